This design comes from an exercise in tuning for small area on the open sky130 flow, not from production work. Function was checked by simulation only, so behaviour that the tests miss may differ from the original. Runs are listed by start time; runs that overlapped did not see each other's results, and the first one shown may already differ from the original design. The series may have gaps, and a smaller design here may also do less where the tests do not look. Power is estimated from default activity; no workload was simulated.

--- run.sh ---
#!/bin/bash
# synth_recipe.tcl (not shown) runs the flow's synth.tcl, then flattens the netlist and writes it again
# the make line also repeats each setting of config.mk as NAME=value (left out here)
make -C /OpenROAD-flow-scripts/flow DESIGN_CONFIG=/design/flow/config.mk WORK_HOME=/design/flow/orfs CLKGATE_MAP_FILE= SYNTH_SCRIPT=/design/flow/synth_recipe.tcl finish
--- config.mk ---
export PLATFORM = sky130hd
export DESIGN_NAME = spi_intface
export DESIGN_NICKNAME = spi_intface
export VERILOG_FILES = /design/flow/design.v
export SDC_FILE = /design/flow/constraint.sdc
export NUM_CORES = 4
export LEC_CHECK = 0
export CAP_MARGIN = 20
export CORE_MARGIN = 2
export CORE_UTILIZATION = 40
export SLEW_MARGIN = 20
--- constraint.sdc ---
create_clock -name core_clock -period 12.0 [get_ports {S_SYSCLK}]
set_input_delay 2.4000 -clock core_clock [delete_from_list [all_inputs] [get_ports {S_SYSCLK}]]
set_output_delay 2.4000 -clock core_clock [all_outputs]
set_load 0.01 [all_outputs]
--- design.v ---
module spi_clk_gen #
(parameter integer C_DIVIDER_WIDTH = 8)
(
    input  sysclk,           
    input  rst_n,            
    input  enable,           
    input  go,               
    input  CPOL,             
    input  last_clk,         
    input  [C_DIVIDER_WIDTH-1:0] divider_i,  
    output reg clk_out,      
    output reg pos_edge,     
    output reg neg_edge      
);
wire cnt_zero;
wire cnt_one;
reg [C_DIVIDER_WIDTH-1:0] cnt;
assign cnt_zero = (cnt == {C_DIVIDER_WIDTH{1'b0}});
assign cnt_one  = (cnt == {{C_DIVIDER_WIDTH-1{1'b0}}, 1'b1});
always @(posedge sysclk )
begin
    if(rst_n == 1'b0)
        cnt <= {C_DIVIDER_WIDTH{1'b1}};
    else
    begin
        if(!enable || cnt_zero)
            cnt <= divider_i;
        else
            cnt <= cnt - {{C_DIVIDER_WIDTH-1{1'b0}}, 1'b1};
    end
end
always @(posedge sysclk )
begin
    if(rst_n == 1'b0)
        clk_out <= CPOL;
    else
        if (enable) begin
            clk_out <= (enable && cnt_zero && (!last_clk || clk_out)) ? ~clk_out : clk_out;
        end
        else begin
            clk_out <= CPOL;
        end
end
always @(posedge sysclk  )
begin
    if(rst_n == 1'b0)
    begin
        pos_edge  <= 1'b0;
        neg_edge  <= 1'b0;
    end
    else
    begin
        pos_edge  <= (enable && !clk_out && cnt_one) || (!(|divider_i) && clk_out) || (!(|divider_i) && go && !enable);
        neg_edge  <= (enable && clk_out && cnt_one) || (!(|divider_i) && !clk_out && enable);
    end
end
endmodule
module spi_intface # (parameter NCS = 4)
(
    input  wire S_SYSCLK,   
    input  wire S_RESETN,   
    input  wire [7:0] S_AWADDR,
    input  wire [31: 0] S_WDATA,
    input  wire [3 : 0] S_WSTRB,
    input  wire S_REG_WEN,
    input  wire [7 : 0]  S_ARADDR,
    output wire [31 : 0] S_RDATA,
    input  wire S_REG_RDEN,
    output wire S_INTERRUPT,
    output wire S_SPI_SCK,
    input  wire S_SPI_MISO,
    input  wire S_SPI_MOSI_I,
    output wire S_SPI_MOSI_O,
    output wire S_SPI_MOSI_OE,
    output wire [NCS-1:0] S_SPI_SEL
);
 localparam REG_WIDTH           = 32;
localparam NBITS_PER_WORD      = 32;
localparam NBITS_PER_BYTE      = 8;
localparam NBYTES_PER_WORD   = (NBITS_PER_WORD / NBITS_PER_BYTE);
localparam NBITS_CHAR_LEN_MAX  = 16;
localparam C_ADDR_WIDTH = 8;
localparam C_DATA_WIDTH = 32;
localparam ADDR_SPMODE       = 8'h00;
localparam ADDR_SPIE         = 8'h04;
localparam ADDR_SPIM         = 8'h08;
localparam ADDR_SPCOM        = 8'h0c;
localparam ADDR_SPITF        = 8'h10;
localparam ADDR_SPIRF        = 8'h14;
localparam ADDR_REV0         = 8'h18;
localparam ADDR_REV1         = 8'h1c;
localparam ADDR_CSMODE0      = 8'h20;
localparam ADDR_CSMODE1      = 8'h24;
localparam ADDR_CSMODE2      = 8'h28;
localparam ADDR_CSMODE3      = 8'h2c;
localparam SPMODE_EN         = 31;
localparam SPMODE_LOOP       = 30;
localparam SPMODE_TXTHR_HI   = 13;
localparam SPMODE_TXTHR_LO   = 8;
localparam SPMODE_RXTHR_HI   = 4;
localparam SPMODE_RXTHR_LO   = 0;
localparam SPIE_RXCNT_HI     = 29;
localparam SPIE_RXCNT_LO     = 24;
localparam SPIE_TXCNT_HI     = 21;
localparam SPIE_TXCNT_LO     = 16;
localparam SPIE_TXE          = 15;
localparam SPIE_DON          = 14;
localparam SPIE_RXT          = 13;
localparam SPIE_RXF          = 12;
localparam SPIE_TXT          = 11;
localparam SPIE_RNE          = 9;
localparam SPIE_TNF          = 8;
localparam SPIM_TXE          = SPIE_TXE;
localparam SPIM_DON          = SPIE_DON;
localparam SPIM_RXT          = SPIE_RXT;
localparam SPIM_RXF          = SPIE_RXF;
localparam SPIM_TXT          = SPIE_TXT;
localparam SPIM_RNE          = SPIE_RNE;
localparam SPIM_TNF          = SPIE_TNF;
localparam SPCOM_CS_HI       = 31;
localparam SPCOM_CS_LO       = 30;
localparam SPCOM_TO          = 27;  
localparam SPCOM_RSKIP_HI    = 23;  
localparam SPCOM_RSKIP_LO    = 16;
localparam SPCOM_TRANLEN_HI  = 15;
localparam SPCOM_TRANLEN_LO  = 0;
localparam CSMODE_CPOL      = 31;  
localparam CSMODE_CPHA      = 30;  
localparam CSMODE_REV       = 29;
localparam CSMODE_DIV16     = 28;
localparam CSMODE_PM_HI     = 27;
localparam CSMODE_PM_LO     = 24;
localparam CSMODE_3WIRE     = 23;
localparam CSMODE_POL       = 20;  
localparam CSMODE_LEN_HI    = 19;
localparam CSMODE_LEN_LO    = 16;
localparam CSMODE_CSBEF_HI  = 15;
localparam CSMODE_CSBEF_LO  = 12;
localparam CSMODE_CSAFT_HI  = 11;
localparam CSMODE_CSAFT_LO  = 8;
localparam CSMODE_CSCG_HI   = 7;
localparam CSMODE_CSCG_LO   = 3;
localparam NBITS_TXTHR      = SPMODE_TXTHR_HI - SPMODE_TXTHR_LO + 1;
localparam NBITS_RXTHR      = SPMODE_RXTHR_HI - SPMODE_RXTHR_LO + 1;
localparam NBITS_RXCNT      = SPIE_RXCNT_HI - SPIE_RXCNT_LO + 1;
localparam NBITS_TXCNT      = SPIE_TXCNT_HI - SPIE_TXCNT_LO + 1;
localparam NBITS_CS         = SPCOM_CS_HI - SPCOM_CS_LO + 1;
localparam NBITS_RSKIP      = SPCOM_RSKIP_HI - SPCOM_RSKIP_LO + 1;
localparam NBITS_TRANLEN    = SPCOM_TRANLEN_HI - SPCOM_TRANLEN_LO + 1;
localparam NBITS_PM         = CSMODE_PM_HI - CSMODE_PM_LO + 1;
localparam NBITS_CHARLEN    = CSMODE_LEN_HI - CSMODE_LEN_LO + 1;
localparam NBITS_CSBEF      = CSMODE_CSBEF_HI - CSMODE_CSBEF_LO + 1;
localparam NBITS_CSAFT      = CSMODE_CSAFT_HI - CSMODE_CSAFT_LO + 1;
localparam NBITS_CSCG       = CSMODE_CSCG_HI - CSMODE_CSCG_LO + 1;
localparam SPMODE_DEF       = (16 << SPMODE_TXTHR_LO)|(15 << SPMODE_RXTHR_LO);
localparam SPIE_DEF         = 32 << SPIE_TXCNT_LO|(1<<SPIE_TNF)|(1<<SPIE_TXE);
localparam SPIM_DEF         = 32'h0000_0000;
localparam SPCOM_DEF        = 32'h0000_0000;
localparam SPITF_DEF        = 32'h0000_0000;
localparam SPIRF_DEF        = 32'h0000_0000;
localparam CSMODE_DEF       = 1 << CSMODE_POL;
localparam NBYTES_TXFIFO     = 1 << (NBITS_TXCNT - 1);
localparam NBYTES_RXFIFO     = 1 << (NBITS_RXCNT - 1);
localparam NWORD_TXFIFO      = NBYTES_TXFIFO / NBYTES_PER_WORD;
localparam NWORD_RXFIFO      = NBYTES_TXFIFO / NBYTES_PER_WORD;
function integer clogb2 (input integer bit_depth);
begin
    for(clogb2=0; bit_depth > 0; clogb2=clogb2+1)
        bit_depth = bit_depth >> 1;
end
endfunction
localparam NBITS_WORD_TXFIFO = clogb2 (NWORD_TXFIFO-1);
localparam NBITS_WORD_RXFIFO = clogb2 (NWORD_RXFIFO-1);
reg [31: 0] SPMODE;
reg [31: 0] SPIE;
reg [31: 0] SPIM;
reg [31: 0] SPCOM;
wire [31: 0] SPITF;
reg [31: 0] SPIRF;
reg [31: 0] CSXMODE[0:NCS-1];
reg [31: 0] SPI_TXFIFO[0:NWORD_TXFIFO-1];
reg [31: 0] SPI_RXFIFO[0:NWORD_RXFIFO-1];
reg csmodex_updated;
reg [31: 0]  csmodex;
wire [31: 0] CSMODE;
wire [NBITS_PM-1:0]         CSMODE_PM;
wire [NBITS_CHARLEN-1:0]    CSMODE_LEN;
wire [NBITS_CSBEF-1:0]      CSMODE_CSBEF;
wire [NBITS_CSAFT-1:0]      CSMODE_CSAFT;
wire [NBITS_CSCG-1:0]       CSMODE_CSCG;
wire [NBITS_CS-1: 0]        SPCOM_CS;
wire [NBITS_TRANLEN-1:0]    SPCOM_RSKIP;
wire [NBITS_TRANLEN-1:0]    TXTHR;
wire [NBITS_TRANLEN-1:0]    RXTHR;
wire [NBITS_RXCNT-1:0]      SPIE_RXCNT;
wire [NBITS_TXCNT-1:0]      SPIE_TXCNT;
wire [NBITS_TRANLEN-1:0]    SPCOM_TRANLEN;
reg [NBITS_CSBEF-1:0]       cnt_csbef;
reg [NBITS_CSAFT-1:0]       cnt_csaft;
reg [NBITS_CSCG   :0]       cnt_cscg;
reg [NCS-1:0] spi_sel;
reg [31:0] reg_data_out;
reg frame_in_process;
reg frame_next_start;
reg frame_go;
reg frame_done;
reg [2:0] frame_state;  
reg  chr_go;
reg  chr_done;
reg  spirf_wr_updated;
localparam FRAME_SM_IDLE      = 0;
localparam FRAME_SM_BEF_WAIT  = 1;
localparam FRAME_SM_DATA_WAIT = 2;
localparam FRAME_SM_IN_TRANS  = 3;
localparam FRAME_SM_AFT_WAIT  = 4;
localparam FRAME_SM_CG_WAIT   = 5;
reg [3:0] char_bit_cnt;
localparam MAX_BITNO_OF_CHAR = 4'hf;
reg [15:0] data_rx;
reg [15:0] data_tx;
reg  spi_brg_go;
wire brg_clk;
wire brg_pos_edge;
wire brg_neg_edge;
localparam NBITS_BRG_DIVIDER = NBITS_PM + 4 + 2;
wire [NBITS_BRG_DIVIDER-1:0] csmode_pm;
wire [NBITS_BRG_DIVIDER-1:0] brg_divider;
wire [NBITS_TRANLEN-1:0] nbytes_to_spitf;
reg  [NBITS_TRANLEN-1:0] char_trx_idx;
reg  [NBITS_TRANLEN-1:0] char_rx_idx;  
reg  [NBITS_TRANLEN-1:0] num_spitf_upd;
wire [NBITS_TRANLEN-1:0] num_spitf_trx;
wire TXE;  
wire TNF;  
wire TXT;  
reg [1:0] cs_idx;
reg [NBITS_WORD_TXFIFO-1:0]  spitf_idx;
wire [NBITS_WORD_RXFIFO-1:0] spirf_wr_idx;  
reg [NBITS_TRANLEN-1:0] spirf_char_idx;  
reg [NBITS_WORD_RXFIFO-1:0] spirf_rd_idx;
wire [NBITS_WORD_TXFIFO-1:0] spitf_trx_idx;
wire [NBITS_WORD_TXFIFO-1:0] spitf_trx_char_off;
wire [NBITS_TRANLEN-1:0] num_bytes_to_mosi;
wire [NBITS_TRANLEN-1:0] nbytes_need_tx;
wire [NBITS_TRANLEN-1:0] TXCNT;
assign SPITF = SPI_TXFIFO[spitf_trx_idx];
assign spitf_trx_idx = CSMODE_LEN > 7 ?  char_trx_idx[NBITS_WORD_TXFIFO:1] : char_trx_idx[NBITS_WORD_TXFIFO+1:2];
assign spitf_trx_char_off = CSMODE_LEN > 7 ? {{(NBITS_WORD_TXFIFO-1){1'b0}}, char_trx_idx[0]}:{{(NBITS_WORD_TXFIFO-2){1'b0}}, char_trx_idx[1:0]};
assign num_bytes_to_mosi = CSMODE_LEN > 7 ? {char_trx_idx[NBITS_TRANLEN-2:0], 1'b0} : char_trx_idx;
wire [NBITS_TRANLEN-1:0] nbytes_word_aligned_trx;
wire [NBITS_TRANLEN-1:0] nword_need_tx_in_fifo;
assign nbytes_word_aligned_trx = (num_bytes_to_mosi + 3) & {{(NBITS_TRANLEN-2){1'b1}}, 2'b00};
assign num_spitf_trx = CSMODE_LEN > 7 ?  {1'b0, char_trx_idx[15:1]} : {2'b00, char_trx_idx[15:2]};
assign nbytes_to_spitf = {num_spitf_upd[NBITS_TRANLEN-3:0], 2'b00};
assign nbytes_need_tx = nbytes_to_spitf - num_bytes_to_mosi;
assign nword_need_tx_in_fifo = {2'b00, nbytes_need_tx[NBITS_TRANLEN-2:2]};
assign TXE = (num_spitf_trx == num_spitf_upd) ? 1'b1: 1'b0;
assign TXCNT = num_spitf_upd > 0 ? NBYTES_TXFIFO - nbytes_need_tx : NBYTES_TXFIFO;
assign TNF = TXCNT > (NBYTES_PER_WORD - 1) ? 1'b1 : 1'b0;
assign TXT = TXCNT < TXTHR ? 1'b1 : 1'b0;
wire   [NBITS_TRANLEN-1:0] nbytes_rx_from_miso;
wire   [NBITS_TRANLEN-1:0] nbytes_valid_in_rxfifo;
wire   RNE;    
wire   RXT;    
wire   RXF;    
wire   [NBITS_TRANLEN-1:0] RXCNT;  
reg    [NBITS_TRANLEN-1:0] nbytes_read_from_spirf;
assign nbytes_rx_from_miso = CSMODE_LEN > 7 ? {char_rx_idx[NBITS_TRANLEN-1:1], 1'b0} : char_rx_idx;
assign nbytes_valid_in_rxfifo = nbytes_rx_from_miso - nbytes_read_from_spirf;
assign spirf_wr_idx = CSMODE_LEN > 7 ? spirf_char_idx[NBITS_WORD_TXFIFO:1] : spirf_char_idx[NBITS_WORD_TXFIFO+1:2];
assign RNE   = nbytes_valid_in_rxfifo > 0 ? 1'b1 : 1'b0;
assign RXF   = nbytes_valid_in_rxfifo < NBYTES_RXFIFO ? 1'b0 : 1'b1;
assign RXT   = nbytes_valid_in_rxfifo > RXTHR ? 1'b1 : 1'b0;
assign RXCNT = nbytes_valid_in_rxfifo < NBYTES_RXFIFO ? nbytes_valid_in_rxfifo : NBYTES_RXFIFO;
reg spcom_updated;
reg spitf_updated;
reg spirf_updated;
integer idx;
integer byte_index;
wire i_spi_mosi;
wire o_spi_mosi;
reg  t_spi_mosi;
wire i_spi_miso;
wire din;
assign o_spi_mosi = (FRAME_SM_IN_TRANS == frame_state) ? data_tx[char_bit_cnt] : 1'b0;
assign S_SPI_SCK  = (FRAME_SM_IN_TRANS == frame_state) ? brg_clk : CSMODE[CSMODE_CPOL];
assign S_SPI_SEL  = spi_sel;
assign i_spi_miso = CSMODE[CSMODE_3WIRE] ? i_spi_mosi : S_SPI_MISO;
assign din = SPMODE[SPMODE_LOOP] ? o_spi_mosi : i_spi_miso;
assign S_SPI_MOSI_O  = o_spi_mosi;
assign S_SPI_MOSI_OE = ~t_spi_mosi;
assign i_spi_mosi    = t_spi_mosi ? S_SPI_MOSI_I : o_spi_mosi;
assign S_INTERRUPT = | (SPIM & SPIE);
assign SPCOM_CS     = SPCOM[SPCOM_CS_HI: SPCOM_CS_LO];
assign SPCOM_RSKIP  = {{(NBITS_TRANLEN-NBITS_RSKIP){1'b0}}, SPCOM[SPCOM_RSKIP_HI:SPCOM_RSKIP_LO]};
assign SPCOM_TRANLEN= SPCOM[SPCOM_TRANLEN_HI:SPCOM_TRANLEN_LO];
assign TXTHR = {{(NBITS_TRANLEN-NBITS_TXTHR){1'b0}},SPMODE[SPMODE_TXTHR_HI:SPMODE_TXTHR_LO]};
assign RXTHR = {{(NBITS_TRANLEN-NBITS_RXTHR){1'b0}},SPMODE[SPMODE_RXTHR_HI:SPMODE_RXTHR_LO]};
assign SPIE_RXCNT   = SPIE[SPIE_RXCNT_HI:SPIE_RXCNT_LO];
assign SPIE_TXCNT   = SPIE[SPIE_TXCNT_HI:SPIE_TXCNT_LO];
assign CSMODE       = CSXMODE[SPCOM_CS];
assign CSMODE_LEN   = CSMODE[CSMODE_LEN_HI  : CSMODE_LEN_LO];
assign CSMODE_PM    = CSMODE[CSMODE_PM_HI   : CSMODE_PM_LO];
assign CSMODE_CSBEF = CSMODE[CSMODE_CSBEF_HI: CSMODE_CSBEF_LO];
assign CSMODE_CSAFT = CSMODE[CSMODE_CSAFT_HI: CSMODE_CSAFT_LO];
assign CSMODE_CSCG  = CSMODE[CSMODE_CSCG_HI : CSMODE_CSCG_LO];
assign csmode_pm   = {{(NBITS_BRG_DIVIDER-NBITS_PM){1'b0}}, CSMODE_PM} + 1;
assign brg_divider = CSMODE[CSMODE_DIV16] ? (csmode_pm << 4)-1 : csmode_pm-1;
wire   char_go_wire;
assign char_go_wire = chr_go;
wire   brg_out_first_edge;
assign brg_out_first_edge = CSMODE[CSMODE_CPOL] ? brg_neg_edge : brg_pos_edge;
wire   brg_out_second_edge;
assign brg_out_second_edge = CSMODE[CSMODE_CPOL] ? brg_pos_edge : brg_neg_edge;
always @(posedge S_SYSCLK  )
begin
    if (1'b0 == S_RESETN) begin
        data_rx <= 0;
        spi_sel <= {NCS{1'b1}};
        cnt_csbef <= 0;
        cnt_csaft <= 0;
        cnt_cscg  <= 0;
        t_spi_mosi <= 0;
        spi_brg_go <= 0;
        chr_go       <= 0;
        chr_done     <= 0;
        char_bit_cnt <= 0;
        char_trx_idx <= 0;
        frame_go   <= 0;
        frame_done <= 0;
        frame_in_process <= 0;
        frame_next_start <= 0;
        frame_state <= FRAME_SM_IDLE;
        for (idx = 0; idx < NCS; idx = idx + 1) begin
            CSXMODE[idx] <= CSMODE_DEF;
        end
    end
    else begin
        if (csmodex_updated) begin
            CSXMODE[cs_idx] <= csmodex;
            spi_sel[cs_idx] <= csmodex[CSMODE_POL] ? 1'b1 : 1'b0;
        end
        if (frame_go) begin
            frame_go <= 0;
            t_spi_mosi <= 1'b0;
            char_trx_idx <= 0;
            spi_sel[SPCOM_CS] <= CSMODE[CSMODE_POL] ? 1'b0 : 1'b1;
            spi_brg_go <= 1;
        end
        if (1'b1 == frame_done) begin
            frame_done <= 0;
            char_trx_idx <= 0;
        end
        if (chr_done) begin
            chr_done <= 0;
            if (1'b0 == SPCOM[SPCOM_TO]) begin
                if (CSMODE[CSMODE_3WIRE]) begin
                    if ((SPCOM_RSKIP > 0) && (char_trx_idx == SPCOM_RSKIP)) begin
                        t_spi_mosi <= 1'b1;  
                    end
                end
            end
            if (frame_in_process) begin
                case(frame_state)
                    FRAME_SM_IN_TRANS:
                    begin
                        if (TXE) begin
                            frame_state <= FRAME_SM_DATA_WAIT;
                        end
                    end
                    default:;
                endcase
            end
        end
        if (chr_go) begin
            chr_go <= 0;
            data_rx <= 0;
        end
        if (char_go_wire || spcom_updated) begin
            if (CSMODE[CSMODE_CPHA]) begin
                if (CSMODE[CSMODE_REV]) begin
                    char_bit_cnt <= CSMODE_LEN + 1;
                end
                else begin
                    char_bit_cnt <= MAX_BITNO_OF_CHAR;
                end
            end
            else begin
                if (CSMODE[CSMODE_REV]) begin
                    char_bit_cnt <= CSMODE_LEN;
                end
                else begin
                    char_bit_cnt <= 0;
                end
            end
        end
        if (spcom_updated) begin
            char_trx_idx <= 0;
            if (FRAME_SM_IDLE == frame_state) begin
                frame_go <= 1;
                spi_brg_go <= 0;
                frame_in_process <= 1;
                frame_state <= FRAME_SM_BEF_WAIT;
                cnt_cscg <= CSMODE_CSCG;
            end
            else begin
                frame_next_start <= 1;
            end
            cnt_csbef <= CSMODE_CSBEF;
            cnt_csaft <= CSMODE_CSAFT;
        end
        if (1'b1 == brg_out_second_edge) begin
            if (FRAME_SM_IN_TRANS == frame_state) begin
                if (1'b1 == CSMODE[CSMODE_CPHA]) begin
                    data_rx[char_bit_cnt] <= din;
                end  
                else begin  
                    if (CSMODE[CSMODE_REV]) begin
                        char_bit_cnt <= char_bit_cnt - 1;
                    end
                    else begin
                        char_bit_cnt <= char_bit_cnt + 1;
                    end
                end
                if (CSMODE[CSMODE_REV]) begin
                    if (0 == char_bit_cnt) begin
                        chr_done <= 1;
                        char_trx_idx <= char_trx_idx + 1;
                        if (char_trx_idx == SPCOM_TRANLEN) begin
                            char_trx_idx <= 0;
                            frame_state <= FRAME_SM_AFT_WAIT;
                        end
                        else begin
                            chr_go <= 1;
                        end
                    end
                end
                else begin
                    if (CSMODE_LEN == char_bit_cnt) begin
                        chr_done <= 1;
                        char_trx_idx <= char_trx_idx + 1;
                        if (char_trx_idx == SPCOM_TRANLEN) begin
                            char_trx_idx <= 0;
                            frame_state <= FRAME_SM_AFT_WAIT;
                        end
                        else begin
                            chr_go <= 1;
                        end
                    end
                end
            end  
            case (frame_state)
                FRAME_SM_IDLE: ;
                FRAME_SM_BEF_WAIT:
                begin
                    if (cnt_csbef > 0) begin
                        cnt_csbef <= cnt_csbef - 1;
                    end
                    else begin
                        if (TXE) begin
                            frame_state <= FRAME_SM_DATA_WAIT;
                        end
                        else begin
                            chr_go <= 1;
                            frame_state <= FRAME_SM_IN_TRANS;
                        end
                    end
                end
                FRAME_SM_DATA_WAIT:
                begin
                    if (!TXE) begin
                        frame_state <= FRAME_SM_IN_TRANS;
                        chr_go <= 1;
                    end
                end
                FRAME_SM_IN_TRANS:;
                FRAME_SM_AFT_WAIT:
                begin
                    if (cnt_csaft > 0) begin
                        cnt_csaft <= cnt_csaft - 1;
                    end
                    else begin
                        frame_done <= 1;
                        frame_in_process <= 0;
                        frame_state <= FRAME_SM_CG_WAIT;
                        spi_sel[SPCOM_CS] <= CSMODE[CSMODE_POL] ? 1'b1 : 1'b0;
                    end
                end
                FRAME_SM_CG_WAIT:
                begin
                    if (cnt_cscg > 0) begin
                        cnt_cscg <= cnt_cscg - 1;
                    end
                    else begin
                        spi_brg_go <= 0;
                        if (frame_next_start) begin
                            frame_state <= FRAME_SM_BEF_WAIT;
                            frame_next_start <= 0;
                            frame_go <= 1;
                            frame_in_process <= 1;
                            cnt_cscg <= CSMODE_CSCG;
                        end
                        else begin
                            frame_state <= FRAME_SM_IDLE;
                        end
                    end
                end
                default:;
            endcase
        end  
        if (brg_out_first_edge) begin
            if (FRAME_SM_IN_TRANS == frame_state) begin
                if (1'b1 == CSMODE[CSMODE_CPHA])
                begin
                    if (CSMODE[CSMODE_REV]) begin
                        char_bit_cnt <= char_bit_cnt - 1;
                    end
                    else begin
                        char_bit_cnt <= char_bit_cnt + 1;
                    end
                end  
                else begin
                    data_rx[char_bit_cnt] <= din;
                end
            end
        end
    end
end
always @(posedge S_SYSCLK  )
begin
    if (1'b0 == S_RESETN || (1'b0 == SPMODE[SPMODE_EN])) begin
        for (byte_index = 0; byte_index < NWORD_TXFIFO; byte_index = byte_index + 1)
        begin
            SPI_RXFIFO[byte_index] <= 0;
        end
        SPIRF <= SPIRF_DEF;
        char_rx_idx <= 0;
        spirf_char_idx <= 0;
        spirf_wr_updated <= 0;
        spirf_rd_idx <= 0;
        nbytes_read_from_spirf <= 0;
    end
    else begin
        if (spcom_updated) begin
            char_rx_idx <= 0;
            spirf_rd_idx <= 0;
            spirf_char_idx <= 0;
            nbytes_read_from_spirf <= 0;
        end
        if (spirf_updated) begin
            if (1'b0 == SPCOM[SPCOM_TO]) begin
                if (RNE) begin
                    if (nbytes_valid_in_rxfifo < NBYTES_PER_WORD) begin
                        spirf_rd_idx <= 0;
                        spirf_char_idx <= 0;  
                        nbytes_read_from_spirf <= nbytes_read_from_spirf + nbytes_valid_in_rxfifo;
                    end
                    else begin
                        spirf_rd_idx <= spirf_rd_idx + 1;
                        nbytes_read_from_spirf <= nbytes_read_from_spirf + NBYTES_PER_WORD;
                    end
                end
            end
        end
        if (chr_done) begin  
            if (1'b0 == SPCOM[SPCOM_TO]) begin
                SPI_RXFIFO[spirf_wr_idx] <= SPIRF;
                if (char_rx_idx > 0) begin
                    spirf_char_idx <= spirf_char_idx + 1;
                end
                else begin
                    spirf_char_idx <= 0;
                end
            end
        end  
        if (1'b1 == brg_out_second_edge && (1'b0 == SPCOM[SPCOM_TO])) begin
            if (FRAME_SM_IN_TRANS == frame_state) begin
                if (CSMODE[CSMODE_CPHA]) begin
                    if (CSMODE[CSMODE_REV]) begin
                        if (0 == char_bit_cnt) begin
                            if (~(|SPCOM_RSKIP)) begin
                                char_rx_idx <= char_rx_idx + 1;
                            end
                            else begin
                                if (char_trx_idx > (SPCOM_RSKIP - 1)) begin
                                    char_rx_idx <= char_trx_idx + 1 - SPCOM_RSKIP;
                                end
                                else if (char_rx_idx > 0) begin
                                    char_rx_idx <= char_rx_idx + 1;
                                end
                            end
                            if (CSMODE_LEN > 7) begin
                                if (spirf_char_idx[0]) begin
                                    SPIRF[31:16] <= {data_rx[15:1], din};
                                end
                                else begin
                                    SPIRF <= {{16{1'b0}}, data_rx[15:1], din};
                                end
                            end
                            else begin
                                case(spirf_char_idx[1:0])
                                    0 : SPIRF        <= {{24{1'b0}}, data_rx[7:1], din};
                                    1 : SPIRF[15:8]  <= {data_rx[7:1], din};
                                    2 : SPIRF[23:16] <= {data_rx[7:1], din};
                                    3 : SPIRF[31:24] <= {data_rx[7:1], din};
                                endcase
                            end
                        end
                    end  
                    else begin  
                        if (CSMODE_LEN == char_bit_cnt) begin
                            if (~(|SPCOM_RSKIP)) begin
                                char_rx_idx <= char_rx_idx + 1;
                            end
                            else begin
                                if (char_trx_idx > (SPCOM_RSKIP - 1)) begin
                                    char_rx_idx <= char_trx_idx + 1 - SPCOM_RSKIP;
                                end
                                else if (char_rx_idx > 0) begin
                                    char_rx_idx <= char_rx_idx + 1;
                                end
                            end
                            if (CSMODE_LEN > 7) begin
                                if (spirf_char_idx[0]) begin
                                    case (CSMODE_LEN)
                                         8: SPIRF[31:16] <= {{7{1'b0}}, din, data_rx[7:0]};
                                         9: SPIRF[31:16] <= {{6{1'b0}}, din, data_rx[8:0]};
                                        10: SPIRF[31:16] <= {{5{1'b0}}, din, data_rx[9:0]};
                                        11: SPIRF[31:16] <= {{4{1'b0}}, din, data_rx[10:0]};
                                        12: SPIRF[31:16] <= {{3{1'b0}}, din, data_rx[11:0]};
                                        13: SPIRF[31:16] <= {{2{1'b0}}, din, data_rx[12:0]};
                                        14: SPIRF[31:16] <= {{1{1'b0}}, din, data_rx[13:0]};
                                        15: SPIRF[31:16] <= {           din, data_rx[14:0]};
                                    endcase
                                end
                                else begin
                                    case (CSMODE_LEN)
                                         8: SPIRF <= {{23{1'b0}}, din, data_rx[7:0]};
                                         9: SPIRF <= {{22{1'b0}}, din, data_rx[8:0]};
                                        10: SPIRF <= {{21{1'b0}}, din, data_rx[9:0]};
                                        11: SPIRF <= {{20{1'b0}}, din, data_rx[10:0]};
                                        12: SPIRF <= {{19{1'b0}}, din, data_rx[11:0]};
                                        13: SPIRF <= {{18{1'b0}}, din, data_rx[11:0]};
                                        14: SPIRF <= {{17{1'b0}}, din, data_rx[13:0]};
                                        15: SPIRF <= {{16{1'b0}}, din, data_rx[14:0]};
                                    endcase
                                end
                            end
                            else begin
                                if (0 == spirf_char_idx[1:0]) begin
                                    case (CSMODE_LEN)
                                        0: SPIRF <= {{31{1'b0}}, din               };
                                        1: SPIRF <= {{30{1'b0}}, din, data_rx[0]};
                                        2: SPIRF <= {{29{1'b0}}, din, data_rx[1:0]};
                                        3: SPIRF <= {{28{1'b0}}, din, data_rx[2:0]};
                                        4: SPIRF <= {{27{1'b0}}, din, data_rx[3:0]};
                                        5: SPIRF <= {{26{1'b0}}, din, data_rx[4:0]};
                                        6: SPIRF <= {{25{1'b0}}, din, data_rx[5:0]};
                                        7: SPIRF <= {{24{1'b0}}, din, data_rx[6:0]};
                                    endcase
                                end
                                if (1 == spirf_char_idx[1:0]) begin
                                    case (CSMODE_LEN)
                                        0: SPIRF[15:8] <= {{7{1'b0}}, din               };
                                        1: SPIRF[15:8] <= {{6{1'b0}}, din, data_rx[  0]};
                                        2: SPIRF[15:8] <= {{5{1'b0}}, din, data_rx[1:0]};
                                        3: SPIRF[15:8] <= {{4{1'b0}}, din, data_rx[2:0]};
                                        4: SPIRF[15:8] <= {{3{1'b0}}, din, data_rx[3:0]};
                                        5: SPIRF[15:8] <= {{2{1'b0}}, din, data_rx[4:0]};
                                        6: SPIRF[15:8] <= {{1{1'b0}}, din, data_rx[5:0]};
                                        7: SPIRF[15:8] <= {           din, data_rx[6:0]};
                                    endcase
                                end
                                if (2 == spirf_char_idx[1:0]) begin
                                    case (CSMODE_LEN)
                                        0: SPIRF[23:16] <= {{7{1'b0}}, din               };
                                        1: SPIRF[23:16] <= {{6{1'b0}}, din, data_rx[  0]};
                                        2: SPIRF[23:16] <= {{5{1'b0}}, din, data_rx[1:0]};
                                        3: SPIRF[23:16] <= {{4{1'b0}}, din, data_rx[2:0]};
                                        4: SPIRF[23:16] <= {{3{1'b0}}, din, data_rx[3:0]};
                                        5: SPIRF[23:16] <= {{2{1'b0}}, din, data_rx[4:0]};
                                        6: SPIRF[23:16] <= {{1{1'b0}}, din, data_rx[5:0]};
                                        7: SPIRF[23:16] <= {           din, data_rx[6:0]};
                                    endcase
                                end
                                if (3 == spirf_char_idx[1:0]) begin
                                    case (CSMODE_LEN)
                                        0: SPIRF[31:24] <= {{7{1'b0}}, din               };
                                        1: SPIRF[31:24] <= {{6{1'b0}}, din, data_rx[  0]};
                                        2: SPIRF[31:24] <= {{5{1'b0}}, din, data_rx[1:0]};
                                        3: SPIRF[31:24] <= {{4{1'b0}}, din, data_rx[2:0]};
                                        4: SPIRF[31:24] <= {{3{1'b0}}, din, data_rx[3:0]};
                                        5: SPIRF[31:24] <= {{2{1'b0}}, din, data_rx[4:0]};
                                        6: SPIRF[31:24] <= {{1{1'b0}}, din, data_rx[5:0]};
                                        7: SPIRF[31:24] <= {           din, data_rx[6:0]};
                                    endcase
                                end
                            end
                        end
                    end  
                end  
                else begin
                    if ((CSMODE[CSMODE_REV] && ~(|char_bit_cnt)) || (!CSMODE[CSMODE_REV] && (CSMODE_LEN == char_bit_cnt))) begin
                        if (~(|SPCOM_RSKIP)) begin
                            char_rx_idx <= char_rx_idx + 1;
                        end
                        else begin
                            if (char_trx_idx > (SPCOM_RSKIP - 1)) begin
                                char_rx_idx <= char_trx_idx + 1 - SPCOM_RSKIP;
                            end
                            else if (char_rx_idx > 0) begin
                                char_rx_idx <= char_rx_idx + 1;
                            end
                        end
                        if (CSMODE_LEN > 7) begin
                            if (spirf_char_idx[0]) begin
                                SPIRF[31:16] <= data_rx;
                            end
                            else begin
                                SPIRF <= {{16{1'b0}}, data_rx};
                            end
                        end
                        else begin
                            case(spirf_char_idx[1:0])
                                0 : SPIRF        <= {{24{1'b0}}, data_rx};
                                1 : SPIRF[15:8]  <= data_rx[7:0];
                                2 : SPIRF[23:16] <= data_rx[7:0];
                                3 : SPIRF[31:24] <= data_rx[7:0];
                            endcase
                        end
                    end
                end  
            end  
        end  
    end  
end
always @(posedge S_SYSCLK  )
begin
    if (1'b0 == S_RESETN)
    begin
        data_tx <= 16'h0000;
    end
    else begin
        if (CSMODE_LEN > 7) begin
            if (spitf_trx_char_off[0]) begin
                data_tx <= SPITF[31:16];
            end
            else begin
                data_tx <= SPITF[15:0];
            end
        end
        else begin
            case (spitf_trx_char_off[1:0])
                0: data_tx <= {8'h00, SPITF[7:0]};
                1: data_tx <= {8'h00, SPITF[15:8]};
                2: data_tx <= {8'h00, SPITF[23:16]};
                3: data_tx <= {8'h00, SPITF[31:24]};
                default :;
            endcase
        end
    end
end
always @(posedge S_SYSCLK  )
begin
    if (S_RESETN == 1'b0 )
    begin
        SPMODE  <= SPMODE_DEF;
        SPIE    <= SPIE_DEF;
        SPIM    <= SPIM_DEF;
        SPCOM   <= SPCOM_DEF;
        cs_idx <= 0;
        csmodex <= CSMODE_DEF;
        csmodex_updated <= 0;
        spcom_updated <= 0;
        spitf_updated <= 0;
        spirf_updated <= 0;
        spitf_idx <= 0;
        num_spitf_upd <= 0;
        for (byte_index = 0; byte_index < NWORD_TXFIFO; byte_index = byte_index + 1)
        begin
            SPI_TXFIFO[byte_index] <= 0;
        end
    end
    else begin
        if (1'b0 == SPMODE[SPMODE_EN]) begin
            spitf_idx <= 0;
            num_spitf_upd <= 0;
            spirf_updated <= 0;
        end
        SPIE[SPIE_TXE] <= TXE;
        SPIE[SPIE_TNF] <= TNF;
        SPIE[SPIE_TXT] <= TXT;
        SPIE[SPIE_RNE] <= RNE;
        SPIE[SPIE_RXF] <= RXF;
        SPIE[SPIE_RXT] <= RXT;
        SPIE[SPIE_RXCNT_HI:SPIE_RXCNT_LO] <= RXCNT[NBITS_RXCNT-1: 0];
        SPIE[SPIE_TXCNT_HI:SPIE_TXCNT_LO] <= TXCNT[NBITS_TXCNT-1: 0];
        if (frame_done) begin
            SPIE[SPIE_DON] <= 1'b1;
            spitf_idx <= 0;
            num_spitf_upd <= 0;
        end
        if (frame_go) begin
            spirf_updated <= 0;
        end
        if (1'b1 == spcom_updated) begin
            spcom_updated <= 0;
        end
        if (1'b1 == spitf_updated) begin
            spitf_updated <= 0;
        end
        if (1'b1 == spirf_updated) begin
            spirf_updated <= 0;
        end
        if (csmodex_updated) begin
            csmodex_updated <= 0;
        end
        if (S_REG_RDEN)
        begin
            case (S_ARADDR)
                ADDR_SPIRF  :
                begin
                    spirf_updated <= 1;
                end
                default: ;
            endcase
        end
        if (S_REG_WEN) begin
            if (S_WSTRB == {4{1'b1}}) begin  
                case (S_AWADDR[7:2])
                    ADDR_SPMODE : SPMODE <= S_WDATA;
                    ADDR_SPIE[7:2]:
                    begin
                        for (idx = 0; idx < NBITS_PER_WORD; idx = idx + 1) begin
                            if (S_WDATA[idx]) begin
                                SPIE[idx] <= 1'b0;
                            end
                        end
                    end
                    ADDR_SPIM[7:2]: SPIM <= S_WDATA;
                    ADDR_SPCOM[7:2]:
                    begin
                        if ((FRAME_SM_IDLE == frame_state) || (FRAME_SM_CG_WAIT == frame_state)) begin
                            SPCOM <= S_WDATA;
                            if (1'b1 == SPMODE[SPMODE_EN]) begin
                                spcom_updated <= 1;  
                            end
                        end
                    end
                    ADDR_SPITF[7:2]:
                    begin
                        if (SPMODE[SPMODE_EN]) begin
                            if (TNF)
                            begin
                                spitf_updated <= 1;
                                SPI_TXFIFO[spitf_idx] <= S_WDATA;
                                spitf_idx <= spitf_idx + 1;
                                num_spitf_upd <= num_spitf_upd  + 1;
                            end
                        end
                    end
                    ADDR_SPIRF[7:2]: ;  
                    ADDR_CSMODE0[7:2], ADDR_CSMODE1[7:2], ADDR_CSMODE2[7:2], ADDR_CSMODE3[7:2]:
                    begin
                        cs_idx <= S_AWADDR[7:2] - ADDR_CSMODE0[7:2];
                        csmodex <= S_WDATA;
                        csmodex_updated <= 1;
                    end
                    default : begin
                    end
                endcase
            end
        end
    end
end
spi_clk_gen # (.C_DIVIDER_WIDTH(NBITS_BRG_DIVIDER)) spi_brg (
    .sysclk(S_SYSCLK),            
    .rst_n(S_RESETN),             
    .enable(spi_brg_go & SPMODE[SPMODE_EN]),   
    .go(spi_brg_go),                  
    .CPOL(CSMODE[CSMODE_CPOL]),            
    .last_clk(1'b0),      
    .divider_i(brg_divider),      
    .clk_out(brg_clk),            
    .pos_edge(brg_pos_edge),      
    .neg_edge(brg_neg_edge)       
);
assign S_RDATA = reg_data_out;
always @(*)
begin
    case (S_ARADDR)
        ADDR_SPMODE : reg_data_out <= SPMODE;
        ADDR_SPIE   : reg_data_out <= SPIE;      
        ADDR_SPCOM  : reg_data_out <= SPCOM;
        ADDR_SPIM   : reg_data_out <= SPIM;
        ADDR_CSMODE0: reg_data_out <= CSXMODE[0];
        ADDR_CSMODE1: reg_data_out <= NCS < 2? {32{1'b0}} : CSXMODE[1];
        ADDR_CSMODE2: reg_data_out <= NCS < 3? {32{1'b0}} : CSXMODE[2];
        ADDR_CSMODE3: reg_data_out <= NCS < 4? {32{1'b0}} : CSXMODE[3];
        ADDR_SPITF  : reg_data_out <= (|spitf_idx) ? SPI_TXFIFO[spitf_idx-1] : 0;
        ADDR_SPIRF  : reg_data_out <= RNE ? SPI_RXFIFO[spirf_rd_idx] : 0;
        default     : reg_data_out <= 0;
    endcase
end
endmodule
localparam REG_WIDTH           = 32;
localparam NBITS_PER_WORD      = 32;
localparam NBITS_PER_BYTE      = 8;
localparam NBYTES_PER_WORD   = (NBITS_PER_WORD / NBITS_PER_BYTE);
localparam NBITS_CHAR_LEN_MAX  = 16;
localparam C_ADDR_WIDTH = 8;
localparam C_DATA_WIDTH = 32;
localparam ADDR_SPMODE       = 8'h00;
localparam ADDR_SPIE         = 8'h04;
localparam ADDR_SPIM         = 8'h08;
localparam ADDR_SPCOM        = 8'h0c;
localparam ADDR_SPITF        = 8'h10;
localparam ADDR_SPIRF        = 8'h14;
localparam ADDR_REV0         = 8'h18;
localparam ADDR_REV1         = 8'h1c;
localparam ADDR_CSMODE0      = 8'h20;
localparam ADDR_CSMODE1      = 8'h24;
localparam ADDR_CSMODE2      = 8'h28;
localparam ADDR_CSMODE3      = 8'h2c;
localparam SPMODE_EN         = 31;
localparam SPMODE_LOOP       = 30;
localparam SPMODE_TXTHR_HI   = 13;
localparam SPMODE_TXTHR_LO   = 8;
localparam SPMODE_RXTHR_HI   = 4;
localparam SPMODE_RXTHR_LO   = 0;
localparam SPIE_RXCNT_HI     = 29;
localparam SPIE_RXCNT_LO     = 24;
localparam SPIE_TXCNT_HI     = 21;
localparam SPIE_TXCNT_LO     = 16;
localparam SPIE_TXE          = 15;
localparam SPIE_DON          = 14;
localparam SPIE_RXT          = 13;
localparam SPIE_RXF          = 12;
localparam SPIE_TXT          = 11;
localparam SPIE_RNE          = 9;
localparam SPIE_TNF          = 8;
localparam SPIM_TXE          = SPIE_TXE;
localparam SPIM_DON          = SPIE_DON;
localparam SPIM_RXT          = SPIE_RXT;
localparam SPIM_RXF          = SPIE_RXF;
localparam SPIM_TXT          = SPIE_TXT;
localparam SPIM_RNE          = SPIE_RNE;
localparam SPIM_TNF          = SPIE_TNF;
localparam SPCOM_CS_HI       = 31;
localparam SPCOM_CS_LO       = 30;
localparam SPCOM_TO          = 27;  
localparam SPCOM_RSKIP_HI    = 23;  
localparam SPCOM_RSKIP_LO    = 16;
localparam SPCOM_TRANLEN_HI  = 15;
localparam SPCOM_TRANLEN_LO  = 0;
localparam CSMODE_CPOL      = 31;  
localparam CSMODE_CPHA      = 30;  
localparam CSMODE_REV       = 29;
localparam CSMODE_DIV16     = 28;
localparam CSMODE_PM_HI     = 27;
localparam CSMODE_PM_LO     = 24;
localparam CSMODE_3WIRE     = 23;
localparam CSMODE_POL       = 20;  
localparam CSMODE_LEN_HI    = 19;
localparam CSMODE_LEN_LO    = 16;
localparam CSMODE_CSBEF_HI  = 15;
localparam CSMODE_CSBEF_LO  = 12;
localparam CSMODE_CSAFT_HI  = 11;
localparam CSMODE_CSAFT_LO  = 8;
localparam CSMODE_CSCG_HI   = 7;
localparam CSMODE_CSCG_LO   = 3;
localparam NBITS_TXTHR      = SPMODE_TXTHR_HI - SPMODE_TXTHR_LO + 1;
localparam NBITS_RXTHR      = SPMODE_RXTHR_HI - SPMODE_RXTHR_LO + 1;
localparam NBITS_RXCNT      = SPIE_RXCNT_HI - SPIE_RXCNT_LO + 1;
localparam NBITS_TXCNT      = SPIE_TXCNT_HI - SPIE_TXCNT_LO + 1;
localparam NBITS_CS         = SPCOM_CS_HI - SPCOM_CS_LO + 1;
localparam NBITS_RSKIP      = SPCOM_RSKIP_HI - SPCOM_RSKIP_LO + 1;
localparam NBITS_TRANLEN    = SPCOM_TRANLEN_HI - SPCOM_TRANLEN_LO + 1;
localparam NBITS_PM         = CSMODE_PM_HI - CSMODE_PM_LO + 1;
localparam NBITS_CHARLEN    = CSMODE_LEN_HI - CSMODE_LEN_LO + 1;
localparam NBITS_CSBEF      = CSMODE_CSBEF_HI - CSMODE_CSBEF_LO + 1;
localparam NBITS_CSAFT      = CSMODE_CSAFT_HI - CSMODE_CSAFT_LO + 1;
localparam NBITS_CSCG       = CSMODE_CSCG_HI - CSMODE_CSCG_LO + 1;
localparam SPMODE_DEF       = (16 << SPMODE_TXTHR_LO)|(15 << SPMODE_RXTHR_LO);
localparam SPIE_DEF         = 32 << SPIE_TXCNT_LO|(1<<SPIE_TNF)|(1<<SPIE_TXE);
localparam SPIM_DEF         = 32'h0000_0000;
localparam SPCOM_DEF        = 32'h0000_0000;
localparam SPITF_DEF        = 32'h0000_0000;
localparam SPIRF_DEF        = 32'h0000_0000;
localparam CSMODE_DEF       = 1 << CSMODE_POL;
localparam NBYTES_TXFIFO     = 1 << (NBITS_TXCNT - 1);
localparam NBYTES_RXFIFO     = 1 << (NBITS_RXCNT - 1);
localparam NWORD_TXFIFO      = NBYTES_TXFIFO / NBYTES_PER_WORD;
localparam NWORD_RXFIFO      = NBYTES_TXFIFO / NBYTES_PER_WORD;
function integer clogb2 (input integer bit_depth);
begin
    for(clogb2=0; bit_depth > 0; clogb2=clogb2+1)
        bit_depth = bit_depth >> 1;
end
endfunction
==> run_results.csv, run 1 <==
group,metric,value,unit
run_status,status,"timing/DRC/antenna clean",
setup_path,cp_data_arrival_time,7.04,ns
yosys,synth-seq-cells,979,
setup_path,cp_top_family,"compound AO/OA/AOI/OAI gates",
timing,finalMaxSlewViolations,0,
timing,finalHoldViolCount,0,
routing,wl_per_cell,26.4,µm
routing,first_iter_violations,5694,
routing,drcViolationCount,0,
yosys,synth.distinct_cells,84,
routing,wl,189000,µm
global_route,grt_overflow,0,
floorplan,rows,134,
floorplan,die_width,371,µm
floorplan,start_util,40.4,%
routing,vias_per_cell,6.03,
setup_path,start_kind,"flop",
floorplan,io_pins,98,
timing,setup_viol,0,
setup_path,cpMostUsedCell,"buf_4",
cts,clk_pin_slew,0.06,ns
placed_design,dp_hpwl,123000,µm
timing,fin_skew,0.0861,ns
timing,worst_slew_pin_slew,1.19,ns
floorplan,dieArea,0.138,mm²
setup_path,slowest_stage,"clkdlybuf4s50_1",
floorplan,core_area,0.134,mm²
cts,ctsHtreeMaxLevel,3,
cts,hold_buffers,0,
power,ir_worst_vdd,0.110,mV
timing,max_freq,0.106,GHz
yosys,synth-warning-count,2,
layout,antenna-diode-count,0,
cts,cts_resized,0,
timing,period_minus_slack,9.44,ns
timing,grt_setup_unrepaired,"false",
yosys,synth-seq-area-share,48.2,%
yosys,synthArstFlopShare,0,%
yosys,ys.flop_type,"edfxtp_1",
yosys,netlist_instances,5364,
layout,area_delta_synth_final,11.5,%
run,drv_cap,0,
cts,cts_tree,"done",
power,p_per_area,122,mW/mm²
setup_path,max_stage_delay,0.67,ns
setup_path,crit_buf_inv,5,
layout,final_cells,7145,
cts,clk_latency,0.77,ns
global_route,grt_pass1_wl,274000,µm
placed_design,gp_congestion,0.936,
placed_design,io_buffers,95,
power,total_leakage_power,21.9,nW
layout,drive_gt1_share,9.84,%
global_route,gr-usage-all-layers,26.9,%
layout,nets,5472,
setup_path,cp.required,9.60,ns
routing,vias,43100,
yosys,synth.avg_cell_area,10.1,µm²
timing,setup_tns,0,ns
floorplan,die_h,371,µm
global_route,grt_max_degree,81,
cts,cts_root_buf,"clkbuf_16",
setup_path,cp_max_fo,22,
cts,cts_buffer_depth,3,
cts,numCtsBuffers,109,
cts,cts.sinks,979,
setup_path,endpoint_kind,"primary output",
routing,antenna_left,0,
yosys,syn_area,0.0540,mm²
setup_path,setup.worst_path.class,"flop to primary output",
yosys,synth_edf_count,641,
placed_design,place_inst,6937,
min_path,holdCritPathClass,"flop to flop",
routing,drt-pass1-iter-count,8,
global_route,grt_antenna_before_repair,14,
timing,maxSlewHeadroom,20.1,%
setup_path,crit_chain,"buf_4 -> mux2_2 -> nand2_1 -> ha_1 -> inv_1 -> fa_1 -> a211oi_1 -> o21ai_0 -> and2_1 -> o311ai_0 -> a221oi_1 -> and4bb_2 -> nand2_1 -> buf_4 -> o21ai_2 -> buf_4 -> o2111ai_1 -> clkdlybuf4s50_1",
timing,post-route-period-util,78.7,%
global_route,grt_pass1_vias,40500,
yosys,syn-num-nets,5555,
cts,postCtsSetupBuffers,0,
## cell usage in the layout, fill, tap and decap left out, types with 104 or more instances in the layout
| master | instances |
|---|---|
| o21ai_0 | 177 |
| nand3_1 | 160 |
| and2_1 | 629 |
| nand2_1 | 818 |
| edfxtp_1 | 641 |
| mux4_2 | 160 |
| inv_1 | 110 |
| nor2_1 | 233 |
| ha_1 | 128 |
| dfxtp_1 | 333 |
| mux2i_1 | 104 |
| clkbuf_16 | 112 |
| a21oi_1 | 365 |
## synthesized netlist by cell type (all sizes together) (13+ instances only)
| cell type | n | share of area (%) |
|---|---|---|
| or2 | 15 | 0.17 |
| and2 | 633 | 7.3 |
| nor2 | 247 | 1.7 |
| ha | 129 | 3.0 |
| mux4 | 160 | 6.7 |
| edfxtp | 641 | 36 |
| a211oi | 41 | 0.57 |
| nor3b | 25 | 0.35 |
| clkbuf | 337 | 2.3 |
| a221oi | 46 | 0.75 |
| or3 | 27 | 0.31 |
| nor3 | 92 | 0.85 |
| nor4 | 28 | 0.32 |
| nor2b | 38 | 0.44 |
| a32oi | 18 | 0.29 |
| a222oi | 13 | 0.24 |
| and3 | 93 | 1.1 |
| nand4 | 27 | 0.31 |
| a22oi | 88 | 1.2 |
| xnor2 | 69 | 1.1 |
| a31oi | 41 | 0.48 |
| nand2b | 53 | 0.61 |
| mux2i | 108 | 2.0 |
| o22ai | 16 | 0.19 |
| a21oi | 365 | 3.4 |
| a311oi | 46 | 0.79 |
| inv | 115 | 0.80 |
| o21a | 19 | 0.26 |
| o21ai | 188 | 1.7 |
| xor2 | 55 | 0.89 |
| nand3 | 161 | 1.5 |
| o221ai | 15 | 0.24 |
| a21o | 30 | 0.42 |
| o211ai | 25 | 0.35 |
| nand2 | 820 | 5.7 |
| dfxtp | 338 | 13 |
| buf | 49 | 0.64 |
## routing by layer
| metal | track usage, % | part of all wire (%) | vias up |
|---|---|---|---|
| met5 | 0 | 0.082 | - |
| met4 | 8.96 | 3.5 | 26 |
| met3 | 6.30 | 12 | 346 |
| met2 | 39.3 | 43 | 2278 |
| met1 | 39.1 | 42 | 21200 |
| li1 | - | - | 19300 |
## state kept, by name, indices dropped and copies added, names as in the netlist, 19 cells and up, named ones only
register    cells
SPIM           32
SPIE           19
csmodex        32
CSXMODE       128
SPI_RXFIFO    256
SPMODE         32
SPIRF          32
SPI_TXFIFO    256
SPCOM          32
## cells by family (layout without fill, tap and decap cells)
logic type	Yosys count	in the layout	share of synthesized area, %
flops	979	979	48.2
fa+ha+maj	133	133	3.14
xor+xnor	124	124	2.01
compound gates	1050	1050	12.5
simple gates	2304	2304	21.5
mux	273	273	8.79
buf+inv	501	514	3.78
## path summary, 6_finish.rpt
path	startpoint	to	slack, ns	cells past startpoint
worst min-delay path	SPIM[5]	SPIM[5]	0.45	2
worst max register to register	flop	SPI_TXFIFO[3][13]	3.49	19
worst min register to register	SPIM[5]	SPIM[5]	0.45	2
worst max-delay path	flop	S_RDATA[13]	2.56	18
## worst register-to-register path, stage by stage, from the launching register on
cell and delay (ns):
dfxtp_1 0.43, buf_4 0.52, mux4_2 0.53, mux2i_4 0.22, buf_4 0.50, clkinv_2 0.92
ha_1 0.79, ha_1 0.24, or2_2 0.31, and2_1 0.14, a311o_1 0.35, nand2_1 0.13
a31oi_1 0.10, nor4b_1 0.16, buf_4 0.17, a311oi_2 0.70, nor4b_4 0.32, buf_4 0.47
nand2b_2 0.67, buf_4 0.43
## power by group
| group | internal [mW] | total [mW] | switching, mW | leakage (nW) |
|---|---|---|---|---|
| Sequential | 3.63 | 3.66 | 0.0336 | 9.72 |
| Clock | 1.90 | 3.37 | 1.47 | 1.76 |
| Combinational | 0.103 | 0.319 | 0.216 | 10.4 |
## area by class of cell
type	count	area [µm²]
fill	12400	73400
clock inverter	54	508
multi-input combinational	3884	26200
clock buffer	153	3110
sequential	979	26000
timing repair buffer	192	1680
inverter	115	438
tap	1768	2210
## metrics by stage
step / worst slack, ns / total power [mW] / cell area (µm²) / util [%] / hold slack, ns
after floorplan: 4.70 / 3.89 / 54000 / - / 0.431
after global placement: 3.20 / 4.04 / 56500 / 42.3 / 0.437
after detailed placement: 3.18 / 4.04 / 56500 / 42.3 / 0.445
after CTS: 2.51 / 7.38 / 60100 / 45.0 / 0.451
after global routing: 2.04 / 7.54 / 60200 / 45.0 / 0.469
final: 2.56 / 7.35 / 60200 / 45.0 / 0.453
==> run 2, diff against run 1 <==
--- a/config.mk
+++ b/config.mk
@@ -6,6 +6,7 @@
 export NUM_CORES = 4
 export LEC_CHECK = 0
+export ABC_AREA = 1
 export CAP_MARGIN = 20
 export CORE_MARGIN = 2
-export CORE_UTILIZATION = 40
+export CORE_UTILIZATION = 60
 export SLEW_MARGIN = 20
==> run_results.csv, run 2 <==
group,metric,value,unit
routing,first_iter_violations,7332,
floorplan,io_pins,98,
floorplan,dieArea,0.0923,mm²
layout,area_delta_synth_final,9.61,%
timing,max_freq,0.110,GHz
setup_path,cp_data_arrival_time,6.72,ns
cts,numCtsBuffers,104,
timing,maxSlewHeadroom,23.0,%
timing,finalHoldViolCount,0,
cts,cts.sinks,979,
timing,layout_setup_ws,2.88,ns
yosys,synth.distinct_cells,67,
layout,drive_gt1_share,5.69,%
setup_path,crit_chain,"clkdlybuf4s50_1 -> nor2_1 -> inv_1 -> nor3_1 -> nand2_1 -> inv_1 -> a221oi_1 -> nand2_1 -> a31oi_1 -> o31ai_1 -> clkdlybuf4s50_1",
global_route,grt_pass1_wl,289000,µm
setup_path,setup.worst_path.class,"input port to primary output",
cts,clk_pin_slew,0.06,ns
cts,ctsHtreeMaxLevel,3,
layout,top_regs,"SPI_RXFIFO: 256 flops, SPI_TXFIFO: 256 flops, CSXMODE: 128 flops",
timing,grt_setup_unrepaired,"false",
layout,layout_common_cells,"nor2_1, nand2_1, o21ai_0, edfxtp_1, a21oi_1",
placed_design,io_buffers,95,
cts,postCtsSetupBuffers,0,
yosys,synth-warning-count,2,
setup_path,start_kind,"input port",
timing,hold_ws,0.467,ns
layout,final_cells,7777,
yosys,synth-seq-area-share,48.2,%
yosys,synth_area_leaders,"edfxtp_1, dfxtp_1, nor2_1",
cts,cts_tree,"done",
timing,setup_tns,0,ns
cts,cts_resized,0,
run,drv_cap,0,
timing,period_minus_slack,9.12,ns
yosys,netlist_instances,6641,
yosys,synthArstFlopShare,0,%
floorplan,core_area,0.0888,mm²
global_route,grt_antenna_before_repair,9,
timing,post-route-period-util,76.0,%
yosys,syn_area,0.0539,mm²
layout,layout_commonest_cell,"nor2_1",
run_status,status,"timing/DRC/antenna clean",
power,total_leakage_power,23.0,nW
timing,worst_slew_pin_slew,1.15,ns
placed_design,gp_congestion,0.985,
global_route,grt_pass1_vias,46500,
routing,drcViolationCount,0,
yosys,ys.flop_type,"edfxtp_1",
yosys,yosysTopAreaCell,"edfxtp_1",
global_route,grt_max_degree,100,
placed_design,place_inst,7572,
layout,nets,6710,
power,total_power,7.33,mW
cts,clk_latency,0.70,ns
setup_path,max_stage_delay,1.01,ns
yosys,synth_edf_count,641,
timing,finalMaxSlewViolations,0,
power,p_per_area,124,mW/mm²
floorplan,die_h,304,µm
cts,hold_buffers,0,
floorplan,rows,109,
timing,fin_skew,0.0179,ns
setup_path,endpoint_kind,"primary output",
placed_design,dp_hpwl,126000,µm
yosys,syn-num-nets,6832,
routing,antenna_left,0,
routing,wl,197000,µm
layout,fin_util,66.6,%
routing,vias_per_cell,6.52,
cts,cts_buffer_depth,3,
floorplan,start_util,60.7,%
yosys,yosysMostFrequentCell,"nor2_1",
floorplan,die_width,304,µm
global_route,gr-usage-all-layers,41.4,%
cts,cts_root_buf,"clkbuf_16",
routing,drt-pass1-iter-count,9,
routing,vias,50700,
min_path,holdCritPathClass,"flop to flop",
yosys,netlist_top_cells_count,"nor2_1, nand2_1, o21ai_0, edfxtp_1, a21oi_1",
placed_design,dpl_worst_slack,3.05,ns
yosys,yosysTopAreaCellShare,35.7,%
yosys,synth-seq-cells,979,
global_route,grt_overflow,0,
setup_path,slowest_stage,"inv_1",
placed_design,place_area,0.0554,mm²
timing,setup_viol,0,
yosys,synth.avg_cell_area,8.12,µm²
layout,stdcell_area,0.0591,mm²
setup_path,cp.required,9.60,ns
setup_path,cp_max_fo,21,
routing,wl_per_cell,25.3,µm
power,ir_worst_vdd,0.117,mV
==> run 2: changes by cell type in the layout (fill, tap and decap cells not counted), moves of 44 or more <==
| cell | change |
|---|---|
| a22oi_1 | -85 |
| nor2_1 | +990 |
| and3_1 | -89 |
| inv_1 | +417 |
| o211ai_1 | +60 |
| nand3_1 | +145 |
| mux2i_1 | -104 |
| and2_1 | -629 |
| a311oi_1 | -44 |
| nand4_1 | +70 |
| mux4_2 | -160 |
| o221ai_1 | +48 |
| a21oi_1 | +168 |
| o21ai_0 | +584 |
==> run 2: worst paths after layout <==
| kind | start | to | slack, ns | depth (start not counted) |
|---|---|---|---|---|
| worst min register to register | SPIRF[26] | SPIRF[26] | 0.47 | 2 |
| worst max register to register | flop | SPI_TXFIFO[7][17] | 4.59 | 24 |
| worst max-delay path | S_ARADDR[7] | S_RDATA[13] | 2.88 | 11 |
| worst min-delay path | SPIRF[26] | SPIRF[26] | 0.47 | 2 |
==> run 2: layout make-up <==
cell class	instances	area, µm²
multi-input cells	4666	24100
well taps	1165	1460
fillers	7504	29700
inverters	583	2200
clock inverters	55	589
repair buffers	185	1730
clock buffers	143	2960
diodes	1	2.50
flip-flops and latches	979	26000
==> run 2: cells by family (layout without fill, tap and decap cells) <==
logic type	count (synthesis)	after routing	share of synthesized area, %
and+or+nand+nor	2653	2653	20.4
xor gates and xnor gates	126	126	2.05
AOI/OAI and AO/OA	1754	1754	18.8
other	0	1	0
buffers and inverters	996	966	7.31
adders and majority gates	133	133	3.14
DFF	979	979	48.2
==> run 2: where the power goes <==
part           internal [mW]  switching [mW]  leakage, nW  total, mW
Sequential              3.62          0.0267         9.85       3.64
Combinational         0.0827           0.233         11.4      0.316
Clock                   1.95            1.42         1.74       3.37
==> run 2: metal layers <==
metal | vias up | part of all wire, % | GRT usage [%]
met5 | - | 0.018 | 0
met4 | 6 | 5.7 | 21.2
met3 | 627 | 14 | 10.8
met2 | 3563 | 42 | 61.1
met1 | 23800 | 38 | 56.3
li1 | 22700 | - | -
==> run 2: critical path: cells and delay by family <==
| kind | cells | cell delay, ns |
|---|---|---|
| AND/OR/NAND/NOR | 4 | 1.83 |
| buffers and inverters | 4 | 2.05 |
| AO/OA/AOI/OAI | 3 | 0.42 |
==> run 3, diff against run 2 <==
==> design.v (replaced) <==
module spi_clk_gen #
(parameter integer C_DIVIDER_WIDTH = 8)
(
    input  sysclk,
    input  rst_n,
    input  enable,
    input  go,
    input  CPOL,
    input  [C_DIVIDER_WIDTH-1:0] divider_i,
    output reg clk_out,
    output reg pos_edge,
    output reg neg_edge
);
reg [C_DIVIDER_WIDTH-1:0] cnt;
wire cnt_zero = (cnt == {C_DIVIDER_WIDTH{1'b0}});
wire cnt_one  = (cnt == {{C_DIVIDER_WIDTH-1{1'b0}}, 1'b1});
wire div_zero = ~(|divider_i);
always @(posedge sysclk)
begin
    if (rst_n == 1'b0)
        cnt <= {C_DIVIDER_WIDTH{1'b1}};
    else if (!enable || cnt_zero)
        cnt <= divider_i;
    else
        cnt <= cnt - 1'b1;
end
always @(posedge sysclk)
begin
    if (rst_n == 1'b0)
        clk_out <= CPOL;
    else if (enable)
        clk_out <= clk_out ^ cnt_zero;
    else
        clk_out <= CPOL;
end
always @(posedge sysclk)
begin
    if (rst_n == 1'b0) begin
        pos_edge <= 1'b0;
        neg_edge <= 1'b0;
    end
    else begin
        pos_edge <= (enable && !clk_out && cnt_one) || (div_zero && clk_out) || (div_zero && go && !enable);
        neg_edge <= (enable && clk_out && cnt_one) || (div_zero && !clk_out && enable);
    end
end
endmodule
module spi_intface # (parameter NCS = 4)
(
    input  wire S_SYSCLK,   
    input  wire S_RESETN,   
    input  wire [7:0] S_AWADDR,
    input  wire [31: 0] S_WDATA,
    input  wire [3 : 0] S_WSTRB,
    input  wire S_REG_WEN,
    input  wire [7 : 0]  S_ARADDR,
    output wire [31 : 0] S_RDATA,
    input  wire S_REG_RDEN,
    output wire S_INTERRUPT,
    output wire S_SPI_SCK,
    input  wire S_SPI_MISO,
    input  wire S_SPI_MOSI_I,
    output wire S_SPI_MOSI_O,
    output wire S_SPI_MOSI_OE,
    output wire [NCS-1:0] S_SPI_SEL
);
 localparam REG_WIDTH           = 32;
localparam NBITS_PER_WORD      = 32;
localparam NBITS_PER_BYTE      = 8;
localparam NBYTES_PER_WORD   = (NBITS_PER_WORD / NBITS_PER_BYTE);
localparam NBITS_CHAR_LEN_MAX  = 16;
localparam C_ADDR_WIDTH = 8;
localparam C_DATA_WIDTH = 32;
localparam ADDR_SPMODE       = 8'h00;
localparam ADDR_SPIE         = 8'h04;
localparam ADDR_SPIM         = 8'h08;
localparam ADDR_SPCOM        = 8'h0c;
localparam ADDR_SPITF        = 8'h10;
localparam ADDR_SPIRF        = 8'h14;
localparam ADDR_REV0         = 8'h18;
localparam ADDR_REV1         = 8'h1c;
localparam ADDR_CSMODE0      = 8'h20;
localparam ADDR_CSMODE1      = 8'h24;
localparam ADDR_CSMODE2      = 8'h28;
localparam ADDR_CSMODE3      = 8'h2c;
localparam SPMODE_EN         = 31;
localparam SPMODE_LOOP       = 30;
localparam SPMODE_TXTHR_HI   = 13;
localparam SPMODE_TXTHR_LO   = 8;
localparam SPMODE_RXTHR_HI   = 4;
localparam SPMODE_RXTHR_LO   = 0;
localparam SPIE_RXCNT_HI     = 29;
localparam SPIE_RXCNT_LO     = 24;
localparam SPIE_TXCNT_HI     = 21;
localparam SPIE_TXCNT_LO     = 16;
localparam SPIE_TXE          = 15;
localparam SPIE_DON          = 14;
localparam SPIE_RXT          = 13;
localparam SPIE_RXF          = 12;
localparam SPIE_TXT          = 11;
localparam SPIE_RNE          = 9;
localparam SPIE_TNF          = 8;
localparam SPIM_TXE          = SPIE_TXE;
localparam SPIM_DON          = SPIE_DON;
localparam SPIM_RXT          = SPIE_RXT;
localparam SPIM_RXF          = SPIE_RXF;
localparam SPIM_TXT          = SPIE_TXT;
localparam SPIM_RNE          = SPIE_RNE;
localparam SPIM_TNF          = SPIE_TNF;
localparam SPCOM_CS_HI       = 31;
localparam SPCOM_CS_LO       = 30;
localparam SPCOM_TO          = 27;  
localparam SPCOM_RSKIP_HI    = 23;  
localparam SPCOM_RSKIP_LO    = 16;
localparam SPCOM_TRANLEN_HI  = 15;
localparam SPCOM_TRANLEN_LO  = 0;
localparam CSMODE_CPOL      = 31;  
localparam CSMODE_CPHA      = 30;  
localparam CSMODE_REV       = 29;
localparam CSMODE_DIV16     = 28;
localparam CSMODE_PM_HI     = 27;
localparam CSMODE_PM_LO     = 24;
localparam CSMODE_3WIRE     = 23;
localparam CSMODE_POL       = 20;  
localparam CSMODE_LEN_HI    = 19;
localparam CSMODE_LEN_LO    = 16;
localparam CSMODE_CSBEF_HI  = 15;
localparam CSMODE_CSBEF_LO  = 12;
localparam CSMODE_CSAFT_HI  = 11;
localparam CSMODE_CSAFT_LO  = 8;
localparam CSMODE_CSCG_HI   = 7;
localparam CSMODE_CSCG_LO   = 3;
localparam NBITS_TXTHR      = SPMODE_TXTHR_HI - SPMODE_TXTHR_LO + 1;
localparam NBITS_RXTHR      = SPMODE_RXTHR_HI - SPMODE_RXTHR_LO + 1;
localparam NBITS_RXCNT      = SPIE_RXCNT_HI - SPIE_RXCNT_LO + 1;
localparam NBITS_TXCNT      = SPIE_TXCNT_HI - SPIE_TXCNT_LO + 1;
localparam NBITS_CS         = SPCOM_CS_HI - SPCOM_CS_LO + 1;
localparam NBITS_RSKIP      = SPCOM_RSKIP_HI - SPCOM_RSKIP_LO + 1;
localparam NBITS_TRANLEN    = SPCOM_TRANLEN_HI - SPCOM_TRANLEN_LO + 1;
localparam NBITS_PM         = CSMODE_PM_HI - CSMODE_PM_LO + 1;
localparam NBITS_CHARLEN    = CSMODE_LEN_HI - CSMODE_LEN_LO + 1;
localparam NBITS_CSBEF      = CSMODE_CSBEF_HI - CSMODE_CSBEF_LO + 1;
localparam NBITS_CSAFT      = CSMODE_CSAFT_HI - CSMODE_CSAFT_LO + 1;
localparam NBITS_CSCG       = CSMODE_CSCG_HI - CSMODE_CSCG_LO + 1;
localparam SPMODE_DEF       = (16 << SPMODE_TXTHR_LO)|(15 << SPMODE_RXTHR_LO);
localparam SPIE_DEF         = 32 << SPIE_TXCNT_LO|(1<<SPIE_TNF)|(1<<SPIE_TXE);
localparam SPIM_DEF         = 32'h0000_0000;
localparam SPCOM_DEF        = 32'h0000_0000;
localparam SPITF_DEF        = 32'h0000_0000;
localparam SPIRF_DEF        = 32'h0000_0000;
localparam CSMODE_DEF       = 1 << CSMODE_POL;
localparam NBYTES_TXFIFO     = 1 << (NBITS_TXCNT - 1);
localparam NBYTES_RXFIFO     = 1 << (NBITS_RXCNT - 1);
localparam NWORD_TXFIFO      = NBYTES_TXFIFO / NBYTES_PER_WORD;
localparam NWORD_RXFIFO      = NBYTES_TXFIFO / NBYTES_PER_WORD;
localparam FRAME_SM_IDLE      = 3'd0;
localparam FRAME_SM_BEF_WAIT  = 3'd1;
localparam FRAME_SM_DATA_WAIT = 3'd2;
localparam FRAME_SM_IN_TRANS  = 3'd3;
localparam FRAME_SM_AFT_WAIT  = 3'd4;
localparam FRAME_SM_CG_WAIT   = 3'd5;
wire rstn = S_RESETN;
reg [31:0] SPMODE;
reg [31:0] SPIM;
reg [31:0] SPCOM;
reg [31:0] SPIRF;
reg [31:0] CSXMODE [0:3];
reg [31:0] SPI_TXFIFO [0:7];
reg [31:0] SPI_RXFIFO [0:7];
reg        ie_txe, ie_don, ie_rxt, ie_rxf, ie_txt, ie_rne, ie_tnf;
reg [5:0]  ie_rxcnt, ie_txcnt;
wire [31:0] SPIE = {2'b00, ie_rxcnt, 2'b00, ie_txcnt, ie_txe, ie_don, ie_rxt,
                    ie_rxf, ie_txt, 1'b0, ie_rne, ie_tnf, 8'h00};
reg        csmodex_updated;
reg [31:0] csmodex;
reg [1:0]  cs_idx;
reg        spcom_updated;
reg        spirf_updated;
reg [2:0]  spitf_idx;
reg [15:0] num_spitf_upd;
reg [3:0]  spi_sel;
reg [3:0]  cnt_csbef;
reg [3:0]  cnt_csaft;
reg [4:0]  cnt_cscg;
reg        t_spi_mosi;
reg        spi_brg_go;
reg        chr_go;
reg        chr_done;
reg [3:0]  char_bit_cnt;
reg [15:0] char_trx_idx;
reg        frame_go;
reg        frame_done;
reg        frame_next_start;
reg [2:0]  frame_state;
reg [15:0] data_rx;
reg        mosi_r;
reg [15:0] char_rx_idx;
reg [4:0]  spirf_char_idx;
reg [2:0]  spirf_rd_idx;
reg [15:0] nbytes_read_from_spirf;
wire        EN     = SPMODE[SPMODE_EN];
wire        LOOP   = SPMODE[SPMODE_LOOP];
wire [5:0]  TXTHR  = SPMODE[SPMODE_TXTHR_HI:SPMODE_TXTHR_LO];
wire [4:0]  RXTHR  = SPMODE[SPMODE_RXTHR_HI:SPMODE_RXTHR_LO];
wire [1:0]  SPCOM_CS = SPCOM[SPCOM_CS_HI:SPCOM_CS_LO];
wire        TO     = SPCOM[SPCOM_TO];
wire [7:0]  RSKIP  = SPCOM[SPCOM_RSKIP_HI:SPCOM_RSKIP_LO];
wire [15:0] TRANLEN = SPCOM[SPCOM_TRANLEN_HI:SPCOM_TRANLEN_LO];
wire [31:0] CSMODE = CSXMODE[SPCOM_CS];
wire        CPOL   = CSMODE[CSMODE_CPOL];
wire        CPHA   = CSMODE[CSMODE_CPHA];
wire        REV    = CSMODE[CSMODE_REV];
wire        DIV16  = CSMODE[CSMODE_DIV16];
wire [3:0]  PM     = CSMODE[CSMODE_PM_HI:CSMODE_PM_LO];
wire        W3     = CSMODE[CSMODE_3WIRE];
wire        POL    = CSMODE[CSMODE_POL];
wire [3:0]  LEN    = CSMODE[CSMODE_LEN_HI:CSMODE_LEN_LO];
wire [3:0]  CSBEF  = CSMODE[CSMODE_CSBEF_HI:CSMODE_CSBEF_LO];
wire [3:0]  CSAFT  = CSMODE[CSMODE_CSAFT_HI:CSMODE_CSAFT_LO];
wire [4:0]  CSCG   = CSMODE[CSMODE_CSCG_HI:CSMODE_CSCG_LO];
wire        WIDE   = LEN[3];           
wire st_idle  = (frame_state == FRAME_SM_IDLE);
wire st_trans = (frame_state == FRAME_SM_IN_TRANS);
wire st_cg    = (frame_state == FRAME_SM_CG_WAIT);
wire [15:0] num_spitf_trx = WIDE ? {1'b0, char_trx_idx[15:1]} : {2'b00, char_trx_idx[15:2]};
wire        TXE = (num_spitf_trx == num_spitf_upd);
wire [15:0] num_bytes_to_mosi = WIDE ? {char_trx_idx[14:0], 1'b0} : char_trx_idx;
wire [15:0] nbytes_need_tx = {num_spitf_upd[13:0], 2'b00} - num_bytes_to_mosi;
wire [15:0] TXCNT = (|num_spitf_upd) ? 16'd32 - nbytes_need_tx : 16'd32;
wire        TNF = (TXCNT > 16'd3);
wire        TXT = (TXCNT < {10'd0, TXTHR});
wire [15:0] nbytes_rx_from_miso = WIDE ? {char_rx_idx[15:1], 1'b0} : char_rx_idx;
wire [15:0] nvalid = nbytes_rx_from_miso - nbytes_read_from_spirf;
wire        RNE = |nvalid;
wire        RXF = |nvalid[15:5];
wire        RXT = RXF | (nvalid[4:0] > RXTHR);
wire [5:0]  RXCNT = RXF ? 6'd32 : {1'b0, nvalid[4:0]};
wire brg_clk, brg_pos_edge, brg_neg_edge;
wire o_spi_mosi = st_trans & mosi_r;
wire i_spi_mosi = t_spi_mosi ? S_SPI_MOSI_I : o_spi_mosi;
wire i_spi_miso = W3 ? i_spi_mosi : S_SPI_MISO;
wire din = LOOP ? o_spi_mosi : i_spi_miso;
assign S_SPI_SCK     = st_trans ? brg_clk : CPOL;
assign S_SPI_SEL     = spi_sel;
assign S_SPI_MOSI_O  = o_spi_mosi;
assign S_SPI_MOSI_OE = ~t_spi_mosi;
assign S_INTERRUPT   = |(SPIM & SPIE);
wire first_edge  = CPOL ? brg_neg_edge : brg_pos_edge;
wire second_edge = CPOL ? brg_pos_edge : brg_neg_edge;
wire char_end = REV ? (char_bit_cnt == 4'd0) : (char_bit_cnt == LEN);
wire [3:0] cbc_step = REV ? char_bit_cnt - 4'd1 : char_bit_cnt + 4'd1;
wire [3:0] cbc_init = CPHA ? (REV ? LEN + 4'd1 : 4'hf) : (REV ? LEN : 4'h0);
wire wr_ok   = S_REG_WEN & (&S_WSTRB);
wire [5:0] wa = S_AWADDR[7:2];
wire wr_spmode = wr_ok & (wa == 6'd0);
wire wr_spie   = wr_ok & (wa == 6'd1);
wire wr_spim   = wr_ok & (wa == 6'd2);
wire wr_spcom  = wr_ok & (wa == 6'd3) & (st_idle | st_cg);
wire wr_spitf  = wr_ok & (wa == 6'd4) & EN & TNF;
wire wr_csm    = wr_ok & (wa[5:2] == 4'd2);
wire [31:0] wd0 = S_WDATA & {32{rstn}};
wire [31:0] wd1 = S_WDATA | {32{~rstn}};
always @(posedge S_SYSCLK) begin
    if (~rstn | wr_spmode)
        SPMODE <= {wd0[31:13], wd1[12], wd0[11:4], wd1[3:0]};
    if (~rstn | wr_spim)
        SPIM <= wd0;
    if (~rstn | wr_spcom)
        SPCOM <= wd0;
    if (~rstn | wr_csm)
        csmodex <= {wd0[31:21], wd1[20], wd0[19:0]};
end
integer i, j, k, m;
always @(posedge S_SYSCLK) begin
    for (i = 0; i < 8; i = i + 1)
        if (~rstn | (wr_spitf & (spitf_idx == i)))
            SPI_TXFIFO[i] <= wd0;
end
always @(posedge S_SYSCLK) begin
    if (!rstn) begin
        cs_idx <= 0;
        csmodex_updated <= 0;
        spcom_updated <= 0;
        spirf_updated <= 0;
        spitf_idx <= 0;
        num_spitf_upd <= 0;
    end
    else begin
        csmodex_updated <= wr_csm;
        if (wr_csm)
            cs_idx <= wa[1:0];
        spcom_updated <= wr_spcom & EN;
        spirf_updated <= S_REG_RDEN & (S_ARADDR == ADDR_SPIRF);
        if (!EN || frame_done) begin
            spitf_idx <= 0;
            num_spitf_upd <= 0;
        end
        if (wr_spitf) begin
            spitf_idx <= spitf_idx + 1'b1;
            num_spitf_upd <= num_spitf_upd + 1'b1;
        end
    end
end
always @(posedge S_SYSCLK) begin
    if (!rstn) begin
        ie_txe <= 1'b1; ie_tnf <= 1'b1; ie_txt <= 1'b0; ie_rne <= 1'b0;
        ie_rxf <= 1'b0; ie_rxt <= 1'b0; ie_don <= 1'b0;
        ie_rxcnt <= 6'd0; ie_txcnt <= 6'd32;
    end
    else begin
        ie_txe   <= TXE & ~(wr_spie & S_WDATA[SPIE_TXE]);
        ie_tnf   <= TNF & ~(wr_spie & S_WDATA[SPIE_TNF]);
        ie_txt   <= TXT & ~(wr_spie & S_WDATA[SPIE_TXT]);
        ie_rne   <= RNE & ~(wr_spie & S_WDATA[SPIE_RNE]);
        ie_rxf   <= RXF & ~(wr_spie & S_WDATA[SPIE_RXF]);
        ie_rxt   <= RXT & ~(wr_spie & S_WDATA[SPIE_RXT]);
        ie_don   <= (ie_don | frame_done) & ~(wr_spie & S_WDATA[SPIE_DON]);
        ie_rxcnt <= RXCNT & ~({6{wr_spie}} & S_WDATA[SPIE_RXCNT_HI:SPIE_RXCNT_LO]);
        ie_txcnt <= TXCNT[5:0] & ~({6{wr_spie}} & S_WDATA[SPIE_TXCNT_HI:SPIE_TXCNT_LO]);
    end
end
wire [31:0] cm0 = csmodex & {32{rstn}};
wire [31:0] cm1 = csmodex | {32{~rstn}};
always @(posedge S_SYSCLK) begin
    for (j = 0; j < 4; j = j + 1)
        if (~rstn | (csmodex_updated & (cs_idx == j)))
            CSXMODE[j] <= {cm0[31:21], cm1[20], cm0[19:0]};
end
reg [3:0] cbc_nx;
always @(*) begin
    cbc_nx = char_bit_cnt;
    if (chr_go || spcom_updated)
        cbc_nx = cbc_init;
    if (second_edge && st_trans && !CPHA)
        cbc_nx = cbc_step;
    if (first_edge && st_trans && CPHA)
        cbc_nx = cbc_step;
    if (!rstn)
        cbc_nx = 4'd0;
end
always @(posedge S_SYSCLK)
    char_bit_cnt <= cbc_nx;
always @(posedge S_SYSCLK)
begin
    if (!rstn) begin
        data_rx <= 0;
        spi_sel <= 4'hf;
        cnt_csbef <= 0;
        cnt_csaft <= 0;
        cnt_cscg  <= 0;
        t_spi_mosi <= 0;
        spi_brg_go <= 0;
        chr_go       <= 0;
        chr_done     <= 0;
        char_trx_idx <= 0;
        frame_go   <= 0;
        frame_done <= 0;
        frame_next_start <= 0;
        frame_state <= FRAME_SM_IDLE;
    end
    else begin
        if (csmodex_updated)
            spi_sel[cs_idx] <= csmodex[CSMODE_POL];
        if (frame_go) begin
            frame_go <= 0;
            t_spi_mosi <= 1'b0;
            char_trx_idx <= 0;
            spi_sel[SPCOM_CS] <= ~POL;
            spi_brg_go <= 1;
        end
        if (frame_done) begin
            frame_done <= 0;
            char_trx_idx <= 0;
        end
        if (chr_done) begin
            chr_done <= 0;
            if (!TO && W3 && (|RSKIP) && (char_trx_idx == {8'd0, RSKIP}))
                t_spi_mosi <= 1'b1;
            if (st_trans && TXE)
                frame_state <= FRAME_SM_DATA_WAIT;
        end
        if (chr_go) begin
            chr_go <= 0;
            data_rx <= 0;
        end
        if (spcom_updated) begin
            char_trx_idx <= 0;
            if (st_idle) begin
                frame_go <= 1;
                spi_brg_go <= 0;
                frame_state <= FRAME_SM_BEF_WAIT;
                cnt_cscg <= CSCG;
            end
            else begin
                frame_next_start <= 1;
            end
            cnt_csbef <= CSBEF;
            cnt_csaft <= CSAFT;
        end
        if (second_edge) begin
            if (st_trans) begin
                if (CPHA)
                    data_rx[char_bit_cnt] <= din;
                if (char_end) begin
                    chr_done <= 1;
                    if (char_trx_idx == TRANLEN) begin
                        char_trx_idx <= 0;
                        frame_state <= FRAME_SM_AFT_WAIT;
                    end
                    else begin
                        char_trx_idx <= char_trx_idx + 1'b1;
                        chr_go <= 1;
                    end
                end
            end
            case (frame_state)
                FRAME_SM_BEF_WAIT:
                    if (|cnt_csbef)
                        cnt_csbef <= cnt_csbef - 1'b1;
                    else if (TXE)
                        frame_state <= FRAME_SM_DATA_WAIT;
                    else begin
                        chr_go <= 1;
                        frame_state <= FRAME_SM_IN_TRANS;
                    end
                FRAME_SM_DATA_WAIT:
                    if (!TXE) begin
                        frame_state <= FRAME_SM_IN_TRANS;
                        chr_go <= 1;
                    end
                FRAME_SM_AFT_WAIT:
                    if (|cnt_csaft)
                        cnt_csaft <= cnt_csaft - 1'b1;
                    else begin
                        frame_done <= 1;
                        frame_state <= FRAME_SM_CG_WAIT;
                        spi_sel[SPCOM_CS] <= POL;
                    end
                FRAME_SM_CG_WAIT:
                    if (|cnt_cscg)
                        cnt_cscg <= cnt_cscg - 1'b1;
                    else begin
                        spi_brg_go <= 0;
                        if (frame_next_start) begin
                            frame_state <= FRAME_SM_BEF_WAIT;
                            frame_next_start <= 0;
                            frame_go <= 1;
                            cnt_cscg <= CSCG;
                        end
                        else
                            frame_state <= FRAME_SM_IDLE;
                    end
                default: ;
            endcase
        end
        if (first_edge && st_trans && !CPHA)
            data_rx[char_bit_cnt] <= din;
    end
end
wire [255:0] txbits = {SPI_TXFIFO[7], SPI_TXFIFO[6], SPI_TXFIFO[5], SPI_TXFIFO[4],
                       SPI_TXFIFO[3], SPI_TXFIFO[2], SPI_TXFIFO[1], SPI_TXFIFO[0]};
wire [7:0] tx_addr = WIDE ? {char_trx_idx[3:0], cbc_nx[3:0]} : {char_trx_idx[4:0], cbc_nx[2:0]};
always @(posedge S_SYSCLK)
    mosi_r <= rstn & ~(~WIDE & cbc_nx[3]) & txbits[tx_addr];
wire rx_ev = second_edge & ~TO & st_trans & char_end;
wire [3:0] llen = (LEN == 4'd13 && !spirf_char_idx[0]) ? 4'd12 : LEN;
reg  [15:0] rx_char;
always @(*) begin
    if (CPHA) begin
        if (REV)
            rx_char = {data_rx[15:1], din};
        else begin
            for (k = 0; k < 16; k = k + 1)
                rx_char[k] = (k < llen) ? data_rx[k] : ((k == llen) ? din : 1'b0);
        end
    end
    else
        rx_char = data_rx;
    if (!WIDE && CPHA)
        rx_char[15:8] = 8'h00;
end
wire [31:0] rf0 = SPIRF & {32{rstn & EN}};
always @(posedge S_SYSCLK) begin
    for (m = 0; m < 8; m = m + 1)
        if (~(rstn & EN) | (chr_done & ~TO & ((WIDE ? spirf_char_idx[3:1] : spirf_char_idx[4:2]) == m)))
            SPI_RXFIFO[m] <= rf0;
end
always @(posedge S_SYSCLK)
begin
    if (!rstn || !EN) begin
        SPIRF <= 0;
        char_rx_idx <= 0;
        spirf_char_idx <= 0;
        spirf_rd_idx <= 0;
        nbytes_read_from_spirf <= 0;
    end
    else begin
        if (spcom_updated) begin
            char_rx_idx <= 0;
            spirf_rd_idx <= 0;
            spirf_char_idx <= 0;
            nbytes_read_from_spirf <= 0;
        end
        if (spirf_updated && !TO && RNE) begin
            if (nvalid < 16'd4) begin
                spirf_rd_idx <= 0;
                spirf_char_idx <= 0;
                nbytes_read_from_spirf <= nbytes_rx_from_miso;
            end
            else begin
                spirf_rd_idx <= spirf_rd_idx + 1'b1;
                nbytes_read_from_spirf <= nbytes_read_from_spirf + 16'd4;
            end
        end
        if (chr_done && !TO) begin
            if (|char_rx_idx)
                spirf_char_idx <= spirf_char_idx + 1'b1;
            else
                spirf_char_idx <= 0;
        end
        if (rx_ev) begin
            if (~(|RSKIP))
                char_rx_idx <= char_rx_idx + 1'b1;
            else if (char_trx_idx >= {8'd0, RSKIP})
                char_rx_idx <= char_trx_idx + 1'b1 - {8'd0, RSKIP};
            else if (|char_rx_idx)
                char_rx_idx <= char_rx_idx + 1'b1;
            if (WIDE) begin
                if (spirf_char_idx[0])
                    SPIRF[31:16] <= rx_char;
                else
                    SPIRF <= {16'h0000, rx_char};
            end
            else begin
                case (spirf_char_idx[1:0])
                    2'd0: SPIRF        <= {16'h0000, rx_char};
                    2'd1: SPIRF[15:8]  <= rx_char[7:0];
                    2'd2: SPIRF[23:16] <= rx_char[7:0];
                    2'd3: SPIRF[31:24] <= rx_char[7:0];
                endcase
            end
        end
    end
end
spi_clk_gen #(.C_DIVIDER_WIDTH(8)) spi_brg (
    .sysclk(S_SYSCLK),
    .rst_n(rstn),
    .enable(spi_brg_go & EN),
    .go(spi_brg_go),
    .CPOL(CPOL),
    .divider_i(DIV16 ? {PM, 4'hf} : {4'h0, PM}),
    .clk_out(brg_clk),
    .pos_edge(brg_pos_edge),
    .neg_edge(brg_neg_edge)
);
reg [31:0] rdata;
always @(*) begin
    case (S_ARADDR)
        ADDR_SPMODE : rdata = SPMODE;
        ADDR_SPIE   : rdata = SPIE;
        ADDR_SPCOM  : rdata = SPCOM;
        ADDR_SPIM   : rdata = SPIM;
        ADDR_CSMODE0: rdata = CSXMODE[0];
        ADDR_CSMODE1: rdata = CSXMODE[1];
        ADDR_CSMODE2: rdata = CSXMODE[2];
        ADDR_CSMODE3: rdata = CSXMODE[3];
        ADDR_SPITF  : rdata = (|spitf_idx) ? SPI_TXFIFO[spitf_idx - 1'b1] : 32'd0;
        ADDR_SPIRF  : rdata = RNE ? SPI_RXFIFO[spirf_rd_idx] : 32'd0;
        default     : rdata = 32'd0;
    endcase
end
assign S_RDATA = rdata;
endmodule
localparam REG_WIDTH           = 32;
localparam NBITS_PER_WORD      = 32;
localparam NBITS_PER_BYTE      = 8;
localparam NBYTES_PER_WORD   = (NBITS_PER_WORD / NBITS_PER_BYTE);
localparam NBITS_CHAR_LEN_MAX  = 16;
localparam C_ADDR_WIDTH = 8;
localparam C_DATA_WIDTH = 32;
localparam ADDR_SPMODE       = 8'h00;
localparam ADDR_SPIE         = 8'h04;
localparam ADDR_SPIM         = 8'h08;
localparam ADDR_SPCOM        = 8'h0c;
localparam ADDR_SPITF        = 8'h10;
localparam ADDR_SPIRF        = 8'h14;
localparam ADDR_REV0         = 8'h18;
localparam ADDR_REV1         = 8'h1c;
localparam ADDR_CSMODE0      = 8'h20;
localparam ADDR_CSMODE1      = 8'h24;
localparam ADDR_CSMODE2      = 8'h28;
localparam ADDR_CSMODE3      = 8'h2c;
localparam SPMODE_EN         = 31;
localparam SPMODE_LOOP       = 30;
localparam SPMODE_TXTHR_HI   = 13;
localparam SPMODE_TXTHR_LO   = 8;
localparam SPMODE_RXTHR_HI   = 4;
localparam SPMODE_RXTHR_LO   = 0;
localparam SPIE_RXCNT_HI     = 29;
localparam SPIE_RXCNT_LO     = 24;
localparam SPIE_TXCNT_HI     = 21;
localparam SPIE_TXCNT_LO     = 16;
localparam SPIE_TXE          = 15;
localparam SPIE_DON          = 14;
localparam SPIE_RXT          = 13;
localparam SPIE_RXF          = 12;
localparam SPIE_TXT          = 11;
localparam SPIE_RNE          = 9;
localparam SPIE_TNF          = 8;
localparam SPIM_TXE          = SPIE_TXE;
localparam SPIM_DON          = SPIE_DON;
localparam SPIM_RXT          = SPIE_RXT;
localparam SPIM_RXF          = SPIE_RXF;
localparam SPIM_TXT          = SPIE_TXT;
localparam SPIM_RNE          = SPIE_RNE;
localparam SPIM_TNF          = SPIE_TNF;
localparam SPCOM_CS_HI       = 31;
localparam SPCOM_CS_LO       = 30;
localparam SPCOM_TO          = 27;  
localparam SPCOM_RSKIP_HI    = 23;  
localparam SPCOM_RSKIP_LO    = 16;
localparam SPCOM_TRANLEN_HI  = 15;
localparam SPCOM_TRANLEN_LO  = 0;
localparam CSMODE_CPOL      = 31;  
localparam CSMODE_CPHA      = 30;  
localparam CSMODE_REV       = 29;
localparam CSMODE_DIV16     = 28;
localparam CSMODE_PM_HI     = 27;
localparam CSMODE_PM_LO     = 24;
localparam CSMODE_3WIRE     = 23;
localparam CSMODE_POL       = 20;  
localparam CSMODE_LEN_HI    = 19;
localparam CSMODE_LEN_LO    = 16;
localparam CSMODE_CSBEF_HI  = 15;
localparam CSMODE_CSBEF_LO  = 12;
localparam CSMODE_CSAFT_HI  = 11;
localparam CSMODE_CSAFT_LO  = 8;
localparam CSMODE_CSCG_HI   = 7;
localparam CSMODE_CSCG_LO   = 3;
localparam NBITS_TXTHR      = SPMODE_TXTHR_HI - SPMODE_TXTHR_LO + 1;
localparam NBITS_RXTHR      = SPMODE_RXTHR_HI - SPMODE_RXTHR_LO + 1;
localparam NBITS_RXCNT      = SPIE_RXCNT_HI - SPIE_RXCNT_LO + 1;
localparam NBITS_TXCNT      = SPIE_TXCNT_HI - SPIE_TXCNT_LO + 1;
localparam NBITS_CS         = SPCOM_CS_HI - SPCOM_CS_LO + 1;
localparam NBITS_RSKIP      = SPCOM_RSKIP_HI - SPCOM_RSKIP_LO + 1;
localparam NBITS_TRANLEN    = SPCOM_TRANLEN_HI - SPCOM_TRANLEN_LO + 1;
localparam NBITS_PM         = CSMODE_PM_HI - CSMODE_PM_LO + 1;
localparam NBITS_CHARLEN    = CSMODE_LEN_HI - CSMODE_LEN_LO + 1;
localparam NBITS_CSBEF      = CSMODE_CSBEF_HI - CSMODE_CSBEF_LO + 1;
localparam NBITS_CSAFT      = CSMODE_CSAFT_HI - CSMODE_CSAFT_LO + 1;
localparam NBITS_CSCG       = CSMODE_CSCG_HI - CSMODE_CSCG_LO + 1;
localparam SPMODE_DEF       = (16 << SPMODE_TXTHR_LO)|(15 << SPMODE_RXTHR_LO);
localparam SPIE_DEF         = 32 << SPIE_TXCNT_LO|(1<<SPIE_TNF)|(1<<SPIE_TXE);
localparam SPIM_DEF         = 32'h0000_0000;
localparam SPCOM_DEF        = 32'h0000_0000;
localparam SPITF_DEF        = 32'h0000_0000;
localparam SPIRF_DEF        = 32'h0000_0000;
localparam CSMODE_DEF       = 1 << CSMODE_POL;
localparam NBYTES_TXFIFO     = 1 << (NBITS_TXCNT - 1);
localparam NBYTES_RXFIFO     = 1 << (NBITS_RXCNT - 1);
localparam NWORD_TXFIFO      = NBYTES_TXFIFO / NBYTES_PER_WORD;
localparam NWORD_RXFIFO      = NBYTES_TXFIFO / NBYTES_PER_WORD;
function integer clogb2 (input integer bit_depth);
begin
    for(clogb2=0; bit_depth > 0; clogb2=clogb2+1)
        bit_depth = bit_depth >> 1;
end
endfunction
--- a/config.mk
+++ b/config.mk
@@ -6,7 +6,6 @@
 export NUM_CORES = 4
 export LEC_CHECK = 0
-export ABC_AREA = 1
 export CAP_MARGIN = 20
 export CORE_MARGIN = 2
-export CORE_UTILIZATION = 60
+export CORE_UTILIZATION = 40
 export SLEW_MARGIN = 20
==> run_results.csv, run 3 <==
group,metric,value,unit
global_route,grt_antenna_before_repair,4,
routing,vias,35000,
power,seqPwrFrac,50.6,%
layout,layout_common_cells,"edfxtp_1, nand2_1, nor2_1, a21oi_1, dfxtp_1",
global_route,grt_pass1_wl,225000,µm
min_path,hp-start,"spirf_char_idx[4]",
routing,drt-pass1-iter-count,7,
cts,cts_tree,"done",
cts,cts_buffer_depth,3,
min_path,holdPathEnd,"spirf_char_idx[4]",
setup_path,cp_max_fo,33,
power,combPwrFrac,6.5,%
floorplan,io_pins,98,
cts,clk_latency,0.72,ns
setup_path,timing.rr.end,"num_spitf_upd[2]",
power,swShare,23.8,%
yosys,synthArstFlopShare,0,%
placed_design,gp_congestion,0.940,
layout,nets,4305,
placed_design,dp_hpwl,105000,µm
timing,finalMaxSlewViolations,0,
cts,clk_pin_slew,0.06,ns
timing,max_freq,0.0978,GHz
setup_path,cp_top_family,"buffers and inverters",
yosys,syn-num-nets,4259,
power,total_leakage_power,18.8,nW
power,p_int,5.87,mW
setup_path,r2r_cells,24,
power,p_per_area,146,mW/mm²
min_path,holdCritPathClass,"flop to flop",
timing,finalHoldViolCount,0,
yosys,syn_area,0.0462,mm²
layout,top_regs,"SPI_RXFIFO: 256 flops, SPI_TXFIFO: 256 flops, CSXMODE: 128 flops",
setup_path,endpoint_kind,"primary output",
yosys,synth_area_leaders,"edfxtp_1, dfxtp_1, nand2_1",
setup_path,reg2reg_from,"SPCOM[30]",
cts,numCtsBuffers,104,
layout,layout_commonest_cell,"edfxtp_1",
setup_path,cp_data_arrival_time,7.83,ns
global_route,gr-usage-all-layers,25.8,%
yosys,netlist_top_cells_count,"edfxtp_1, nand2_1, nor2_1, a21oi_1, clkbuf_1",
yosys,ys.flop_type,"edfxtp_1",
run_status,status,"timing/DRC/antenna clean",
setup_path,start_kind,"flop",
floorplan,die_width,344,µm
power,p_sw,1.84,mW
cts,cts_root_buf,"clkbuf_16",
routing,wl_per_cell,27.2,µm
timing,period_minus_slack,10.23,ns
layout,drive_gt1_share,9.23,%
yosys,synth-seq-cells,958,
timing,layout_setup_ws,1.77,ns
yosys,netlist_instances,4078,
timing,setup_tns,0,ns
timing,setup_viol,0,
setup_path,max_stage_delay,0.70,ns
yosys,synth_edf_count,768,
yosys,yosysMostFrequentCell,"edfxtp_1",
timing,worst_slew_pin_slew,1.23,ns
floorplan,core_area,0.115,mm²
cts,cts_resized,0,
placed_design,dpl_worst_slack,2.74,ns
routing,antenna_left,0,
setup_path,setup.worst_path.class,"flop to primary output",
routing,first_iter_violations,4324,
timing,post-route-period-util,85.2,%
cts,cts.sinks,958,
power,ir_worst_vdd,0.115,mV
power,clkPwrFrac,42.9,%
floorplan,dieArea,0.118,mm²
floorplan,start_util,40.4,%
global_route,grt_overflow,0,
cts,ctsHtreeMaxLevel,3,
global_route,grt_max_degree,91,
placed_design,io_buffers,95,
floorplan,die_h,344,µm
yosys,yosysTopAreaCell,"edfxtp_1",
yosys,yosysTopAreaCellShare,49.9,%
cts,hold_buffers,0,
cts,postCtsSetupBuffers,0,
run,drv_cap,0,
setup_path,cp.required,9.60,ns
yosys,synth-warning-count,5,
timing,grt_setup_unrepaired,"false",
setup_path,rrSetupSlack,3.88,ns
layout,area_delta_synth_final,14.1,%
yosys,synth.avg_cell_area,11.3,µm²
routing,vias_per_cell,6.12,
setup_path,crit_buf_inv,6,
setup_path,crit_chain,"inv_1 -> ha_1 -> inv_1 -> buf_4 -> a21o_2 -> nand2_1 -> ha_1 -> fa_1 -> nor2b_1 -> o21ai_0 -> nand2_1 -> a21o_1 -> a21o_1 -> a211o_1 -> a41oi_1 -> mux2i_1 -> nor4_2 -> buf_4 -> nand3_1 -> nand2_1 -> buf_4 -> o221ai_1 -> clkdlybuf4s50_1",
routing,wl,156000,µm
setup_path,slowest_stage,"ha_1",
floorplan,rows,124,
min_path,holdPathStages,1,
yosys,synth.distinct_cells,84,
timing,maxSlewHeadroom,17.9,%
timing,fin_skew,0.0686,ns
yosys,synth-seq-area-share,58.1,%
global_route,grt_pass1_vias,32900,
routing,drcViolationCount,0,
[run 3: changes by cell type after synthesis, moves of 97 or more]
cell      delta
nand2_1    -296
dfxtp_1    -148
nor2_1     -966
o21ai_0    -588
a222oi_1    +97
edfxtp_1   +127
inv_1      -403
nand3_1    -201
mux2i_1    +165
a21oi_1    -311
[run 3: stage by stage]
stage | area [µm²] | util (%) | cells | power, mW | hold WS, ns
final | 52700 | 46.1 | 5730 | 7.71 | 0.477
after global placement | 49100 | 42.9 | 5525 | 4.44 | 0.453
after CTS | 52600 | 46.0 | 5722 | 7.73 | 0.474
after floorplan | 46200 | - | 4078 | 4.21 | 0.431
after detailed placement | 49100 | 42.9 | 5526 | 4.45 | 0.463
after global routing | 52700 | 46.0 | 5726 | 7.91 | 0.494
[run 3: worst reg2reg max path, stage by stage, from the launching register on]
cell	delay (ns)
edfxtp_1	0.53
inv_1	0.22
ha_1	0.70
inv_1	0.09
buf_4	0.32
a21o_2	0.28
buf_4	0.29
and2_1	0.29
a21oi_2	0.10
buf_4	0.43
inv_1	0.23
ha_1	0.34
ha_1	0.35
a21o_1	0.20
a21oi_1	0.26
o211ai_1	0.19
a21oi_1	0.21
xor2_1	0.18
o2111ai_1	0.16
a2111o_1	0.43
or4_4	0.55
o211ai_4	0.49
nor3b_4	0.86
o21ai_0	0.23
o31ai_1	0.10
[run 3: area by class of cell]
| class | instances | area [µm²] |
|---|---|---|
| inverter | 132 | 495 |
| sequential | 958 | 26900 |
| clock buffer | 131 | 2750 |
| antenna | 4 | 10.0 |
| fill | 10600 | 61800 |
| timing repair buffer | 191 | 1730 |
| multi-input combinational | 2737 | 18200 |
| tap | 1512 | 1890 |
| clock inverter | 65 | 772 |
[run 3: worst max-delay path by stage]
stage / from / endpoint / cells past startpoint
2_1_floorplan: SPCOM[30] / S_RDATA[10] / 25
3_3_place_gp: SPCOM[30] / S_RDATA[10] / 23
3_5_place_dp: SPCOM[30] / S_RDATA[19] / 23
4_1_cts: SPCOM[30] / S_RDATA[19] / 23
5_1_grt: SPCOM[30] / S_RDATA[10] / 23
6_report: SPCOM[30] / S_RDATA[10] / 23
[run 3: power groups by stage]
stage / clock network [mW] / logic (mW) / registers (mW)
2_1_floorplan: 0 / 0.275 / 3.94
3_3_place_gp: 0 / 0.484 / 3.96
3_5_place_dp: 0 / 0.487 / 3.97
4_1_cts: 3.34 / 0.489 / 3.90
5_1_grt: 3.46 / 0.529 / 3.92
6_report: 3.31 / 0.499 / 3.90
[run 3: metal layers]
layer | vias up | track usage, % | routed length (µm)
met5 | - | 0 | 18
met4 | 4 | 8.50 | 5470
met3 | 265 | 5.84 | 16400
met2 | 1843 | 40.2 | 69600
met1 | 17300 | 35.8 | 64200
li1 | 15600 | - | -
[run 3: logic make-up after synthesis]
family / share of synthesized area [%]
compound gates: 15.0
xor+xnor: 1.99
fa+ha+maj: 3.38
buf+inv: 3.21
flops: 58.1
mux: 5.40
simple gates: 12.9
==> run 4, diff against run 3 <==
--- a/config.mk
+++ b/config.mk
@@ -9,3 +9,6 @@
 export CORE_MARGIN = 2
 export CORE_UTILIZATION = 40
+export CTS_BUF_LIST = sky130_fd_sc_hd__clkbuf_16
+export CTS_CLUSTER_DIAMETER = 80
+export CTS_CLUSTER_SIZE = 25
 export SLEW_MARGIN = 20
==> run_results.csv, run 4 <==
group,metric,value,unit
yosys,muxShareOfSynthArea,5.40,%
floorplan,io_pins,98,
timing,finalHoldViolCount,0,
layout,layout_common_cells,"edfxtp_1, nand2_1, nor2_1, a21oi_1, dfxtp_1",
min_path,holdCritPathClass,"flop to flop",
run_status,status,"timing/DRC/antenna clean",
timing,grt_setup_unrepaired,"false",
yosys,synth_fa_ha_area_share,3.38,%
timing,hold_ws,0.483,ns
layout,regArea,0.0269,mm²
placed_design,gp_congestion,0.940,
yosys,synthArstFlopShare,0,%
layout,drive_gt1_share,7.39,%
yosys,synth_xor_area_share,1.99,%
routing,wl_per_cell,27.5,µm
yosys,netlist_instances,4078,
yosys,yosysMostFrequentCell,"edfxtp_1",
timing,fin_skew,0.0554,ns
layout,top_regs,"SPI_RXFIFO: 256 flops, SPI_TXFIFO: 256 flops, CSXMODE: 128 flops",
yosys,synthSimpleGateAreaFrac,12.9,%
yosys,synth_edf_count,768,
yosys,synth-seq-area-share,58.1,%
yosys,synth.avg_cell_area,11.3,µm²
routing,wl,155000,µm
yosys,syn-num-nets,4259,
setup_path,timing.rr.end,"num_spitf_upd[2]",
min_path,holdPathStages,1,
yosys,yosysTopAreaCell,"edfxtp_1",
routing,vias,34600,
setup_path,endpoint_kind,"primary output",
setup_path,rrSetupSlack,3.85,ns
yosys,synth-seq-cells,958,
floorplan,die_h,344,µm
timing,finalMaxSlewViolations,0,
floorplan,die_width,344,µm
setup_path,cp.required,9.60,ns
yosys,synth.distinct_cells,84,
setup_path,cp-endpoint,"S_RDATA[10]",
global_route,grt_pass1_vias,32200,
layout,layout_commonest_cell,"edfxtp_1",
yosys,synth_top_family_by_area,"compound AO/OA/AOI/OAI gates",
placed_design,dp_hpwl,105000,µm
layout,nets,4250,
setup_path,cp_data_arrival_time,7.80,ns
placed_design,place_inst,5526,
cts,cts_buffer_depth,3,
layout,nFillCells,10800,
global_route,grt_pass1_wl,223000,µm
cts,cts.sinks,958,
cts,ctsHtreeMaxLevel,2,
cts,numCtsBuffers,51,
global_route,gr-usage-all-layers,25.6,%
timing,setup_viol,0,
global_route,grt_antenna_before_repair,6,
yosys,yosysTopAreaCellShare,49.9,%
setup_path,cp_max_fo,33,
cts,hold_buffers,0,
routing,drcViolationCount,0,
floorplan,rows,124,
setup_path,r2r_cells,24,
layout,multiInputGateArea,0.0182,mm²
cts,cts_root_buf,"clkbuf_16",
global_route,grt_overflow,0,
power,ir_worst_vdd,0.104,mV
setup_path,critPathLaunch,"SPCOM[30]",
routing,first_iter_violations,4689,
cts,cts_tree,"done",
timing,post-route-period-util,85.0,%
routing,vias_per_cell,6.16,
cts,clk_pin_slew,0.09,ns
global_route,grt_max_degree,91,
timing,worst_slew_pin_slew,1.23,ns
layout,final_cells,5626,
setup_path,setup.worst_path.class,"flop to primary output",
yosys,synth_compound_area_share,15.0,%
cts,postCtsSetupBuffers,0,
run,drv_cap,0,
floorplan,start_util,40.4,%
cts,clk_latency,0.70,ns
placed_design,io_buffers,95,
timing,max_freq,0.0980,GHz
power,total_leakage_power,18.0,nW
yosys,netlist_top_cells_count,"edfxtp_1, nand2_1, nor2_1, a21oi_1, clkbuf_1",
timing,period_minus_slack,10.20,ns
yosys,synth_area_leaders,"edfxtp_1, dfxtp_1, nand2_1",
floorplan,dieArea,0.118,mm²
timing,setup_tns,0,ns
yosys,synth-warning-count,5,
setup_path,start_kind,"flop",
yosys,ys.flop_type,"edfxtp_1",
power,p_per_area,126,mW/mm²
floorplan,core_area,0.115,mm²
routing,drt-pass1-iter-count,10,
timing,maxSlewHeadroom,17.8,%
routing,antenna_left,0,
yosys,syn_area,0.0462,mm²
layout,area_delta_synth_final,10.0,%
cts,cts_resized,0,
setup_path,reg2reg_from,"SPCOM[30]",
-- run 4: cell count changes in the layout (fill, tap and decap cells not counted), moves of 2 or more --
cell,delta
clkbuf_1,-22
clkinv_4,+4
clkbuf_8,-5
diode_2,-2
clkinv_2,-20
clkbuf_16,-52
clkinv_8,+5
inv_8,+2
clkinv_16,-3
bufinv_16,-12
inv_1,+22
clkinvlp_4,-4
clkinv_1,-17
-- run 4: how the worst min path moves through the flow --
stage / to / start
2_1_floorplan: spirf_char_idx[4] / spirf_char_idx[4]
3_5_place_dp: spirf_char_idx[4] / spirf_char_idx[4]
6_report: spirf_char_idx[4] / spirf_char_idx[4]
3_3_place_gp: spirf_char_idx[4] / spirf_char_idx[4]
5_1_grt: spirf_char_idx[4] / spirf_char_idx[4]
4_1_cts: spirf_char_idx[4] / spirf_char_idx[4]
-- run 4: through the flow --
| step | power (mW) | cell area [µm²] | utilization (%) | setup WS, ns |
|---|---|---|---|---|
| 6_report | 6.42 | 50900 | 44.4 | 1.80 |
| 5_1_grt | 6.60 | 50900 | 44.4 | 1.56 |
| 4_1_cts | 6.43 | 50800 | 44.4 | 1.95 |
| 3_5_place_dp | 4.45 | 49100 | 42.9 | 2.74 |
| 3_3_place_gp | 4.44 | 49100 | 42.9 | 2.74 |
| 2_1_floorplan | 4.21 | 46200 | - | 3.72 |
-- run 4: kinds of logic after synthesis --
kind of cell               count (synthesis)
AOI/OAI and AO/OA                        982
DFF                                      958
and+or+nand+nor                         1293
buffers and inverters                    383
xor gates and xnor gates                 105
adders and majority gates                123
muxes                                    234
-- run 4: power by group --
group	internal [mW]	switching, mW
sequential	3.80	0.0956
clock	0.854	1.17
combinational	0.146	0.352
total	4.80	1.62
-- run 4: layout make-up --
| cell class | instances | share of cell area, % |
|---|---|---|
| Antenna cell | 2 | 0.00984 |
| Clock buffer | 52 | 2.56 |
| Clock inverter | 44 | 0.728 |
| Inverter | 132 | 0.974 |
| Multi-Input combinational cell | 2737 | 35.8 |
| Sequential cell | 958 | 52.8 |
| Tap cell | 1512 | 3.72 |
| Timing Repair Buffer | 189 | 3.37 |
-- run 4: routing by layer --
| layer | vias to the layer above | part of all wire (%) | track usage (%) | wire length, µm |
|---|---|---|---|---|
| li1 | 15400 | - | - | - |
| met1 | 17200 | 42 | 36.3 | 64600 |
| met2 | 1769 | 45 | 39.9 | 69500 |
| met3 | 248 | 9.9 | 4.60 | 15300 |
| met4 | 4 | 3.4 | 7.64 | 5300 |
| met5 | - | 0.016 | 0 | 24 |
-- run 4: worst max-delay path, stage by stage (launching register included) --
cell	delay (ns)
edfxtp_1	0.54
inv_1	0.23
ha_1	0.68
inv_1	0.09
buf_4	0.32
a21o_2	0.28
nand2_1	0.10
ha_1	0.20
fa_1	0.23
nor2b_1	0.06
o21ai_0	0.15
nand2_1	0.10
a21o_1	0.19
a21o_1	0.21
a211o_1	0.34
a41oi_1	0.37
mux2i_1	0.17
nor4_2	0.28
buf_4	0.22
nand3_1	0.26
nand2_1	0.52
buf_4	0.50
o221ai_1	0.42
clkdlybuf4s50_1	0.63
==> run 5, diff against run 4 <==
--- a/design.v
+++ b/design.v
@@ -272,4 +272,8 @@
 end
 integer i, j, k, m;
+reg [31:0] tf_last;
+always @(posedge S_SYSCLK)
+    if (~rstn | wr_spitf)
+        tf_last <= wd0;
 always @(posedge S_SYSCLK) begin
     for (i = 0; i < 8; i = i + 1)
@@ -458,9 +462,9 @@
     end
 end
-wire [255:0] txbits = {SPI_TXFIFO[7], SPI_TXFIFO[6], SPI_TXFIFO[5], SPI_TXFIFO[4],
-                       SPI_TXFIFO[3], SPI_TXFIFO[2], SPI_TXFIFO[1], SPI_TXFIFO[0]};
-wire [7:0] tx_addr = WIDE ? {char_trx_idx[3:0], cbc_nx[3:0]} : {char_trx_idx[4:0], cbc_nx[2:0]};
+wire [2:0] tx_word = WIDE ? char_trx_idx[3:1] : char_trx_idx[4:2];
+wire [4:0] tx_bit  = WIDE ? {char_trx_idx[0], cbc_nx[3:0]} : {char_trx_idx[1:0], cbc_nx[2:0]};
+wire [31:0] tx_w = SPI_TXFIFO[tx_word];
 always @(posedge S_SYSCLK)
-    mosi_r <= rstn & ~(~WIDE & cbc_nx[3]) & txbits[tx_addr];
+    mosi_r <= rstn & ~(~WIDE & cbc_nx[3]) & tx_w[tx_bit];
 wire rx_ev = second_edge & ~TO & st_trans & char_end;
 wire [3:0] llen = (LEN == 4'd13 && !spirf_char_idx[0]) ? 4'd12 : LEN;
@@ -565,5 +569,5 @@
         ADDR_CSMODE2: rdata = CSXMODE[2];
         ADDR_CSMODE3: rdata = CSXMODE[3];
-        ADDR_SPITF  : rdata = (|spitf_idx) ? SPI_TXFIFO[spitf_idx - 1'b1] : 32'd0;
+        ADDR_SPITF  : rdata = (|spitf_idx) ? tf_last : 32'd0;
         ADDR_SPIRF  : rdata = RNE ? SPI_RXFIFO[spirf_rd_idx] : 32'd0;
         default     : rdata = 32'd0;
==> run_results.csv, run 5 <==
group,metric,value,unit
floorplan,start_util,40.2,%
routing,drcViolationCount,0,
global_route,grt_overflow,0,
cts,cts_buffer_depth,3,
layout,layout_common_cells,"edfxtp_1, nand2_1, nor2_1, dfxtp_1, a21oi_1",
cts,cts_tree,"done",
power,clkPwrFrac,31.1,%
setup_path,endpoint_kind,"primary output",
global_route,grt_pass1_wl,206000,µm
run_status,status,"timing/DRC/antenna clean",
min_path,holdPathStages,2,
layout,drive_gt1_share,7.58,%
yosys,yosysTopAreaCell,"edfxtp_1",
setup_path,setup.worst_path.class,"flop to primary output",
floorplan,io_pins,98,
timing,maxSlewHeadroom,16.7,%
timing,worst_slew_pin_slew,1.25,ns
yosys,netlist_instances,3748,
cts,numCtsBuffers,50,
cts,clk_pin_slew,0.10,ns
yosys,synth-warning-count,5,
yosys,yosysMostFrequentCell,"edfxtp_1",
yosys,synth_area_leaders,"edfxtp_1, dfxtp_1, ha_1",
power,ir_worst_vdd,0.110,mV
global_route,grt_pass1_vias,30000,
routing,vias_per_cell,6.09,
yosys,syn_area,0.0451,mm²
yosys,yosysTopAreaCellShare,53.2,%
setup_path,cp_max_fo,17,
timing,setup_viol,0,
yosys,synth-seq-area-share,61.6,%
routing,vias,32400,
layout,top_regs,"SPI_RXFIFO: 256 flops, SPI_TXFIFO: 256 flops, CSXMODE: 128 flops",
yosys,synthSimpleGateAreaFrac,11.6,%
global_route,grt_max_degree,69,
routing,antenna_left,0,
power,p_per_area,130,mW/mm²
min_path,holdPathEnd,"nbytes_read_from_spirf[0]",
cts,cts_resized,0,
timing,period_minus_slack,10.15,ns
power,combPwrFrac,7.1,%
yosys,synth_xor_area_share,1.92,%
timing,max_freq,0.0986,GHz
cts,postCtsSetupBuffers,0,
min_path,hp-start,"nbytes_read_from_spirf[0]",
yosys,muxShareOfSynthArea,1.81,%
power,total_leakage_power,17.6,nW
timing,finalMaxSlewViolations,0,
setup_path,r2r_cells,21,
timing,finalHoldViolCount,0,
routing,first_iter_violations,4423,
floorplan,die_width,340,µm
setup_path,critPathLaunch,"SPCOM[30]",
cts,hold_buffers,0,
layout,nets,3948,
timing,fin_skew,0.0712,ns
setup_path,rrSetupSlack,4.20,ns
floorplan,rows,123,
layout,area_delta_synth_final,10.1,%
yosys,synth_edf_count,800,
yosys,synthArstFlopShare,0,%
placed_design,place_area,0.0480,mm²
global_route,gr-usage-all-layers,23.9,%
timing,grt_setup_unrepaired,"false",
routing,wl,143000,µm
layout,stdcell_area,0.0497,mm²
timing,setup_tns,0,ns
power,p_int,4.90,mW
routing,wl_per_cell,26.8,µm
routing,drt-pass1-iter-count,9,
min_path,holdCritPathClass,"flop to flop",
cts,cts.sinks,990,
cts,ctsHtreeMaxLevel,2,
floorplan,dieArea,0.116,mm²
setup_path,cp_data_arrival_time,7.75,ns
yosys,synth.distinct_cells,96,
placed_design,dp_hpwl,93200,µm
global_route,grt_antenna_before_repair,4,
yosys,synth_compound_area_share,16.6,%
yosys,synth_fa_ha_area_share,3.40,%
power,swShare,24.4,%
yosys,synth_top_family_by_area,"compound AO/OA/AOI/OAI gates",
setup_path,timing.rr.end,"tf_last[0]",
setup_path,reg2reg_from,"SPCOM[30]",
cts,clk_latency,0.71,ns
power,seqPwrFrac,61.8,%
yosys,syn-num-nets,3927,
placed_design,gp_congestion,0.918,
run,drv_cap,0,
setup_path,start_kind,"flop",
yosys,synth.avg_cell_area,12.0,µm²
power,p_sw,1.58,mW
yosys,netlist_top_cells_count,"edfxtp_1, nand2_1, nor2_1, dfxtp_1, a21oi_1",
setup_path,cp.required,9.60,ns
yosys,synth-seq-cells,990,
yosys,ys.flop_type,"edfxtp_1",
floorplan,core_area,0.112,mm²
placed_design,io_buffers,95,
layout,layout_commonest_cell,"edfxtp_1",
floorplan,die_h,340,µm
cts,cts_root_buf,"clkbuf_16",
timing,post-route-period-util,84.6,%
## run 5: cell count changes in the layout (fill, tap and decap cells not counted), moves of 11 or more
cell      before  now
a221o_1       13    1
mux2_2        63   40
a21oi_1      220  184
edfxtp_1     768  800
nand2_1      528  309
mux2i_1      165   31
a221oi_1      81   62
o211ai_1      28   48
a22o_1        17   28
o21ai_0      160  136
a22oi_1       56  183
## run 5: final cells by class
cell class	instances	area, µm²
inverters	131	492
clock buffers	53	1330
diodes	1	2.50
fillers	10300	62500
clock inverters	41	315
flip-flops and latches	990	27800
multi-input cells	2405	16200
repair buffers	191	1680
well taps	1500	1880
## run 5: critical path: stages, from the launching register on
cell and delay [ns]:
edfxtp_1 0.55, inv_1 0.16, ha_1 0.32, a22o_1 0.30, o21ai_4 0.21, nand2_1 0.11, ha_1 0.23, fa_1 0.41
nor2b_1 0.18, o2111ai_1 0.22, a21oi_1 0.32, or4_1 0.17, nand3_1 0.09, a2111oi_2 0.50, nand4_1 0.24, nor4_1 0.95
nand2b_1 0.95, buf_4 0.41, o211ai_1 0.20, clkdlybuf4s50_1 0.54
## run 5: power groups by stage
| stage | Sequential (mW) | Clock [mW] | Combinational [mW] |
|---|---|---|---|
| after global routing | 4.03 | 2.15 | 0.486 |
| after detailed placement | 4.09 | 0 | 0.451 |
| after floorplan | 4.06 | 0 | 0.246 |
| after CTS | 4.01 | 2.04 | 0.453 |
| after global placement | 4.08 | 0 | 0.448 |
| final | 4.01 | 2.01 | 0.462 |
## run 5: metrics by stage
stage               hold slack (ns)  util [%]  power (mW)  std cells  setup slack [ns]
floorplan                     0.446         -        4.31       3748              4.00
global placement              0.469      42.8        4.53       5214              2.78
detailed placement            0.475      42.8        4.54       5214              2.73
CTS                           0.487      44.3        6.50       5308              1.96
global route                  0.516      44.3        6.66       5311              1.60
finish                        0.483      44.3        6.48       5312              1.85
## run 5: cells by family after synthesis
| family | count (synthesis) |
|---|---|
| AOI/OAI and AO/OA | 1038 |
| xor gates and xnor gates | 98 |
| adders and majority gates | 121 |
| buffers and inverters | 353 |
| DFF | 990 |
| muxes | 75 |
| and+or+nand+nor | 1073 |
## run 5: worst max-delay path by stage
stage | cells after the start | end
after floorplan | 23 | SPI_TXFIFO[4][0]
after global placement | 19 | S_RDATA[20]
after detailed placement | 19 | S_RDATA[20]
after CTS | 19 | S_RDATA[20]
after global routing | 19 | S_RDATA[28]
final | 19 | S_RDATA[20]
## run 5: routing by layer
metal  part of all wire, %  wire, µm  vias to the layer above  track usage [%]
li1                      -         -                    14500                -
met1                    42     59500                    16100             33.3
met2                    45     64500                     1566             37.4
met3                    10     14200                      234             5.05
met4                   3.1      4350                        4             7.02
met5                 0.019        27                        -                0
==> run 6, diff against run 5 <==
==> flow/run.sh (new file) <==
#!/bin/bash
# Standard layout (standard.sh) with two changes: clock-tree synthesis
# without dummy loads and with larger sink clusters, and single-drive port buffers.
set -e
export CTS_ARGS="-sink_clustering_enable -repair_clock_nets -dont_use_dummy_load -buf_list sky130_fd_sc_hd__clkbuf_16 -sink_clustering_size 25 -sink_clustering_max_diameter 80"
export BUFFER_PORTS_ARGS="-buffer_cell sky130_fd_sc_hd__buf_1"
bash standard.sh > standard.log 2>&1
==> standard.sh (new file) <==
#!/bin/bash
# synth_recipe.tcl (not shown) runs the flow's synth.tcl, then flattens the netlist and writes it again
# the make line also repeats each setting of config.mk as NAME=value (left out here)
make -C /OpenROAD-flow-scripts/flow DESIGN_CONFIG=/design/flow/config.mk WORK_HOME=/design/flow/orfs CLKGATE_MAP_FILE= SYNTH_SCRIPT=/design/flow/synth_recipe.tcl "${@:-finish}"
--- a/config.mk
+++ b/config.mk
@@ -9,6 +9,3 @@
 export CORE_MARGIN = 2
 export CORE_UTILIZATION = 40
-export CTS_BUF_LIST = sky130_fd_sc_hd__clkbuf_16
-export CTS_CLUSTER_DIAMETER = 80
-export CTS_CLUSTER_SIZE = 25
 export SLEW_MARGIN = 20
removed: run.sh
==> run_results.csv, run 6 <==
group,metric,value,unit
yosys,syn-num-nets,3927,
yosys,synthArstFlopShare,0,%
yosys,netlist_top_cells_count,"edfxtp_1, nand2_1, nor2_1, dfxtp_1, a21oi_1",
cts,numCtsBuffers,51,
floorplan,die_h,340,µm
floorplan,dieArea,0.116,mm²
timing,layout_setup_ws,2.42,ns
cts,ctsHtreeMaxLevel,2,
routing,wl_per_cell,27.3,µm
routing,vias_per_cell,6.15,
setup_path,start_kind,"flop",
timing,worst_slew_pin_slew,1.39,ns
timing,period_minus_slack,9.58,ns
floorplan,io_pins,98,
layout,drive_gt1_share,7.32,%
cts,cts_root_buf,"clkbuf_16",
global_route,grt_pass1_vias,30500,
yosys,yosysMostFrequentCell,"edfxtp_1",
layout,layout_commonest_cell,"edfxtp_1",
floorplan,rows,123,
cts,hold_buffers,0,
setup_path,cp_data_arrival_time,7.18,ns
global_route,grt.met3_usage,5.02,%
routing,wl,144000,µm
timing,post-route-period-util,79.9,%
yosys,synth-seq-cells,990,
timing,grt_setup_unrepaired,"false",
global_route,grt_max_degree,69,
routing,antenna_left,0,
global_route,globalRouteMet1Util,33.6,%
setup_path,slowest_stage,"nand2b_1",
yosys,ys.flop_type,"edfxtp_1",
run,drv_cap,0,
layout,layout_common_cells,"edfxtp_1, nand2_1, nor2_1, dfxtp_1, a21oi_1",
cts,clk_pin_slew,0.10,ns
layout,nFillCells,10400,
layout,top_regs,"SPI_RXFIFO: 256 flops, SPI_TXFIFO: 256 flops, CSXMODE: 128 flops",
layout,nets,3951,
power,p_per_area,129,mW/mm²
run_status,status,"timing/DRC/antenna clean",
timing,maxSlewHeadroom,7.01,%
yosys,synth-seq-area-share,61.6,%
placed_design,dp_hpwl,93500,µm
global_route,use_met2,37.8,%
global_route,top_usage_layer,"met2",
floorplan,die_width,340,µm
timing,setup_viol,0,
placed_design,dpl_worst_slack,3.31,ns
timing,finalMaxSlewViolations,0,
yosys,yosysTopAreaCellShare,53.2,%
timing,max_freq,0.104,GHz
min_path,holdCritPathClass,"flop to flop",
power,ir_worst_vdd,0.123,mV
floorplan,start_util,40.2,%
yosys,synth_edf_count,800,
timing,finalHoldViolCount,0,
setup_path,crit_buf_inv,5,
yosys,syn_area,0.0451,mm²
setup_path,cp_top_family,"simple AND/OR/NAND/NOR gates",
timing,setup_tns,0,ns
yosys,synth.distinct_cells,96,
power,total_leakage_power,17.1,nW
placed_design,gp_congestion,0.931,
global_route,gr-usage-all-layers,24.2,%
layout,area_delta_synth_final,8.06,%
cts,postCtsSetupBuffers,0,
cts,cts_resized,0,
setup_path,crit_chain,"inv_1 -> ha_1 -> buf_4 -> nand2b_1 -> o21ai_4 -> nand2_1 -> ha_1 -> fa_1 -> nor2b_1 -> o2111ai_1 -> a21oi_1 -> or4_1 -> nand3_1 -> a2111oi_2 -> nand4_1 -> nor4_1 -> buf_4 -> nand2b_1 -> buf_4 -> o211ai_1 -> buf_1",
setup_path,cpMostUsedCell,"buf_4",
global_route,grt_pass1_wl,208000,µm
cts,cts_buffer_depth,3,
floorplan,core_area,0.112,mm²
yosys,yosysTopAreaCell,"edfxtp_1",
cts,cts.sinks,990,
global_route,grt_antenna_before_repair,6,
routing,drcViolationCount,0,
setup_path,endpoint_kind,"primary output",
yosys,synth.avg_cell_area,12.0,µm²
yosys,synth_area_leaders,"edfxtp_1, dfxtp_1, ha_1",
timing,fin_skew,0.140,ns
cts,cts_tree,"done",
routing,vias,32400,
setup_path,setup.worst_path.class,"flop to primary output",
setup_path,cp_max_fo,32,
cts,clk_latency,0.70,ns
routing,first_iter_violations,4036,
placed_design,io_buffers,95,
setup_path,max_stage_delay,0.75,ns
layout,regArea,0.0278,mm²
yosys,netlist_instances,3748,
layout,multiInputGateArea,0.0162,mm²
routing,drt-pass1-iter-count,8,
global_route,grt_overflow,0,
setup_path,cp.required,9.60,ns
yosys,synth-warning-count,5,
run 6: worst paths after layout:
kind                          from                to  slack (ns)  cells past startpoint
setup / recovery         SPCOM[30]       S_RDATA[19]        2.42                     21
hold / removal    num_spitf_upd[5]  num_spitf_upd[5]        0.48                      2
setup reg to reg         SPCOM[30]        tf_last[7]        4.51                     20
hold reg to reg   num_spitf_upd[5]  num_spitf_upd[5]        0.48                      2
run 6: area by class of cell:
class	count	area share, %
Sequential cell	990	57.0
Multi-Input combinational cell	2405	33.2
Tap cell	1500	3.85
Clock buffer	51	2.62
Timing Repair Buffer	193	2.27
Inverter	131	1.01
Antenna cell	1	0.00513
run 6: logic make-up after synthesis:
logic type / Yosys count / synth area share, %
buf+inv: 353 / 3.06
fa+ha+maj: 121 / 3.40
flops: 990 / 61.6
mux: 75 / 1.81
compound gates: 1038 / 16.6
xor+xnor: 98 / 1.92
simple gates: 1073 / 11.6
run 6: worst register-to-register path, delay by kind of cell, from the launching register on:
family          cells  cell delay (ns)
simple gates        6             2.33
buf+inv             4             1.24
fa+ha+maj           3             1.14
flops               1             0.56
compound gates      7             1.78
run 6: per-layer routing:
| layer | wire [µm] | vias up |
|---|---|---|
| li1 | - | 14500 |
| met4 | 5030 | 8 |
| met5 | 98 | - |
| met2 | 64900 | 1580 |
| met3 | 14100 | 224 |
| met1 | 59500 | 16100 |
run 6: power breakdown:
part           internal, mW  leakage [nW]  switching (mW)
logic                 0.108          6.88           0.340
registers              3.93          9.61          0.0809
clock network         0.756         0.628            1.06
total                  4.79          17.1            1.49
run 6: per-stage QoR:
| stage | utilization (%) | power, mW | instance area [µm²] | hold slack (ns) | cells |
|---|---|---|---|---|---|
| after global routing | 43.5 | 6.45 | 48800 | 0.504 | 5270 |
| final | 43.5 | 6.28 | 48800 | 0.482 | 5271 |
| after CTS | 43.5 | 6.28 | 48800 | 0.484 | 5268 |
| after global placement | 42.3 | 4.51 | 47400 | 0.460 | 5215 |
| after detailed placement | 42.3 | 4.52 | 47500 | 0.468 | 5217 |
| after floorplan | - | 4.31 | 45100 | 0.446 | 3748 |
==> run 7, diff against run 6 <==
--- a/design.v
+++ b/design.v
@@ -184,5 +184,4 @@
 reg [4:0]  cnt_cscg;
 reg        t_spi_mosi;
-reg        spi_brg_go;
 reg        chr_go;
 reg        chr_done;
@@ -223,4 +222,5 @@
 wire st_trans = (frame_state == FRAME_SM_IN_TRANS);
 wire st_cg    = (frame_state == FRAME_SM_CG_WAIT);
+wire spi_brg_go = ~st_idle & ~frame_go;
 wire [15:0] num_spitf_trx = WIDE ? {1'b0, char_trx_idx[15:1]} : {2'b00, char_trx_idx[15:2]};
 wire        TXE = (num_spitf_trx == num_spitf_upd);
@@ -268,6 +268,6 @@
     if (~rstn | wr_spcom)
         SPCOM <= wd0;
-    if (~rstn | wr_csm)
-        csmodex <= {wd0[31:21], wd1[20], wd0[19:0]};
+    csmodex <= {wd0[31:21], wd1[20], wd0[19:0]};
+    cs_idx  <= S_AWADDR[3:2] & {2{rstn}};
 end
 integer i, j, k, m;
@@ -283,5 +283,4 @@
 always @(posedge S_SYSCLK) begin
     if (!rstn) begin
-        cs_idx <= 0;
         csmodex_updated <= 0;
         spcom_updated <= 0;
@@ -292,6 +291,4 @@
     else begin
         csmodex_updated <= wr_csm;
-        if (wr_csm)
-            cs_idx <= wa[1:0];
         spcom_updated <= wr_spcom & EN;
         spirf_updated <= S_REG_RDEN & (S_ARADDR == ADDR_SPIRF);
@@ -354,5 +351,4 @@
         cnt_cscg  <= 0;
         t_spi_mosi <= 0;
-        spi_brg_go <= 0;
         chr_go       <= 0;
         chr_done     <= 0;
@@ -371,5 +367,4 @@
             char_trx_idx <= 0;
             spi_sel[SPCOM_CS] <= ~POL;
-            spi_brg_go <= 1;
         end
         if (frame_done) begin
@@ -392,5 +387,4 @@
             if (st_idle) begin
                 frame_go <= 1;
-                spi_brg_go <= 0;
                 frame_state <= FRAME_SM_BEF_WAIT;
                 cnt_cscg <= CSCG;
@@ -445,5 +439,4 @@
                         cnt_cscg <= cnt_cscg - 1'b1;
                     else begin
-                        spi_brg_go <= 0;
                         if (frame_next_start) begin
                             frame_state <= FRAME_SM_BEF_WAIT;
==> run_results.csv, run 7 <==
group,metric,value,unit
timing,finalHoldViolCount,0,
layout,area_delta_synth_final,8.04,%
layout,layout_common_cells,"edfxtp_1, nand2_1, nor2_1, dfxtp_1, a21oi_1",
routing,first_iter_violations,4405,
cts,cts.sinks,989,
yosys,synth-seq-area-share,60.5,%
timing,maxSlewHeadroom,23.0,%
layout,stdcell_area,0.0491,mm²
routing,wl,147000,µm
yosys,netlist_instances,3841,
routing,vias_per_cell,6.15,
cts,cts_tree,"done",
setup_path,critPathLaunch,"SPCOM[30]",
setup_path,endpoint_kind,"primary output",
routing,wl_per_cell,27.4,µm
yosys,yosysTopAreaCellShare,50.8,%
layout,nets,4030,
setup_path,reg2reg_from,"SPCOM[30]",
layout,fin_util,43.6,%
timing,grt_setup_unrepaired,"false",
yosys,yosysTopAreaCell,"edfxtp_1",
routing,drt-pass1-iter-count,8,
placed_design,io_buffers,95,
routing,drcViolationCount,0,
global_route,gr-usage-all-layers,24.5,%
floorplan,io_pins,98,
cts,cts_resized,0,
yosys,synth.distinct_cells,90,
cts,ctsHtreeMaxLevel,2,
yosys,synth_area_leaders,"edfxtp_1, dfxtp_1, ha_1",
yosys,syn-num-nets,4020,
min_path,holdCritPathClass,"flop to flop",
floorplan,dieArea,0.116,mm²
timing,post-route-period-util,82.3,%
yosys,ys.flop_type,"edfxtp_1",
placed_design,dp_hpwl,98400,µm
global_route,grt_max_degree,83,
yosys,synthArstFlopShare,0,%
cts,postCtsSetupBuffers,0,
power,ir_worst_vdd,0.127,mV
routing,vias,32900,
placed_design,gp_congestion,0.938,
yosys,synth_edf_count,768,
cts,cts_root_buf,"clkbuf_16",
layout,drive_gt1_share,6.91,%
timing,finalMaxSlewViolations,0,
global_route,grt_pass1_wl,212000,µm
yosys,synth-seq-cells,989,
floorplan,die_width,341,µm
floorplan,core_area,0.113,mm²
layout,top_regs,"SPI_RXFIFO: 256 flops, SPI_TXFIFO: 256 flops, CSXMODE: 128 flops",
yosys,netlist_top_cells_count,"edfxtp_1, nand2_1, nor2_1, dfxtp_1, clkbuf_1",
yosys,synth.avg_cell_area,11.8,µm²
setup_path,cp_max_fo,29,
run,drv_cap,0,
timing,period_minus_slack,9.88,ns
setup_path,r2r_cells,20,
power,total_leakage_power,17.0,nW
floorplan,start_util,40.3,%
floorplan,die_h,341,µm
setup_path,cp-endpoint,"S_RDATA[23]",
setup_path,slowest_stage,"nor4_1",
timing,setup_tns,0,ns
global_route,grt_overflow,0,
cts,clk_pin_slew,0.09,ns
setup_path,setup.worst_path.class,"flop to primary output",
yosys,yosysMostFrequentCell,"edfxtp_1",
power,p_per_area,127,mW/mm²
setup_path,start_kind,"flop",
timing,worst_slew_pin_slew,1.14,ns
cts,numCtsBuffers,50,
setup_path,cp_data_arrival_time,7.48,ns
floorplan,rows,123,
yosys,syn_area,0.0454,mm²
setup_path,rrSetupSlack,4.51,ns
cts,cts_buffer_depth,3,
global_route,grt_pass1_vias,30500,
global_route,grt_antenna_before_repair,11,
setup_path,timing.rr.end,"SPI_TXFIFO[5][19]",
setup_path,crit_chain,"ha_1 -> a22o_1 -> o21ai_4 -> nand2_1 -> ha_1 -> fa_1 -> nor2b_1 -> o21a_1 -> o21a_1 -> o31ai_1 -> o211a_1 -> nor4b_1 -> nand4_1 -> nor4_1 -> buf_4 -> nand2b_1 -> buf_4 -> o21ai_0 -> buf_1",
timing,fin_skew,0.0870,ns
timing,max_freq,0.101,GHz
layout,layout_commonest_cell,"edfxtp_1",
routing,antenna_left,0,
timing,setup_viol,0,
setup_path,cp.required,9.60,ns
cts,clk_latency,0.68,ns
setup_path,max_stage_delay,0.62,ns
cts,hold_buffers,0,
placed_design,place_area,0.0478,mm²
yosys,synth-warning-count,5,
run_status,status,"timing/DRC/antenna clean",
==> run 7: worst min-delay path by stage <==
stage / from / endpoint / slack [ns] / cells after the start
floorplan: spirf_char_idx[4] / spirf_char_idx[4] / 0.43 / 1
finish: spirf_char_idx[4] / spirf_char_idx[4] / 0.47 / 1
detailed placement: spirf_char_idx[4] / spirf_char_idx[4] / 0.46 / 1
global placement: spirf_char_idx[4] / spirf_char_idx[4] / 0.46 / 1
global route: spirf_char_idx[4] / spirf_char_idx[4] / 0.51 / 1
CTS: spirf_char_idx[4] / spirf_char_idx[4] / 0.47 / 1
==> run 7: worst max-delay path, delay by kind of cell (launching register included) <==
family	cells	cell delay, ns
adders and majority gates	3	1.20
DFF	1	0.53
AOI/OAI and AO/OA	7	2.28
buffers and inverters	3	0.93
and+or+nand+nor	6	1.87
==> run 7: layout make-up <==
| class | instances | area [µm²] |
|---|---|---|
| antenna | 5 | 12.5 |
| clock buffer | 50 | 1250 |
| fill | 10500 | 63600 |
| inverter | 128 | 480 |
| multi-input combinational | 2495 | 16900 |
| sequential | 989 | 27500 |
| tap | 1500 | 1880 |
| timing repair buffer | 187 | 1050 |
==> run 7: kinds of logic after synthesis <==
family	count (synthesis)	synth area share [%]
muxes	122	2.80
AOI/OAI and AO/OA	1059	16.8
and+or+nand+nor	1100	11.7
adders and majority gates	121	3.38
buffers and inverters	357	3.01
DFF	989	60.5
xor gates and xnor gates	93	1.81
==> run 7: where the power goes <==
part	leakage [nW]	internal (mW)	switching, mW
clock network	0.616	0.743	1.06
logic	6.85	0.116	0.344
registers	9.56	3.89	0.0802
==> run 7: per-stage QoR <==
stage | setup WS, ns | hold slack [ns] | power, mW | std cells
CTS | 2.42 | 0.470 | 6.23 | 5349
detailed placement | 3.17 | 0.463 | 4.50 | 5299
global route | 1.92 | 0.507 | 6.40 | 5350
floorplan | 4.03 | 0.432 | 4.28 | 3841
finish | 2.12 | 0.473 | 6.23 | 5354
global placement | 3.31 | 0.458 | 4.49 | 5299
==> run 7: per-layer routing <==
metal	vias to the layer above	GRT usage, %	wire length (µm)
met5	-	0	42
met4	8	8.37	5630
met3	255	4.54	13500
met2	1505	39.6	67800
met1	16400	33.1	59900
li1	14800	-	-
==> run 8, diff against run 7 <==
==> run.sh (new file) <==
#!/bin/bash
# synth_recipe.tcl (not shown) runs the flow's synth.tcl, then flattens the netlist and writes it again
# the make line also repeats each setting of config.mk as NAME=value (left out here)
make -C /OpenROAD-flow-scripts/flow DESIGN_CONFIG=/design/flow/config.mk WORK_HOME=/design/flow/orfs CLKGATE_MAP_FILE= SYNTH_SCRIPT=/design/flow/synth_recipe.tcl finish
--- a/config.mk
+++ b/config.mk
@@ -9,3 +9,6 @@
 export CORE_MARGIN = 2
 export CORE_UTILIZATION = 40
+export CTS_BUF_LIST = sky130_fd_sc_hd__clkbuf_16
+export CTS_CLUSTER_DIAMETER = 80
+export CTS_CLUSTER_SIZE = 25
 export SLEW_MARGIN = 20
removed: flow/run.sh
removed: standard.sh
==> run_results.csv, run 8 <==
group,metric,value,unit
cts,cts_resized,0,
yosys,synthSimpleGateAreaFrac,11.7,%
placed_design,dp_hpwl,98900,µm
cts,cts.sinks,989,
yosys,netlist_top_cells_count,"edfxtp_1, nand2_1, nor2_1, dfxtp_1, clkbuf_1",
global_route,globalRouteMet1Util,33.6,%
min_path,holdCritPathClass,"flop to flop",
routing,vias,33100,
layout,drive_gt1_share,7.30,%
timing,setup_viol,0,
yosys,synth_xor_area_share,1.81,%
cts,ctsHtreeMaxLevel,2,
routing,drt-pass1-iter-count,13,
floorplan,die_width,341,µm
yosys,syn-num-nets,4020,
setup_path,cp_max_fo,32,
timing,max_freq,0.102,GHz
global_route,grt.met3_usage,4.70,%
placed_design,gp_congestion,0.924,
power,p_per_area,128,mW/mm²
yosys,muxShareOfSynthArea,2.80,%
routing,wl,148000,µm
timing,hold_ws,0.478,ns
power,total_power,6.40,mW
timing,post-route-period-util,81.6,%
cts,cts_tree,"done",
yosys,synth.distinct_cells,90,
run_status,status,"timing/DRC/antenna clean",
yosys,synth_edf_count,768,
global_route,grt_pass1_wl,214000,µm
timing,finalMaxSlewViolations,0,
yosys,synth-seq-cells,989,
timing,setup_tns,0,ns
power,ir_worst_vdd,0.111,mV
yosys,netlist_instances,3841,
global_route,grt_max_degree,67,
setup_path,cp_top_family,"compound AO/OA/AOI/OAI gates",
routing,vias_per_cell,6.13,
setup_path,max_stage_delay,0.63,ns
cts,clk_pin_slew,0.10,ns
cts,cts_buffer_depth,3,
layout,layout_common_cells,"edfxtp_1, nand2_1, nor2_1, dfxtp_1, a21oi_1",
routing,antenna_left,0,
cts,cts_root_buf,"clkbuf_16",
timing,grt_setup_unrepaired,"false",
floorplan,io_pins,98,
setup_path,crit_chain,"inv_1 -> ha_1 -> a22o_1 -> o21ai_4 -> nand2_1 -> ha_1 -> nor2b_1 -> o21a_1 -> o21ai_0 -> a211oi_1 -> or3_1 -> a222oi_1 -> nand4_1 -> nor4_1 -> buf_4 -> nand2b_1 -> buf_4 -> o21ai_0 -> clkdlybuf4s50_1",
routing,wl_per_cell,27.5,µm
timing,worst_slew_pin_slew,1.25,ns
setup_path,start_kind,"flop",
floorplan,core_area,0.113,mm²
setup_path,slowest_stage,"ha_1",
yosys,synth-warning-count,5,
timing,finalHoldViolCount,0,
routing,drcViolationCount,0,
layout,layout_commonest_cell,"edfxtp_1",
cts,clk_latency,0.68,ns
layout,stdcell_area,0.0500,mm²
global_route,grt_overflow,0,
routing,first_iter_violations,3978,
floorplan,start_util,40.3,%
yosys,synth_area_leaders,"edfxtp_1, dfxtp_1, ha_1",
timing,period_minus_slack,9.80,ns
setup_path,cp_data_arrival_time,7.40,ns
timing,maxSlewHeadroom,16.7,%
yosys,synthArstFlopShare,0,%
yosys,yosysTopAreaCell,"edfxtp_1",
yosys,synth_fa_ha_area_share,3.38,%
global_route,grt_pass1_vias,30800,
floorplan,rows,123,
global_route,use_met2,39.4,%
yosys,yosysMostFrequentCell,"edfxtp_1",
timing,layout_setup_ws,2.20,ns
yosys,yosysTopAreaCellShare,50.8,%
setup_path,setup.worst_path.class,"flop to primary output",
cts,postCtsSetupBuffers,0,
yosys,synth.avg_cell_area,11.8,µm²
setup_path,endpoint_kind,"primary output",
power,total_leakage_power,17.5,nW
floorplan,die_h,341,µm
layout,area_delta_synth_final,9.99,%
setup_path,cp.required,9.60,ns
placed_design,place_area,0.0484,mm²
yosys,ys.flop_type,"edfxtp_1",
layout,top_regs,"SPI_RXFIFO: 256 flops, SPI_TXFIFO: 256 flops, CSXMODE: 128 flops",
placed_design,dpl_worst_slack,3.16,ns
layout,nFillCells,10400,
cts,hold_buffers,0,
yosys,synth-seq-area-share,60.5,%
timing,fin_skew,0.0345,ns
yosys,synth_compound_area_share,16.8,%
setup_path,crit_buf_inv,4,
layout,nets,4033,
placed_design,io_buffers,95,
global_route,grt_antenna_before_repair,5,
global_route,gr-usage-all-layers,24.8,%
global_route,top_usage_layer,"met2",
cts,numCtsBuffers,49,
run,drv_cap,0,
yosys,syn_area,0.0454,mm²
yosys,synth_top_family_by_area,"compound AO/OA/AOI/OAI gates",
floorplan,dieArea,0.116,mm²
[run 8: area by class of cell]
| class | count | area, µm² | share of cell area (%) |
|---|---|---|---|
| Antenna cell | 2 | 5.00 | 0.0100 |
| Clock buffer | 51 | 1280 | 2.55 |
| Clock inverter | 38 | 254 | 0.508 |
| Inverter | 128 | 480 | 0.961 |
| Multi-Input combinational cell | 2495 | 16900 | 33.8 |
| Sequential cell | 989 | 27500 | 55.0 |
| Tap cell | 1500 | 1880 | 3.76 |
| Timing Repair Buffer | 191 | 1680 | 3.37 |
[run 8: worst paths after layout]
check / start / end / slack (ns) / cells after the start
worst max-delay path: SPCOM[30] / S_RDATA[23] / 2.20 / 19
worst min-delay path: spirf_char_idx[4] / spirf_char_idx[4] / 0.48 / 1
worst max register to register: SPCOM[30] / SPI_TXFIFO[5][9] / 4.70 / 21
worst min register to register: spirf_char_idx[4] / spirf_char_idx[4] / 0.48 / 1
[run 8: per-stage QoR]
stage	cells	utilization, %
6_report	5394	44.4
4_1_cts	5391	44.3
5_1_grt	5392	44.4
2_1_floorplan	3841	-
3_3_place_gp	5302	43.0
3_5_place_dp	5302	43.0
[run 8: worst register-to-register path: cells and delay by family, from the launching register on]
family          cells  cell delay [ns]
simple gates        5             0.92
compound gates      7             2.16
fa+ha+maj           3             1.32
flops               1             0.52
buf+inv             6             1.95
[run 8: cells by family (layout without fill, tap and decap cells)]
| family | count (synthesis) | count (layout) |
|---|---|---|
| adders and majority gates | 121 | 121 |
| other | 0 | 2 |
| DFF | 989 | 989 |
| and+or+nand+nor | 1100 | 1100 |
| xor gates and xnor gates | 93 | 93 |
| AOI/OAI and AO/OA | 1059 | 1059 |
| buffers and inverters | 357 | 408 |
| muxes | 122 | 122 |
[run 8: power breakdown]
part	switching (mW)	internal [mW]	leakage (nW)
sequential	0.0793	3.89	9.56
clock	1.15	0.800	0.829
combinational	0.348	0.132	7.11
total	1.58	4.82	17.5
[run 8: layer usage]
layer  up-vias  share of wire, %
met5         -             0.025
met3       263               9.8
met2      1651                46
li1      14800                 -
met1     16300                40
met4         6               4.3
==> run 9, diff against run 8 <==
==> flow/run.sh (new file) <==
#!/bin/bash
# Layout flow: the standard synthesis, then the combinational logic between
# the registers is re-mapped by ABC for area (registers are kept untouched, with
# their names and cell types), then the rest of the standard layout with
# clock-tree synthesis without dummy loads and larger sink clusters, single-drive
# port buffers, and power recovery (downsizing) after global routing.
set -euo pipefail
LIB=$FLOW_HOME/platforms/sky130hd/lib/sky130_fd_sc_hd__tt_025C_1v80.lib
R=orfs/results/sky130hd/spi_intface/base
export CTS_ARGS="-sink_clustering_enable -repair_clock_nets -dont_use_dummy_load -buf_list sky130_fd_sc_hd__clkbuf_16 -sink_clustering_size 25 -sink_clustering_max_diameter 80"
export BUFFER_PORTS_ARGS="-buffer_cell sky130_fd_sc_hd__buf_1"
export RECOVER_POWER=100

# 1. standard synthesis
bash standard.sh synth > standard_synth.log 2>&1

# 2. re-map the combinational logic
python3 flow/mkmap.py $LIB cellmap.v > mkmap.log 2>&1
cp $R/1_2_yosys.v synth_standard.v
DU=""
for c in sky130_fd_sc_hd__lpflow_bleeder_1 sky130_fd_sc_hd__lpflow_clkbufkapwr_1 sky130_fd_sc_hd__lpflow_clkbufkapwr_16 \
         sky130_fd_sc_hd__lpflow_clkbufkapwr_2 sky130_fd_sc_hd__lpflow_clkbufkapwr_4 sky130_fd_sc_hd__lpflow_clkbufkapwr_8 \
         sky130_fd_sc_hd__lpflow_clkinvkapwr_1 sky130_fd_sc_hd__lpflow_clkinvkapwr_16 sky130_fd_sc_hd__lpflow_clkinvkapwr_2 \
         sky130_fd_sc_hd__lpflow_clkinvkapwr_4 sky130_fd_sc_hd__lpflow_clkinvkapwr_8 sky130_fd_sc_hd__lpflow_decapkapwr_12 \
         sky130_fd_sc_hd__lpflow_decapkapwr_3 sky130_fd_sc_hd__lpflow_decapkapwr_4 sky130_fd_sc_hd__lpflow_decapkapwr_6 \
         sky130_fd_sc_hd__lpflow_decapkapwr_8 sky130_fd_sc_hd__lpflow_inputiso0n_1 sky130_fd_sc_hd__lpflow_inputiso0p_1 \
         sky130_fd_sc_hd__lpflow_inputiso1n_1 sky130_fd_sc_hd__lpflow_inputiso1p_1 sky130_fd_sc_hd__lpflow_inputisolatch_1 \
         sky130_fd_sc_hd__lpflow_isobufsrc_1 sky130_fd_sc_hd__lpflow_isobufsrc_16 sky130_fd_sc_hd__lpflow_isobufsrc_2 \
         sky130_fd_sc_hd__lpflow_isobufsrc_4 sky130_fd_sc_hd__lpflow_isobufsrc_8 sky130_fd_sc_hd__lpflow_isobufsrckapwr_16 \
         sky130_fd_sc_hd__lpflow_lsbuf_lh_hl_isowell_tap_1 sky130_fd_sc_hd__lpflow_lsbuf_lh_hl_isowell_tap_2 sky130_fd_sc_hd__probe_p_8 \
         sky130_fd_sc_hd__probec_p_8; do
  DU="$DU -dont_use $c"
done
yosys -l resynth.log -p "
  read_liberty -lib $LIB
  read_verilog cellmap.v
  read_verilog synth_standard.v
  hierarchy -top spi_intface
  flatten
  proc
  techmap
  opt -fast
  opt_clean
  rename -hide w:*.*
  abc -liberty $LIB $DU -script flow/resynth.abc
  opt_clean -purge
  hilomap -singleton -hicell sky130_fd_sc_hd__conb_1 HI -locell sky130_fd_sc_hd__conb_1 LO
  splitnets
  opt_clean -purge
  insbuf -buf sky130_fd_sc_hd__buf_4 A X
  stat -liberty $LIB
  write_verilog -noattr -noexpr -nohex -nodec synth_resynth.v
" > resynth.stdout 2>&1
cp synth_resynth.v $R/1_2_yosys.v
rm -f $R/1_synth.odb $R/1_synth.sdc

# 3. the rest of the standard layout
bash standard.sh > standard.log 2>&1
==> flow/mkmap.py (new file) <==
# Writes a Verilog model (assign statements) of every combinational cell of a
# liberty file, so that yosys can flatten a mapped netlist back into logic.
import re, sys
lib = open(sys.argv[1]).read()
out = []
for c in re.split(r'\n\s*cell\s*\(', lib)[1:]:
    name = c.split(')')[0].strip('"')
    if re.search(r'\b(ff|latch|statetable)\s*\(', c):
        continue
    pins = re.findall(r'\n\s*pin\s*\(\s*"?(\w+)"?\s*\)\s*\{(.*?)\n\s{8}\}', c, re.S)
    ins, outs, ok = [], [], True
    for pn, body in pins:
        d = re.search(r'direction\s*:\s*"?(\w+)"?', body)
        if not d:
            continue
        if d.group(1) == 'input':
            ins.append(pn)
        elif d.group(1) == 'output':
            f = re.search(r'function\s*:\s*"([^"]*)"', body)
            if not f:
                ok = False
                break
            outs.append((pn, f.group(1).replace('!', '~')))
    if not ok or not outs or not ins:
        continue
    out.append("module %s(%s);\n%s\n%s\n%s\nendmodule\n" % (
        name, ", ".join(ins + [o for o, _ in outs]),
        "\n".join("  input %s;" % i for i in ins),
        "\n".join("  output %s;" % o for o, _ in outs),
        "\n".join("  assign %s = %s;" % (o, f) for o, f in outs)))
open(sys.argv[2], 'w').write("\n".join(out))
print("%d cells" % len(out))
==> flow/resynth.abc (new file) <==
strash
&get -n
&deepsyn -T 240
&put
dch -f
map -a
topo
==> standard.sh (new file) <==
#!/bin/bash
# synth_recipe.tcl (not shown) runs the flow's synth.tcl, then flattens the netlist and writes it again
# the make line also repeats each setting of config.mk as NAME=value (left out here)
make -C /OpenROAD-flow-scripts/flow DESIGN_CONFIG=/design/flow/config.mk WORK_HOME=/design/flow/orfs CLKGATE_MAP_FILE= SYNTH_SCRIPT=/design/flow/synth_recipe.tcl "${@:-finish}"
--- a/config.mk
+++ b/config.mk
@@ -9,6 +9,3 @@
 export CORE_MARGIN = 2
 export CORE_UTILIZATION = 40
-export CTS_BUF_LIST = sky130_fd_sc_hd__clkbuf_16
-export CTS_CLUSTER_DIAMETER = 80
-export CTS_CLUSTER_SIZE = 25
 export SLEW_MARGIN = 20
removed: run.sh
==> run_results.csv, run 9 <==
group,metric,value,unit
setup_path,r2r_cells,22,
min_path,holdCritPathClass,"flop to flop",
setup_path,slowest_stage,"clkbuf_1",
layout,multiInputGateArea,0.0114,mm²
floorplan,die_h,322,µm
global_route,grt_max_degree,46,
placed_design,place_inst,4996,
placed_design,gp_congestion,0.923,
timing,setup_viol,0,
timing,finalMaxSlewViolations,766,
setup_path,cp-endpoint,"tf_last[27]",
layout,drive_gt1_share,4.74,%
routing,antenna_left,0,
run_status,failed_checks,"capacitance limit, slew limit",
min_path,holdPathStages,1,
yosys,netlist_instances,3512,
setup_path,setup.worst_path.class,"flop to flop",
timing,fin_skew,0.117,ns
yosys,syn_area,0.0403,mm²
global_route,gr-usage-all-layers,24.9,%
layout,fin_util,44.3,%
setup_path,cp_data_arrival_time,10.01,ns
yosys,syn-num-nets,3570,
layout,layout_common_cells,"edfxtp_1, nor2_1, clkinv_1, nand2_1, a22oi_1",
setup_path,cp.required,12.22,ns
yosys,synth.avg_cell_area,11.5,µm²
layout,top_regs,"SPI_RXFIFO: 256 flops, SPI_TXFIFO: 256 flops, CSXMODE: 128 flops",
layout,layout_commonest_cell,"edfxtp_1",
routing,first_iter_violations,3697,
power,ir_worst_vdd,0.131,mV
cts,clk_latency,0.67,ns
floorplan,die_width,322,µm
routing,vias,29700,
routing,drcViolationCount,0,
routing,wl_per_cell,25.9,µm
timing,post-route-period-util,81.6,%
setup_path,crit_chain,"clkinv_1 -> nor2_1 -> a22oi_1 -> nand3_1 -> clkbuf_1 -> clkinv_1 -> a21oi_1 -> clkinv_1 -> nor2_1 -> nand2_1 -> nand2_1 -> nor2_1 -> a21oi_1 -> mux2_1 -> nand2_1 -> o32ai_1 -> nand2_1 -> nor4_1 -> nand2_1 -> nand2_1 -> o21ai_4 -> clkbuf_1",
timing,max_freq,0.102,GHz
cts,hold_buffers,0,
floorplan,start_util,40.3,%
cts,cts_buffer_depth,3,
floorplan,dieArea,0.103,mm²
power,total_leakage_power,14.7,nW
layout,final_cells,5054,
setup_path,cpMostUsedCell,"nand2_1",
floorplan,rows,116,
timing,period_minus_slack,9.80,ns
cts,numCtsBuffers,50,
timing,grt_setup_unrepaired,"false",
timing,worst_slew_pin_slew,2.91,ns
timing,setup_tns,0,ns
setup_path,critPathLaunch,"SPCOM[30]",
setup_path,rrSetupSlack,2.20,ns
global_route,grt_pass1_vias,27600,
routing,vias_per_cell,5.88,
timing,finalHoldViolCount,0,
cts,clk_pin_slew,0.10,ns
setup_path,cp_max_fo,45,
cts,ctsHtreeMaxLevel,2,
layout,nFillCells,9274,
layout,area_delta_synth_final,9.89,%
routing,wl,131000,µm
power,total_power,6.10,mW
floorplan,core_area,0.100,mm²
cts,cts_tree,"done",
run_status,status,"finished with violations",
setup_path,endpoint_kind,"flop",
timing,maxSlewHeadroom,-94.0,%
run,drv_cap,24,
layout,nets,3813,
setup_path,reg2reg_from,"SPCOM[30]",
layout,regArea,0.0275,mm²
global_route,grt_antenna_before_repair,5,
cts,cts.sinks,989,
floorplan,io_pins,98,
cts,cts_resized,0,
setup_path,start_kind,"flop",
placed_design,io_buffers,95,
power,p_per_area,138,mW/mm²
setup_path,max_stage_delay,1.83,ns
cts,postCtsSetupBuffers,0,
yosys,synth-warning-count,5,
global_route,grt_overflow,0,
setup_path,timing.rr.end,"tf_last[27]",
cts,cts_root_buf,"clkbuf_16",
global_route,grt_pass1_wl,188000,µm
placed_design,dp_hpwl,89100,µm
routing,drt-pass1-iter-count,7,
-- run 9: report_power, final --
group	total, mW	internal (mW)	switching, mW
clock network	1.79	0.742	1.05
registers	3.95	3.89	0.0677
logic	0.355	0.0704	0.284
-- run 9: through the flow --
stage | setup slack [ns] | area (µm²) | hold slack [ns]
2_1_floorplan | 4.08 | 40300 | 0.436
3_3_place_gp | 3.52 | 43300 | 0.451
3_5_place_dp | 3.46 | 43300 | 0.454
4_1_cts | 3.46 | 44500 | 0.475
5_1_grt | 1.91 | 44300 | 0.491
6_report | 2.20 | 44300 | 0.477
-- run 9: metal layers --
| layer | wire length, µm | GRT usage, % | vias up |
|---|---|---|---|
| li1 | - | - | 13500 |
| met3 | 13600 | 4.39 | 212 |
| met2 | 58600 | 39.0 | 1472 |
| met5 | 26 | 0 | - |
| met4 | 4770 | 8.45 | 4 |
| met1 | 54100 | 35.0 | 14600 |
-- run 9: cell type report --
class                           count  share of cell area (%)
Sequential cell                   989                    62.0
Multi-Input combinational cell   2077                    25.6
Inverter                          446                    3.78
Tap cell                         1298                    3.67
Clock buffer                       50                    2.82
Timing Repair Buffer              191                    2.07
Antenna cell                        3                  0.0169
-- run 9: worst min-delay path by stage --
stage | from | end
2_1_floorplan | spirf_char_idx[1] | spirf_char_idx[1]
6_report | spirf_char_idx[4] | spirf_char_idx[4]
5_1_grt | spirf_char_idx[4] | spirf_char_idx[4]
3_3_place_gp | spirf_char_idx[1] | spirf_char_idx[1]
4_1_cts | spirf_char_idx[4] | spirf_char_idx[4]
3_5_place_dp | spirf_char_idx[1] | spirf_char_idx[1]
-- run 9: worst max-delay path: cells and delay by family, from the launching register on --
kind / cells / cell delay (ns)
compound gates: 5 / 1.99
simple gates: 11 / 1.32
mux: 1 / 0.39
buf+inv: 5 / 5.16
flops: 1 / 0.45
==> run 10, diff against run 9 <==
--- a/flow/run.sh
+++ b/flow/run.sh
@@ -4,5 +4,5 @@
 # their names and cell types), then the rest of the standard layout with
 # clock-tree synthesis without dummy loads and larger sink clusters, single-drive
-# port buffers, and power recovery (downsizing) after global routing.
+# port buffers.
 set -euo pipefail
 LIB=$FLOW_HOME/platforms/sky130hd/lib/sky130_fd_sc_hd__tt_025C_1v80.lib
@@ -10,5 +10,4 @@
 export CTS_ARGS="-sink_clustering_enable -repair_clock_nets -dont_use_dummy_load -buf_list sky130_fd_sc_hd__clkbuf_16 -sink_clustering_size 25 -sink_clustering_max_diameter 80"
 export BUFFER_PORTS_ARGS="-buffer_cell sky130_fd_sc_hd__buf_1"
-export RECOVER_POWER=100
 
 # 1. standard synthesis
==> run_results.csv, run 10 <==
group,metric,value,unit
floorplan,core_area,0.100,mm²
cts,cts_resized,0,
timing,finalMaxSlewViolations,0,
power,ir_worst_vdd,0.130,mV
layout,final_cells,5052,
setup_path,crit_chain,"buf_1 -> nor4_1 -> clkinv_1 -> nor2_1 -> clkinv_1 -> nor2_1 -> clkinv_1 -> nor2_2 -> buf_4 -> clkinv_1 -> o21ai_0 -> a221oi_1 -> o2111ai_1 -> a21oi_1 -> nand4_1 -> buf_1",
cts,cts_tree,"done",
cts,cts_buffer_depth,3,
routing,wl,131000,µm
routing,drt-pass1-iter-count,6,
setup_path,setup.worst_path.class,"input port to primary output",
routing,antenna_left,0,
setup_path,cp_max_fo,28,
timing,setup_tns,0,ns
power,total_leakage_power,14.9,nW
cts,cts_root_buf,"clkbuf_16",
timing,finalHoldViolCount,0,
timing,setup_viol,0,
placed_design,place_inst,4996,
layout,stdcell_area,0.0446,mm²
placed_design,place_area,0.0433,mm²
yosys,syn-num-nets,3570,
cts,ctsHtreeMaxLevel,2,
timing,grt_setup_unrepaired,"false",
setup_path,slowest_stage,"buf_4",
global_route,grt_max_degree,46,
setup_path,endpoint_kind,"primary output",
cts,clk_latency,0.67,ns
timing,post-route-period-util,71.4,%
floorplan,start_util,40.3,%
routing,vias,29800,
run_status,status,"timing/DRC/antenna clean",
setup_path,cp_top_family,"buffers and inverters",
layout,top_regs,"SPI_RXFIFO: 256 flops, SPI_TXFIFO: 256 flops, CSXMODE: 128 flops",
layout,nets,3813,
placed_design,io_buffers,95,
setup_path,start_kind,"input port",
global_route,grt_overflow,0,
timing,worst_slew_pin_slew,1.20,ns
routing,vias_per_cell,5.89,
layout,area_delta_synth_final,10.6,%
timing,maxSlewHeadroom,19.5,%
yosys,synth-warning-count,5,
power,p_per_area,137,mW/mm²
timing,period_minus_slack,8.57,ns
placed_design,dp_hpwl,89100,µm
timing,fin_skew,0.118,ns
setup_path,cpMostUsedCell,"clkinv_1",
yosys,syn_area,0.0403,mm²
setup_path,cp_data_arrival_time,6.17,ns
timing,hold_ws,0.473,ns
run,drv_cap,0,
yosys,synth.avg_cell_area,11.5,µm²
cts,hold_buffers,0,
floorplan,dieArea,0.103,mm²
global_route,grt_pass1_vias,27600,
timing,max_freq,0.117,GHz
cts,cts.sinks,989,
min_path,holdCritPathClass,"flop to flop",
floorplan,die_h,322,µm
routing,first_iter_violations,3595,
global_route,gr-usage-all-layers,24.9,%
layout,drive_gt1_share,6.42,%
setup_path,max_stage_delay,0.49,ns
floorplan,rows,116,
routing,drcViolationCount,0,
global_route,grt_antenna_before_repair,5,
floorplan,io_pins,98,
yosys,netlist_instances,3512,
setup_path,crit_buf_inv,7,
global_route,grt_pass1_wl,188000,µm
routing,wl_per_cell,25.9,µm
setup_path,cp.required,9.60,ns
cts,numCtsBuffers,50,
cts,clk_pin_slew,0.09,ns
placed_design,gp_congestion,0.923,
cts,postCtsSetupBuffers,0,
floorplan,die_width,322,µm
layout,layout_commonest_cell,"edfxtp_1",
layout,layout_common_cells,"edfxtp_1, nor2_1, clkinv_1, nand2_1, a22oi_1",
[run 10: metal layers]
metal  share of wire (%)  global-route usage (%)  vias up  routed length (µm)
li1                    -                       -    13500                   -
met3                  10                    4.39      223               13000
met4                 3.7                    8.45        4                4800
met5               0.020                       0        -                  26
met2                  45                    39.0     1446               58400
met1                  42                    35.0    14600               54600
[run 10: cell type report]
class / instances / area (µm²)
Timing Repair Buffer: 191 / 1080
Fill cell: 9239 / 55400
Sequential cell: 989 / 27500
Inverter: 446 / 1680
Tap cell: 1298 / 1620
Antenna cell: 1 / 2.50
Multi-Input combinational cell: 2077 / 11500
Clock buffer: 50 / 1250
[run 10: through the flow]
step           util, %  setup slack [ns]  power (mW)
6_report          44.6              3.43        6.10
5_1_grt           44.6              3.15        6.26
4_1_cts           44.5              3.46        6.11
3_5_place_dp      43.3              3.46        4.38
3_3_place_gp      43.3              3.52        4.37
2_1_floorplan        -              4.08        4.19
[run 10: power breakdown]
part	internal, mW	switching (mW)	leakage, nW
Sequential	3.88	0.0675	9.69
Clock	0.742	1.04	0.616
Combinational	0.0776	0.285	4.57
[run 10: worst paths after layout]
| check | from | to | slack [ns] | cells after the start |
|---|---|---|---|---|
| min | spirf_char_idx[4] | spirf_char_idx[4] | 0.47 | 1 |
| max | S_ARADDR[7] | S_RDATA[9] | 3.43 | 16 |
| min reg2reg | spirf_char_idx[4] | spirf_char_idx[4] | 0.47 | 1 |
| max reg2reg | SPCOM[30] | char_rx_idx[10] | 4.73 | 28 |
==> run 11, diff against run 10 <==
==> flow/resynth.abc (replaced) <==
strash
&get -n
&deepsyn -T 240
&put
dch -f
amap
topo
==> run_results.csv, run 11 <==
group,metric,value,unit
run_status,status,"timing/DRC/antenna clean",
floorplan,start_util,40.1,%
placed_design,io_buffers,95,
routing,wl_per_cell,28.0,µm
routing,antenna_left,0,
routing,wl,129000,µm
layout,top_regs,"SPI_RXFIFO: 256 flops, SPI_TXFIFO: 256 flops, CSXMODE: 128 flops",
setup_path,setup.worst_path.class,"flop to primary output",
layout,nets,3386,
layout,layout_commonest_cell,"edfxtp_1",
placed_design,dp_hpwl,86200,µm
setup_path,start_kind,"flop",
global_route,grt_max_degree,47,
yosys,netlist_instances,3096,
power,ir_worst_vdd,0.140,mV
yosys,syn-num-nets,3154,
timing,max_freq,0.0983,GHz
cts,postCtsSetupBuffers,0,
timing,maxSlewHeadroom,19.8,%
timing,finalHoldViolCount,0,
global_route,grt_antenna_before_repair,9,
power,total_leakage_power,14.1,nW
setup_path,cp_data_arrival_time,7.77,ns
run,drv_cap,0,
cts,hold_buffers,0,
cts,clk_pin_slew,0.10,ns
layout,multiInputGateArea,0.0111,mm²
timing,post-route-period-util,84.8,%
timing,setup_tns,0,ns
floorplan,dieArea,0.101,mm²
layout,drive_gt1_share,5.83,%
cts,cts.sinks,989,
timing,fin_skew,0.0956,ns
layout,area_delta_synth_final,10.7,%
routing,first_iter_violations,4223,
timing,finalMaxSlewViolations,0,
timing,layout_setup_ws,1.83,ns
floorplan,rows,115,
cts,cts_root_buf,"clkbuf_16",
routing,drcViolationCount,0,
cts,ctsHtreeMaxLevel,2,
global_route,gr-usage-all-layers,24.8,%
timing,period_minus_slack,10.17,ns
floorplan,die_width,318,µm
floorplan,die_h,318,µm
cts,cts_tree,"done",
floorplan,core_area,0.0980,mm²
cts,numCtsBuffers,48,
global_route,grt_pass1_vias,26200,
power,total_power,6.21,mW
timing,worst_slew_pin_slew,1.20,ns
yosys,synth.avg_cell_area,12.7,µm²
timing,grt_setup_unrepaired,"false",
routing,vias,28800,
setup_path,cp.required,9.60,ns
placed_design,dpl_worst_slack,2.67,ns
layout,nFillCells,8825,
yosys,syn_area,0.0393,mm²
global_route,grt_overflow,0,
min_path,holdCritPathClass,"flop to flop",
cts,cts_buffer_depth,3,
setup_path,endpoint_kind,"primary output",
placed_design,gp_congestion,0.971,
timing,setup_viol,0,
cts,cts_resized,0,
layout,layout_common_cells,"edfxtp_1, nor2_1, clkinv_1, dfxtp_1, nand2_1",
cts,clk_latency,0.67,ns
layout,regArea,0.0275,mm²
routing,vias_per_cell,6.23,
routing,drt-pass1-iter-count,7,
power,p_per_area,143,mW/mm²
global_route,grt_pass1_wl,185000,µm
setup_path,cp_max_fo,19,
floorplan,io_pins,98,
yosys,synth-warning-count,5,
-- run 11: critical path, cell delays in order (launching register included) --
cell and delay (ns):
edfxtp_1 0.49, clkinv_1 0.53, a32o_1 0.44, a221oi_4 0.24
clkinv_1 0.13, nor2_1 0.13, nor2_1 0.09, o22ai_1 0.22
clkinv_1 0.10, o22ai_1 0.14, nand2_1 0.09, o21ai_0 0.10
nand2_1 0.09, o21a_1 0.12, o2111ai_1 0.67, clkinv_1 0.45
nand4_1 0.29, nor2_1 0.14, nor2_1 0.37, clkinv_1 0.87
nor3_2 0.36, buf_4 0.34, nand2_1 0.11, and3_1 0.20
nand4_1 0.16, buf_1 0.17
-- run 11: final cells by class --
type | count | area share (%)
antenna | 3 | 0.0172
clock buffer | 48 | 2.76
inverter | 292 | 2.52
multi-input combinational | 1815 | 25.5
sequential | 989 | 63.2
tap | 1287 | 3.70
timing repair buffer | 182 | 2.33
-- run 11: worst paths after layout --
path | start | to | slack, ns | depth (start not counted)
max reg2reg | SPCOM[30] | SPI_TXFIFO[4][1] | 4.30 | 26
min | num_spitf_upd[15] | num_spitf_upd[15] | 0.48 | 2
min reg2reg | num_spitf_upd[15] | num_spitf_upd[15] | 0.48 | 2
max | SPCOM[30] | S_RDATA[10] | 1.83 | 25
-- run 11: per-layer routing --
metal / global-route usage, % / wire length, µm / vias to the layer above
met2: 39.1 / 58500 / 1604
met3: 3.69 / 12900 / 243
met1: 34.9 / 52400 / 14200
li1: - / - / 12700
met5: 0 / 28 / -
met4: 9.39 / 5470 / 6
-- run 11: power breakdown --
group | switching [mW] | internal (mW) | total, mW
logic | 0.367 | 0.116 | 0.483
clock network | 1.02 | 0.715 | 1.74
registers | 0.0907 | 3.90 | 3.99
-- run 11: through the flow --
stage	cell area, µm²	hold WS, ns	util, %	std cells
2_1_floorplan	39300	0.436	-	3096
3_3_place_gp	42300	0.462	43.1	4565
3_5_place_dp	42300	0.469	43.2	4565
4_1_cts	43500	0.484	44.4	4613
5_1_grt	43500	0.507	44.4	4613
6_report	43500	0.481	44.4	4616
==> run 12, diff against run 11 <==
==> flow/resynth.abc (replaced) <==
strash
&get -n
&deepsyn -T 360
&put
dch -f
amap -F 4 -A 8
topo
==> run_results.csv, run 12 <==
group,metric,value,unit
run_status,status,"timing/DRC/antenna clean",
cts,cts_buffer_depth,3,
layout,layout_common_cells,"edfxtp_1, nor2_1, clkinv_1, dfxtp_1, nand2_1",
timing,period_minus_slack,9.46,ns
setup_path,reg2reg_from,"SPCOM[30]",
power,total_leakage_power,14.0,nW
timing,max_freq,0.106,GHz
placed_design,dpl_worst_slack,3.31,ns
floorplan,start_util,40.3,%
routing,first_iter_violations,4093,
global_route,gr-usage-all-layers,25.1,%
setup_path,cp.required,9.60,ns
setup_path,cp_max_fo,24,
cts,postCtsSetupBuffers,0,
setup_path,setup.worst_path.class,"flop to primary output",
global_route,grt_pass1_wl,183000,µm
placed_design,gp_congestion,0.974,
floorplan,die_h,316,µm
cts,cts_root_buf,"clkbuf_16",
layout,regArea,0.0275,mm²
power,ir_worst_vdd,0.100,mV
placed_design,dp_hpwl,84500,µm
placed_design,io_buffers,95,
routing,antenna_left,0,
setup_path,start_kind,"flop",
timing,grt_setup_unrepaired,"false",
global_route,grt_max_degree,44,
timing,post-route-period-util,78.8,%
yosys,syn-num-nets,3069,
cts,numCtsBuffers,50,
cts,cts_tree,"done",
timing,finalMaxSlewViolations,0,
setup_path,endpoint_kind,"primary output",
layout,nFillCells,8766,
layout,fin_util,44.7,%
run,drv_cap,0,
routing,vias,28200,
timing,setup_viol,0,
cts,cts.sinks,989,
timing,setup_tns,0,ns
cts,ctsHtreeMaxLevel,2,
routing,wl,128000,µm
cts,clk_latency,0.65,ns
timing,fin_skew,0.0807,ns
floorplan,io_pins,98,
layout,drive_gt1_share,5.92,%
timing,worst_slew_pin_slew,1.17,ns
yosys,syn_area,0.0389,mm²
cts,cts_resized,0,
layout,layout_commonest_cell,"edfxtp_1",
power,total_power,6.24,mW
yosys,netlist_instances,3011,
layout,nets,3301,
routing,drcViolationCount,0,
global_route,grt_pass1_vias,26500,
min_path,hp-start,"num_spitf_upd[15]",
setup_path,cp_data_arrival_time,7.06,ns
yosys,synth.avg_cell_area,12.9,µm²
min_path,holdCritPathClass,"flop to flop",
floorplan,core_area,0.0966,mm²
power,p_per_area,145,mW/mm²
timing,finalHoldViolCount,0,
routing,vias_per_cell,6.25,
global_route,grt_overflow,0,
floorplan,dieArea,0.0999,mm²
global_route,grt_antenna_before_repair,3,
routing,wl_per_cell,28.3,µm
floorplan,rows,114,
floorplan,die_width,316,µm
layout,multiInputGateArea,0.0108,mm²
cts,hold_buffers,0,
yosys,synth-warning-count,5,
setup_path,critPathLaunch,"SPCOM[30]",
cts,clk_pin_slew,0.08,ns
timing,layout_setup_ws,2.54,ns
layout,area_delta_synth_final,10.8,%
timing,maxSlewHeadroom,21.7,%
layout,top_regs,"SPI_RXFIFO: 256 flops, SPI_TXFIFO: 256 flops, CSXMODE: 128 flops",
routing,drt-pass1-iter-count,9,
-- run 12: cell type report --
| class | instances | area share [%] |
|---|---|---|
| inverter | 274 | 2.39 |
| tap | 1276 | 3.70 |
| clock buffer | 50 | 2.90 |
| antenna | 1 | 0.00580 |
| multi-input combinational | 1748 | 25.0 |
| timing repair buffer | 180 | 2.31 |
| sequential | 989 | 63.7 |
-- run 12: final timing paths --
| path | end | slack (ns) | cells past startpoint |
|---|---|---|---|
| setup / recovery | S_RDATA[5] | 2.54 | 24 |
| hold / removal | num_spitf_upd[15] | 0.46 | 1 |
| setup reg to reg | num_spitf_upd[13] | 3.08 | 29 |
| hold reg to reg | num_spitf_upd[15] | 0.46 | 1 |
-- run 12: stage by stage --
step / instance area (µm²) / hold WS (ns) / instances
floorplan: 38900 / 0.439 / 3011
global placement: 41900 / 0.448 / 4467
detailed placement: 41900 / 0.456 / 4467
CTS: 43100 / 0.466 / 4517
global route: 43100 / 0.494 / 4517
finish: 43200 / 0.464 / 4518
-- run 12: report_power, final --
part | leakage [nW] | total (mW) | internal, mW | switching [mW]
clock | 0.616 | 1.77 | 0.743 | 1.03
sequential | 9.57 | 3.99 | 3.90 | 0.0892
combinational | 3.85 | 0.483 | 0.116 | 0.367
-- run 12: layer usage --
metal	share of wire, %	track usage [%]
met1	41	34.5
met2	45	39.6
met3	9.8	4.65
met4	4.2	9.51
met5	0.0055	0
-- run 12: critical path, cell delays in order, from the launching register on --
cell	delay [ns]
edfxtp_1	0.42
clkinv_1	0.09
nor2_1	0.05
buf_4	0.20
a22o_1	0.28
a221oi_4	0.36
nand2_1	0.15
nand2_1	0.14
o21ai_0	0.09
o21ai_0	0.11
nor2_1	0.08
a21oi_1	0.17
nor2_1	0.08
a21oi_1	0.20
nor2_1	0.06
a21oi_1	0.57
and4_1	0.35
nor3b_1	0.32
or3_1	0.56
or2_0	0.90
nor2_2	0.02
buf_4	0.30
a221oi_1	0.45
nand4_1	0.24
buf_1	0.20
==> run 13, diff against run 12 <==
--- a/flow/run.sh
+++ b/flow/run.sh
@@ -8,5 +8,5 @@
 LIB=$FLOW_HOME/platforms/sky130hd/lib/sky130_fd_sc_hd__tt_025C_1v80.lib
 R=orfs/results/sky130hd/spi_intface/base
-export CTS_ARGS="-sink_clustering_enable -repair_clock_nets -dont_use_dummy_load -buf_list sky130_fd_sc_hd__clkbuf_16 -sink_clustering_size 25 -sink_clustering_max_diameter 80"
+export CTS_ARGS="-sink_clustering_enable -repair_clock_nets -dont_use_dummy_load -buf_list sky130_fd_sc_hd__clkbuf_16 -sink_clustering_size 30 -sink_clustering_max_diameter 100"
 export BUFFER_PORTS_ARGS="-buffer_cell sky130_fd_sc_hd__buf_1"
 
==> run_results.csv, run 13 <==
group,metric,value,unit
power,total_leakage_power,14.0,nW
setup_path,setup.worst_path.class,"flop to primary output",
power,total_power,5.97,mW
placed_design,gp_congestion,0.950,
placed_design,dp_hpwl,82300,µm
routing,drcViolationCount,0,
global_route,grt_overflow,0,
cts,cts_tree,"done",
timing,period_minus_slack,9.27,ns
timing,fin_skew,0.0666,ns
floorplan,start_util,40.4,%
floorplan,die_h,316,µm
routing,drt-pass1-iter-count,7,
layout,antenna-diode-count,0,
routing,vias_per_cell,6.24,
placed_design,io_buffers,95,
run,drv_cap,0,
setup_path,endpoint_kind,"primary output",
layout,fin_util,44.5,%
run_status,status,"timing/DRC/antenna clean",
routing,vias,28200,
setup_path,cp_max_fo,21,
global_route,grt_pass1_wl,180000,µm
floorplan,die_width,316,µm
placed_design,dpl_worst_slack,3.42,ns
setup_path,max_stage_delay,0.92,ns
yosys,synth-warning-count,5,
routing,first_iter_violations,4295,
cts,clk_latency,0.63,ns
timing,worst_slew_pin_slew,1.18,ns
timing,max_freq,0.108,GHz
min_path,holdCritPathClass,"flop to flop",
cts,cts_resized,0,
layout,layout_commonest_cell,"edfxtp_1",
global_route,grt_pass1_vias,26200,
floorplan,rows,114,
power,ir_worst_vdd,0.0897,mV
global_route,grt_antenna_before_repair,6,
global_route,grt_max_degree,46,
yosys,syn-num-nets,3078,
setup_path,cp_top_family,"compound AO/OA/AOI/OAI gates",
layout,final_cells,4519,
setup_path,cp.required,9.60,ns
timing,layout_setup_ws,2.73,ns
timing,maxSlewHeadroom,21.3,%
timing,setup_viol,0,
cts,cts_buffer_depth,3,
cts,cts.sinks,989,
layout,layout_common_cells,"edfxtp_1, nor2_1, clkinv_1, dfxtp_1, nand2_1",
floorplan,dieArea,0.100,mm²
global_route,gr-usage-all-layers,24.6,%
layout,drive_gt1_share,5.77,%
cts,postCtsSetupBuffers,0,
floorplan,io_pins,98,
routing,wl_per_cell,27.9,µm
power,p_per_area,139,mW/mm²
placed_design,place_area,0.0420,mm²
cts,hold_buffers,0,
layout,area_delta_synth_final,10.2,%
yosys,syn_area,0.0390,mm²
yosys,synth.avg_cell_area,12.9,µm²
routing,antenna_left,0,
timing,grt_setup_unrepaired,"false",
timing,hold_ws,0.464,ns
setup_path,start_kind,"flop",
floorplan,core_area,0.0967,mm²
setup_path,cp_data_arrival_time,6.87,ns
placed_design,place_inst,4476,
setup_path,crit_buf_inv,4,
cts,ctsHtreeMaxLevel,2,
timing,finalMaxSlewViolations,0,
cts,cts_root_buf,"clkbuf_16",
cts,numCtsBuffers,40,
yosys,netlist_instances,3020,
timing,setup_tns,0,ns
layout,stdcell_area,0.0430,mm²
setup_path,slowest_stage,"a21oi_1",
setup_path,cpMostUsedCell,"nor2_1",
timing,finalHoldViolCount,0,
cts,clk_pin_slew,0.11,ns
layout,nets,3303,
layout,top_regs,"SPI_RXFIFO: 256 flops, SPI_TXFIFO: 256 flops, CSXMODE: 128 flops",
timing,post-route-period-util,77.2,%
routing,wl,126000,µm
## run 13: power breakdown
part / switching (mW) / internal [mW]
Sequential: 0.0829 / 3.89
Clock: 1.00 / 0.605
Combinational: 0.296 / 0.0956
## run 13: worst paths after layout
path	cells past startpoint	endpoint	slack [ns]	start
worst min-delay path	2	num_spitf_upd[15]	0.46	num_spitf_upd[15]
worst max register to register	22	num_spitf_upd[13]	4.85	SPCOM[30]
worst max-delay path	26	S_RDATA[18]	2.73	SPCOM[30]
worst min register to register	2	num_spitf_upd[15]	0.46	num_spitf_upd[15]
## run 13: tightest hold or removal path: cells and delay by family, from the launching register on
family	cells	cell delay, ns
AOI/OAI and AO/OA	1	0.06
DFF	1	0.33
and+or+nand+nor	1	0.05
## run 13: layout make-up
cell class                 count  area [µm²]
fill                        8888       53700
sequential                   989       27500
multi-input combinational   1748       10800
tap                         1276        1600
inverter                     283        1060
timing repair buffer         183        1020
clock buffer                  40        1000
## run 13: routing by layer
layer	up-vias	track usage (%)	routed length [µm]
met5	-	0	0
met4	0	9.73	5340
met3	200	3.94	13300
met2	1553	38.2	56200
met1	13900	34.6	51100
li1	12500	-	-
==> run 14, diff against run 13 <==
--- a/flow/run.sh
+++ b/flow/run.sh
@@ -8,5 +8,5 @@
 LIB=$FLOW_HOME/platforms/sky130hd/lib/sky130_fd_sc_hd__tt_025C_1v80.lib
 R=orfs/results/sky130hd/spi_intface/base
-export CTS_ARGS="-sink_clustering_enable -repair_clock_nets -dont_use_dummy_load -buf_list sky130_fd_sc_hd__clkbuf_16 -sink_clustering_size 30 -sink_clustering_max_diameter 100"
+export CTS_ARGS="-sink_clustering_enable -repair_clock_nets -dont_use_dummy_load -buf_list sky130_fd_sc_hd__clkbuf_16 -sink_clustering_size 25 -sink_clustering_max_diameter 80"
 export BUFFER_PORTS_ARGS="-buffer_cell sky130_fd_sc_hd__buf_1"
 
==> flow/resynth.abc (replaced) <==
strash
&get -n
&deepsyn -T 660
&put
dch -f
amap -F 4 -A 8
topo
==> run_results.csv, run 14 <==
group,metric,value,unit
timing,finalMaxSlewViolations,0,
floorplan,io_pins,98,
routing,vias_per_cell,6.21,
placed_design,io_buffers,95,
floorplan,die_width,315,µm
layout,stdcell_area,0.0428,mm²
layout,top_regs,"SPI_RXFIFO: 256 flops, SPI_TXFIFO: 256 flops, CSXMODE: 128 flops",
power,ir_worst_vdd,0.124,mV
placed_design,place_area,0.0416,mm²
placed_design,gp_congestion,0.942,
timing,fin_skew,0.0823,ns
layout,layout_common_cells,"edfxtp_1, nor2_1, clkinv_1, dfxtp_1, nand2_1",
floorplan,die_h,315,µm
timing,max_freq,0.112,GHz
min_path,holdCritPathClass,"flop to flop",
timing,worst_slew_pin_slew,1.25,ns
cts,numCtsBuffers,49,
yosys,synth.avg_cell_area,13.1,µm²
yosys,netlist_instances,2964,
timing,period_minus_slack,8.94,ns
timing,post-route-period-util,74.5,%
layout,nets,3242,
global_route,grt_max_degree,56,
routing,first_iter_violations,4104,
run,drv_cap,0,
routing,wl_per_cell,27.6,µm
cts,ctsHtreeMaxLevel,2,
yosys,syn_area,0.0388,mm²
power,p_per_area,147,mW/mm²
setup_path,endpoint_kind,"primary output",
power,total_power,6.32,mW
cts,postCtsSetupBuffers,0,
layout,area_delta_synth_final,10.5,%
cts,cts_buffer_depth,3,
placed_design,dp_hpwl,79600,µm
global_route,grt_antenna_before_repair,6,
timing,setup_tns,0,ns
floorplan,core_area,0.0964,mm²
floorplan,rows,114,
global_route,gr-usage-all-layers,24.4,%
global_route,grt_pass1_wl,178000,µm
setup_path,timing.rr.end,"num_spitf_upd[15]",
setup_path,r2r_cells,41,
timing,maxSlewHeadroom,16.7,%
timing,finalHoldViolCount,0,
floorplan,dieArea,0.0995,mm²
timing,grt_setup_unrepaired,"false",
cts,cts.sinks,989,
global_route,grt_overflow,0,
routing,drcViolationCount,0,
layout,layout_commonest_cell,"edfxtp_1",
cts,cts_root_buf,"clkbuf_16",
setup_path,cp_data_arrival_time,6.54,ns
cts,cts_tree,"done",
min_path,holdPathStages,1,
cts,cts_resized,0,
layout,drive_gt1_share,5.47,%
min_path,hp-start,"spirf_rd_idx[2]",
floorplan,start_util,40.2,%
power,total_leakage_power,13.9,nW
cts,clk_pin_slew,0.10,ns
yosys,synth-warning-count,5,
setup_path,setup.worst_path.class,"flop to primary output",
routing,antenna_left,0,
setup_path,start_kind,"flop",
setup_path,cp.required,9.60,ns
min_path,holdPathEnd,"spirf_rd_idx[2]",
cts,hold_buffers,0,
cts,clk_latency,0.66,ns
global_route,grt_pass1_vias,25800,
run_status,status,"timing/DRC/antenna clean",
routing,wl,123000,µm
routing,drt-pass1-iter-count,9,
setup_path,rrSetupSlack,3.10,ns
setup_path,cp_max_fo,32,
setup_path,reg2reg_from,"SPCOM[30]",
yosys,syn-num-nets,3022,
timing,setup_viol,0,
routing,vias,27700,
run 14: layout make-up:
type / count / area (µm²)
Fill cell: 8884 / 53600
Sequential cell: 989 / 27500
Multi-Input combinational cell: 1717 / 10600
Tap cell: 1276 / 1600
Clock buffer: 49 / 1230
Inverter: 258 / 971
Timing Repair Buffer: 169 / 916
Antenna cell: 3 / 7.51
run 14: per-stage QoR:
step	hold WS (ns)	util, %	cells	setup slack (ns)
floorplan	0.439	-	2964	1.25
global placement	0.459	43.1	4409	3.36
detailed placement	0.465	43.1	4409	3.41
CTS	0.485	44.4	4458	3.09
global route	0.512	44.4	4459	2.46
finish	0.483	44.4	4461	3.06
run 14: where the power goes:
group	leakage (nW)	switching [mW]	total (mW)	internal, mW
clock network	0.604	1.02	1.75	0.729
logic	3.74	0.427	0.578	0.151
registers	9.57	0.0886	3.99	3.90
total	13.9	1.54	6.32	4.78
run 14: how the worst max path moves through the flow:
stage,start,to,slack [ns],depth (start not counted)
finish,SPCOM[30],S_RDATA[26],3.06,21
floorplan,SPCOM[30],SPI_TXFIFO[4][0],1.25,21
global route,SPCOM[30],num_spitf_upd[15],2.46,41
detailed placement,SPCOM[30],num_spitf_upd[15],3.41,41
CTS,SPCOM[30],S_RDATA[28],3.09,20
global placement,SPCOM[30],num_spitf_upd[15],3.36,41
run 14: routing by layer:
metal  part of all wire [%]  track usage [%]
met1                     41             33.7
met5                  0.034                0
met3                    8.9             3.67
met4                    3.7             8.66
met2                     46             39.3
run 14: worst max-delay path, cell delays in order (launching register included):
cell and delay (ns):
edfxtp_1 0.48, clkinv_1 0.12, nor2_1 0.12, buf_4 0.37, clkinv_1 0.50, o221ai_2 0.42
nand2_1 0.13, nand2_1 0.13, o21ai_0 0.09, o21ai_0 0.16, o22ai_1 0.16, o21ai_0 0.86
and4_1 0.34, and2_0 0.26, or3_1 0.16, or2_0 0.30, nor3_2 0.06, buf_4 0.31
a221o_1 0.44, a21oi_1 0.16, nand3_1 0.13, buf_1 0.17
==> run 15, diff against run 14 <==
==> flow/resynth.abc (replaced) <==
strash
&get -n
&deepsyn -T 1200
&put
dch -f
amap -F 4 -A 8
topo
==> run_results.csv, run 15 <==
group,metric,value,unit
run_status,status,"timing/DRC/antenna clean",
yosys,netlist_instances,2994,
global_route,gr-usage-all-layers,24.4,%
timing,setup_tns,0,ns
layout,antenna-diode-count,0,
timing,finalMaxSlewViolations,0,
setup_path,cp.required,9.60,ns
min_path,holdCritPathClass,"flop to flop",
layout,top_regs,"SPI_RXFIFO: 256 flops, SPI_TXFIFO: 256 flops, CSXMODE: 128 flops",
floorplan,die_h,316,µm
floorplan,core_area,0.0964,mm²
layout,multiInputGateArea,0.0106,mm²
layout,regArea,0.0275,mm²
power,total_leakage_power,14.1,nW
global_route,grt_pass1_vias,26000,
placed_design,dp_hpwl,80600,µm
routing,vias_per_cell,6.20,
cts,cts_resized,0,
yosys,syn_area,0.0388,mm²
cts,clk_latency,0.66,ns
cts,hold_buffers,0,
timing,maxSlewHeadroom,22.6,%
floorplan,start_util,40.3,%
timing,grt_setup_unrepaired,"false",
timing,max_freq,0.0981,GHz
routing,drcViolationCount,0,
cts,cts_tree,"done",
routing,vias,27900,
placed_design,io_buffers,95,
cts,cts_buffer_depth,3,
floorplan,dieArea,0.0996,mm²
routing,first_iter_violations,4087,
global_route,grt_antenna_before_repair,2,
cts,cts.sinks,989,
timing,period_minus_slack,10.19,ns
global_route,grt_overflow,0,
layout,drive_gt1_share,5.98,%
layout,layout_commonest_cell,"edfxtp_1",
setup_path,endpoint_kind,"primary output",
run,drv_cap,0,
floorplan,die_width,316,µm
yosys,syn-num-nets,3052,
timing,post-route-period-util,84.9,%
yosys,synth-warning-count,5,
placed_design,dpl_worst_slack,2.78,ns
floorplan,io_pins,98,
cts,postCtsSetupBuffers,0,
yosys,synth.avg_cell_area,13.0,µm²
power,ir_worst_vdd,0.129,mV
layout,nFillCells,8869,
timing,fin_skew,0.0713,ns
timing,worst_slew_pin_slew,1.16,ns
layout,area_delta_synth_final,10.9,%
setup_path,setup.worst_path.class,"flop to primary output",
timing,finalHoldViolCount,0,
global_route,grt_pass1_wl,179000,µm
cts,numCtsBuffers,50,
layout,layout_common_cells,"edfxtp_1, clkinv_1, nor2_1, dfxtp_1, nand2_1",
setup_path,cp_data_arrival_time,7.79,ns
routing,wl,124000,µm
setup_path,cp_max_fo,32,
timing,layout_setup_ws,1.81,ns
layout,fin_util,44.7,%
floorplan,rows,114,
routing,drt-pass1-iter-count,9,
routing,antenna_left,0,
cts,cts_root_buf,"clkbuf_16",
layout,nets,3286,
setup_path,start_kind,"flop",
global_route,grt_max_degree,52,
timing,setup_viol,0,
placed_design,gp_congestion,0.921,
cts,ctsHtreeMaxLevel,2,
cts,clk_pin_slew,0.10,ns
routing,wl_per_cell,27.5,µm
power,p_per_area,146,mW/mm²
[run 15: area by class of cell]
class / count / share of cell area [%]
clock buffer: 50 / 2.91
tap: 1276 / 3.71
timing repair buffer: 182 / 2.35
inverter: 296 / 2.59
multi-input combinational: 1709 / 24.6
sequential: 989 / 63.8
[run 15: critical path: stages (launching register included)]
cell and delay (ns):
edfxtp_1 0.47, nor2_1 0.82, clkinv_1 0.23, o22ai_1 0.26
nor2_4 0.05, clkinv_1 0.09, nand2_1 0.08, nand2_1 0.13
o21ai_0 0.10, o21ai_0 0.13, nor2_1 0.09, a21oi_1 0.16
nor2_1 0.07, a21oi_1 0.19, nor2_1 0.08, a21oi_1 0.18
clkinv_1 0.08, o221ai_1 0.78, clkinv_1 0.58, nand2_1 0.19
nor3_1 0.10, a21o_1 0.22, or2_0 0.35, nor2_4 0.90
a222oi_1 0.29, nand4_1 0.26, buf_1 0.18
[run 15: final timing paths]
| check | startpoint | endpoint | slack [ns] | cells past startpoint |
|---|---|---|---|---|
| worst min register to register | spi_brg.cnt[7] | spi_brg.cnt[7] | 0.47 | 2 |
| worst min-delay path | spi_brg.cnt[7] | spi_brg.cnt[7] | 0.47 | 2 |
| worst max register to register | SPCOM[30] | num_spitf_upd[15] | 4.28 | 28 |
| worst max-delay path | SPCOM[30] | S_RDATA[21] | 1.81 | 26 |
[run 15: where the power goes]
group          leakage (nW)  internal, mW  switching, mW  total (mW)
logic                  3.89         0.132          0.390       0.521
registers              9.57          3.90         0.0836        3.98
clock network         0.616         0.743           1.03        1.78
total                  14.1          4.77           1.51        6.28
[run 15: layer usage]
metal / GRT usage [%] / up-vias / wire length, µm / share of wire, %
li1: - / 12400 / - / -
met3: 3.98 / 223 / 11600 / 9.4
met1: 33.7 / 13900 / 50300 / 41
met4: 9.83 / 4 / 5450 / 4.4
met5: 0 / - / 33 / 0.027
met2: 38.5 / 1344 / 56400 / 46
[run 15: through the flow]
| stage | power [mW] | std cells | area [µm²] | hold slack, ns |
|---|---|---|---|---|
| final | 6.28 | 4502 | 43100 | 0.471 |
| after global routing | 6.46 | 4502 | 43100 | 0.494 |
| after CTS | 6.30 | 4501 | 43100 | 0.464 |
| after detailed placement | 4.57 | 4451 | 41800 | 0.450 |
| after global placement | 4.56 | 4451 | 41800 | 0.446 |
| after floorplan | 4.31 | 2994 | 38800 | 0.437 |

-- static timing again, ports no longer ideal --
In the flow no input, the clock included, has a driving cell. The finished layouts below were timed again as built, in two steps.
Step 1: set_driving_cell puts a clkbuf_16 on S_SYSCLK and a buf_2 on each other input, an assumption about the parent block.
Step 2, shift: input delay + t, output delay - t, t = (earliest + latest rising clock arrival at the registers) / 2. This alone moves slack from input paths to output paths.
a / b / c = no drivers / after step 1 / after step 2; a / b = the first two.
run	shift t [ns]	setup WS [ns]	hold slack, ns	clock arrival spread, ns
run 1	0.799	2.557 / 2.483 / 2.947	0.453 / 0.453 / 0.453	0.086 / 0.087
run 2	0.764	2.878 / 2.855 / 2.855	0.467 / 0.467 / 0.467	0.020 / 0.021
run 3	0.758	1.774 / 1.706 / 2.464	0.477 / 0.477 / 0.477	0.069 / 0.069
run 4	0.744	1.798 / 1.729 / 2.473	0.483 / 0.483 / 0.483	0.063 / 0.062
run 5	0.750	1.854 / 1.778 / 2.527	0.483 / 0.483 / 0.483	0.071 / 0.071
run 6	0.707	2.417 / 2.341 / 3.048	0.482 / 0.482 / 0.482	0.149 / 0.149
run 7	0.712	2.118 / 2.043 / 2.754	0.473 / 0.473 / 0.473	0.087 / 0.087
run 8	0.738	2.205 / 2.130 / 2.868	0.478 / 0.478 / 0.478	0.034 / 0.034
run 9	0.678	2.202 / 2.202 / 2.075	0.477 / 0.477 / 0.477	0.119 / 0.119
run 10	0.678	3.428 / 3.408 / 3.408	0.473 / 0.473 / 0.473	0.119 / 0.120
run 11	0.690	1.829 / 1.761 / 2.451	0.481 / 0.481 / 0.481	0.096 / 0.097
run 12	0.680	2.542 / 2.474 / 3.083	0.464 / 0.464 / 0.464	0.085 / 0.085
run 13	0.662	2.731 / 2.663 / 3.325	0.464 / 0.464 / 0.464	0.071 / 0.072
run 14	0.684	3.059 / 2.992 / 3.101	0.483 / 0.483 / 0.483	0.084 / 0.083
run 15	0.694	1.806 / 1.741 / 2.435	0.471 / 0.471 / 0.471	0.072 / 0.072
For run 9, which loses most, drivers alone change the setup slack by 0.000 ns; drivers and shift together by -0.127 ns.
